What follows belongs to an exercise in optimizing a design on an open flow for small area, a short achievable clock period and few clock cycles per item; a production flow would make more cautious choices. At most, simulation tests tie the RTL to the original design; equivalence was not proved. The runs stand in the order in which they began. Some may have run side by side, so a run need not build on the results above it, and the first need not be the original design. The series may have gaps, and a smaller design here may also do less where the tests do not look. Only the layout flow was run in runs 1, 2, 5 to 7, 15 to 19, 27, 28, 30 and 31; the RTL was not checked for function there. The clock cells of runs 17 to 20 and 31 come from the design's own scripts or RTL, not from TritonCTS. The flow treats the clock pin as an ideal source. Dropping or thinning the clock tree relies on that and would not hold on a real chip. No activity file was given, so power comes from the tool's default toggle rates.

==> flow/design.v <==
module butterfly #(
    parameter int WIDTH = 32
)(
    input  logic signed [WIDTH-1:0] A,
    input  logic signed [WIDTH-1:0] B,
    input  logic signed [WIDTH-1:0] W,
    output logic signed [WIDTH-1:0] out0,
    output logic signed [WIDTH-1:0] out1
);
    localparam int HALF = WIDTH/2;
    logic signed [HALF-1:0] A_real, A_imag, B_real, B_imag, W_real, W_imag;
    assign A_real = A[WIDTH-1:HALF];
    assign A_imag = A[HALF-1:0];
    assign B_real = B[WIDTH-1:HALF];
    assign B_imag = B[HALF-1:0];
    assign W_real = W[WIDTH-1:HALF];
    assign W_imag = W[HALF-1:0];
    logic signed [WIDTH-1:0] mult_ac, mult_bd, mult_ad, mult_bc;
    logic signed [WIDTH-1:0] temp_real, temp_imag;
    assign mult_ac  = B_real * W_real;
    assign mult_bd  = B_imag * W_imag;
    assign mult_ad  = B_real * W_imag;
    assign mult_bc  = B_imag * W_real;
    assign temp_real = mult_ac - mult_bd;
    assign temp_imag = mult_ad + mult_bc;
    logic signed [2*HALF-1:0] bw_real_full, bw_imag_full;
    logic signed [HALF-1:0]   bw_real, bw_imag;
    assign bw_real_full = (temp_real + (1 <<< 14)) >>> 15;
    assign bw_imag_full = (temp_imag + (1 <<< 14)) >>> 15;
    assign bw_real = bw_real_full[HALF-1:0];
    assign bw_imag = bw_imag_full[HALF-1:0];
    logic signed [HALF:0] sum0_r, sum0_i, sum1_r, sum1_i;
    assign sum0_r = A_real + bw_real;
    assign sum0_i = A_imag + bw_imag;
    assign sum1_r = A_real - bw_real;
    assign sum1_i = A_imag - bw_imag;
    assign out0 = {sum0_r[HALF-1:0], sum0_i[HALF-1:0]};
    assign out1 = {sum1_r[HALF-1:0], sum1_i[HALF-1:0]};
endmodule
module fft4 #(
    parameter int WIDTH = 32
)(
    input logic clk,
    input logic rst,
    input logic start,
    output logic done,
    input logic signed [WIDTH-1:0] in0,
    input logic signed [WIDTH-1:0] in1,
    input logic signed [WIDTH-1:0] in2,
    input logic signed [WIDTH-1:0] in3,
    output logic signed [WIDTH-1:0] out0,
    output logic signed [WIDTH-1:0] out1,
    output logic signed [WIDTH-1:0] out2,
    output logic signed [WIDTH-1:0] out3
);
    localparam logic signed [WIDTH-1:0] W0 = {16'sd32767,  16'sd0};           
    localparam logic signed [WIDTH-1:0] W1 = {16'sd0,     -16'sd32768};       
    localparam logic signed [WIDTH-1:0] W2 = {-16'sd32768, 16'sd0};           
    localparam logic signed [WIDTH-1:0] W3 = {16'sd0,      16'sd32767};       
    typedef enum logic [1:0] { 
        RESET = 2'b00,
        STAGE1 = 2'b01,
        STAGE2 = 2'b10,
        DONE = 2'b11
    } state;
    state current_state, next_state;
    logic signed [WIDTH-1:0] bf1_out1, bf1_out2;
    logic signed [WIDTH-1:0] bf2_out1, bf2_out2;
    logic signed [WIDTH-1:0] bf_in0, bf_in1, bf_in2, bf_in3;
    logic signed [WIDTH-1:0] tw_even, tw_odd;
    butterfly #(.WIDTH(WIDTH)) bfeven (
        .A(bf_in0),
        .B(bf_in1),
        .W(tw_even),
        .out0(bf1_out1),
        .out1(bf1_out2)
    );
    butterfly #(.WIDTH(WIDTH)) bfodd (
        .A(bf_in2),
        .B(bf_in3),
        .W(tw_odd),
        .out0(bf2_out1),
        .out1(bf2_out2)
    );
    always_comb begin : state_transition
        case (current_state)
            RESET: next_state = start ? STAGE1 : RESET;  
            STAGE1: next_state = STAGE2;
            STAGE2: next_state = DONE;
            DONE: next_state = start ? STAGE1 : DONE;  
            default next_state = RESET;  
        endcase
    end
    always_ff @(posedge clk or posedge rst) begin
        if (rst) begin
            current_state <= RESET;
        end else begin
            current_state <= next_state;
        end
    end
    always_ff @(posedge clk) begin
        case (current_state)
            RESET: begin
                done <= 0;
                out0 <= 0;
                out1 <= 0;
                out2 <= 0;
                out3 <= 0;
                if (start) begin
                    bf_in0 <= in0;
                    bf_in1 <= in2;
                    bf_in2 <= in1;
                    bf_in3 <= in3;
                    tw_even <= W0;  
                    tw_odd <= W0;   
                end
            end
            STAGE1: begin
                done <= 0;
                bf_in0 <= bf1_out1;  
                bf_in1 <= bf2_out1;  
                bf_in2 <= bf1_out2;  
                bf_in3 <= bf2_out2;  
                tw_even <= W0;  
                tw_odd <= W1;   
            end
            STAGE2: begin
                out0 <= bf1_out1;
                out2 <= bf1_out2;
                out1 <= bf2_out1;
                out3 <= bf2_out2;
                done <= 1;  
            end
            DONE: begin
                if (start) begin
                    done <= 0;
                    bf_in0 <= in0;
                    bf_in1 <= in2;
                    bf_in2 <= in1;
                    bf_in3 <= in3;
                    tw_even <= W0;
                    tw_odd <= W0;
                end
            end
        endcase
    end
endmodule
==> flow/run.sh <==
#!/bin/bash
# synth_recipe.tcl (not shown) runs the flow's synth.tcl, then flattens the netlist and writes it again
# the make line also repeats each setting of config.mk as NAME=value (left out here)
make -C /OpenROAD-flow-scripts/flow DESIGN_CONFIG=/design/flow/config.mk WORK_HOME=/design/flow/orfs CLKGATE_MAP_FILE= SYNTH_SCRIPT=/design/flow/synth_recipe.tcl finish
==> flow/config.mk <==
export PLATFORM = sky130hd
export DESIGN_NAME = fft4
export DESIGN_NICKNAME = fft4
export VERILOG_FILES = /design/flow/design.v
export SDC_FILE = /design/flow/constraint.sdc
export NUM_CORES = 4
export LEC_CHECK = 0
export CAP_MARGIN = 20
export CORE_MARGIN = 2
export CORE_UTILIZATION = 40
export SLEW_MARGIN = 20
==> flow/constraint.sdc <==
create_clock -name core_clock -period 10.0 [get_ports {clk}]
set_input_delay 2.0000 -clock core_clock [delete_from_list [all_inputs] [get_ports {clk}]]
set_output_delay 2.0000 -clock core_clock [all_outputs]
set_load 0.01 [all_outputs]
==> results of run 1 <==
==> cell families after synthesis <==
family	after synthesis	synth area share, %
multiplexers	73	1.834
XOR/XNOR	265	5.226
buffers and inverters	1353	11.49
flip-flops	257	17.35
AND/OR/NAND/NOR	646	7.231
AO/OA/AOI/OAI	482	7.026
adder cells (fa/ha/maj)	1386	49.85
==> through the flow <==
step	util, %	hold WS [ns]	setup slack, ns
5_1_grt	45.38	0.6902	0.01318
4_1_cts	45.33	0.6120	0.2299
2_1_floorplan	-	0.5250	0.7407
3_3_place_gp	44.23	0.5964	0.3741
6_report	45.39	0.6246	0.5241
3_5_place_dp	44.25	0.6046	0.2541
==> worst reg2reg max path: cells and delay by family, from the launching register on <==
kind / cells / cell delay [ns]
fa+ha+maj: 10 / 4.71
flops: 1 / 0.52
xor+xnor: 1 / 0.11
buf+inv: 6 / 0.42
compound gates: 7 / 2.47
simple gates: 6 / 0.99
==> layout make-up <==
type                       count  area, sq um  area share (%)
inverter                    1270         4768           9.519
tap                         1488         1862           3.717
multi-input combinational   2852        31680           63.23
sequential                   257         7707           15.39
clock inverter                20        188.9          0.3772
clock buffer                  46         1002           2.001
timing repair buffer         294         2879           5.747
antenna                        4        10.01         0.01998
==> sequential cells by signal, summed over array words and instances, names as in the netlist, 2 cells and up <==
name           cells
bf_in1            32
out3              32
tw_odd             2
out0              30
current_state      2
bf_in0            32
out2              32
out1              30
bf_in2            32
bf_in3            32
==> what timing repair did <==
item / CTS / global route
gates resized for setup: 0 / 11
buffers inserted: 0 / 2
setup endpoints to repair: 0 / 23
==> synthesized netlist by cell type (all sizes together) (21+ instances only) <==
master     n  area, sq um
inv     1270         4767
ha       747         9346
fa       639        12790
edfxtp   255         7657
nor2     225        844.6
xnor2    196         1717
a21oi    164        820.8
nand2     88        330.3
o21ai     87        439.2
and2      85        531.8
xor2      69        604.3
clkbuf    65        244.0
mux2      64        720.7
a21o      49        367.9
nor2b     48        300.3
nor3      45        225.2
nand3     29        150.1
or2       29        181.4
and3      28        175.2
o21bai    22        165.2
or3       21        136.4
==> layer usage <==
layer / vias up / share of wire [%] / global-route usage, %
li1: 14440 / - / -
met1: 14840 / 44 / 28.84
met2: 612 / 45 / 33.60
met3: 128 / 7.7 / 5.575
met4: 8 / 2.8 / 5.937
met5: - / 0.049 / 0
==> path summary, 6_finish.rpt <==
path,startpoint,to
worst min-delay path,current_state[1],current_state[1]
max in group asynchronous,rst,current_state[1]
min in group asynchronous,rst,current_state[0]
worst min register to register,current_state[1],current_state[1]
worst max-delay path,bf_in1[24],bf_in0[31]
worst max register to register,bf_in1[24],bf_in0[31]
==> layout by cell type, fill, tap and decap left out, drive strengths merged, types with 7 or more instances in the layout <==
cell type	n
a211oi	11
a21boi	7
a21o	49
a21oi	164
a221oi	7
a31oi	20
and2	85
and3	28
buf	35
clkbuf	46
clkdlybuf4s50	259
clkinv	13
edfxtp	255
fa	639
ha	747
inv	1273
mux2	64
mux2i	9
nand2	88
nand2b	20
nand3	29
nand4	10
nor2	225
nor2b	48
nor3	45
o2111ai	7
o211ai	14
o21a	20
o21ai	87
o21bai	22
o31ai	13
or2	29
or3	21
xnor2	196
xor2	69
==> impl_metrics.toml, run 1 <==
[floorplanning]
start_util_pct = 40.24
chipWidth_um = 337.2
core_sq_um = 110400
rows = 122
ios = 260
dieArea_sq_um = 113700
fp.dieH_um = 337.2

[drt]
num_vias = 30020
drc = 0
drt-total-wl_mm = 116.7
ant_nets = 0
drt_pre_antenna_iters = 5
drt_iter0_markers = 1484
viasPerCell = 4.818
wl_per_cell_um = 18.73

[critical_path]
arrival_ns = 9.80
rrSetupSlack_ns = 0.52
crit_family = "adder cells"
cp_slowest_cell = "fa_1"
critPathLaunchType = "register"
endpoint_kind = "register"
crit_top_cell = "fa_1"
worstSetupPathType = "register to register"
cp_num_buf_inv = 6
required_ns = 10.32
cp_num_cells = 30
max_stage_delay_ns = 0.69
cp_max_fo = 6
rr_worst_depth = 30

[clock_network]
cts_max_path_buffers = 3
cts_hold_buf = 0
clkTransAtPathRegs_ns = 0.06
cts_tree = "built"
clock_latency_ns = 0.60
cts_buffers = 37
cts-root-buf = "clkbuf_16"
htreeDepth = 2
cts_sinks = 257

[finish]
drive_gt1_share_pct = 4.516
fin_area_sq_um = 50090
areaGrowthSynthToFinish_pct = 12.78
n_fill_cell = 10450
nets = 6229
stdcell_count = 6231

[min_path]
hp-class = "register to register"
whs_path_depth = 1

[yosys]
synth-edff-count = 255
synthFlopType = "edfxtp_1"
seq_area_frac_synth_pct = 17.35
ys_ff_latch = 257
async_reset_ff_share_pct = 0.7782
syn-cell-area_sq_um = 44420
syn_avg_cell_area_sq_um = 9.954
ys_warn_count = 1
syn_nets = 5979
synthCells = 4462
synth_cell_types = 79

[timing]
tns_ns = 0
min_period_over_period_pct = 94.76
timing.fmax_mhz = 105.5
worstMarginPinSlew_ns = 1.014
finalClockSkew_ns = 0.02876
drv_slew = 0
min_period_ns = 9.476
grt_setup_unrepaired = "no"
hold_viol_final = 0
slew_headroom_pct = 32.40
setup_violations = 0

[global_route]
grt_usage_pct = 21.30
grt_max_degree = 73
grt_overflow = 0
grt_antenna_before_repair = 7
grt_pass1_wl_mm = 183.2
grt_pass1_vias = 31920

[place]
placed_area_sq_um = 48840
place.detailed.hpwl_mm = 100.2
gp_congestion = 0.9424
placedCellCount = 6159
placement.io_buffers = 259

[flow_run]
maxCapViolCount = 0

[run_status]
status = "finished clean"
Power of run 1 is not shown: default switching activity piles up to over one toggle a cycle in this logic, so the estimate is an artifact.
==> run 2: changes to the inputs <==
==> flow/design.v (replaced) <==
module butterfly #(
    parameter int WIDTH   = 32,
    parameter bit MINUS_J = 1'b0
)(
    input  logic [WIDTH-1:0] A,
    input  logic [WIDTH-1:0] B,
    output logic [WIDTH-1:0] out0,
    output logic [WIDTH-1:0] out1
);
    localparam int HALF = WIDTH/2;
    function automatic logic [HALF-1:0] mulw0(input logic [HALF-1:0] b);
        logic dn, up;
        dn = ~b[HALF-1] &  b[HALF-2] &  (|b[HALF-3:0]);
        up =  b[HALF-1] & (~b[HALF-2] | ~(|b[HALF-3:0]));
        mulw0 = b - {{(HALF-1){1'b0}}, dn} + {{(HALF-1){1'b0}}, up};
    endfunction
    logic [HALF-1:0] a_r, a_i, bw_r, bw_i;
    assign a_r = A[WIDTH-1:HALF];
    assign a_i = A[HALF-1:0];
    generate
        if (MINUS_J) begin : g_mj
            assign bw_r = B[HALF-1:0];
            assign bw_i = -B[WIDTH-1:HALF];
        end else begin : g_w0
            assign bw_r = mulw0(B[WIDTH-1:HALF]);
            assign bw_i = mulw0(B[HALF-1:0]);
        end
    endgenerate
    assign out0 = {a_r + bw_r, a_i + bw_i};
    assign out1 = {a_r - bw_r, a_i - bw_i};
endmodule
module fft4 #(
    parameter int WIDTH = 32
)(
    input logic clk,
    input logic rst,
    input logic start,
    output logic done,
    input logic signed [WIDTH-1:0] in0,
    input logic signed [WIDTH-1:0] in1,
    input logic signed [WIDTH-1:0] in2,
    input logic signed [WIDTH-1:0] in3,
    output logic signed [WIDTH-1:0] out0,
    output logic signed [WIDTH-1:0] out1,
    output logic signed [WIDTH-1:0] out2,
    output logic signed [WIDTH-1:0] out3
);
    logic [WIDTH-1:0] e0_d, e1_d, o0_d, o1_d;
    logic [WIDTH-1:0] e0, e1, o0, o1;
    butterfly #(.WIDTH(WIDTH), .MINUS_J(1'b0)) bf_e (.A(in0), .B(in2), .out0(e0_d), .out1(e1_d));
    butterfly #(.WIDTH(WIDTH), .MINUS_J(1'b0)) bf_o (.A(in1), .B(in3), .out0(o0_d), .out1(o1_d));
    always_ff @(posedge clk) begin
        if (start) begin
            e0 <= e0_d;
            e1 <= e1_d;
            o0 <= o0_d;
            o1 <= o1_d;
        end
    end
    always_ff @(posedge clk or posedge rst) begin
        if (rst) done <= 1'b0;
        else if (start) done <= 1'b1;
    end
    butterfly #(.WIDTH(WIDTH), .MINUS_J(1'b0)) bf_0 (.A(e0), .B(o0), .out0(out0), .out1(out2));
    butterfly #(.WIDTH(WIDTH), .MINUS_J(1'b1)) bf_1 (.A(e1), .B(o1), .out0(out1), .out1(out3));
endmodule
==> run 2 against run 1 <==
Net effect:
- worst setup slack gained 1.5 ns
- register-to-register slack better by 8.7 ns
- worst hold slack worse by 0.16 ns
- clock skew decreased by 0.029 ns
- synthesized cell count fell by 45%
- still clean
- critical path depth fell by 7
==> impl_metrics.toml, run 2 <==
[finish]
final_cell_mix = "386 x ha_1, 329 x inv_1, 258 x clkdlybuf4s50_1, 216 x a21oi_1, 199 x xnor2_1"
regMostFlops = "o0"
nets = 3205
layout_commonest_cell = "ha_1"
reg_top3 = "o0: 32 flops, e0: 31 flops, e1: 31 flops"
drive_gt1_share_pct = 2.949
areaGrowthSynthToFinish_pct = 18.59
largest_reg_flops = 32

[global_route]
grt_pass1_vias = 17540
grt_overflow = 0
grt_pass1_wl_mm = 90.88
grt_usage_pct = 21.38
grt_max_degree = 66
grt_antenna_before_repair = 2

[timing]
setup_ws_ns = 2.072
min_period_ns = 7.928
hold_viol_final = 0
grt_setup_unrepaired = "no"
slew_headroom_pct = 42.90
min_period_over_period_pct = 79.28
tns_ns = 0
timing.fmax_mhz = 126.1
drv_slew = 0
worstMarginPinSlew_ns = 0.8565
finalClockSkew_ns = 0
setup_violations = 0

[flow_run]
maxCapViolCount = 0

[drt]
num_vias = 17950
ant_nets = 0
wl_per_cell_um = 17.15
viasPerCell = 5.342
drt_iter0_markers = 976
drt-total-wl_mm = 57.63
drt_pre_antenna_iters = 5
drc = 0

[critical_path]
crit_path_start = "o0[3]"
r2r-start = "done"
rrSetupSlack_ns = 9.23
rr_worst_depth = 1
max_stage_delay_ns = 0.55
cp_max_fo = 13
cp_slowest_cell = "clkdlybuf4s50_1"
required_ns = 8.00
r2r-end = "done"
worstSetupEndpoint = "out0[15]"
crit_chain = "inv_1 -> ha_1 -> nand4_1 -> nor4_1 -> o21ai_0 -> ha_1 -> inv_1 -> ha_1 -> fa_1 -> a21oi_1 -> o21bai_1 -> a21oi_1 -> a211o_1 -> o221a_2 -> nor2b_1 -> xnor2_1 -> ha_1 -> inv_1 -> nor3_1 -> nand2_1 -> o31ai_1 -> xnor2_1 -> clkdlybuf4s50_1"
arrival_ns = 5.93
worstSetupPathType = "register to primary output"
endpoint_kind = "primary output"
critPathLaunchType = "register"
crit_top_cell = "ha_1"

[floorplanning]
rows = 83
fp.dieH_um = 230.6
dieArea_sq_um = 53160
core_sq_um = 50990
ios = 260
chipWidth_um = 230.6
start_util_pct = 40.27

[yosys]
yosys-top-cells-count = "386 x ha_1, 329 x inv_1, 216 x a21oi_1, 199 x xnor2_1, 176 x nor2_1"
async_reset_ff_share_pct = 0.8000
synth_cell_types = 87
synthCells = 2454
synth.most_common_cell = "ha_1"
ys_warn_count = 2
yosysTopAreaCellShare_pct = 23.52
syn_nets = 2993
seq_area_frac_synth_pct = 18.25
syn_avg_cell_area_sq_um = 8.368
syn-cell-area_sq_um = 20530
synth-edff-count = 124
ys_ff_latch = 125
synthFlopType = "edfxtp_1"
yosys.area.top_type = "ha_1"
synth.area.top_cells = "ha_1 24%, edfxtp_1 18%, xnor2_1 8.5%, inv_1 6.0%, a21oi_1 5.3%"

[min_path]
hp-class = "register to register"

[clock_network]
clkTransAtPathRegs_ns = 0.06
cts_sinks = 125
cts-root-buf = "clkbuf_16"
cts_hold_buf = 0
cts_resized = 0
postCtsSetupRepairBufs = 0
cts_max_path_buffers = 2
clock_latency_ns = 0.44
cts_tree = "built"
htreeDepth = 4
cts_buffers = 17

[place]
gp_congestion = 0.9677
pre_cts_ws_ns = 2.353
placement.io_buffers = 259
place.detailed.hpwl_mm = 48.69

[run_status]
status = "finished clean"
-- run 2: layer usage --
metal	GRT usage, %	wire, um	up-vias
li1	-	-	9032
met5	0	16	-
met2	35.52	26620	430
met1	28.62	26940	8414
met4	6.653	1555	2
met3	3.039	2505	70
-- run 2: cell type report --
class,count,area (sq um)
Tap cell,680,850.8
Clock inverter,15,225.2
Inverter,330,1239
Timing Repair Buffer,261,2605
Multi-Input combinational cell,1931,15260
Fill cell,4897,26640
Clock buffer,17,425.4
Sequential cell,125,3749
Antenna cell,1,2.502
-- run 2: cells by family (layout without fill, tap and decap cells) --
group | after synthesis | after routing | share of synthesized area, %
AO/OA/AOI/OAI | 635 | 635 | 20.45
AND/OR/NAND/NOR | 565 | 565 | 14.31
adder cells (fa/ha/maj) | 408 | 408 | 25.66
buffers and inverters | 398 | 623 | 7.452
XOR/XNOR | 317 | 317 | 13.56
flip-flops | 125 | 125 | 18.25
multiplexers | 6 | 6 | 0.3047
other | 0 | 1 | 0
-- run 2: through the flow --
step / hold WS, ns / instances / util (%) / instance area [sq um]
final: 0.4641 / 3360 / 47.76 / 24350
after global routing: 0.5041 / 3359 / 47.75 / 24350
after CTS: 0.4727 / 3359 / 47.75 / 24350
after detailed placement: 0.4599 / 3327 / 46.48 / 23700
after global placement: 0.4547 / 3327 / 46.48 / 23700
after floorplan: 0.5121 / 2454 / - / 20530
-- run 2: worst max-delay path: cells and delay by family, from the launching register on --
family / cells / cell delay, ns
adder cells (fa/ha/maj): 5 / 1.63
AO/OA/AOI/OAI: 7 / 1.37
AND/OR/NAND/NOR: 5 / 0.95
flip-flops: 1 / 0.41
XOR/XNOR: 2 / 0.26
buffers and inverters: 4 / 0.87
-- run 2: how the worst min path moves through the flow --
| stage | end | cells past startpoint | slack (ns) | start |
|---|---|---|---|---|
| finish | done | 1 | 0.46 | done |
| CTS | done | 1 | 0.47 | done |
| detailed placement | done | 1 | 0.46 | done |
| floorplan | done | 1 | 0.51 | done |
| global route | done | 1 | 0.50 | done |
| global placement | done | 1 | 0.45 | done |
Power of run 2 is not shown: the default activity estimate is doubtful for this run.
==> run 3: changes to the inputs <==
==> flow/design.v (replaced) <==
module w0_pre (
    input  logic [15:0] b,
    output logic [15:0] bm,
    output logic        up
);
    logic [14:0] z;    
    logic        dn;
    always_comb begin
        logic [13:0] t;
        t = ~b[13:0];
        for (int l = 0; l < 4; l++)
            for (int i = 0; i < 14; i++)
                if ((i >> l) & 1) t[i] = t[i] & t[((i >> l) << l) - 1];
        z = {t, 1'b1};
    end
    assign dn = ~b[15] &  b[14] & ~z[14];
    assign up =  b[15] & (~b[14] | z[14]);
    assign bm = {b[15:14], b[13:0] ^ ({14{dn}} & z[13:0])};
endmodule
module add16 (
    input  logic [15:0] a,
    input  logic [15:0] b,
    input  logic        ci,
    output logic [15:0] s
);
    localparam int STYLE = 2;
    generate
        if (STYLE == 0) begin : g_plain
            logic [16:0] t;
            assign t = {a, 1'b1} + {b, ci};
            assign s = t[16:1];
        end else if (STYLE == 1) begin : g_ripple
            logic [16:0] c;
            always_comb begin
                c[0] = ci;
                for (int i = 0; i < 16; i++)
                    c[i+1] = (a[i] & b[i]) | (a[i] & c[i]) | (b[i] & c[i]);
            end
            assign s = a ^ b ^ c[15:0];
        end else begin : g_prefix
            logic [15:0] p, g, G, P;
            always_comb begin
                p = a ^ b;
                g = a & b;
                G = g; P = p;
                G[0] = g[0] | (p[0] & ci);
                if (STYLE == 2) begin
                    for (int l = 0; l < 4; l++)
                        for (int i = 15; i >= 0; i--)
                            if ((i >> l) & 1) begin
                                G[i] = G[i] | (P[i] & G[((i >> l) << l) - 1]);
                                P[i] = P[i] & P[((i >> l) << l) - 1];
                            end
                end else if (STYLE == 3) begin
                    for (int l = 0; l < 4; l++)
                        for (int i = 15; i >= 0; i--)
                            if (i >= (1 << l)) begin
                                G[i] = G[i] | (P[i] & G[i - (1 << l)]);
                                P[i] = P[i] & P[i - (1 << l)];
                            end
                end else begin
                    for (int l = 0; l < 4; l++)
                        for (int i = 0; i < 16; i++)
                            if ((i % (2 << l)) == (2 << l) - 1) begin
                                G[i] = G[i] | (P[i] & G[i - (1 << l)]);
                                P[i] = P[i] & P[i - (1 << l)];
                            end
                    for (int l = 2; l >= 0; l--)
                        for (int i = 0; i < 16; i++)
                            if ((i % (2 << l)) == (1 << l) - 1 && i >= (2 << l)) begin
                                G[i] = G[i] | (P[i] & G[i - (1 << l)]);
                                P[i] = P[i] & P[i - (1 << l)];
                            end
                end
            end
            assign s = p ^ {G[14:0], ci};
        end
    endgenerate
endmodule
module butterfly (
    input  logic [15:0] a,
    input  logic [15:0] bm,
    input  logic        up,
    output logic [15:0] out0,
    output logic [15:0] out1
);
    add16 u_add (.a(a), .b(bm),  .ci(up),  .s(out0));
    add16 u_sub (.a(a), .b(~bm), .ci(~up), .s(out1));
endmodule
module fft4 #(
    parameter int WIDTH = 32
)(
    input logic clk,
    input logic rst,
    input logic start,
    output logic done,
    input logic signed [WIDTH-1:0] in0,
    input logic signed [WIDTH-1:0] in1,
    input logic signed [WIDTH-1:0] in2,
    input logic signed [WIDTH-1:0] in3,
    output logic signed [WIDTH-1:0] out0,
    output logic signed [WIDTH-1:0] out1,
    output logic signed [WIDTH-1:0] out2,
    output logic signed [WIDTH-1:0] out3
);
    logic [15:0] b2r, b2i, b3r, b3i;
    logic        u2r, u2i, u3r, u3i;
    w0_pre p2r (.b(in2[31:16]), .bm(b2r), .up(u2r));
    w0_pre p2i (.b(in2[15:0]),  .bm(b2i), .up(u2i));
    w0_pre p3r (.b(in3[31:16]), .bm(b3r), .up(u3r));
    w0_pre p3i (.b(in3[15:0]),  .bm(b3i), .up(u3i));
    logic [15:0] e0r_d, e0i_d, e1r_d, e1i_d, o0r_d, o0i_d, o1r_d, o1i_d;
    butterfly bf_er (.a(in0[31:16]), .bm(b2r), .up(u2r), .out0(e0r_d), .out1(e1r_d));
    butterfly bf_ei (.a(in0[15:0]),  .bm(b2i), .up(u2i), .out0(e0i_d), .out1(e1i_d));
    butterfly bf_or (.a(in1[31:16]), .bm(b3r), .up(u3r), .out0(o0r_d), .out1(o1r_d));
    butterfly bf_oi (.a(in1[15:0]),  .bm(b3i), .up(u3i), .out0(o0i_d), .out1(o1i_d));
    logic [15:0] m0r_d, m0i_d;
    logic        v0r_d, v0i_d;
    w0_pre p0r (.b(o0r_d), .bm(m0r_d), .up(v0r_d));
    w0_pre p0i (.b(o0i_d), .bm(m0i_d), .up(v0i_d));
    logic [15:0] e0r, e0i, e1r, e1i, m0r, m0i, o1r, o1i;
    logic        v0r, v0i;
    always_ff @(posedge clk) begin
        if (start) begin
            e0r <= e0r_d; e0i <= e0i_d;
            e1r <= e1r_d; e1i <= e1i_d;
            m0r <= m0r_d; m0i <= m0i_d;
            v0r <= v0r_d; v0i <= v0i_d;
            o1r <= o1r_d; o1i <= o1i_d;
        end
    end
    always_ff @(posedge clk or posedge rst) begin
        if (rst) done <= 1'b0;
        else if (start) done <= 1'b1;
    end
    butterfly bf_0r (.a(e0r), .bm(m0r), .up(v0r), .out0(out0[31:16]), .out1(out2[31:16]));
    butterfly bf_0i (.a(e0i), .bm(m0i), .up(v0i), .out0(out0[15:0]),  .out1(out2[15:0]));
    add16 a1r (.a(e1r), .b(o1i),  .ci(1'b0), .s(out1[31:16]));
    add16 a3r (.a(e1r), .b(~o1i), .ci(1'b1), .s(out3[31:16]));
    add16 a1i (.a(e1i), .b(~o1r), .ci(1'b1), .s(out1[15:0]));
    add16 a3i (.a(e1i), .b(o1r),  .ci(1'b0), .s(out3[15:0]));
endmodule
==> run 3 against run 2 <==
Net effect:
- worst setup slack improved by 0.11 ns
- first-iteration DRC count decreased by 47%
- via count decreased by 32%
- critical path depth decreased by 4
- highest routed layer is now met4
==> impl_metrics.toml, run 3 <==
[floorplanning]
fp.dieH_um = 201.4
ios = 260
chipWidth_um = 201.4
core_sq_um = 38560
start_util_pct = 40.42
rows = 72
dieArea_sq_um = 40560

[global_route]
grt_pass1_vias = 12350
grt_antenna_before_repair = 1
grt_usage_pct = 19.69
grt_pass1_wl_mm = 63.17
grt_overflow = 0
grt_max_degree = 72

[yosys]
syn-cell-area_sq_um = 15580
ys_ff_latch = 129
ys_warn_count = 3
synthCells = 1670
synthFlopType = "edfxtp_1"
yosys-top-cells-count = "257 x inv_1, 218 x ha_1, 154 x xnor2_1, 128 x edfxtp_1, 96 x nor2_1"
seq_area_frac_synth_pct = 24.82
async_reset_ff_share_pct = 0.7752
yosys.area.top_type = "edfxtp_1"
synth_cell_types = 77
syn_avg_cell_area_sq_um = 9.332
synth-edff-count = 128
synth.area.top_cells = "edfxtp_1 25%, ha_1 18%, fa_1 9.5%, xnor2_1 8.7%, inv_1 6.2%"
yosysTopAreaCellShare_pct = 24.66
syn_nets = 2093
synth.most_common_cell = "inv_1"

[finish]
final_cell_mix = "258 x clkdlybuf4s50_1, 257 x inv_1, 218 x ha_1, 154 x xnor2_1, 128 x edfxtp_1"
areaGrowthSynthToFinish_pct = 23.47
drive_gt1_share_pct = 3.443
layout_commonest_cell = "clkdlybuf4s50_1"
nets = 2327

[drt]
num_vias = 12290
wl_per_cell_um = 16.36
viasPerCell = 5.046
ant_nets = 0
drt_iter0_markers = 517
drc = 0
drt-total-wl_mm = 39.85
drt_pre_antenna_iters = 5

[place]
placement.io_buffers = 259
gp_congestion = 0.8564
place.detailed.hpwl_mm = 33.37

[timing]
finalClockSkew_ns = 0
slew_headroom_pct = 35.32
setup_violations = 0
hold_viol_final = 0
min_period_over_period_pct = 78.20
drv_slew = 0
worstMarginPinSlew_ns = 0.9701
holdWs_ns = 0.4811
timing.fmax_mhz = 127.9
tns_ns = 0
grt_setup_unrepaired = "no"
min_period_ns = 7.820

[power]
power_mw = 3.852
power_density_nw_per_um2 = 200.2
ir_drop_mv = 0.1688
p_leak_nw = 8.255

[critical_path]
rrSetupSlack_ns = 9.22
required_ns = 10.17
critPathLaunchType = "primary input"
arrival_ns = 7.99
cp_max_fo = 13
endpoint_kind = "register"
worstSetupPathType = "primary input to register"

[clock_network]
cts_resized = 0
clock_latency_ns = 0.43
cts_tree = "built"
htreeDepth = 4
postCtsSetupRepairBufs = 0
cts_hold_buf = 0
clkTransAtPathRegs_ns = 0.06
cts-root-buf = "clkbuf_16"
cts_buffers = 17
cts_sinks = 129
cts_max_path_buffers = 2

[run_status]
status = "finished clean"

[flow_run]
maxCapViolCount = 0

[min_path]
hp-class = "register to register"
## run 3: changes by cell type after synthesis, moves of 20 or more
cell	change
ha_1	-168
a21oi_1	-132
nor2_1	-80
inv_1	-72
o21ai_0	-63
fa_1	+52
xnor2_1	-45
nor2b_1	-29
xor2_1	-26
a21o_1	-24
nand2b_1	-21
nor3_1	-20
## run 3: final timing paths
check / start / end / depth (start not counted)
max in group asynchronous: rst / done / 2
max reg2reg: done / done / 1
min reg2reg: done / done / 1
max: in3[18] / m0r[11] / 19
min in group asynchronous: rst / done / 2
min: done / done / 1
## run 3: area by class of cell
class / count / area, sq um
Clock buffer: 18 / 429.2
Clock inverter: 14 / 163.9
Sequential cell: 129 / 3869
Tap cell: 518 / 648.1
Inverter: 257 / 964.7
Fill cell: 3626 / 19310
Timing Repair Buffer: 260 / 2597
Multi-Input combinational cell: 1239 / 10570
Antenna cell: 1 / 2.502
## run 3: kinds of logic (layout without fill, tap and decap cells)
| kind of cell | count (synthesis) | after routing | synth area share [%] |
|---|---|---|---|
| simple gates | 386 | 386 | 13.13 |
| compound gates | 310 | 310 | 13.50 |
| buf+inv | 302 | 549 | 7.370 |
| fa+ha+maj | 292 | 292 | 27.01 |
| xor+xnor | 245 | 245 | 13.77 |
| flops | 129 | 129 | 24.82 |
| mux | 6 | 6 | 0.3934 |
| other cells | 0 | 1 | 0 |
## run 3: worst max-delay path, cell delays in order
cell	delay (ns)
clkdlybuf4s50_1	0.46
or4_1	0.68
o41ai_1	0.49
or2_2	0.27
inv_1	0.06
ha_1	0.32
inv_1	0.07
fa_1	0.40
fa_1	0.46
a21o_1	0.19
a21oi_1	0.17
fa_1	0.48
and3_1	0.21
o311ai_0	0.16
a21oi_2	0.12
a221oi_2	0.84
and2b_1	0.28
mux2i_1	0.22
xor2_1	0.08
## run 3: metrics by stage
stage | cell area (sq um) | util (%) | std cells | setup slack, ns
after CTS | 19240 | 49.90 | 2435 | 2.249
final | 19240 | 49.91 | 2436 | 2.180
after detailed placement | 18650 | 48.36 | 2403 | 1.766
after floorplan | 15580 | - | 1670 | 3.376
after global placement | 18650 | 48.36 | 2403 | 1.913
after global routing | 19240 | 49.91 | 2436 | 1.803
## run 3: per-layer routing
layer,wire (um),track usage [%],part of all wire (%),vias to the layer above
met5,0,0,0,-
met4,646,4.753,1.6,0
met3,1600,2.770,4.0,31
met2,19290,34.38,48,249
met1,18310,25.69,46,5854
li1,-,-,-,6159
## run 3: power breakdown
group	leakage, nW	switching [mW]	internal (mW)
clock	0.288	0.249	0.391
combinational	6.71	1.17	1.22
sequential	1.26	0.0908	0.731
Testbench counts for the RTL of run 3, summed over its fixed seeds: cycles 1,600, items 1,600.
==> run 4: changes to the inputs <==
==> flow/flow/run.sh (new file) <==
#!/bin/bash
# Standard layout (standard.sh, standard synthesis), with the port
# buffers made of sky130 buf_1 cells instead of the default pick (a delay
# buffer). Every port still gets its own buffer. make's full output goes to
# standard.log; ORFS keeps each step's log under orfs/logs.
set -euo pipefail
export BUFFER_PORTS_ARGS="-buffer_cell sky130_fd_sc_hd__buf_1"
bash standard.sh > standard.log 2>&1
==> flow/standard.sh (new file) <==
#!/bin/bash
# synth_recipe.tcl (not shown) runs the flow's synth.tcl, then flattens the netlist and writes it again
# the make line also repeats each setting of config.mk as NAME=value (left out here)
make -C /OpenROAD-flow-scripts/flow DESIGN_CONFIG=/design/flow/config.mk WORK_HOME=/design/flow/orfs CLKGATE_MAP_FILE= SYNTH_SCRIPT=/design/flow/synth_recipe.tcl "${@:-finish}"
--- a/flow/config.mk
+++ b/flow/config.mk
@@ -10,2 +10,3 @@
 export CORE_UTILIZATION = 40
+export SETUP_SLACK_MARGIN = 3
 export SLEW_MARGIN = 20
removed: flow/run.sh
==> run 4 against run 3 <==
Net effect:
- still clean
- critical path depth is 1 lower
- sequential share of layout area increased by 1.7 points
- final area down 7.6%
- worst setup slack gained 1.1 ns
- largest cell class unchanged
==> impl_metrics.toml, run 4 <==
[critical_path]
cp_num_buf_inv = 3
r2r-start = "done"
rr_worst_depth = 1
crit_top_cell = "inv_1"
endpoint_kind = "register"
max_stage_delay_ns = 0.62
cp_num_cells = 18
crit_family = "compound AO/OA/AOI/OAI gates"
worstSetupPathType = "primary input to register"
crit_chain = "buf_1 -> or4_4 -> o41ai_4 -> or2_4 -> inv_1 -> ha_1 -> inv_1 -> fa_1 -> fa_2 -> a211oi_4 -> o211a_1 -> o21ai_1 -> a31oi_4 -> mux2i_2 -> a221oi_4 -> a311o_1 -> a21oi_1 -> xnor2_1"
r2r-end = "done"
worstSetupEndpoint = "m0r[9]"
arrival_ns = 6.94
crit_path_start = "in3[18]"
required_ns = 10.18
critPathLaunchType = "primary input"
rrSetupSlack_ns = 9.23
cp_slowest_cell = "or4_4"
cp_max_fo = 7

[finish]
final_cell_mix = "258 x buf_1, 257 x inv_1, 218 x ha_1, 154 x xnor2_1, 128 x edfxtp_1"
diodes = 0
layout_commonest_cell = "buf_1"
drive_gt1_share_pct = 4.309
areaGrowthSynthToFinish_pct = 14.08
nets = 2336

[power]
p_leak_nw = 7.602
power_mw = 3.370
power_density_nw_per_um2 = 189.5
ir_drop_mv = 0.1477

[timing]
min_period_ns = 6.758
setup_violations = 0
holdWs_ns = 0.4654
worstMarginPinSlew_ns = 0.9528
timing.fmax_mhz = 148.0
grt_setup_unrepaired = "no"
finalClockSkew_ns = 0
drv_slew = 0
tns_ns = 0
hold_viol_final = 0
min_period_over_period_pct = 67.58
slew_headroom_pct = 36.48

[global_route]
grt_max_degree = 74
grt_pass1_vias = 12100
grt_antenna_before_repair = 0
grt_pass1_wl_mm = 62.54
grt_overflow = 0
grt_usage_pct = 19.57

[floorplanning]
ios = 260
dieArea_sq_um = 40560
rows = 72
start_util_pct = 40.42
fp.dieH_um = 201.4
core_sq_um = 38560
chipWidth_um = 201.4

[drt]
drt_iter0_markers = 591
ant_nets = 0
num_vias = 12370
drt_pre_antenna_iters = 5
drc = 0
viasPerCell = 5.060
drt-total-wl_mm = 39.73
wl_per_cell_um = 16.26

[yosys]
async_reset_ff_share_pct = 0.7752
syn_nets = 2093
ys_warn_count = 3
yosysTopAreaCellShare_pct = 24.66
syn-cell-area_sq_um = 15580
syn_avg_cell_area_sq_um = 9.332
synth.most_common_cell = "inv_1"
yosys-top-cells-count = "257 x inv_1, 218 x ha_1, 154 x xnor2_1, 128 x edfxtp_1, 96 x nor2_1"
synthFlopType = "edfxtp_1"
seq_area_frac_synth_pct = 24.82
synth-edff-count = 128
yosys.area.top_type = "edfxtp_1"
ys_ff_latch = 129
synth_cell_types = 77
synthCells = 1670
synth.area.top_cells = "edfxtp_1 25%, ha_1 18%, fa_1 9.5%, xnor2_1 8.7%, inv_1 6.2%"

[min_path]
hp-class = "register to register"
hp-start = "done"

[place]
gp_congestion = 0.9236
placement.io_buffers = 259
place.detailed.hpwl_mm = 33.00

[clock_network]
cts_buffers = 17
clkTransAtPathRegs_ns = 0.06
cts-root-buf = "clkbuf_16"
htreeDepth = 4
clock_latency_ns = 0.43
cts_max_path_buffers = 2
cts_sinks = 129
cts_hold_buf = 0
cts_tree = "built"

[run_status]
status = "finished clean"

[flow_run]
maxCapViolCount = 0
-- run 4: cell counts after synthesis --
No cell type changed its count.
-- run 4: cell families (layout without fill, tap and decap cells) --
group           Yosys count  count (layout)  share of synthesized area [%]
mux                       6               6                         0.3934
simple gates            386             386                          13.13
fa+ha+maj               292             292                          27.01
xor+xnor                245             245                          13.77
flops                   129             129                          24.82
buf+inv                 302             557                          7.370
compound gates          310             311                          13.50
-- run 4: worst min-delay path by stage --
| stage | cells past startpoint | slack, ns | end |
|---|---|---|---|
| 2_1_floorplan | 1 | 0.51 | done |
| 3_3_place_gp | 1 | 0.46 | done |
| 3_5_place_dp | 1 | 0.46 | done |
| 4_1_cts | 1 | 0.47 | done |
| 5_1_grt | 1 | 0.51 | done |
| 6_report | 1 | 0.47 | done |
-- run 4: through the flow --
step	instance area, sq um	std cells	utilization [%]	worst slack, ns
6_report	17780	2444	46.11	3.242
3_5_place_dp	17030	2403	44.18	2.170
3_3_place_gp	17030	2403	44.18	2.299
2_1_floorplan	15580	1670	-	3.376
4_1_cts	17660	2436	45.81	3.069
5_1_grt	17780	2444	46.11	2.972
-- run 4: layout make-up --
| class | count | area, sq um |
|---|---|---|
| Timing Repair Buffer | 268 | 1044 |
| Clock buffer | 17 | 425.4 |
| Inverter | 257 | 964.7 |
| Clock inverter | 15 | 168.9 |
| Sequential cell | 129 | 3869 |
| Tap cell | 518 | 648.1 |
| Fill cell | 3777 | 20780 |
| Multi-Input combinational cell | 1240 | 10660 |
-- run 4: timing repair --
item                       4_1_cts  5_1_grt
pin swaps                        1        3
cloned                           0        1
resized for setup                3       12
buffers inserted                 1        7
setup endpoints to repair       14       25
-- run 4: metal layers --
metal  track usage, %  vias up  part of all wire [%]
li1                 -     6164                     -
met1            26.12     5878                    46
met2            33.28      290                    48
met3            2.802       35                   4.6
met4            5.095        0                   1.8
met5                0        -                     0
-- run 4: where the power goes --
group / internal, mW / total (mW) / leakage [nW] / switching, mW
combinational: 0.751 / 1.91 / 6.06 / 1.16
sequential: 0.731 / 0.824 / 1.26 / 0.0926
clock: 0.389 / 0.639 / 0.280 / 0.250
==> run 5: changes to the inputs <==
--- a/flow/design.v
+++ b/flow/design.v
@@ -1 +1,23 @@
+module zero_prefix (
+    input  logic [15:0] b,
+    output logic [14:0] z
+);
+    always_comb begin
+        logic [13:0] t;
+        t = ~b[13:0];
+        for (int l = 0; l < 4; l++)
+            for (int i = 13; i >= 0; i--)
+                if ((i >> l) & 1) t[i] = t[i] & t[((i >> l) << l) - 1];
+        z = {t, 1'b1};
+    end
+endmodule
+module w0_flags (
+    input  logic [1:0] top,    
+    input  logic       z14,
+    output logic       dn,
+    output logic       up
+);
+    assign dn = ~top[1] &  top[0] & ~z14;
+    assign up =  top[1] & (~top[0] | z14);
+endmodule
 module w0_pre (
@@ -5,14 +27,6 @@
 );
-    logic [14:0] z;    
+    logic [14:0] z;
     logic        dn;
-    always_comb begin
-        logic [13:0] t;
-        t = ~b[13:0];
-        for (int l = 0; l < 4; l++)
-            for (int i = 0; i < 14; i++)
-                if ((i >> l) & 1) t[i] = t[i] & t[((i >> l) << l) - 1];
-        z = {t, 1'b1};
-    end
-    assign dn = ~b[15] &  b[14] & ~z[14];
-    assign up =  b[15] & (~b[14] | z[14]);
+    zero_prefix u_z (.b(b), .z(z));
+    w0_flags    u_f (.top(b[15:14]), .z14(z[14]), .dn(dn), .up(up));
     assign bm = {b[15:14], b[13:0] ^ ({14{dn}} & z[13:0])};
@@ -31,10 +45,2 @@
             assign s = t[16:1];
-        end else if (STYLE == 1) begin : g_ripple
-            logic [16:0] c;
-            always_comb begin
-                c[0] = ci;
-                for (int i = 0; i < 16; i++)
-                    c[i+1] = (a[i] & b[i]) | (a[i] & c[i]) | (b[i] & c[i]);
-            end
-            assign s = a ^ b ^ c[15:0];
         end else begin : g_prefix
@@ -45,3 +51,2 @@
                 G = g; P = p;
-                G[0] = g[0] | (p[0] & ci);
                 if (STYLE == 2) begin
@@ -75,3 +80,3 @@
             end
-            assign s = p ^ {G[14:0], ci};
+            assign s = p ^ ({G[14:0], 1'b0} | ({P[14:0], 1'b1} & {16{ci}}));
         end
@@ -116,8 +121,7 @@
     butterfly bf_oi (.a(in1[15:0]),  .bm(b3i), .up(u3i), .out0(o0i_d), .out1(o1i_d));
-    logic [15:0] m0r_d, m0i_d;
-    logic        v0r_d, v0i_d;
-    w0_pre p0r (.b(o0r_d), .bm(m0r_d), .up(v0r_d));
-    w0_pre p0i (.b(o0i_d), .bm(m0i_d), .up(v0i_d));
-    logic [15:0] e0r, e0i, e1r, e1i, m0r, m0i, o1r, o1i;
-    logic        v0r, v0i;
+    logic dn0r_d, up0r_d, dn0i_d, up0i_d;
+    w0_flags f0r (.top(o0r_d[15:14]), .z14(~|o0r_d[13:0]), .dn(dn0r_d), .up(up0r_d));
+    w0_flags f0i (.top(o0i_d[15:14]), .z14(~|o0i_d[13:0]), .dn(dn0i_d), .up(up0i_d));
+    logic [15:0] e0r, e0i, e1r, e1i, o0r, o0i, o1r, o1i;
+    logic        dn0r, up0r, dn0i, up0i;
     always_ff @(posedge clk) begin
@@ -126,5 +130,6 @@
             e1r <= e1r_d; e1i <= e1i_d;
-            m0r <= m0r_d; m0i <= m0i_d;
-            v0r <= v0r_d; v0i <= v0i_d;
+            o0r <= o0r_d; o0i <= o0i_d;
             o1r <= o1r_d; o1i <= o1i_d;
+            dn0r <= dn0r_d; up0r <= up0r_d;
+            dn0i <= dn0i_d; up0i <= up0i_d;
         end
@@ -135,4 +140,10 @@
     end
-    butterfly bf_0r (.a(e0r), .bm(m0r), .up(v0r), .out0(out0[31:16]), .out1(out2[31:16]));
-    butterfly bf_0i (.a(e0i), .bm(m0i), .up(v0i), .out0(out0[15:0]),  .out1(out2[15:0]));
+    logic [14:0] z0r, z0i;
+    logic [15:0] m0r, m0i;
+    zero_prefix zp0r (.b(o0r), .z(z0r));
+    zero_prefix zp0i (.b(o0i), .z(z0i));
+    assign m0r = {o0r[15:14], o0r[13:0] ^ ({14{dn0r}} & z0r[13:0])};
+    assign m0i = {o0i[15:14], o0i[13:0] ^ ({14{dn0i}} & z0i[13:0])};
+    butterfly bf_0r (.a(e0r), .bm(m0r), .up(up0r), .out0(out0[31:16]), .out1(out2[31:16]));
+    butterfly bf_0i (.a(e0i), .bm(m0i), .up(up0i), .out0(out0[15:0]),  .out1(out2[15:0]));
     add16 a1r (.a(e1r), .b(o1i),  .ci(1'b0), .s(out1[31:16]));
==> run 5 against run 4 <==
Net effect:
- still clean on timing, DRC and antenna
- via count increased by 1.6%
- sequential power fell by 2%
- clock skew is the same
- synthesized cell count grew 2.2%
- first-iteration DRC count increased by 14%
- critical endpoint is now out2[31]
- largest cell class unchanged
==> impl_metrics.toml, run 5 <==
[run_status]
status = "finished clean"

[clock_network]
cts_tree = "built"
htreeDepth = 4
cts-root-buf = "clkbuf_16"
postCtsSetupRepairBufs = 0
cts_buffers = 17
clkTransAtPathRegs_ns = 0.06
cts_max_path_buffers = 2
clock_latency_ns = 0.43
cts_sinks = 129

[critical_path]
cp_slowest_cell = "edfxtp_1"
crit_chain = "nor4b_2 -> nor2b_1 -> nand2b_1 -> nor3_1 -> nand2b_1 -> nor3_1 -> nand2b_1 -> xnor2_1 -> ha_1 -> nor2_1 -> a311oi_1 -> nor2_1 -> o41ai_1 -> xnor2_1 -> buf_1"
endpoint_kind = "primary output"
max_stage_delay_ns = 0.50
r2r-start = "done"
cp_num_cells = 15
crit_top_cell = "nand2b_1"
required_ns = 8.00
worstSetupPathType = "register to primary output"
rr_worst_depth = 1
rrSetupSlack_ns = 9.22
critPathLaunchType = "register"
r2r-end = "done"
cp_num_buf_inv = 1
cp_max_fo = 7
crit_family = "simple AND/OR/NAND/NOR gates"
arrival_ns = 4.49

[timing]
worstMarginPinSlew_ns = 0.9811
setup_violations = 0
finalClockSkew_ns = 0
hold_viol_final = 0
tns_ns = 0
min_period_over_period_pct = 64.86
grt_setup_unrepaired = "no"
min_period_ns = 6.486
slew_headroom_pct = 32.90
drv_slew = 0
timing.fmax_mhz = 154.2

[floorplanning]
core_sq_um = 37760
start_util_pct = 40.68
rows = 71
dieArea_sq_um = 39980
ios = 260
chipWidth_um = 199.9
fp.dieH_um = 199.9

[yosys]
synth.area.top_cells = "edfxtp_1 25%, ha_1 20%, xnor2_1 8.5%, xor2_1 7.5%, inv_1 5.0%"
synth.most_common_cell = "ha_1"
yosys-top-cells-count = "250 x ha_1, 206 x inv_1, 149 x nor2_1, 149 x xnor2_1, 132 x xor2_1"
yosysTopAreaCellShare_pct = 25.03
synthCells = 1706
ys_ff_latch = 129
seq_area_frac_synth_pct = 25.19
syn_nets = 2107
yosys.area.top_type = "edfxtp_1"
synth-edff-count = 128
async_reset_ff_share_pct = 0.7752
ys_warn_count = 3
syn-cell-area_sq_um = 15360
synthFlopType = "edfxtp_1"
synth_cell_types = 68
syn_avg_cell_area_sq_um = 9.002

[finish]
n_fill_cell = 3772
drive_gt1_share_pct = 3.015
nets = 2346
seq_area_sq_um = 3869
areaGrowthSynthToFinish_pct = 13.57
multiInputGateArea_sq_um = 10530
layout_commonest_cell = "buf_1"
stdcell_count = 2469
final_cell_mix = "258 x buf_1, 250 x ha_1, 206 x inv_1, 149 x nor2_1, 149 x xnor2_1"

[power]
power_density_nw_per_um2 = 199.2
power_mw = 3.474
ir_drop_mv = 0.1408
p_leak_nw = 7.538

[global_route]
grt_usage_pct = 20.23
grt_pass1_vias = 12090
grt_use_met3_pct = 2.520
grt_use_met2_pct = 34.10
grt_most_used_layer = "met2"
grt_antenna_before_repair = 0
grt_max_degree = 71
grt_pass1_wl_mm = 62.87
grtUsageMet1_pct = 27.62
grt_overflow = 0

[drt]
drt_pre_antenna_iters = 6
ant_nets = 0
drt-total-wl_mm = 40.26
drt_iter0_markers = 676
viasPerCell = 5.092
drc = 0
wl_per_cell_um = 16.30
num_vias = 12570

[min_path]
min_to = "done"
hp-class = "register to register"
hp-start = "done"
whs_path_depth = 1

[place]
place.detailed.hpwl_mm = 33.86
gp_congestion = 0.9047
placedCellCount = 2437
placement.io_buffers = 259

[flow_run]
maxCapViolCount = 0
run 5: changes by cell type after synthesis, moves of 23 or more:
cell / delta
fa_1: -54
ha_1: +32
inv_1: -51
nor2_1: +53
nor3_1: +23
xor2_1: +41
run 5: per-layer routing:
metal  vias to the layer above  part of all wire (%)
met5                         -                     0
met4                         0                   1.7
met3                        33                   4.0
met2                       269                    47
met1                      5909                    47
li1                       6360                     -
run 5: cell type report:
class	instances	share of cell area, %
Antenna cell	1	0.01435
Clock buffer	17	2.439
Clock inverter	14	1.234
Inverter	206	4.434
Multi-Input combinational cell	1331	60.39
Sequential cell	129	22.18
Tap cell	511	3.666
Timing Repair Buffer	260	5.639
run 5: worst max-delay path by stage:
| stage | start | slack, ns | to |
|---|---|---|---|
| after global routing | o0r[0] | 3.08 | out2[31] |
| after CTS | o0r[0] | 3.32 | out2[31] |
| after floorplan | in3[20] | 4.05 | dn0r |
| final | o0r[0] | 3.51 | out2[31] |
| after global placement | in3[21] | 3.15 | dn0r |
| after detailed placement | in3[21] | 3.07 | dn0r |
run 5: where the power goes:
group	internal (mW)	total, mW	switching, mW
sequential	0.726	0.809	0.0826
clock	0.440	0.684	0.244
combinational	0.756	1.98	1.23
total	1.92	3.47	1.55
run 5: cells by family (layout without fill, tap and decap cells):
group	Yosys count	after routing	synth area share [%]
xor+xnor	281	281	16.03
buf+inv	246	497	6.298
other cells	0	1	0
flops	129	129	25.19
fa+ha+maj	270	270	22.98
simple gates	448	448	14.88
compound gates	332	332	14.63
run 5: timing repair:
item                       4_1_cts  5_1_grt
hold buffers                     0        0
setup endpoints to repair        0        2
gates resized for setup          0        2
run 5: per-stage QoR:
stage / area (sq um) / worst slack (ns) / hold slack, ns / util, %
2_1_floorplan: 15360 / 4.054 / 0.5121 / -
3_3_place_gp: 16790 / 3.155 / 0.4525 / 44.46
3_5_place_dp: 16790 / 3.070 / 0.4555 / 44.46
4_1_cts: 17430 / 3.323 / 0.4796 / 46.16
5_1_grt: 17440 / 3.080 / 0.5072 / 46.19
6_report: 17440 / 3.514 / 0.4770 / 46.19
==> run 6: changes to the inputs <==
--- a/flow/config.mk
+++ b/flow/config.mk
@@ -7,2 +7,3 @@
 export LEC_CHECK = 0
+export ABC_AREA = 1
 export CAP_MARGIN = 20
==> run 6 against run 5 <==
Net effect:
- sequential share of layout area decreased by 2.3 points
- combinational power increased by 2%
- clock-buffer cell count increased by 1
- synthesized area increased by 14%
- critical path type unchanged
==> impl_metrics.toml, run 6 <==
[run_status]
status = "finished clean"

[floorplanning]
ios = 260
start_util_pct = 40.56
rows = 76
chipWidth_um = 213.0
fp.dieH_um = 213.0
dieArea_sq_um = 45370
core_sq_um = 43080

[yosys]
syn_avg_cell_area_sq_um = 7.265
yosys-top-cells-count = "464 x nand2_1, 424 x inv_1, 250 x ha_1, 245 x nor2_1, 188 x xor2_1"
ys_ff_latch = 129
synthFlopType = "edfxtp_1"
synth-edff-count = 128
synth_cell_types = 52
yosysTopAreaCellShare_pct = 22.00
async_reset_ff_share_pct = 0.7752
ys_warn_count = 3
syn_nets = 2806
synth.most_common_cell = "nand2_1"
synth.area.top_cells = "edfxtp_1 22%, ha_1 18%, nand2_1 10%, xor2_1 9.4%, inv_1 9.1%"
synthCells = 2405
syn-cell-area_sq_um = 17470
yosys.area.top_type = "edfxtp_1"
seq_area_frac_synth_pct = 22.14

[clock_network]
htreeDepth = 4
cts_tree = "built"
cts-root-buf = "clkbuf_16"
postCtsSetupRepairBufs = 0
cts_max_path_buffers = 2
cts_buffers = 17
clock_latency_ns = 0.43
cts_resized = 0
cts_hold_buf = 0
clkTransAtPathRegs_ns = 0.06
cts_sinks = 129

[finish]
areaGrowthSynthToFinish_pct = 11.54
post-route-util_pct = 45.24
nets = 3041
layout_commonest_cell = "nand2_1"
final_cell_mix = "464 x nand2_1, 424 x inv_1, 258 x buf_1, 250 x ha_1, 245 x nor2_1"
drive_gt1_share_pct = 5.729
n_fill_cell = 4436

[power]
power_mw = 3.417
p_leak_nw = 9.808
power_density_nw_per_um2 = 175.3
ir_drop_mv = 0.1590

[critical_path]
r2r-end = "done"
rr_worst_depth = 1
cp_slowest_cell = "edfxtp_1"
crit_family = "simple AND/OR/NAND/NOR gates"
crit_chain = "nor2_1 -> nand2_1 -> nor2_2 -> nand2_2 -> nor2_4 -> nand4_2 -> or2_4 -> xor2_1 -> inv_1 -> ha_1 -> inv_1 -> nor2_1 -> nor2_1 -> nor2_1 -> nor2_1 -> inv_1 -> a31oi_1 -> nand3_1 -> xor2_1 -> buf_1"
worstSetupPathType = "register to primary output"
cp_num_buf_inv = 4
required_ns = 8.00
critPathLaunchType = "register"
max_stage_delay_ns = 0.47
endpoint_kind = "primary output"
cp_max_fo = 5
arrival_ns = 3.86
rrSetupSlack_ns = 9.22
crit_top_cell = "nor2_1"
r2r-start = "done"

[timing]
setup_violations = 0
min_period_ns = 5.863
grt_setup_unrepaired = "no"
drv_slew = 0
slew_headroom_pct = 34.73
min_period_over_period_pct = 58.63
finalClockSkew_ns = 0
tns_ns = 0
timing.fmax_mhz = 170.6
worstMarginPinSlew_ns = 0.9791
hold_viol_final = 0

[min_path]
min_to = "done"
whs_path_depth = 1
hp-class = "register to register"
hp-start = "done"

[flow_run]
maxCapViolCount = 0

[place]
place.detailed.hpwl_mm = 40.25
placement.io_buffers = 259
gp_congestion = 0.9338

[drt]
ant_nets = 0
drt-total-wl_mm = 48.30
drc = 0
drt_iter0_markers = 1064
viasPerCell = 4.885
num_vias = 15820
wl_per_cell_um = 14.91
drt_pre_antenna_iters = 5

[global_route]
grt_usage_pct = 21.12
grt_pass1_vias = 14960
grt_antenna_before_repair = 4
grt_max_degree = 74
grt_pass1_wl_mm = 75.38
grt_overflow = 0
[run 6: cell type report]
cell class                      instances  area [sq um]  area share (%)
Tap cell                              585         732.0           3.756
Antenna cell                            1         2.502         0.01284
Sequential cell                       129          3869           19.85
Timing Repair Buffer                  262         998.5           5.124
Multi-Input combinational cell       1797         11730           60.17
Inverter                              433          1625           8.340
Clock inverter                         14         105.1          0.5393
Clock buffer                           18         429.2           2.202
[run 6: cell families (layout without fill, tap and decap cells)]
logic type      count (synthesis)  in the layout  synth area share, %
flops                         129            129                22.14
fa+ha+maj                     270            270                20.19
other cells                     0              1                    0
simple gates                 1029           1029                26.22
buf+inv                       479            727                10.74
compound gates                273            273                9.331
xor+xnor                      225            225                11.36
[run 6: worst max-delay path by stage]
| stage | depth (start not counted) | slack, ns | from | to |
|---|---|---|---|---|
| after floorplan | 20 | 4.96 | in2[20] | e0r[8] |
| after global placement | 23 | 4.32 | in2[1] | e1i[13] |
| after detailed placement | 19 | 4.28 | in2[17] | e0r[8] |
| after CTS | 20 | 4.08 | o0r[0] | out0[30] |
| after global routing | 20 | 3.74 | o0r[0] | out0[29] |
| final | 20 | 4.14 | o0r[0] | out0[30] |
[run 6: power by group]
part / switching, mW / internal [mW]
clock network: 0.268 / 0.319
logic: 1.32 / 0.701
registers: 0.0825 / 0.722
total: 1.67 / 1.74
[run 6: through the flow]
stage	worst slack (ns)	cell area (sq um)	instances	hold WS (ns)
floorplan	4.963	17470	2405	0.5121
global placement	4.320	18950	3206	0.4587
detailed placement	4.279	18950	3206	0.4705
CTS	4.080	19480	3238	0.4855
global route	3.745	19490	3239	0.5086
finish	4.137	19490	3239	0.4835
[run 6: per-layer routing]
metal  GRT usage [%]  part of all wire (%)  wire length, um  vias to the layer above
met5               0                 0.087               42                        -
met4           6.197                   2.3             1122                        6
met3           2.397                   3.7             1805                       64
met2           37.22                    49            23660                      347
met1           27.08                    45            21670                     7293
li1                -                     -                -                     8114
==> run 7: changes to the inputs <==
--- a/flow/config.mk
+++ b/flow/config.mk
@@ -7,3 +7,2 @@
 export LEC_CHECK = 0
-export ABC_AREA = 1
 export CAP_MARGIN = 20
@@ -11,3 +10,3 @@
 export CORE_UTILIZATION = 40
-export SETUP_SLACK_MARGIN = 3
+export SETUP_SLACK_MARGIN = 4
 export SLEW_MARGIN = 20
==> run 7 against run 6 <==
Net effect:
- still clean on timing, DRC and antenna
- register-to-register slack about the same
- clock-buffer cell count decreased by 1
- sequential share of layout area increased by 1.1 points
- via count decreased by 19%
- fmax decreased by 2.9%
- flip-flop and latch count unchanged
- critical endpoint is now out2[31]
==> impl_metrics.toml, run 7 <==
[critical_path]
critPathLaunchType = "register"
required_ns = 8.00
arrival_ns = 4.04
worstSetupPathType = "register to primary output"
endpoint_kind = "primary output"
rr_worst_depth = 1
cp_max_fo = 4

[finish]
final_cell_mix = "250 x buf_1, 238 x ha_1, 206 x inv_1, 147 x xnor2_1, 145 x nor2_1"
diodes = 0
nets = 2386
areaGrowthSynthToFinish_pct = 20.11
drive_gt1_share_pct = 9.514
seq_area_sq_um = 3869
multiInputGateArea_sq_um = 11230
n_fill_cell = 3695
layout_commonest_cell = "buf_1"

[yosys]
ys_ff_latch = 129
ys_warn_count = 3
synth-edff-count = 128
syn_avg_cell_area_sq_um = 9.002
syn_nets = 2107
async_reset_ff_share_pct = 0.7752
synth_cell_types = 68
synthCells = 1706
yosys.area.top_type = "edfxtp_1"
seq_area_frac_synth_pct = 25.19
yosysTopAreaCellShare_pct = 25.03
syn-cell-area_sq_um = 15360
synth.most_common_cell = "ha_1"
synthFlopType = "edfxtp_1"
yosys-top-cells-count = "250 x ha_1, 206 x inv_1, 149 x nor2_1, 149 x xnor2_1, 132 x xor2_1"
synth.area.top_cells = "edfxtp_1 25%, ha_1 20%, xnor2_1 8.5%, xor2_1 7.5%, inv_1 5.0%"

[place]
placement.io_buffers = 259
gp_congestion = 0.9047
place.detailed.hpwl_mm = 33.86

[timing]
worstMarginPinSlew_ns = 0.9402
slew_headroom_pct = 37.32
holdWs_ns = 0.4772
finalClockSkew_ns = 0
tns_ns = 0
grt_setup_unrepaired = "yes"
timing.fmax_mhz = 165.7
min_period_over_period_pct = 60.36
min_period_ns = 6.036
hold_viol_final = 0
drv_slew = 0
setup_violations = 0

[drt]
drt_iter0_markers = 720
wl_per_cell_um = 16.52
ant_nets = 0
drc = 0
num_vias = 12840
viasPerCell = 5.119
drt_pre_antenna_iters = 5
drt-total-wl_mm = 41.42

[power]
power_switching_mw = 1.622
power_density_nw_per_um2 = 196.7
seq_power_share_pct = 22.5
intPower_mw = 2.006
p_clk_share_pct = 18.9
switching_share_pct = 44.70
ir_drop_mv = 0.1436
combPwrFrac_pct = 58.6
p_leak_nw = 7.898

[floorplanning]
rows = 71
dieArea_sq_um = 39980
ios = 260
core_sq_um = 37760
fp.dieH_um = 199.9
chipWidth_um = 199.9
start_util_pct = 40.68

[clock_network]
cts_buffers = 17
cts_max_path_buffers = 2
cts_tree = "built"
clock_latency_ns = 0.43
cts_hold_buf = 0
cts-root-buf = "clkbuf_16"
clkTransAtPathRegs_ns = 0.06
htreeDepth = 4
cts_sinks = 129

[global_route]
grt_antenna_before_repair = 1
grt_usage_pct = 20.41
grt_pass1_wl_mm = 63.49
grt_max_degree = 71
grt_pass1_vias = 12240
grt_overflow = 0

[min_path]
hp-class = "register to register"
whs_path_depth = 1

[run_status]
status = "finished clean"

[flow_run]
maxCapViolCount = 0
==> run 7: changes by cell type after synthesis, moves of 21 or more <==
cell | previous run | this run
nand2_1 | 464 | 60
a21oi_1 | 140 | 106
xor2_1 | 188 | 132
nand2_2 | 27 | 0
or3_1 | 0 | 21
nor3_1 | 19 | 67
xnor2_1 | 35 | 149
nor2_1 | 245 | 149
inv_1 | 424 | 206
nand3_1 | 169 | 17
nand2b_1 | 0 | 31
==> run 7: repair_timing <==
| action | in CTS | in global routing |
|---|---|---|
| setup buffers | 12 | 28 |
| pin swaps | 10 | 39 |
| resized for setup | 43 | 91 |
| setup endpoints to repair | 37 | 42 |
==> run 7: layer usage <==
| metal | vias to the layer above | track usage, % | part of all wire, % |
|---|---|---|---|
| li1 | 6425 | - | - |
| met3 | 46 | 2.537 | 4.1 |
| met5 | - | 0 | 0.029 |
| met4 | 2 | 4.966 | 2.0 |
| met1 | 6061 | 27.69 | 46 |
| met2 | 305 | 34.56 | 48 |
==> run 7: path summary, 6_finish.rpt <==
kind	from	end	slack (ns)
setup / recovery	o0r[0]	out2[31]	3.96
hold / removal	done	done	0.48
setup reg to reg	done	done	9.22
min in group asynchronous	rst	done	1.37
max in group asynchronous	rst	done	8.54
hold reg to reg	done	done	0.48
==> run 7: power by group through the flow <==
stage                     sequential (mW)  combinational (mW)  clock (mW)
after floorplan                     0.784                1.36           0
after global routing                0.831                2.36       0.717
after detailed placement            0.820                1.97           0
after CTS                           0.815                2.03       0.700
after global placement              0.819                1.96           0
final                               0.818                2.13       0.685
==> run 7: worst max-delay path: stages, from the launching register on <==
cell and delay, ns:
edfxtp_1 0.46, nor4b_4 0.32, nor2b_4 0.22, buf_4 0.13
xor2_2 0.17, inv_1 0.07, ha_2 0.18, or3_4 0.39
o22ai_4 0.23, o211ai_1 0.11, buf_4 0.16, a311oi_4 0.26
nor2_2 0.08, o41ai_2 0.38, xnor2_1 0.24, buf_2 0.20
==> run 7: through the flow <==
stage	worst slack, ns	instances	instance area, sq um	total power [mW]	util (%)
after global routing	3.773	2508	18450	3.907	48.86
after floorplan	4.054	1706	15360	2.141	-
after CTS	3.944	2480	17730	3.549	46.97
after global placement	3.155	2437	16790	2.777	44.46
final	3.964	2508	18450	3.628	48.86
after detailed placement	3.070	2437	16790	2.793	44.46
==> run 7: cell type report <==
cell class / instances / share of cell area (%)
Clock buffer: 17 / 2.306
Sequential cell: 129 / 20.97
Clock inverter: 14 / 1.167
Inverter: 206 / 4.192
Multi-Input combinational cell: 1331 / 60.86
Tap cell: 511 / 3.466
Timing Repair Buffer: 300 / 7.034
==> run 7: cell families (layout without fill, tap and decap cells) <==
kind of cell / Yosys count / after routing / share of synthesized area (%)
compound gates: 332 / 332 / 14.63
xor+xnor: 281 / 281 / 16.03
fa+ha+maj: 270 / 270 / 22.98
buf+inv: 246 / 537 / 6.298
flops: 129 / 129 / 25.19
simple gates: 448 / 448 / 14.88
==> run 8: changes to the inputs <==
==> flow/design.v (replaced) <==
module w0_flags (
    input  logic [1:0] top,    
    input  logic       nz,
    output logic       dn,
    output logic       up
);
    assign dn = ~top[1] &  top[0] & nz;
    assign up =  top[1] & (~top[0] | ~nz);
endmodule
module w0_dec (
    input  logic [15:0] b,
    input  logic        dn,
    output logic [15:0] bm
);
    logic [13:0] z;    
    always_comb begin
        logic [13:0] t;
        t = {~b[12:0], 1'b1};
        for (int l = 0; l < 4; l++)
            for (int i = 13; i >= 0; i--)
                if ((i >> l) & 1) t[i] = t[i] & t[((i >> l) << l) - 1];
        z = t;
    end
    assign bm = {b[15:14], b[13:0] ^ ({14{dn}} & z)};
endmodule
module w0_pre (
    input  logic [15:0] b,
    output logic [15:0] bm,
    output logic        up
);
    logic dn;
    w0_flags u_f (.top(b[15:14]), .nz(|b[13:0]), .dn(dn), .up(up));
    w0_dec   u_d (.b(b), .dn(dn), .bm(bm));
endmodule
module add16 #(
    parameter bit SUB = 1'b0,
    parameter int CI  = 2
)(
    input  logic [15:0] a,
    input  logic [15:0] b,
    input  logic        ci,
    output logic [15:0] s
);
    logic [15:0] bb, p, g, G, P;
    logic        c;
    assign bb = SUB ? ~b : b;
    assign c  = (CI == 2) ? ci : (CI == 3) ? ~ci : CI[0];
    always_comb begin
        p = a ^ bb;
        g = a & bb;
        G = g; P = p;
        for (int l = 0; l < 4; l++)
            for (int i = 0; i < 16; i++)
                if ((i % (2 << l)) == (2 << l) - 1) begin
                    G[i] = G[i] | (P[i] & G[i - (1 << l)]);
                    P[i] = P[i] & P[i - (1 << l)];
                end
        for (int l = 2; l >= 0; l--)
            for (int i = 0; i < 16; i++)
                if ((i % (2 << l)) == (1 << l) - 1 && i >= (2 << l)) begin
                    G[i] = G[i] | (P[i] & G[i - (1 << l)]);
                    P[i] = P[i] & P[i - (1 << l)];
                end
    end
    assign s = p ^ ({G[14:0], 1'b0} | ({P[14:0], 1'b1} & {16{c}}));
endmodule
module butterfly (
    input  logic [15:0] a,
    input  logic [15:0] bm,
    input  logic        up,
    output logic [15:0] out0,
    output logic [15:0] out1
);
    add16 #(.SUB(1'b0), .CI(2)) u_add (.a(a), .b(bm), .ci(up),  .s(out0));
    add16 #(.SUB(1'b1), .CI(3)) u_sub (.a(a), .b(bm), .ci(up), .s(out1));
endmodule
module fft4 #(
    parameter int WIDTH = 32
)(
    input logic clk,
    input logic rst,
    input logic start,
    output logic done,
    input logic signed [WIDTH-1:0] in0,
    input logic signed [WIDTH-1:0] in1,
    input logic signed [WIDTH-1:0] in2,
    input logic signed [WIDTH-1:0] in3,
    output logic signed [WIDTH-1:0] out0,
    output logic signed [WIDTH-1:0] out1,
    output logic signed [WIDTH-1:0] out2,
    output logic signed [WIDTH-1:0] out3
);
    logic [15:0] b2r, b2i, b3r, b3i;
    logic        u2r, u2i, u3r, u3i;
    w0_pre p2r (.b(in2[31:16]), .bm(b2r), .up(u2r));
    w0_pre p2i (.b(in2[15:0]),  .bm(b2i), .up(u2i));
    w0_pre p3r (.b(in3[31:16]), .bm(b3r), .up(u3r));
    w0_pre p3i (.b(in3[15:0]),  .bm(b3i), .up(u3i));
    logic [15:0] e0r_d, e0i_d, e1r_d, e1i_d, o0r_d, o0i_d, o1r_d, o1i_d;
    butterfly bf_er (.a(in0[31:16]), .bm(b2r), .up(u2r), .out0(e0r_d), .out1(e1r_d));
    butterfly bf_ei (.a(in0[15:0]),  .bm(b2i), .up(u2i), .out0(e0i_d), .out1(e1i_d));
    butterfly bf_or (.a(in1[31:16]), .bm(b3r), .up(u3r), .out0(o0r_d), .out1(o1r_d));
    butterfly bf_oi (.a(in1[15:0]),  .bm(b3i), .up(u3i), .out0(o0i_d), .out1(o1i_d));
    logic dn0r_d, up0r_d, dn0i_d, up0i_d;
    w0_flags f0r (.top(o0r_d[15:14]), .nz(|o0r_d[13:0]), .dn(dn0r_d), .up(up0r_d));
    w0_flags f0i (.top(o0i_d[15:14]), .nz(|o0i_d[13:0]), .dn(dn0i_d), .up(up0i_d));
    logic [15:0] e0r, e0i, o0r, o0i;
    logic [15:1] e1r_h, e1i_h, o1r_h, o1i_h;
    logic        dn0r, up0r, dn0i, up0i;
    always_ff @(posedge clk) begin
        if (start) begin
            e0r <= e0r_d; e0i <= e0i_d;
            e1r_h <= e1r_d[15:1]; e1i_h <= e1i_d[15:1];
            o0r <= o0r_d; o0i <= o0i_d;
            o1r_h <= o1r_d[15:1]; o1i_h <= o1i_d[15:1];
            dn0r <= dn0r_d; up0r <= up0r_d;
            dn0i <= dn0i_d; up0i <= up0i_d;
        end
    end
    logic [15:0] e1r, e1i, o1r, o1i;
    assign e1r = {e1r_h, e0r[0]};
    assign e1i = {e1i_h, e0i[0]};
    assign o1r = {o1r_h, o0r[0]};
    assign o1i = {o1i_h, o0i[0]};
    always_ff @(posedge clk or posedge rst) begin
        if (rst) done <= 1'b0;
        else if (start) done <= 1'b1;
    end
    logic [15:0] m0r, m0i;
    w0_dec d0r (.b(o0r), .dn(dn0r), .bm(m0r));
    w0_dec d0i (.b(o0i), .dn(dn0i), .bm(m0i));
    butterfly bf_0r (.a(e0r), .bm(m0r), .up(up0r), .out0(out0[31:16]), .out1(out2[31:16]));
    butterfly bf_0i (.a(e0i), .bm(m0i), .up(up0i), .out0(out0[15:0]),  .out1(out2[15:0]));
    add16 #(.SUB(1'b0), .CI(0)) a1r (.a(e1r), .b(o1i), .ci(1'b0), .s(out1[31:16]));
    add16 #(.SUB(1'b1), .CI(1)) a3r (.a(e1r), .b(o1i), .ci(1'b0), .s(out3[31:16]));
    add16 #(.SUB(1'b1), .CI(1)) a1i (.a(e1i), .b(o1r), .ci(1'b0), .s(out1[15:0]));
    add16 #(.SUB(1'b0), .CI(0)) a3i (.a(e1i), .b(o1r), .ci(1'b0), .s(out3[15:0]));
endmodule
--- a/flow/config.mk
+++ b/flow/config.mk
@@ -7,2 +7,3 @@
 export LEC_CHECK = 0
+export ABC_AREA = 1
 export CAP_MARGIN = 20
@@ -10,3 +11,5 @@
 export CORE_UTILIZATION = 40
-export SETUP_SLACK_MARGIN = 4
+export SETUP_SLACK_MARGIN = 5
 export SLEW_MARGIN = 20
+export SYNTH_HIERARCHICAL = 1
+export SYNTH_MINIMUM_KEEP_SIZE = 0
==> run 8 against run 7 <==
Net effect:
- still clean on timing, DRC and antenna
- clock-buffer cell count stayed put
- non-clock buffer count is 4 higher
- clock power is 3.5% lower
- die area is 12% higher
- sequential power is 1% higher
- largest power group unchanged
==> impl_metrics.toml, run 8 <==
[run_status]
status = "finished clean"

[critical_path]
rrSetupSlack_ns = 9.22
worstSetupEndpoint = "out2[30]"
cp_max_fo = 5
crit_path_start = "o0r[0]"
endpoint_kind = "primary output"
worstSetupPathType = "register to primary output"
r2r-end = "done"
rr_worst_depth = 1
r2r-start = "done"
required_ns = 8.00
critPathLaunchType = "register"
arrival_ns = 3.07

[min_path]
hp-class = "register to register"

[finish]
areaGrowthSynthToFinish_pct = 21.26
final_cell_mix = "555 x nand2_1, 380 x inv_1, 207 x ha_1, 205 x buf_1, 195 x nor2_1"
drive_gt1_share_pct = 19.30
n_fill_cell = 4305
layout_commonest_cell = "nand2_1"
post-route-util_pct = 48.85
nets = 3089

[clock_network]
cts-root-buf = "clkbuf_16"
cts_sinks = 129
clkTransAtPathRegs_ns = 0.06
clock_latency_ns = 0.44
cts_tree = "built"
cts_hold_buf = 0
htreeDepth = 4
cts_max_path_buffers = 2
cts_buffers = 17

[drt]
drt_pre_antenna_iters = 5
drc = 0
wl_per_cell_um = 14.46
num_vias = 15580
drt-total-wl_mm = 46.96
ant_nets = 0
drt_iter0_markers = 688
viasPerCell = 4.797

[timing]
slew_headroom_pct = 33.31
drv_slew = 0
worstMarginPinSlew_ns = 1.000
grt_setup_unrepaired = "yes"
hold_viol_final = 0
tns_ns = 0
min_period_over_period_pct = 50.72
setup_violations = 0
min_period_ns = 5.072
finalClockSkew_ns = 0
timing.fmax_mhz = 197.2

[yosys]
syn-cell-area_sq_um = 17240
syn_avg_cell_area_sq_um = 7.252
ys_warn_count = 12
synthCells = 2377
syn_nets = 2780

[place]
place.detailed.hpwl_mm = 39.33
placement.io_buffers = 259
gp_congestion = 0.9165

[power]
ir_drop_mv = 0.1196
seq_power_share_pct = 21.1
switching_share_pct = 45.87
combPwrFrac_pct = 62.1
p_clk_share_pct = 16.9
power_switching_mw = 1.800
power_density_nw_per_um2 = 187.7
p_leak_nw = 10.41
intPower_mw = 2.123

[global_route]
grt_max_degree = 76
grt_usage_pct = 20.87
grt_pass1_vias = 15220
grt_antenna_before_repair = 3
grt_pass1_wl_mm = 73.84
grt_overflow = 0

[floorplanning]
fp.dieH_um = 211.6
dieArea_sq_um = 44770
ios = 260
chipWidth_um = 211.6
start_util_pct = 40.29
core_sq_um = 42790
rows = 76

[flow_run]
maxCapViolCount = 0
==> run 8: how the worst min path moves through the flow <==
| stage | from | to | slack [ns] | cells after the start |
|---|---|---|---|---|
| after detailed placement | done | done | 0.46 | 1 |
| after CTS | done | done | 0.48 | 1 |
| after global routing | done | done | 0.52 | 1 |
| after global placement | done | done | 0.45 | 1 |
| after floorplan | done | done | 0.51 | 1 |
| final | done | done | 0.47 | 1 |
==> run 8: per-layer routing <==
layer | GRT usage (%) | up-vias | share of wire (%)
met4 | 5.221 | 4 | 1.8
li1 | - | 8106 | -
met2 | 36.85 | 288 | 49
met5 | 0 | - | 0.055
met1 | 25.98 | 7129 | 45
met3 | 4.139 | 49 | 4.7
==> run 8: area by class of cell <==
class                   instances  area (sq um)  area share [%]
multi-input cells            1817         12730           60.90
well taps                     546         683.2           3.268
clock buffers                  17         425.4           2.035
inverters                     417          1568           7.500
clock inverters                15         190.2          0.9098
diodes                          2         5.005         0.02394
repair buffers                304          1434           6.859
flip-flops and latches        129          3869           18.51
==> run 8: worst max-delay path: stages, from the launching register on <==
cell and delay [ns]:
edfxtp_1 0.50, inv_2 0.13, nand2_4 0.06, nor2_4 0.20, xor2_2 0.27, inv_2 0.08
ha_4 0.29, nand2_2 0.08, inv_2 0.05, nand2_1 0.06, nand2_2 0.11, nand2_2 0.08
nand2_2 0.07, nand2_2 0.06, nand2_4 0.09, nand2_4 0.06, nand2_4 0.07, xor2_2 0.19
buf_2 0.18
==> run 8: through the flow <==
step | area [sq um] | instances | hold WS (ns) | setup WS, ns | total power [mW]
final | 20900 | 3247 | 0.4729 | 4.928 | 3.923
after global placement | 18800 | 3169 | 0.4528 | 4.501 | 2.922
after detailed placement | 18800 | 3169 | 0.4615 | 4.532 | 2.958
after CTS | 19910 | 3216 | 0.4767 | 4.955 | 3.734
after global routing | 20900 | 3245 | 0.5177 | 4.767 | 4.264
after floorplan | 17240 | 2377 | 0.5121 | 5.313 | 2.301
==> run 8: power groups by stage <==
stage	sequential, mW	clock (mW)	combinational [mW]
final	0.827	0.661	2.43
after global placement	0.833	0	2.09
after detailed placement	0.832	0	2.13
after global routing	0.838	0.699	2.73
after floorplan	0.787	0	1.51
after CTS	0.824	0.676	2.23
==> run 8: what timing repair did <==
item / CTS / global route
setup buffers: 15 / 29
gates resized for setup: 78 / 206
pin swaps: 21 / 71
endpoints found under the setup margin: 39 / 60
Testbench counts for the RTL of run 8, summed over its fixed seeds: cycles 1,600, items 1,600.
==> run 9: changes to the inputs <==
--- a/flow/config.mk
+++ b/flow/config.mk
@@ -11,3 +11,3 @@
 export CORE_UTILIZATION = 40
-export SETUP_SLACK_MARGIN = 5
+export SETUP_SLACK_MARGIN = 3
 export SLEW_MARGIN = 20
==> run 9 against run 8 <==
Net effect:
- synthesized cell count stayed put
- fmax fell by 5.2%
- clock skew unchanged
- critical path type unchanged
- largest power group unchanged
- highest routed layer unchanged
==> impl_metrics.toml, run 9 <==
[run_status]
status = "finished clean"

[drt]
viasPerCell = 4.768
ant_nets = 0
wl_per_cell_um = 14.09
drt_pre_antenna_iters = 7
drt_iter0_markers = 823
drc = 0
wl_met2_mm = 21.70
highest_layer = "met5"
wl_met1_mm = 20.46
met3_length_mm = 2.272
num_vias = 15270
drt-total-wl_mm = 45.14

[timing]
slew_headroom_pct = 31.69
drv_slew = 0
worstMarginPinSlew_ns = 1.025
setup_violations = 0
grt_setup_unrepaired = "no"
tns_ns = 0
min_period_over_period_pct = 53.53
finalClockSkew_ns = 0
min_period_ns = 5.353
timing.fmax_mhz = 186.8
setup_ws_ns = 4.647
hold_viol_final = 0

[critical_path]
critPathLaunchType = "register"
cp_slowest_cell = "edfxtp_1"
max_stage_delay_ns = 0.54
crit_top_cell = "nand2_1"
crit_chain = "nor2_1 -> nand2_1 -> nor2_1 -> nand2_1 -> nand2_1 -> nand2_1 -> ha_1 -> nand2_1 -> nor2_1 -> nand3_1 -> nand2_1 -> nor2_1 -> nand2_2 -> nand2_2 -> nand2_2 -> xor2_1 -> buf_1"
endpoint_kind = "primary output"
rrSetupSlack_ns = 9.22
cp_max_fo = 5
arrival_ns = 3.35
required_ns = 8.00
worstSetupPathType = "register to primary output"

[finish]
final_cell_mix = "602 x nand2_1, 389 x inv_1, 258 x buf_1, 244 x ha_1, 218 x nor2_1"
n_fill_cell = 4452
layout_commonest_cell = "nand2_1"
areaGrowthSynthToFinish_pct = 12.66
fin_area_sq_um = 19420
nets = 3045
drive_gt1_share_pct = 9.642

[place]
gp_congestion = 0.9165
placed_area_sq_um = 18800
placement.io_buffers = 259
pre_cts_ws_ns = 4.532
place.detailed.hpwl_mm = 39.33

[floorplanning]
ios = 260
chipWidth_um = 211.6
start_util_pct = 40.29
dieArea_sq_um = 44770
fp.dieH_um = 211.6
rows = 76
core_sq_um = 42790

[yosys]
syn_nets = 2780
ys_warn_count = 12
syn_avg_cell_area_sq_um = 7.252
syn-cell-area_sq_um = 17240
synthCells = 2377

[clock_network]
cts_resized = 0
cts_tree = "built"
cts_max_path_buffers = 2
cts-root-buf = "clkbuf_16"
clkTransAtPathRegs_ns = 0.06
postCtsSetupRepairBufs = 0
cts_sinks = 129
htreeDepth = 4
clock_latency_ns = 0.44
cts_buffers = 17
cts_hold_buf = 0

[global_route]
grt_usage_pct = 20.57
grt_overflow = 0
grt_antenna_before_repair = 3
grt_pass1_wl_mm = 72.77
grt_pass1_vias = 14990
grt_max_degree = 76

[power]
power_switching_mw = 1.670
intPower_mw = 1.925
p_leak_nw = 9.880
p_clk_share_pct = 18.4
ir_drop_mv = 0.1194
switching_share_pct = 46.45
combPwrFrac_pct = 58.8
seq_power_share_pct = 22.8
power_density_nw_per_um2 = 185.1

[flow_run]
maxCapViolCount = 0

[min_path]
hp-class = "register to register"
==> run 9: path summary, 6_finish.rpt <==
kind / cells after the start / endpoint / startpoint
hold / removal: 1 / done / done
hold reg to reg: 1 / done / done
setup / recovery: 17 / out0[30] / o0r[0]
setup reg to reg: 1 / done / done
max in group asynchronous: 2 / done / rst
min in group asynchronous: 2 / done / rst
==> run 9: layout make-up <==
type | count | area (sq um) | area share [%]
multi-input combinational | 1817 | 11700 | 60.24
tap | 546 | 683.2 | 3.518
clock buffer | 17 | 425.4 | 2.190
inverter | 417 | 1565 | 8.060
timing repair buffer | 260 | 983.4 | 5.064
sequential | 129 | 3869 | 19.92
clock inverter | 15 | 190.2 | 0.9793
antenna | 2 | 5.005 | 0.02577
==> run 9: power by group through the flow <==
stage	combinational, mW	clock, mW	sequential (mW)
after global placement	2.09	0	0.833
after CTS	2.14	0.676	0.824
after floorplan	1.51	0	0.787
after detailed placement	2.13	0	0.832
final	2.11	0.661	0.821
after global routing	2.40	0.698	0.834
==> run 9: per-layer routing <==
| metal | vias to the layer above | global-route usage [%] |
|---|---|---|
| met4 | 4 | 4.760 |
| met1 | 6913 | 25.82 |
| li1 | 8027 | - |
| met5 | - | 0 |
| met3 | 39 | 4.035 |
| met2 | 289 | 36.30 |
==> run 9: per-stage QoR <==
step / total power, mW / util (%) / hold WS (ns) / instances
after CTS: 3.642 / 45.37 / 0.4767 / 3201
final: 3.594 / 45.39 / 0.4733 / 3203
after detailed placement: 2.958 / 43.94 / 0.4615 / 3169
after global routing: 3.933 / 45.37 / 0.5167 / 3201
after floorplan: 2.301 / - / 0.5121 / 2377
after global placement: 2.922 / 43.94 / 0.4528 / 3169
==> run 9: worst max-delay path, delay by kind of cell (launching register included) <==
kind                       cells  cell delay (ns)
DFF                            1             0.54
adders and majority gates      1             0.38
xor gates and xnor gates       1             0.26
buffers and inverters          1             0.22
and+or+nand+nor               14             1.51
==> run 10: changes to the inputs <==
--- a/flow/config.mk
+++ b/flow/config.mk
@@ -11,2 +11,4 @@
 export CORE_UTILIZATION = 40
+export CTS_CLUSTER_DIAMETER = 300
+export CTS_CLUSTER_SIZE = 40
 export SETUP_SLACK_MARGIN = 3
==> run 10 against run 9 <==
Net effect:
- still clean on timing, DRC and antenna
- clock power about the same
- fmax unchanged
- synthesized cell count unchanged
- synthesized area unchanged
- sequential power about the same
- critical endpoint unchanged
- highest routed layer unchanged
==> impl_metrics.toml, run 10 <==
[yosys]
syn-cell-area_sq_um = 17240
ys_warn_count = 12
syn_nets = 2780
syn_avg_cell_area_sq_um = 7.252
synthCells = 2377

[power]
ir_drop_mv = 0.1194
intPower_mw = 1.925
p_clk_share_pct = 18.4
p_leak_nw = 9.880
seq_power_share_pct = 22.8
combPwrFrac_pct = 58.8
power_switching_mw = 1.670
switching_share_pct = 46.45
power_density_nw_per_um2 = 185.1

[critical_path]
rrSetupSlack_ns = 9.22
arrival_ns = 3.35
critPathLaunchType = "register"
r2r-start = "done"
required_ns = 8.00
cp_max_fo = 5
endpoint_kind = "primary output"
worstSetupPathType = "register to primary output"
crit_path_start = "o0r[0]"

[finish]
multiInputGateArea_sq_um = 11700
layout_commonest_cell = "nand2_1"
areaGrowthSynthToFinish_pct = 12.66
drive_gt1_share_pct = 9.642
seq_area_sq_um = 3869
n_fill_cell = 4452
nets = 3045
final_cell_mix = "602 x nand2_1, 389 x inv_1, 258 x buf_1, 244 x ha_1, 218 x nor2_1"

[clock_network]
htreeDepth = 4
cts_buffers = 17
cts_max_path_buffers = 2
cts_hold_buf = 0
cts_sinks = 129
clkTransAtPathRegs_ns = 0.06
clock_latency_ns = 0.44
cts_resized = 0
postCtsSetupRepairBufs = 0
cts-root-buf = "clkbuf_16"
cts_tree = "built"

[floorplanning]
rows = 76
core_sq_um = 42790
start_util_pct = 40.29
fp.dieH_um = 211.6
ios = 260
dieArea_sq_um = 44770
chipWidth_um = 211.6

[min_path]
hp-start = "done"
hp-class = "register to register"

[run_status]
status = "finished clean"

[timing]
setup_violations = 0
timing.fmax_mhz = 186.8
holdWs_ns = 0.4733
slew_headroom_pct = 31.69
tns_ns = 0
grt_setup_unrepaired = "no"
worstMarginPinSlew_ns = 1.025
hold_viol_final = 0
min_period_ns = 5.353
min_period_over_period_pct = 53.53
drv_slew = 0
finalClockSkew_ns = 0

[drt]
drt_pre_antenna_iters = 7
drt-total-wl_mm = 45.14
ant_nets = 0
num_vias = 15270
drt_iter0_markers = 823
wl_per_cell_um = 14.09
drc = 0
viasPerCell = 4.768

[global_route]
grt_antenna_before_repair = 3
grt_usage_pct = 20.57
grt_pass1_vias = 14990
grt_pass1_wl_mm = 72.77
grt_overflow = 0
grt_max_degree = 76

[place]
gp_congestion = 0.9165
placement.io_buffers = 259
place.detailed.hpwl_mm = 39.33

[flow_run]
maxCapViolCount = 0
## run 10: cell counts in the layout (fill, tap and decap cells not counted)
Identical to the previous run, type by type.
## run 10: power groups by stage
stage          registers [mW]  logic, mW  clock network, mW
2_1_floorplan           0.787       1.51                  0
3_3_place_gp            0.833       2.09                  0
3_5_place_dp            0.832       2.13                  0
4_1_cts                 0.824       2.14              0.676
5_1_grt                 0.834       2.40              0.698
6_report                0.821       2.11              0.661
## run 10: per-stage QoR
step / setup slack [ns] / power, mW / cell area (sq um) / utilization (%) / cells
global route: 4.390 / 3.933 / 19420 / 45.37 / 3201
finish: 4.647 / 3.594 / 19420 / 45.39 / 3203
global placement: 4.501 / 2.922 / 18800 / 43.94 / 3169
detailed placement: 4.532 / 2.958 / 18800 / 43.94 / 3169
CTS: 4.631 / 3.642 / 19420 / 45.37 / 3201
floorplan: 5.313 / 2.301 / 17240 / - / 2377
## run 10: metal layers
layer  global-route usage (%)  wire length, um
met1                    25.82            20460
met2                    36.30            21700
met3                    4.035             2272
met4                    4.760              673
met5                        0               26
## run 10: worst paths after layout
| kind | to | cells after the start |
|---|---|---|
| max reg2reg | done | 1 |
| max in group asynchronous | done | 2 |
| min reg2reg | done | 1 |
| min | done | 1 |
| max | out0[30] | 17 |
| min in group asynchronous | done | 2 |
## run 10: cell type report
| type | instances | area share, % |
|---|---|---|
| Antenna cell | 2 | 0.02577 |
| Clock buffer | 17 | 2.190 |
| Clock inverter | 15 | 0.9793 |
| Inverter | 417 | 8.060 |
| Multi-Input combinational cell | 1817 | 60.24 |
| Sequential cell | 129 | 19.92 |
| Tap cell | 546 | 3.518 |
| Timing Repair Buffer | 260 | 5.064 |
## run 10: critical path, cell delays in order, from the launching register on
cell	delay, ns
edfxtp_1	0.54
nor2_1	0.28
nand2_1	0.10
nor2_1	0.17
nand2_1	0.11
nand2_1	0.08
nand2_1	0.11
ha_1	0.38
nand2_1	0.08
nor2_1	0.14
nand3_1	0.09
nand2_1	0.07
nor2_1	0.04
nand2_2	0.10
nand2_2	0.06
nand2_2	0.08
xor2_1	0.26
buf_1	0.22
==> run 11: changes to the inputs <==
--- a/flow/config.mk
+++ b/flow/config.mk
@@ -10,5 +10,3 @@
 export CORE_MARGIN = 2
-export CORE_UTILIZATION = 40
-export CTS_CLUSTER_DIAMETER = 300
-export CTS_CLUSTER_SIZE = 40
+export CORE_UTILIZATION = 60
 export SETUP_SLACK_MARGIN = 3
==> run 11 against run 10 <==
Net effect:
- still clean
- worst hold slack improved by 0.0030 ns
- sequential share of layout area rose by 0.16 points
- fmax rose by 2.6%
- worst setup slack improved by 0.14 ns
- final area fell by 0.81%
- clock power rose by 6.8%
- routed wire length fell by 6.0%
- register-to-register slack barely moved
- sequential power fell by 1%
- global-route usage rose by 7.9 points
- largest cell class unchanged
- largest power group unchanged
==> impl_metrics.toml, run 11 <==
[flow_run]
maxCapViolCount = 0

[drt]
wl_per_cell_um = 13.95
drt-total-wl_mm = 42.44
viasPerCell = 5.089
drt_pre_antenna_iters = 6
ant_nets = 0
drc = 0
drt_iter0_markers = 874
num_vias = 15480

[floorplanning]
start_util_pct = 60.55
ios = 260
chipWidth_um = 173.5
rows = 62
core_sq_um = 28470
dieArea_sq_um = 30100
fp.dieH_um = 173.5

[timing]
min_period_ns = 5.217
grt_setup_unrepaired = "no"
finalClockSkew_ns = 0
hold_viol_final = 0
drv_slew = 0
timing.fmax_mhz = 191.7
worstMarginPinSlew_ns = 1.002
setup_violations = 0
min_period_over_period_pct = 52.17
tns_ns = 0
slew_headroom_pct = 33.21
setup_ws_ns = 4.783

[clock_network]
cts_tree = "built"
cts-root-buf = "clkbuf_16"
postCtsSetupRepairBufs = 0
cts_max_path_buffers = 2
cts_buffers = 17
cts_hold_buf = 0
clock_latency_ns = 0.43
htreeDepth = 4
cts_resized = 0
clkTransAtPathRegs_ns = 0.07
cts_sinks = 129

[place]
placedCellCount = 3007
place.detailed.hpwl_mm = 36.09
placement.io_buffers = 259
pre_cts_ws_ns = 4.561
gp_congestion = 0.9440

[finish]
nets = 3045
stdcell_count = 3042
layout_commonest_cell = "nand2_1"
drive_gt1_share_pct = 9.755
areaGrowthSynthToFinish_pct = 11.74
final_cell_mix = "602 x nand2_1, 389 x inv_1, 258 x buf_1, 244 x ha_1, 218 x nor2_1"

[critical_path]
rr_worst_depth = 1
required_ns = 8.00
critPathLaunchType = "register"
worstSetupPathType = "register to primary output"
arrival_ns = 3.22
endpoint_kind = "primary output"
cp_max_fo = 5
rrSetupSlack_ns = 9.22

[power]
power_density_nw_per_um2 = 188.2
power_mw = 3.625
ir_drop_mv = 0.1361
p_leak_nw = 9.906

[yosys]
syn-cell-area_sq_um = 17240
synthCells = 2377
ys_warn_count = 12
syn_avg_cell_area_sq_um = 7.252
syn_nets = 2780

[run_status]
status = "finished clean"

[global_route]
grt_most_used_layer = "met2"
grt_usage_pct = 28.46
grtUsageMet1_pct = 35.32
grt_pass1_vias = 14830
grt_antenna_before_repair = 5
grt_pass1_wl_mm = 69.39
grt_overflow = 0
grt_use_met2_pct = 49.67
grt_max_degree = 77
grt_use_met3_pct = 5.811

[min_path]
hp-class = "register to register"
whs_path_depth = 1
run 11: metrics by stage:
stage                     cell area [sq um]  hold slack [ns]  util, %
after detailed placement              18600           0.4665    65.32
after floorplan                       17240           0.5121        -
final                                 19260           0.4763    67.66
after global placement                18600           0.4527    65.32
after CTS                             19260           0.4818    67.64
after global routing                  19260           0.4899    67.65
run 11: routing by layer:
layer  part of all wire, %  up-vias
li1                      -     8037
met1                    43     6963
met2                    47      403
met3                   6.8       73
met4                   2.8        4
met5                 0.047        -
run 11: path summary, 6_finish.rpt:
path / from / to
worst max register to register: done / done
max in group asynchronous: rst / done
worst min register to register: done / done
worst max-delay path: o0r[0] / out2[31]
min in group asynchronous: rst / done
worst min-delay path: done / done
run 11: final cells by class:
| cell class | instances | area (sq um) |
|---|---|---|
| multi-input combinational | 1817 | 11700 |
| fill | 2535 | 9206 |
| sequential | 129 | 3869 |
| inverter | 417 | 1565 |
| timing repair buffer | 260 | 983.4 |
| tap | 384 | 480.5 |
| clock buffer | 17 | 425.4 |
| clock inverter | 15 | 232.7 |
| antenna | 3 | 7.507 |
run 11: critical path, stage by stage, from the launching register on:
cell and delay (ns):
edfxtp_1 0.48, nor2_1 0.25, nand2_1 0.09, nor2_1 0.16
nand2_1 0.10, nand2_1 0.18, inv_1 0.07, ha_1 0.34
nand2_1 0.10, nand2_1 0.07, nand2_1 0.04, a21oi_1 0.20
nor2_1 0.09, nand2_2 0.12, nand2_2 0.06, nand2_2 0.07
nand2_2 0.05, nand2_1 0.05, nand2_1 0.05, nand2_1 0.07
buf_1 0.15
run 11: where the power goes:
| group | total, mW | internal, mW | switching [mW] |
|---|---|---|---|
| clock network | 0.706 | 0.446 | 0.261 |
| logic | 2.11 | 0.785 | 1.32 |
| registers | 0.812 | 0.724 | 0.0878 |
==> run 12: changes to the inputs <==
--- a/flow/config.mk
+++ b/flow/config.mk
@@ -11,3 +11,3 @@
 export CORE_UTILIZATION = 60
-export SETUP_SLACK_MARGIN = 3
+export SETUP_SLACK_MARGIN = 4
 export SLEW_MARGIN = 20
==> run 12 against run 11 <==
Net effect:
- first-iteration DRC count did not move
- still clean
- fmax did not move
- synthesized cell count did not move
- sequential power barely moved
- via count did not move
- non-clock buffer count did not move
- largest cell class unchanged
- flip-flop and latch count did not move
==> impl_metrics.toml, run 12 <==
[run_status]
status = "finished clean"

[finish]
drive_gt1_share_pct = 9.755
post-route-util_pct = 67.66
areaGrowthSynthToFinish_pct = 11.74
nets = 3045
final_cell_mix = "602 x nand2_1, 389 x inv_1, 258 x buf_1, 244 x ha_1, 218 x nor2_1"
stdcell_count = 3042
layout_commonest_cell = "nand2_1"

[timing]
timing.fmax_mhz = 191.7
worstMarginPinSlew_ns = 1.002
slew_headroom_pct = 33.21
hold_viol_final = 0
setup_violations = 0
tns_ns = 0
holdWs_ns = 0.4763
min_period_ns = 5.217
grt_setup_unrepaired = "no"
finalClockSkew_ns = 0
drv_slew = 0
min_period_over_period_pct = 52.17

[power]
switching_share_pct = 46.09
p_leak_nw = 9.906
intPower_mw = 1.955
power_switching_mw = 1.671
ir_drop_mv = 0.1361
seq_power_share_pct = 22.4
combPwrFrac_pct = 58.1
power_mw = 3.625
power_density_nw_per_um2 = 188.2
p_clk_share_pct = 19.5

[clock_network]
cts-root-buf = "clkbuf_16"
cts_sinks = 129
htreeDepth = 4
cts_max_path_buffers = 2
clkTransAtPathRegs_ns = 0.07
cts_buffers = 17
cts_tree = "built"
postCtsSetupRepairBufs = 0
clock_latency_ns = 0.43
cts_hold_buf = 0
cts_resized = 0

[drt]
drt_pre_antenna_iters = 6
drc = 0
drt_iter0_markers = 874
ant_nets = 0
wl_per_cell_um = 13.95
drt-total-wl_mm = 42.44
num_vias = 15480
viasPerCell = 5.089

[critical_path]
crit_top_cell = "nand2_1"
cp_max_fo = 5
worstSetupPathType = "register to primary output"
critPathLaunchType = "register"
max_stage_delay_ns = 0.48
required_ns = 8.00
cp_slowest_cell = "edfxtp_1"
crit_chain = "nor2_1 -> nand2_1 -> nor2_1 -> nand2_1 -> nand2_1 -> inv_1 -> ha_1 -> nand2_1 -> nand2_1 -> nand2_1 -> a21oi_1 -> nor2_1 -> nand2_2 -> nand2_2 -> nand2_2 -> nand2_2 -> nand2_1 -> nand2_1 -> nand2_1 -> buf_1"
endpoint_kind = "primary output"
arrival_ns = 3.22

[yosys]
syn_avg_cell_area_sq_um = 7.252
ys_warn_count = 12
synthCells = 2377
syn-cell-area_sq_um = 17240
syn_nets = 2780

[floorplanning]
rows = 62
core_sq_um = 28470
ios = 260
fp.dieH_um = 173.5
chipWidth_um = 173.5
start_util_pct = 60.55
dieArea_sq_um = 30100

[global_route]
grt_overflow = 0
grt_pass1_vias = 14830
grt_max_degree = 77
grt_usage_pct = 28.46
grt_pass1_wl_mm = 69.39
grt_antenna_before_repair = 5

[place]
placedCellCount = 3007
place.detailed.hpwl_mm = 36.09
placement.io_buffers = 259
gp_congestion = 0.9440

[min_path]
hp-class = "register to register"

[flow_run]
maxCapViolCount = 0
[run 12: layout make-up]
type,instances,area (sq um)
Timing Repair Buffer,260,983.4
Fill cell,2535,9206
Tap cell,384,480.5
Antenna cell,3,7.507
Clock inverter,15,232.7
Sequential cell,129,3869
Multi-Input combinational cell,1817,11700
Clock buffer,17,425.4
Inverter,417,1565
[run 12: power by group through the flow]
stage                     Clock, mW  Combinational [mW]  Sequential (mW)
after floorplan                   0                1.51            0.787
after global placement            0                2.04            0.819
after detailed placement          0                2.09            0.821
after CTS                     0.713                2.11            0.812
after global routing          0.739                2.36            0.823
final                         0.706                2.11            0.812
[run 12: worst paths after layout]
path / start / slack [ns] / cells past startpoint / end
worst max-delay path: o0r[0] / 4.78 / 20 / out2[31]
worst min-delay path: done / 0.48 / 1 / done
worst max register to register: done / 9.22 / 1 / done
worst min register to register: done / 0.48 / 1 / done
max in group asynchronous: rst / 8.54 / 2 / done
min in group asynchronous: rst / 1.37 / 2 / done
[run 12: layer usage]
layer	part of all wire, %	track usage (%)	routed length, um	vias to the layer above
met5	0.047	0	20	-
met4	2.8	8.934	1183	4
met3	6.8	5.811	2900	73
met2	47	49.67	20140	403
met1	43	35.32	18200	6963
li1	-	-	-	8037
[run 12: worst max-delay path: cells and delay by family, from the launching register on]
kind	cells	cell delay (ns)
buf+inv	2	0.22
compound gates	1	0.20
flops	1	0.48
simple gates	16	1.55
fa+ha+maj	1	0.34
[run 12: stage by stage]
stage	worst slack (ns)	instance area (sq um)
4_1_cts	4.805	19260
2_1_floorplan	5.313	17240
3_3_place_gp	4.676	18600
3_5_place_dp	4.561	18600
6_report	4.783	19260
5_1_grt	4.471	19260
==> run 13: changes to the inputs <==
--- a/flow/config.mk
+++ b/flow/config.mk
@@ -11,3 +11,5 @@
 export CORE_UTILIZATION = 60
-export SETUP_SLACK_MARGIN = 4
+export GPL_ROUTABILITY_DRIVEN = 0
+export GPL_TIMING_DRIVEN = 1
+export SETUP_SLACK_MARGIN = 3
 export SLEW_MARGIN = 20
==> run 13 against run 12 <==
Net effect:
- synthesized area did not move
- worst setup slack worse by 0.053 ns
- largest cell class unchanged
- clock skew is the same
- cell count is essentially flat
- sequential power down 0.5%
==> impl_metrics.toml, run 13 <==
[run_status]
status = "finished clean"

[clock_network]
cts_max_path_buffers = 2
clock_latency_ns = 0.43
postCtsSetupRepairBufs = 0
cts_hold_buf = 0
cts_tree = "built"
htreeDepth = 4
cts_resized = 0
cts-root-buf = "clkbuf_16"
clkTransAtPathRegs_ns = 0.06
cts_buffers = 17
cts_sinks = 129

[critical_path]
worstSetupPathType = "register to primary output"
crit_path_start = "o0r[0]"
r2r-end = "done"
worstSetupEndpoint = "out2[30]"
arrival_ns = 3.27
rr_worst_depth = 1
rrSetupSlack_ns = 9.21
r2r-start = "done"
endpoint_kind = "primary output"
required_ns = 8.00
critPathLaunchType = "register"
cp_max_fo = 5

[global_route]
grt_pass1_wl_mm = 66.83
grt_antenna_before_repair = 2
grt_max_degree = 75
grt_usage_pct = 27.34
grt_pass1_vias = 14750
grt_overflow = 0

[drt]
num_vias = 15360
ant_nets = 0
viasPerCell = 5.054
drc = 0
drt-total-wl_mm = 40.51
drt_iter0_markers = 884
drt_pre_antenna_iters = 5
wl_per_cell_um = 13.32

[timing]
min_period_ns = 5.270
grt_setup_unrepaired = "no"
setup_violations = 0
worstMarginPinSlew_ns = 0.9513
drv_slew = 0
timing.fmax_mhz = 189.7
finalClockSkew_ns = 0
hold_viol_final = 0
min_period_over_period_pct = 52.70
holdWs_ns = 0.4849
tns_ns = 0
slew_headroom_pct = 36.58

[place]
placedCellCount = 3007
placement.io_buffers = 259
place.detailed.hpwl_mm = 34.97

[yosys]
syn_nets = 2780
ys_warn_count = 12
synthCells = 2377
syn-cell-area_sq_um = 17240
syn_avg_cell_area_sq_um = 7.252

[finish]
areaGrowthSynthToFinish_pct = 11.05
drive_gt1_share_pct = 9.605
nets = 3045
stdcell_count = 3040
final_cell_mix = "602 x nand2_1, 389 x inv_1, 258 x buf_1, 244 x ha_1, 218 x nor2_1"
layout_commonest_cell = "nand2_1"

[min_path]
whs_path_depth = 1
hp-start = "done"
hp-class = "register to register"

[floorplanning]
core_sq_um = 28470
rows = 62
ios = 260
dieArea_sq_um = 30100
fp.dieH_um = 173.5
chipWidth_um = 173.5
start_util_pct = 60.55

[flow_run]
maxCapViolCount = 0

[power]
p_leak_nw = 9.851
power_mw = 3.490
ir_drop_mv = 0.1354
power_density_nw_per_um2 = 182.3
==> run 13: cell count changes in the layout (fill, tap and decap cells not counted) <==
cell and change:
clkinvlp_4 +1, clkbuf_1 +1, inv_6 +1, clkinv_1 +3
clkinv_4 -4, bufinv_16 -4, clkinv_2 +2, diode_2 -2
==> run 13: worst min path at each step <==
| stage | endpoint |
|---|---|
| global route | done |
| floorplan | done |
| detailed placement | done |
| finish | done |
| CTS | done |
| global placement | done |
==> run 13: final cells by class <==
cell class                 instances  area [sq um]
tap                              384         480.5
fill                            2651          9325
multi-input combinational       1817         11700
clock inverter                    14         115.1
sequential                       129          3869
timing repair buffer             260         983.4
inverter                         417          1565
clock buffer                      18         429.2
antenna                            1         2.502
==> run 13: stage by stage <==
| stage | setup WS [ns] | instance area (sq um) | util (%) |
|---|---|---|---|
| floorplan | 5.313 | 17240 | - |
| global placement | 4.714 | 18600 | 65.32 |
| detailed placement | 4.680 | 18600 | 65.32 |
| CTS | 4.738 | 19140 | 67.24 |
| global route | 4.510 | 19140 | 67.24 |
| finish | 4.730 | 19140 | 67.25 |
==> run 13: metal layers <==
layer  wire length, um  up-vias  global-route usage (%)
met5                17        -                       0
met4              1032        2                   8.898
met3              2571       65                   5.263
met2             19220      368                   47.68
met1             17670     6903                   34.02
li1                  -     8025                       -
==> run 13: power by group <==
part / switching (mW) / total, mW / internal [mW]
clock network: 0.246 / 0.586 / 0.340
logic: 1.31 / 2.10 / 0.783
registers: 0.0840 / 0.808 / 0.724
total: 1.64 / 3.49 / 1.85
==> run 13: worst max-delay path, stage by stage, from the launching register on <==
cell      delay [ns]
edfxtp_1        0.47
nor2_1          0.23
nand2_1         0.08
nor2_1          0.20
nand2_1         0.10
nand2_1         0.16
inv_1           0.06
ha_1            0.34
nand2_1         0.07
nor2_1          0.16
nand3_1         0.10
nand2_1         0.07
nor2_1          0.04
nand2_2         0.11
nand2_2         0.06
nand2_2         0.10
xor2_1          0.30
buf_1           0.19
==> run 14: changes to the inputs <==
--- a/flow/config.mk
+++ b/flow/config.mk
@@ -10,5 +10,3 @@
 export CORE_MARGIN = 2
-export CORE_UTILIZATION = 60
-export GPL_ROUTABILITY_DRIVEN = 0
-export GPL_TIMING_DRIVEN = 1
+export CORE_UTILIZATION = 75
 export SETUP_SLACK_MARGIN = 3
==> run 14 against run 13 <==
Net effect:
- worst hold slack worse by 0.0057 ns
- final area is 0.59% lower
- die area is 20% lower
- clock-buffer cell count is 1 higher
- fmax is 3.3% lower
- via count is 9.0% higher
- cell count is 3.3% lower
- register-to-register slack hardly changed
- critical endpoint is now out2[31]
==> impl_metrics.toml, run 14 <==
[floorplanning]
ios = 260
dieArea_sq_um = 24210
start_util_pct = 76.37
chipWidth_um = 155.6
rows = 55
core_sq_um = 22570
fp.dieH_um = 155.6

[finish]
final_cell_mix = "602 x nand2_1, 389 x inv_1, 258 x buf_1, 244 x ha_1, 218 x nor2_1"
multiInputGateArea_sq_um = 11700
post-route-util_pct = 84.31
nets = 3045
areaGrowthSynthToFinish_pct = 10.39
stdcell_count = 2941
n_fill_cell = 1311
seq_area_sq_um = 3869
drive_gt1_share_pct = 9.570
layout_commonest_cell = "nand2_1"

[clock_network]
cts_buffers = 17
cts_sinks = 129
clkTransAtPathRegs_ns = 0.06
cts_hold_buf = 0
htreeDepth = 4
clock_latency_ns = 0.43
cts_max_path_buffers = 2
cts_resized = 0
postCtsSetupRepairBufs = 0
cts-root-buf = "clkbuf_16"
cts_tree = "built"

[drt]
drt_iter0_markers = 1393
wl_per_cell_um = 16.27
drt-total-wl_mm = 47.84
viasPerCell = 5.693
drt_pre_antenna_iters = 6
num_vias = 16740
ant_nets = 0
drc = 0

[yosys]
synthCells = 2377
syn_avg_cell_area_sq_um = 7.252
syn-cell-area_sq_um = 17240
syn_nets = 2780
ys_warn_count = 12

[timing]
finalClockSkew_ns = 0
tns_ns = 0
grt_setup_unrepaired = "no"
drv_slew = 0
timing.fmax_mhz = 183.5
worstMarginPinSlew_ns = 0.9700
min_period_ns = 5.451
hold_viol_final = 0
setup_violations = 0
min_period_over_period_pct = 54.51
slew_headroom_pct = 35.33

[critical_path]
r2r-start = "done"
r2r-end = "done"
cp_max_fo = 5
endpoint_kind = "primary output"
worstSetupPathType = "register to primary output"
rr_worst_depth = 1
critPathLaunchType = "register"
rrSetupSlack_ns = 9.21
required_ns = 8.00
arrival_ns = 3.45

[global_route]
grt_max_degree = 71
grt_usage_pct = 38.85
grt_overflow = 0
grt_antenna_before_repair = 3
grt_pass1_vias = 16250
grt_pass1_wl_mm = 74.78

[place]
placement.io_buffers = 259
placedCellCount = 2908
gp_congestion = 0.9314
place.detailed.hpwl_mm = 38.10

[min_path]
hp-start = "done"
hp-class = "register to register"
whs_path_depth = 1
min_to = "done"

[power]
p_leak_nw = 9.851
power_density_nw_per_um2 = 190.7
power_mw = 3.629
ir_drop_mv = 0.1672

[flow_run]
maxCapViolCount = 0

[run_status]
status = "finished clean"
## run 14: area by class of cell
cell class / instances / share of cell area, %
Timing Repair Buffer: 260 / 5.168
Multi-Input combinational cell: 1817 / 61.48
Inverter: 417 / 8.225
Sequential cell: 129 / 20.33
Clock buffer: 19 / 2.275
Clock inverter: 12 / 0.6246
Tap cell: 285 / 1.874
Antenna cell: 2 / 0.02630
## run 14: per-stage QoR
step	hold WS (ns)	area [sq um]	setup slack, ns
finish	0.4792	19030	4.549
global route	0.4908	19030	4.403
CTS	0.4841	19030	4.664
detailed placement	0.4703	18470	4.518
global placement	0.4503	18470	4.686
floorplan	0.5121	17240	5.313
## run 14: power breakdown
part | internal (mW) | leakage, nW | switching, mW
clock | 0.361 | 0.263 | 0.248
combinational | 0.793 | 8.33 | 1.41
sequential | 0.725 | 1.26 | 0.0928
## run 14: worst max path at each step
stage,start,endpoint,slack (ns),cells after the start
finish,o0r[0],out2[31],4.55,20
global route,o0r[0],out2[31],4.40,20
CTS,o0r[0],out2[31],4.66,20
detailed placement,in3[3],dn0i,4.52,29
global placement,in3[19],dn0r,4.69,30
floorplan,in3[1],dn0i,5.31,27
## run 14: critical path: stages (launching register included)
cell	delay, ns
edfxtp_1	0.48
nor2_1	0.25
nand2_1	0.09
nor2_1	0.24
nand2_1	0.12
nand2_1	0.18
inv_1	0.06
ha_1	0.34
nand2_1	0.10
nand2_1	0.07
nand2_1	0.05
a21oi_1	0.16
nor2_1	0.08
nand2_2	0.14
nand2_2	0.07
nand2_2	0.08
nand2_2	0.05
nand2_1	0.06
nand2_1	0.06
nand2_1	0.09
buf_1	0.25
## run 14: layer usage
metal | track usage, % | routed length (um) | vias to the layer above
li1 | - | - | 8044
met1 | 44.59 | 18200 | 7670
met2 | 68.84 | 23320 | 825
met3 | 7.667 | 3923 | 201
met4 | 19.92 | 2381 | 4
met5 | 0 | 24 | -
==> run 15: changes to the inputs <==
--- a/flow/design.v
+++ b/flow/design.v
@@ -1,18 +1,9 @@
-module w0_flags (
-    input  logic [1:0] top,    
-    input  logic       nz,
-    output logic       dn,
-    output logic       up
+module w0_pre (
+    input  logic [15:0] b,
+    output logic [15:0] bm,
+    output logic        up
 );
-    assign dn = ~top[1] &  top[0] & nz;
-    assign up =  top[1] & (~top[0] | ~nz);
-endmodule
-module w0_dec (
-    input  logic [15:0] b,
-    input  logic        dn,
-    output logic [15:0] bm
-);
-    logic [13:0] z;    
+    logic [13:0] z, s;    
     always_comb begin
-        logic [13:0] t;
+        logic [13:0] t, u;
         t = {~b[12:0], 1'b1};
@@ -22,13 +13,10 @@
         z = t;
+        u = b[13:0];
+        for (int l = 0; l < 4; l++)
+            for (int j = 13; j >= 0; j--)
+                if ((j >> l) & 1) u[13 - j] = u[13 - j] | u[13 - (((j >> l) << l) - 1)];
+        s = u;
     end
-    assign bm = {b[15:14], b[13:0] ^ ({14{dn}} & z)};
-endmodule
-module w0_pre (
-    input  logic [15:0] b,
-    output logic [15:0] bm,
-    output logic        up
-);
-    logic dn;
-    w0_flags u_f (.top(b[15:14]), .nz(|b[13:0]), .dn(dn), .up(up));
-    w0_dec   u_d (.b(b), .dn(dn), .bm(bm));
+    assign up = b[15] & (~b[14] | ~s[0]);
+    assign bm = {b[15:14], b[13:0] ^ ({14{~b[15] & b[14]}} & z & s)};
 endmodule
@@ -103,8 +91,9 @@
     butterfly bf_oi (.a(in1[15:0]),  .bm(b3i), .up(u3i), .out0(o0i_d), .out1(o1i_d));
-    logic dn0r_d, up0r_d, dn0i_d, up0i_d;
-    w0_flags f0r (.top(o0r_d[15:14]), .nz(|o0r_d[13:0]), .dn(dn0r_d), .up(up0r_d));
-    w0_flags f0i (.top(o0i_d[15:14]), .nz(|o0i_d[13:0]), .dn(dn0i_d), .up(up0i_d));
-    logic [15:0] e0r, e0i, o0r, o0i;
-    logic [15:1] e1r_h, e1i_h, o1r_h, o1i_h;
-    logic        dn0r, up0r, dn0i, up0i;
+    logic [15:0] m0r_d, m0i_d;
+    logic        up0r_d, up0i_d;
+    w0_pre p0r (.b(o0r_d), .bm(m0r_d), .up(up0r_d));
+    w0_pre p0i (.b(o0i_d), .bm(m0i_d), .up(up0i_d));
+    logic [15:0] e0r, e0i, m0r, m0i, o1r, o1i;
+    logic [15:1] e1r_h, e1i_h;
+    logic        up0r, up0i;
     always_ff @(posedge clk) begin
@@ -113,13 +102,10 @@
             e1r_h <= e1r_d[15:1]; e1i_h <= e1i_d[15:1];
-            o0r <= o0r_d; o0i <= o0i_d;
-            o1r_h <= o1r_d[15:1]; o1i_h <= o1i_d[15:1];
-            dn0r <= dn0r_d; up0r <= up0r_d;
-            dn0i <= dn0i_d; up0i <= up0i_d;
+            m0r <= m0r_d; m0i <= m0i_d;
+            up0r <= up0r_d; up0i <= up0i_d;
+            o1r <= o1r_d; o1i <= o1i_d;
         end
     end
-    logic [15:0] e1r, e1i, o1r, o1i;
+    logic [15:0] e1r, e1i;
     assign e1r = {e1r_h, e0r[0]};
     assign e1i = {e1i_h, e0i[0]};
-    assign o1r = {o1r_h, o0r[0]};
-    assign o1i = {o1i_h, o0i[0]};
     always_ff @(posedge clk or posedge rst) begin
@@ -128,5 +114,2 @@
     end
-    logic [15:0] m0r, m0i;
-    w0_dec d0r (.b(o0r), .dn(dn0r), .bm(m0r));
-    w0_dec d0i (.b(o0i), .dn(dn0i), .bm(m0i));
     butterfly bf_0r (.a(e0r), .bm(m0r), .up(up0r), .out0(out0[31:16]), .out1(out2[31:16]));
--- a/flow/config.mk
+++ b/flow/config.mk
@@ -10,3 +10,5 @@
 export CORE_MARGIN = 2
-export CORE_UTILIZATION = 75
+export CORE_UTILIZATION = 60
+export GPL_ROUTABILITY_DRIVEN = 0
+export GPL_TIMING_DRIVEN = 1
 export SETUP_SLACK_MARGIN = 3
==> run 15 against run 14 <==
Net effect:
- largest power group unchanged
- register-to-register slack better by 0.21 ns
- clock skew stayed put
- fmax is 8.1% higher
- clock power is 5.1% higher
- sequential power is 0.7% lower
- synthesized area is 2.0% higher
- first-iteration DRC count is 42% lower
- combinational power is 7% lower
- flip-flop and latch count stayed put
- cell count is 5.3% higher
- die area is 27% higher
==> impl_metrics.toml, run 15 <==
[drt]
ant_nets = 0
drc = 0
viasPerCell = 5.058
drt_iter0_markers = 803
drt_pre_antenna_iters = 5
wl_per_cell_um = 13.50
num_vias = 15660
drt-total-wl_mm = 41.82

[clock_network]
cts_buffers = 17
htreeDepth = 4
cts_resized = 0
cts-root-buf = "clkbuf_16"
cts_sinks = 129
clock_latency_ns = 0.43
cts_hold_buf = 0
postCtsSetupRepairBufs = 0
cts_max_path_buffers = 2
clkTransAtPathRegs_ns = 0.06
cts_tree = "built"

[critical_path]
cp_max_fo = 7
cp_num_buf_inv = 1
max_stage_delay_ns = 0.58
critPathLaunchType = "register"
endpoint_kind = "primary output"
arrival_ns = 3.04
crit_family = "adder cells"
crit_chain = "ha_1 -> fa_1 -> nand3_1 -> nand3_2 -> nand2_1 -> nand2_2 -> nand2_2 -> nand2_2 -> nand2_1 -> nand2_1 -> fa_1 -> xnor2_1 -> buf_1"
worstSetupPathType = "register to primary output"
cp_slowest_cell = "edfxtp_1"
required_ns = 8.00

[floorplanning]
chipWidth_um = 175.2
start_util_pct = 61.07
ios = 260
dieArea_sq_um = 30680
rows = 62
core_sq_um = 28780
fp.dieH_um = 175.2

[yosys]
synthCells = 2441
syn_nets = 2838
syn_avg_cell_area_sq_um = 7.201
syn-cell-area_sq_um = 17580
ys_warn_count = 12

[finish]
fin_area_sq_um = 19460
n_fill_cell = 2548
layout_commonest_cell = "nand2_1"
post-route-util_pct = 67.62
drive_gt1_share_pct = 10.07
seq_area_sq_um = 3869
areaGrowthSynthToFinish_pct = 10.73
final_cell_mix = "607 x nand2_1, 453 x inv_1, 258 x buf_1, 238 x ha_1, 178 x nor2_1"
stdcell_count = 3097
multiInputGateArea_sq_um = 11720
nets = 3097

[timing]
slew_headroom_pct = 30.49
min_period_ns = 5.041
worstMarginPinSlew_ns = 1.043
setup_ws_ns = 4.959
tns_ns = 0
setup_violations = 0
holdWs_ns = 0.4684
timing.fmax_mhz = 198.4
min_period_over_period_pct = 50.41
drv_slew = 0
grt_setup_unrepaired = "no"
hold_viol_final = 0
finalClockSkew_ns = 0

[global_route]
grt_use_met2_pct = 50.71
grt_max_degree = 70
grt_most_used_layer = "met2"
grt_antenna_before_repair = 1
grt_overflow = 0
grt_pass1_vias = 15180
grtUsageMet1_pct = 32.86
grt_use_met3_pct = 4.983
grt_usage_pct = 27.73
grt_pass1_wl_mm = 68.93

[place]
placement.io_buffers = 259
pre_cts_ws_ns = 4.739
placed_area_sq_um = 18870
place.detailed.hpwl_mm = 35.98
placedCellCount = 3065

[min_path]
hp-class = "register to register"

[power]
p_leak_nw = 10.08
power_mw = 3.501
ir_drop_mv = 0.1238
power_density_nw_per_um2 = 179.9

[flow_run]
maxCapViolCount = 0

[run_status]
status = "finished clean"
## run 15: final cells by class
cell class | instances | share of cell area [%]
Multi-Input combinational cell | 1807 | 60.19
Sequential cell | 129 | 19.88
Inverter | 485 | 9.354
Timing Repair Buffer | 260 | 5.053
Tap cell | 384 | 2.469
Clock buffer | 18 | 2.205
Clock inverter | 13 | 0.8357
Antenna cell | 1 | 0.01286
## run 15: final timing paths
| kind | from | to | slack, ns | cells past startpoint |
|---|---|---|---|---|
| setup / recovery | e0i[0] | out3[15] | 4.96 | 13 |
| hold / removal | done | done | 0.47 | 2 |
| setup reg to reg | done | done | 9.42 | 2 |
| hold reg to reg | done | done | 0.47 | 2 |
| max in group asynchronous | rst | done | 8.54 | 2 |
| min in group asynchronous | rst | done | 1.37 | 2 |
## run 15: per-layer routing
layer	vias to the layer above	part of all wire, %	wire length (um)
met2	353	49	20640
met5	-	0.038	16
met3	57	5.9	2455
met4	2	2.3	945
met1	7048	42	17760
li1	8204	-	-
## run 15: worst reg2reg max path, cell delays in order (launching register included)
cell and delay [ns]:
dfrtp_1 0.38, inv_1 0.06, nand2_1 0.04
## run 15: power breakdown
group / switching [mW] / total, mW / internal [mW] / leakage, nW
clock network: 0.249 / 0.640 / 0.391 / 0.284
registers: 0.0868 / 0.811 / 0.725 / 1.26
logic: 1.29 / 2.05 / 0.760 / 8.53
total: 1.63 / 3.50 / 1.88 / 10.1
==> run 16: changes to the inputs <==
--- a/flow/config.mk
+++ b/flow/config.mk
@@ -13,3 +13,3 @@
 export GPL_TIMING_DRIVEN = 1
-export SETUP_SLACK_MARGIN = 3
+export SETUP_SLACK_MARGIN = 5
 export SLEW_MARGIN = 20
==> run 16 against run 15 <==
Net effect:
- still clean
- global-route usage rose by 0.056 points
- synthesized cell count did not move
- worst setup slack better by 0.21 ns
- clock power hardly changed
- critical path type unchanged
==> impl_metrics.toml, run 16 <==
[clock_network]
cts_max_path_buffers = 2
cts_sinks = 129
htreeDepth = 4
cts_buffers = 17
cts_hold_buf = 0
clock_latency_ns = 0.43
cts-root-buf = "clkbuf_16"
cts_tree = "built"
clkTransAtPathRegs_ns = 0.06

[drt]
drt_iter0_markers = 933
wl_per_cell_um = 13.61
viasPerCell = 5.093
num_vias = 15850
ant_nets = 0
drc = 0
drt_pre_antenna_iters = 5
drt-total-wl_mm = 42.36

[critical_path]
worstSetupPathType = "register to primary output"
cp_max_fo = 3
crit_path_start = "e0i[0]"
rrSetupSlack_ns = 9.42
required_ns = 8.00
rr_worst_depth = 2
crit_chain = "ha_1 -> fa_1 -> nand3_1 -> nand3_2 -> nand2_1 -> nand2_2 -> nand2_2 -> nand2_2 -> nand2_1 -> nand2_1 -> fa_1 -> xnor2_1 -> buf_1"
cp_slowest_cell = "edfxtp_1"
cp_num_cells = 13
arrival_ns = 2.83
r2r-start = "done"
cp_num_buf_inv = 1
crit_family = "adder cells"
endpoint_kind = "primary output"
worstSetupEndpoint = "out3[15]"
max_stage_delay_ns = 0.43
critPathLaunchType = "register"
r2r-end = "done"

[finish]
areaGrowthSynthToFinish_pct = 11.72
layout_commonest_cell = "nand2_1"
stdcell_count = 3112
post-route-util_pct = 68.23
final_cell_mix = "606 x nand2_1, 453 x inv_1, 255 x buf_1, 237 x ha_1, 176 x nor2_1"
nets = 3112
n_fill_cell = 2537
drive_gt1_share_pct = 11.04

[power]
power_density_nw_per_um2 = 178.9
p_leak_nw = 10.16
p_clk_share_pct = 18.2
ir_drop_mv = 0.1240
power_switching_mw = 1.632
switching_share_pct = 46.44
combPwrFrac_pct = 58.8
seq_power_share_pct = 23.0
intPower_mw = 1.882

[timing]
timing.fmax_mhz = 207.1
holdWs_ns = 0.4683
drv_slew = 0
min_period_over_period_pct = 48.30
finalClockSkew_ns = 0
slew_headroom_pct = 31.14
worstMarginPinSlew_ns = 1.033
setup_ws_ns = 5.170
hold_viol_final = 0
setup_violations = 0
tns_ns = 0
min_period_ns = 4.830
grt_setup_unrepaired = "yes"

[yosys]
synthCells = 2441
syn_nets = 2838
syn-cell-area_sq_um = 17580
ys_warn_count = 12
syn_avg_cell_area_sq_um = 7.201

[floorplanning]
ios = 260
core_sq_um = 28780
rows = 62
fp.dieH_um = 175.2
chipWidth_um = 175.2
start_util_pct = 61.07
dieArea_sq_um = 30680

[global_route]
grt_pass1_wl_mm = 69.06
grt_max_degree = 70
grt_overflow = 0
grt_antenna_before_repair = 1
grt_usage_pct = 27.79
grt_pass1_vias = 15200

[place]
place.detailed.hpwl_mm = 35.98
placedCellCount = 3065
placement.io_buffers = 259
pre_cts_ws_ns = 4.739

[run_status]
status = "finished clean"

[flow_run]
maxCapViolCount = 0

[min_path]
hp-class = "register to register"
[run 16: cell count changes in the layout (fill, tap and decap cells not counted), sizes merged]
cell / previous run / this run
nor2: 236 / 239
buf: 259 / 268
clkbuf: 19 / 22
[run 16: per-stage QoR]
| stage | power, mW | cell area, sq um |
|---|---|---|
| floorplan | 2.268 | 17580 |
| global placement | 2.834 | 18870 |
| detailed placement | 2.872 | 18870 |
| CTS | 3.531 | 19480 |
| global route | 3.817 | 19630 |
| finish | 3.513 | 19640 |
[run 16: metal layers]
metal  up-vias  GRT usage [%]  part of all wire [%]
li1       8245              -                     -
met1      7162          32.90                    42
met2       367          50.84                    49
met3        72          5.004                   6.0
met4         2          8.542                   2.8
met5         -              0                 0.038
[run 16: area by class of cell]
type	count	area [sq um]	share of cell area [%]
clock buffers	18	429.2	2.186
well taps	384	480.5	2.447
multi-input cells	1810	11790	60.02
flip-flops and latches	129	3869	19.70
inverters	485	1821	9.271
repair buffers	272	1087	5.537
clock inverters	13	162.7	0.8283
diodes	1	2.502	0.01274
[run 16: timing repair]
item,4_1_cts,5_1_grt
gates resized for setup,1,14
endpoints found under the setup margin,3,29
cloned,0,3
buffers inserted,3,9
pin swaps,0,6
[run 16: worst min-delay path by stage]
| stage | depth (start not counted) | from | slack, ns | to |
|---|---|---|---|---|
| 3_5_place_dp | 2 | done | 0.45 | done |
| 6_report | 2 | done | 0.47 | done |
| 3_3_place_gp | 2 | done | 0.43 | done |
| 4_1_cts | 2 | done | 0.47 | done |
| 5_1_grt | 2 | done | 0.48 | done |
| 2_1_floorplan | 2 | done | 0.49 | done |
[run 16: tightest hold or removal path: stages, from the launching register on]
cell	delay, ns
dfrtp_1	0.35
inv_1	0.04
nand2_1	0.04
[run 16: power groups by stage]
stage,Combinational [mW],Clock [mW],Sequential (mW)
floorplan,1.49,0,0.782
global placement,2.01,0,0.821
detailed placement,2.05,0,0.821
CTS,2.07,0.648,0.810
global route,2.32,0.672,0.820
finish,2.07,0.639,0.809
==> run 17: changes to the inputs <==
==> flow/flow/run.sh (replaced) <==
#!/bin/bash
# Standard layout (standard.sh, standard synthesis), with two changes:
#  - the port buffers are sky130 buf_1 cells instead of the default pick (a
#    delay buffer); every port still gets its own buffer;
#  - the clock tree is a balanced two-stage tree built by cts_pre.tcl
#    (4 clkbuf_8 driven by the clock port, 8 clkbuf_16 leaves) instead of
#    TritonCTS's 17-buffer H-tree.
# make's full output goes to standard.log; ORFS keeps each step's log under
# orfs/logs.
set -euo pipefail
export BUFFER_PORTS_ARGS="-buffer_cell sky130_fd_sc_hd__buf_1"
export PRE_CTS_TCL="$PWD/flow/cts_pre.tcl"
bash standard.sh > standard.log 2>&1
==> flow/flow/cts_pre.tcl (new file) <==
# Clock tree built here instead of by TritonCTS (hooked in as PRE_CTS_TCL).
# The clock port drives 4 level-1 clock buffers; each drives 2 leaf clock
# buffers; each leaf drives the clock pins of one group of flip-flops.
# Groups come from recursive halving of the flip-flop positions, alternating
# x and y, so every flip-flop sits behind the same two buffer stages.
# The tree only balances the clock: no register is given a clock earlier or
# later than the others on purpose.
proc my_split {items idx} {
  set s [lsort -integer -index $idx $items]
  set n [llength $s]
  return [list [lrange $s 0 [expr {$n / 2 - 1}]] [lrange $s [expr {$n / 2}] end]]
}
proc my_groups {items n idx} {
  if {$n <= 1} { return [list $items] }
  set halves [my_split $items $idx]
  set nidx [expr {3 - $idx}]
  return [concat [my_groups [lindex $halves 0] [expr {$n / 2}] $nidx] \
                 [my_groups [lindex $halves 1] [expr {$n / 2}] $nidx]]
}
proc my_centroid {items} {
  set sx 0; set sy 0
  foreach s $items { incr sx [lindex $s 1]; incr sy [lindex $s 2] }
  set n [llength $items]
  return [list [expr {$sx / $n}] [expr {$sy / $n}]]
}
proc my_build_clock_tree {nl1 nl2 l1cell l2cell} {
  set block [ord::get_db_block]
  set clknet [$block findNet clk]
  set sinks {}
  foreach it [$clknet getITerms] {
    set inst [$it getInst]
    set loc [$inst getLocation]
    lappend sinks [list $it [lindex $loc 0] [lindex $loc 1]]
  }
  puts "bench clock tree: [llength $sinks] clock sinks"
  set m1 [[ord::get_db] findMaster $l1cell]
  set m2 [[ord::get_db] findMaster $l2cell]
  set k 0
  set j 0
  foreach grp [my_groups $sinks $nl1 1] {
    set n1 [odb::dbNet_create $block "clknet_l1_$k"]
    $n1 setSigType CLOCK
    set b1 [odb::dbInst_create $block $m1 "clkbuf_l1_$k"]
    [$b1 findITerm A] connect $clknet
    [$b1 findITerm X] connect $n1
    set c [my_centroid $grp]
    $b1 setLocation [lindex $c 0] [lindex $c 1]
    $b1 setPlacementStatus PLACED
    foreach leaf [my_groups $grp $nl2 2] {
      set n2 [odb::dbNet_create $block "clknet_l2_$j"]
      $n2 setSigType CLOCK
      set b2 [odb::dbInst_create $block $m2 "clkbuf_l2_$j"]
      [$b2 findITerm A] connect $n1
      [$b2 findITerm X] connect $n2
      foreach s $leaf {
        set it [lindex $s 0]
        $it disconnect
        $it connect $n2
      }
      set c [my_centroid $leaf]
      $b2 setLocation [lindex $c 0] [lindex $c 1]
      $b2 setPlacementStatus PLACED
      puts "bench clock tree: clkbuf_l2_$j drives [llength $leaf] sinks"
      incr j
    }
    incr k
  }
}

my_build_clock_tree 4 2 sky130_fd_sc_hd__clkbuf_8 sky130_fd_sc_hd__clkbuf_16
set_propagated_clock [all_clocks]
rename clock_tree_synthesis my_tritoncts_unused
proc clock_tree_synthesis {args} {
  puts "clock_tree_synthesis skipped: the clock tree was built by cts_pre.tcl"
}
--- a/flow/config.mk
+++ b/flow/config.mk
@@ -13,3 +13,3 @@
 export GPL_TIMING_DRIVEN = 1
-export SETUP_SLACK_MARGIN = 5
+export SETUP_SLACK_MARGIN = 3
 export SLEW_MARGIN = 20
==> run 17 against run 16 <==
Net effect:
- power down 8.6%
- flip-flop and latch count unchanged
- synthesized cell count stayed put
- largest cell class unchanged
- clock skew unchanged
- critical path depth rose by 12
- clock power shrank 45%
- worst setup slack worse by 0.16 ns
- critical path type is now primary input to register
- die area stayed put
- cell count is 1.1% lower
- still clean
- routed wire length shrank 2.4%
==> impl_metrics.toml, run 17 <==
[run_status]
status = "finished clean"

[critical_path]
worstSetupEndpoint = "m0i[10]"
rrSetupSlack_ns = 9.42
cp_max_fo = 12
required_ns = 10.04
r2r-end = "done"
endpoint_kind = "register"
worstSetupPathType = "primary input to register"
r2r-start = "done"
crit_path_start = "in3[14]"
arrival_ns = 5.03
critPathLaunchType = "primary input"
rr_worst_depth = 2

[global_route]
grt_overflow = 0
grt_use_met3_pct = 3.525
grt_pass1_vias = 15010
grt_pass1_wl_mm = 67.74
grt_usage_pct = 26.70
grtUsageMet1_pct = 32.51
grt_most_used_layer = "met2"
grt_max_degree = 70
grt_antenna_before_repair = 2
grt_use_met2_pct = 48.87

[clock_network]
clock_latency_ns = 0.28
cts_hold_buf = 0
cts_resized = 0
clkTransAtPathRegs_ns = 0.07
postCtsSetupRepairBufs = 0

[finish]
final_cell_mix = "607 x nand2_1, 453 x inv_1, 258 x buf_1, 238 x ha_1, 178 x nor2_1"
seq_area_sq_um = 3869
multiInputGateArea_sq_um = 11720
layout_commonest_cell = "nand2_1"
fin_area_sq_um = 19130
n_fill_cell = 2614
nets = 3092
drive_gt1_share_pct = 9.506
stdcell_count = 3078
areaGrowthSynthToFinish_pct = 8.812

[place]
placement.io_buffers = 259
place.detailed.hpwl_mm = 35.98
placed_area_sq_um = 18870
placedCellCount = 3065

[yosys]
syn_nets = 2838
synthCells = 2441
syn-cell-area_sq_um = 17580
syn_avg_cell_area_sq_um = 7.201
ys_warn_count = 12

[timing]
min_period_over_period_pct = 49.93
drv_slew = 0
hold_viol_final = 0
grt_setup_unrepaired = "no"
worstMarginPinSlew_ns = 1.034
timing.fmax_mhz = 200.3
slew_headroom_pct = 31.07
min_period_ns = 4.993
setup_violations = 0
finalClockSkew_ns = 0
holdWs_ns = 0.4700
tns_ns = 0

[flow_run]
maxCapViolCount = 0

[power]
ir_drop_mv = 0.1296
power_density_nw_per_um2 = 167.9
p_leak_nw = 9.920
power_mw = 3.211

[floorplanning]
ios = 260
dieArea_sq_um = 30680
core_sq_um = 28780
start_util_pct = 61.07
fp.dieH_um = 175.2
rows = 62
chipWidth_um = 175.2

[min_path]
hp-class = "register to register"

[drt]
viasPerCell = 5.060
drt_iter0_markers = 800
ant_nets = 0
wl_per_cell_um = 13.43
drt_pre_antenna_iters = 5
drc = 0
drt-total-wl_mm = 41.34
num_vias = 15580
[run 17: changes by cell type in the layout (fill, tap and decap cells not counted), sizes merged]
cell,delta
clkinvlp,-2
inv,-2
clkbuf,-9
nor2,-3
bufinv,-3
clkinv,-6
buf,-9
[run 17: worst min path at each step]
stage | endpoint | slack [ns] | start | cells after the start
2_1_floorplan | done | 0.49 | done | 2
3_3_place_gp | done | 0.43 | done | 2
3_5_place_dp | done | 0.45 | done | 2
4_1_cts | done | 0.47 | done | 2
5_1_grt | done | 0.48 | done | 2
6_report | done | 0.47 | done | 2
[run 17: power breakdown]
| part | internal (mW) | total, mW | switching, mW |
|---|---|---|---|
| combinational | 0.760 | 2.05 | 1.29 |
| sequential | 0.724 | 0.810 | 0.0870 |
| clock | 0.179 | 0.354 | 0.175 |
[run 17: worst max-delay path: stages]
cell	delay, ns
buf_1	0.21
inv_2	0.07
nor2_4	0.12
nand3_4	0.09
nor2_4	0.23
nand2_1	0.11
nand2_1	0.06
nand2_1	0.07
ha_1	0.36
nand2_1	0.07
nor2_1	0.16
nand3_1	0.09
nand2_1	0.06
nor2_1	0.04
nand2_2	0.10
nand2_2	0.06
nand2_2	0.08
xor2_1	0.29
inv_2	0.08
nor2_4	0.11
nand3_4	0.09
nor2_4	0.22
nand2_1	0.12
nand2_1	0.07
nand2_1	0.05
[run 17: area by class of cell]
| cell class | count | area share [%] |
|---|---|---|
| antenna | 1 | 0.01308 |
| buffer | 12 | 1.335 |
| inverter | 485 | 9.519 |
| multi-input combinational | 1807 | 61.25 |
| sequential | 129 | 20.23 |
| tap | 384 | 2.512 |
| timing repair buffer | 260 | 5.142 |
[run 17: per-layer routing]
metal / wire (um) / part of all wire [%]
met1: 17640 / 43
met2: 19810 / 48
met3: 2381 / 5.8
met4: 1466 / 3.5
met5: 41 / 0.099
[run 17: metrics by stage]
step / utilization (%) / setup WS [ns]
CTS: 66.45 / 5.043
floorplan: - / 5.317
global placement: 65.56 / 4.872
global route: 66.45 / 4.598
detailed placement: 65.56 / 4.739
finish: 66.46 / 5.007
==> run 18: changes to the inputs <==
--- a/flow/config.mk
+++ b/flow/config.mk
@@ -13,3 +13,3 @@
 export GPL_TIMING_DRIVEN = 1
-export SETUP_SLACK_MARGIN = 3
+export SETUP_SLACK_MARGIN = 5
 export SLEW_MARGIN = 20
==> run 18 against run 17 <==
Net effect:
- sequential share of layout area fell by 0.39 points
- worst hold slack barely moved
- worst setup slack improved by 0.16 ns
- global-route usage stayed put
- routed wire length is 2.0% higher
- clock power barely moved
- die area is the same
- critical endpoint unchanged
- highest routed layer unchanged
==> impl_metrics.toml, run 18 <==
[clock_network]
clock_latency_ns = 0.28
clkTransAtPathRegs_ns = 0.07

[drt]
viasPerCell = 5.094
drt_pre_antenna_iters = 5
drt_iter0_markers = 856
wl_per_cell_um = 13.61
drt-total-wl_mm = 42.16
ant_nets = 0
drc = 0
num_vias = 15780

[critical_path]
worstSetupPathType = "primary input to register"
rr_worst_depth = 2
cp_max_fo = 5
required_ns = 10.04
rrSetupSlack_ns = 9.42
r2r-end = "done"
endpoint_kind = "register"
arrival_ns = 4.87
r2r-start = "done"
critPathLaunchType = "primary input"

[global_route]
grt_pass1_vias = 15010
grt_pass1_wl_mm = 67.74
grt_max_degree = 70
grt_overflow = 0
grt_antenna_before_repair = 2
grt_usage_pct = 26.70

[min_path]
hp-start = "done"
whs_path_depth = 2
min_to = "done"
hp-class = "register to register"

[yosys]
syn-cell-area_sq_um = 17580
ys_warn_count = 12
synthCells = 2441
syn_avg_cell_area_sq_um = 7.201
syn_nets = 2838

[timing]
timing.fmax_mhz = 207.0
tns_ns = 0
grt_setup_unrepaired = "yes"
setup_violations = 0
drv_slew = 0
min_period_ns = 4.831
min_period_over_period_pct = 48.31
hold_viol_final = 0
worstMarginPinSlew_ns = 1.036
finalClockSkew_ns = 0
slew_headroom_pct = 30.92

[power]
power_density_nw_per_um2 = 166.0
p_leak_nw = 10.05
ir_drop_mv = 0.1306

[floorplanning]
fp.dieH_um = 175.2
dieArea_sq_um = 30680
ios = 260
core_sq_um = 28780
chipWidth_um = 175.2
rows = 62
start_util_pct = 61.07

[finish]
layout_commonest_cell = "nand2_1"
diodes = 0
nets = 3113
areaGrowthSynthToFinish_pct = 10.98
drive_gt1_share_pct = 11.50
final_cell_mix = "602 x nand2_1, 451 x inv_1, 255 x buf_1, 234 x ha_1, 168 x nor2_1"
fin_area_sq_um = 19510

[flow_run]
maxCapViolCount = 0

[place]
placement.io_buffers = 259
place.detailed.hpwl_mm = 35.98
placed_area_sq_um = 18870

[run_status]
status = "finished clean"
-- run 18: cell count changes in the layout (fill, tap and decap cells not counted), moves of 5 or more --
cell / previous run / this run
buf_4: 1 / 17
nand2_1: 607 / 602
nor2_1: 178 / 168
nor2_2: 44 / 50
nor2_4: 14 / 21
-- run 18: timing repair --
action | CTS | global route
endpoints found under the setup margin | 0 | 33
setup buffers | 0 | 18
gates resized for setup | 0 | 46
hold buffers | 0 | 0
-- run 18: report_power, final --
group	total (mW)	leakage (nW)	internal [mW]	switching, mW
combinational	2.08	8.67	0.773	1.30
sequential	0.808	1.26	0.724	0.0848
clock	0.353	0.127	0.179	0.174
total	3.24	10.1	1.68	1.56
-- run 18: layout make-up --
type                       instances  area [sq um]
buffer                            12         255.2
fill                            2576          9274
inverter                         485          1821
multi-input combinational       1810         11950
sequential                       129          3869
tap                              384         480.5
timing repair buffer             278          1132
-- run 18: how the worst max path moves through the flow --
stage | end | start | cells after the start
after detailed placement | m0i[10] | in3[14] | 25
after global placement | m0i[10] | in3[14] | 25
after global routing | m0i[10] | in3[8] | 25
after floorplan | m0i[13] | in3[5] | 25
final | m0i[10] | in3[4] | 24
after CTS | m0i[10] | in3[14] | 25
-- run 18: per-layer routing --
metal,global-route usage (%),up-vias,routed length [um]
met5,0,-,41
met4,7.951,6,1482
met3,3.525,82,2394
met2,48.87,386,20300
met1,32.51,7082,17940
li1,-,8225,-
-- run 18: critical path, stage by stage --
cell and delay (ns):
buf_1 0.11, nor2_1 0.21, nand2_1 0.13, nor2_4 0.14
clkbuf_2 0.18, nand2_1 0.06, nand2_1 0.06, nand2_1 0.11
ha_4 0.31, nand2_1 0.05, nor2_1 0.14, nand3_1 0.09
nand2_1 0.06, nor2_1 0.04, nand2_2 0.10, a21oi_1 0.09
xnor2_1 0.33, inv_1 0.10, nand2_1 0.11, nor2_1 0.07
nor2_1 0.15, nand2_1 0.09, nand2_1 0.07, nand2_1 0.05
-- run 18: per-stage QoR --
step                instances  setup slack [ns]  hold slack, ns  power (mW)  util (%)
finish                   3098             5.169          0.4698       3.239     67.78
detailed placement       3065             4.739          0.4527       2.872     65.56
floorplan                2441             5.317          0.4928       2.268         -
global route             3098             4.882          0.4816       3.535     67.78
CTS                      3077             5.043          0.4705       3.236     66.45
global placement         3065             4.872          0.4347       2.834     65.56
==> run 19: changes to the inputs <==
--- a/flow/flow/run.sh
+++ b/flow/flow/run.sh
@@ -12,2 +12,3 @@
 export PRE_CTS_TCL="$PWD/flow/cts_pre.tcl"
+export SETUP_SLACK_MARGIN=6
 bash standard.sh > standard.log 2>&1
--- a/flow/config.mk
+++ b/flow/config.mk
@@ -13,3 +13,2 @@
 export GPL_TIMING_DRIVEN = 1
-export SETUP_SLACK_MARGIN = 5
 export SLEW_MARGIN = 20
==> run 19 against run 18 <==
Net effect:
- still clean on timing, DRC and antenna
- utilization grew 23 points
- global-route usage grew 5.2 points
- synthesized area is the same
- routed wire length grew 67%
- final area grew 34%
- flip-flop and latch count is the same
- fmax shrank 1.8%
- worst setup slack lost 0.090 ns
- critical endpoint unchanged
- largest power group unchanged
==> impl_metrics.toml, run 19 <==
[critical_path]
endpoint_kind = "register"
critPathLaunchType = "primary input"
r2r-start = "done"
required_ns = 10.04
rrSetupSlack_ns = 9.43
cp_max_fo = 7
worstSetupPathType = "primary input to register"
arrival_ns = 4.96
r2r-end = "done"
rr_worst_depth = 2

[timing]
hold_viol_final = 0
timing.fmax_mhz = 203.2
slew_headroom_pct = 51.68
grt_setup_unrepaired = "yes"
min_period_ns = 4.921
setup_violations = 0
tns_ns = 0
worstMarginPinSlew_ns = 0.7248
drv_slew = 0
holdWs_ns = 0.4616
finalClockSkew_ns = 0
min_period_over_period_pct = 49.21

[min_path]
whs_path_depth = 2
hp-class = "register to register"
min_to = "done"
hp-start = "done"

[floorplanning]
fp.dieH_um = 175.2
chipWidth_um = 175.2
rows = 62
dieArea_sq_um = 30680
ios = 260
core_sq_um = 28780
start_util_pct = 61.07

[power]
switching_share_pct = 48.35
power_density_nw_per_um2 = 168.9
intPower_mw = 2.280
seq_power_share_pct = 19.0
ir_drop_mv = 0.1435
power_switching_mw = 2.135
p_leak_nw = 12.62
p_clk_share_pct = 8.5
combPwrFrac_pct = 72.4

[place]
place.detailed.hpwl_mm = 38.03
placement.io_buffers = 259

[yosys]
ys_warn_count = 12
synthCells = 2441
syn_nets = 2838
syn_avg_cell_area_sq_um = 7.201
syn-cell-area_sq_um = 17580

[drt]
drt-total-wl_mm = 70.31
wl_per_cell_um = 21.20
drt_pre_antenna_iters = 8
drc = 0
viasPerCell = 5.968
drt_iter0_markers = 1799
ant_nets = 0
num_vias = 19790

[finish]
nets = 3330
drive_gt1_share_pct = 45.99
layout_commonest_cell = "nand2_1"
n_fill_cell = 1150
post-route-util_pct = 90.84
areaGrowthSynthToFinish_pct = 48.75
final_cell_mix = "406 x nand2_1, 394 x inv_1, 229 x nand2_2, 153 x ha_1, 147 x buf_4"

[global_route]
grt_antenna_before_repair = 3
grt_pass1_vias = 16550
grt_max_degree = 52
grt_usage_pct = 31.90
grt_pass1_wl_mm = 80.03
grt_overflow = 0

[flow_run]
maxCapViolCount = 0

[run_status]
status = "finished clean"

[clock_network]
clock_latency_ns = 0.29
clkTransAtPathRegs_ns = 0.08
cts_hold_buf = 0
run 19: worst max-delay path: stages:
cell and delay (ns):
clkbuf_2 0.11, inv_1 0.13, nand3_2 0.15, nor2_4 0.21
nand2_2 0.11, nand2_2 0.10, nand2_4 0.07, ha_4 0.29
nand2_2 0.07, nand2_2 0.08, nand2_2 0.07, nand2_4 0.10
nor2_4 0.05, nor2_2 0.12, nor2_1 0.09, xnor2_1 0.38
nor2_1 0.16, buf_4 0.18, nand2_1 0.09, nor2_4 0.08
buf_6 0.14, nand3_1 0.10, nand2_1 0.06
run 19: per-layer routing:
| metal | routed length [um] | vias up | track usage, % |
|---|---|---|---|
| met4 | 5513 | 4 | 8.021 |
| li1 | - | 8649 | - |
| met2 | 33080 | 1434 | 55.10 |
| met1 | 24680 | 9229 | 42.95 |
| met3 | 7006 | 473 | 3.003 |
| met5 | 29 | - | 0 |
run 19: worst max path at each step:
stage                       start  endpoint  slack (ns)  cells after the start
after floorplan            in3[7]   m0i[13]        5.43                     26
after global placement    in3[30]   m0r[10]        4.82                     25
after detailed placement  in3[14]   m0i[10]        4.72                     25
after CTS                  in3[8]   m0i[10]        5.37                     26
after global routing       in3[8]   m0i[10]        4.91                     23
final                     in3[11]   m0i[10]        5.08                     23
run 19: power by group through the flow:
stage / Sequential [mW] / Combinational (mW) / Clock (mW)
2_1_floorplan: 0.782 / 1.51 / 0
3_3_place_gp: 0.836 / 2.02 / 0
3_5_place_dp: 0.836 / 2.07 / 0
4_1_cts: 0.827 / 2.54 / 0.362
5_1_grt: 0.845 / 3.39 / 0.393
6_report: 0.841 / 3.20 / 0.377
run 19: through the flow:
stage	setup slack [ns]	power [mW]	std cells	area, sq um
2_1_floorplan	5.430	2.292	2441	17820
3_3_place_gp	4.820	2.859	3067	19130
3_5_place_dp	4.720	2.902	3067	19130
4_1_cts	5.370	3.728	3208	22470
5_1_grt	4.905	4.623	3316	26150
6_report	5.079	4.415	3316	26150
run 19: cell type report:
class | instances | area (sq um) | share of cell area, %
antenna | 1 | 2.502 | 0.009571
buffer | 12 | 255.2 | 0.9763
inverter | 485 | 1866 | 7.135
multi-input combinational | 1810 | 16030 | 61.33
sequential | 129 | 3869 | 14.80
tap | 384 | 480.5 | 1.838
timing repair buffer | 495 | 3638 | 13.92
run 19: what timing repair did:
action	4_1_cts	5_1_grt
pin swaps	231	352
resized for setup	519	755
setup endpoints to repair	193	214
setup buffers	126	107
cloned	3	0
==> run 20: changes to the inputs <==
--- a/flow/design.v
+++ b/flow/design.v
@@ -22,5 +22,4 @@
 endmodule
-module add16 #(
-    parameter bit SUB = 1'b0,
-    parameter int CI  = 2
+module add16_pg #(
+    parameter bit SUB = 1'b0
 )(
@@ -28,2 +27,15 @@
     input  logic [15:0] b,
+    output logic [15:0] p,
+    output logic [15:0] g
+);
+    logic [15:0] bb;
+    assign bb = SUB ? ~b : b;
+    assign p = a ^ bb;
+    assign g = a & bb;
+endmodule
+module add16_sum #(
+    parameter int CI = 2
+)(
+    input  logic [15:0] p,
+    input  logic [15:0] g,
     input  logic        ci,
@@ -31,9 +43,6 @@
 );
-    logic [15:0] bb, p, g, G, P;
+    logic [15:0] G, P;
     logic        c;
-    assign bb = SUB ? ~b : b;
-    assign c  = (CI == 2) ? ci : (CI == 3) ? ~ci : CI[0];
+    assign c = (CI == 2) ? ci : (CI == 3) ? ~ci : CI[0];
     always_comb begin
-        p = a ^ bb;
-        g = a & bb;
         G = g; P = p;
@@ -53,2 +62,15 @@
     assign s = p ^ ({G[14:0], 1'b0} | ({P[14:0], 1'b1} & {16{c}}));
+endmodule
+module add16 #(
+    parameter bit SUB = 1'b0,
+    parameter int CI  = 2
+)(
+    input  logic [15:0] a,
+    input  logic [15:0] b,
+    input  logic        ci,
+    output logic [15:0] s
+);
+    logic [15:0] p, g;
+    add16_pg  #(.SUB(SUB)) u_pg  (.a(a), .b(b), .p(p), .g(g));
+    add16_sum #(.CI(CI))   u_sum (.p(p), .g(g), .ci(ci), .s(s));
 endmodule
--- a/flow/flow/run.sh
+++ b/flow/flow/run.sh
@@ -12,3 +12,2 @@
 export PRE_CTS_TCL="$PWD/flow/cts_pre.tcl"
-export SETUP_SLACK_MARGIN=6
 bash standard.sh > standard.log 2>&1
--- a/flow/config.mk
+++ b/flow/config.mk
@@ -13,2 +13,3 @@
 export GPL_TIMING_DRIVEN = 1
+export SETUP_SLACK_MARGIN = 5
 export SLEW_MARGIN = 20
==> run 20 against run 19 <==
Net effect:
- still clean on timing, DRC and antenna
- utilization shrank 23 points
- sequential power shrank 5.1%
- via count shrank 20%
- worst hold slack lost 0.0047 ns
- fmax grew 0.87%
- synthesized area grew 0.38%
- critical path depth grew 3
- cell count shrank 6.5%
- synthesized cell count is essentially flat
- die area grew 0.38%
- power shrank 24%
- largest cell class unchanged
==> impl_metrics.toml, run 20 <==
[run_status]
status = "finished clean"

[floorplanning]
ios = 260
rows = 62
dieArea_sq_um = 30800
fp.dieH_um = 175.5
core_sq_um = 28860
start_util_pct = 61.14
chipWidth_um = 175.5

[finish]
drive_gt1_share_pct = 12.89
nets = 3133
layout_commonest_cell = "nand2_1"
post-route-util_pct = 68.17
stdcell_count = 3101
areaGrowthSynthToFinish_pct = 11.49
final_cell_mix = "592 x nand2_1, 439 x inv_1, 277 x ha_1, 254 x buf_1, 193 x nor2_1"

[critical_path]
critPathLaunchType = "primary input"
cp_slowest_cell = "ha_1"
endpoint_kind = "register"
max_stage_delay_ns = 0.35
crit_top_cell = "nand2_1"
worstSetupPathType = "primary input to register"
cp_max_fo = 4
required_ns = 10.06
arrival_ns = 4.93

[place]
pre_cts_ws_ns = 4.608
place.detailed.hpwl_mm = 36.41
placedCellCount = 3064
placement.io_buffers = 259

[timing]
hold_viol_final = 0
tns_ns = 0
drv_slew = 0
finalClockSkew_ns = 0
grt_setup_unrepaired = "yes"
timing.fmax_mhz = 205.0
slew_headroom_pct = 35.51
worstMarginPinSlew_ns = 0.9674
setup_ws_ns = 5.122
setup_violations = 0
min_period_over_period_pct = 48.78
min_period_ns = 4.878

[drt]
wl_per_cell_um = 13.94
highest_layer = "met5"
drc = 0
met3_length_mm = 2.594
ant_nets = 0
drt-total-wl_mm = 43.23
drt_pre_antenna_iters = 10
wl_met2_mm = 19.83
wl_met1_mm = 19.81
num_vias = 15910
viasPerCell = 5.131
drt_iter0_markers = 954

[global_route]
grt_max_degree = 74
grt_pass1_wl_mm = 67.61
grt_antenna_before_repair = 2
grt_overflow = 0
grt_pass1_vias = 14530
grt_usage_pct = 26.76

[flow_run]
maxCapViolCount = 0

[power]
switching_share_pct = 48.53
power_switching_mw = 1.618
p_clk_share_pct = 10.8
seq_power_share_pct = 23.9
p_leak_nw = 10.13
ir_drop_mv = 0.1409
power_density_nw_per_um2 = 169.5
combPwrFrac_pct = 65.2
intPower_mw = 1.716

[yosys]
synthCells = 2439
ys_warn_count = 12
syn_avg_cell_area_sq_um = 7.234
syn_nets = 2854
syn-cell-area_sq_um = 17640

[clock_network]
clock_latency_ns = 0.29
clkTransAtPathRegs_ns = 0.08

[min_path]
hp-class = "register to register"
[run 20: power groups by stage]
| stage | sequential (mW) | combinational, mW | clock (mW) |
|---|---|---|---|
| 3_5_place_dp | 0.810 | 2.14 | 0 |
| 6_report | 0.798 | 2.18 | 0.361 |
| 3_3_place_gp | 0.809 | 2.08 | 0 |
| 4_1_cts | 0.799 | 2.15 | 0.363 |
| 2_1_floorplan | 0.773 | 1.55 | 0 |
| 5_1_grt | 0.807 | 2.43 | 0.381 |
[run 20: layout make-up]
class | count | area, sq um
timing repair buffer | 281 | 1149
tap | 384 | 480.5
multi-input combinational | 1823 | 12150
inverter | 471 | 1768
buffer | 12 | 255.2
antenna | 1 | 2.502
sequential | 129 | 3869
fill | 2648 | 9186
[run 20: path summary, 6_finish.rpt]
kind	to	start	cells past startpoint	slack, ns
min in group asynchronous	done	rst	2	1.50
max	m0i[12]	in3[13]	26	5.12
max in group asynchronous	done	rst	2	8.41
min	done	done	2	0.46
min reg2reg	done	done	2	0.46
max reg2reg	done	done	2	9.43
[run 20: through the flow]
stage               hold slack [ns]  area, sq um  total power, mW
floorplan                    0.4928        17640            2.322
global placement             0.4360        18940            2.894
detailed placement           0.4414        18940            2.946
CTS                          0.4603        19210            3.314
global route                 0.4814        19670            3.618
finish                       0.4568        19670            3.335
[run 20: critical path, delay by kind of cell]
| family | cells | cell delay, ns |
|---|---|---|
| adder cells (fa/ha/maj) | 1 | 0.35 |
| AND/OR/NAND/NOR | 21 | 2.09 |
| AO/OA/AOI/OAI | 2 | 0.29 |
| buffers and inverters | 2 | 0.20 |
[run 20: timing repair]
item / in CTS / in global routing
buffers inserted: 0 / 20
endpoints found under the hold margin: 0 / 0
pin swaps: 0 / 25
endpoints found under the setup margin: 10 / 30
gates resized for setup: 2 / 59
gates cloned: 0 / 4
hold buffers: 0 / 0
[run 20: routing by layer]
metal,global-route usage [%],vias up
li1,-,8243
met1,36.85,7161
met2,45.90,437
met3,2.641,67
met4,5.234,2
met5,0,-
Testbench counts for the RTL of run 20, summed over its fixed seeds: cycles 1,600, items 1,600.
==> run 21: changes to the inputs <==
==> flow/flow/run.sh (replaced) <==
#!/bin/bash
# Standard layout (standard.sh, standard synthesis), with the port
# buffers made of sky130 buf_1 cells instead of the default pick (a delay
# buffer). Every port still gets its own buffer. make's full output goes to
# standard.log; ORFS keeps each step's log under orfs/logs.
set -euo pipefail
export BUFFER_PORTS_ARGS="-buffer_cell sky130_fd_sc_hd__buf_1"
bash standard.sh > standard.log 2>&1
removed: flow/flow/cts_pre.tcl
==> run 21 against run 20 <==
Net effect:
- clock skew unchanged
- global-route usage up 0.97 points
- power up 8.8%
- first-iteration DRC count down 9.4%
- cell count up 0.23%
- flip-flop and latch count unchanged
- synthesized area unchanged
- sequential share of layout area about the same
- largest power group unchanged
- highest routed layer unchanged
==> impl_metrics.toml, run 21 <==
[critical_path]
endpoint_kind = "primary output"
required_ns = 8.00
cp_slowest_cell = "edfxtp_1"
crit_chain = "ha_1 -> ha_1 -> inv_1 -> nand2_4 -> nand2_2 -> nand2_2 -> nand2_2 -> nand2_4 -> nand2_2 -> nand2_2 -> nand2_1 -> nand2_1 -> ha_1 -> nor2_1 -> xnor2_1 -> buf_1"
cp_num_buf_inv = 2
rr_worst_depth = 2
critPathLaunchType = "register"
max_stage_delay_ns = 0.52
cp_max_fo = 4
arrival_ns = 2.73
cp_num_cells = 16
worstSetupPathType = "register to primary output"
crit_top_cell = "nand2_2"
crit_family = "simple AND/OR/NAND/NOR gates"

[timing]
slew_headroom_pct = 35.97
setup_violations = 0
hold_viol_final = 0
worstMarginPinSlew_ns = 0.9605
tns_ns = 0
min_period_over_period_pct = 47.27
timing.fmax_mhz = 211.6
grt_setup_unrepaired = "yes"
drv_slew = 0
min_period_ns = 4.727
finalClockSkew_ns = 0

[global_route]
grt_antenna_before_repair = 2
grt_usage_pct = 27.72
grt_pass1_vias = 14630
grt_pass1_wl_mm = 68.61
grt_overflow = 0
grt_max_degree = 74

[finish]
final_cell_mix = "603 x nand2_1, 439 x inv_1, 284 x ha_1, 256 x buf_1, 198 x nor2_1"
stdcell_count = 3108
drive_gt1_share_pct = 11.86
layout_commonest_cell = "nand2_1"
n_fill_cell = 2658
areaGrowthSynthToFinish_pct = 11.64
nets = 3125

[floorplanning]
core_sq_um = 28860
ios = 260
fp.dieH_um = 175.5
dieArea_sq_um = 30800
rows = 62
start_util_pct = 61.14
chipWidth_um = 175.5

[drt]
viasPerCell = 5.090
wl_per_cell_um = 13.86
num_vias = 15820
drc = 0
drt_iter0_markers = 864
drt_pre_antenna_iters = 6
drt-total-wl_mm = 43.07
ant_nets = 0

[run_status]
status = "finished clean"

[power]
ir_drop_mv = 0.1430
power_density_nw_per_um2 = 184.2
p_leak_nw = 10.19

[place]
placedCellCount = 3064
place.detailed.hpwl_mm = 36.41
placement.io_buffers = 259

[clock_network]
cts_hold_buf = 0
cts_max_path_buffers = 2
cts-root-buf = "clkbuf_16"
cts_sinks = 129
htreeDepth = 4
clkTransAtPathRegs_ns = 0.06
clock_latency_ns = 0.43
cts_tree = "built"
cts_buffers = 17

[yosys]
syn_avg_cell_area_sq_um = 7.234
syn-cell-area_sq_um = 17640
synthCells = 2439
syn_nets = 2854
ys_warn_count = 12

[min_path]
hp-class = "register to register"
whs_path_depth = 2

[flow_run]
maxCapViolCount = 0
-- run 21: worst paths after layout --
| path | startpoint | endpoint | slack (ns) |
|---|---|---|---|
| max | e0i[0] | out3[15] | 5.27 |
| min | done | done | 0.45 |
| max reg2reg | done | done | 9.43 |
| min reg2reg | done | done | 0.45 |
| max in group asynchronous | rst | done | 8.55 |
| min in group asynchronous | rst | done | 1.37 |
-- run 21: metal layers --
metal  vias up  wire [um]  track usage, %
met4         2       1011           7.507
li1       8240          -               -
met5         -         13               0
met2       444      19720           46.59
met3        60       2515           4.004
met1      7075      19810           37.36
-- run 21: area by class of cell --
type                            count  area (sq um)  area share [%]
Tap cell                          384         480.5           2.439
Clock inverter                     14         191.4          0.9719
Timing Repair Buffer              269          1054           5.348
Clock buffer                       18         429.2           2.179
Antenna cell                        1         2.502         0.01270
Sequential cell                   129          3869           19.64
Inverter                          471          1768           8.975
Multi-Input combinational cell   1822         11900           60.43
-- run 21: report_power, final --
| group | switching [mW] | internal [mW] |
|---|---|---|
| Clock | 0.257 | 0.417 |
| Combinational | 1.36 | 0.799 |
| Sequential | 0.0733 | 0.726 |
| Total | 1.69 | 1.94 |
-- run 21: tightest hold or removal path, cell delays in order (launching register included) --
cell and delay (ns):
dfrtp_1 0.34, inv_1 0.04, nand2_1 0.05
-- run 21: metrics by stage --
step	total power [mW]	setup WS (ns)	hold WS, ns	area, sq um	utilization (%)
4_1_cts	3.637	5.069	0.4572	19560	67.79
5_1_grt	3.916	4.919	0.4783	19700	68.26
6_report	3.628	5.273	0.4530	19700	68.26
3_5_place_dp	2.946	4.608	0.4414	18940	65.64
3_3_place_gp	2.894	4.742	0.4360	18940	65.64
2_1_floorplan	2.322	5.321	0.4928	17640	-
-- run 21: timing repair --
action,4_1_cts,5_1_grt
gates resized for setup,0,14
buffers inserted,0,8
setup endpoints to repair,0,29
==> run 22: changes to the inputs <==
--- a/flow/design.v
+++ b/flow/design.v
@@ -22,5 +22,3 @@
 endmodule
-module add16_pg #(
-    parameter bit SUB = 1'b0
-)(
+module bf_pg (
     input  logic [15:0] a,
@@ -30,8 +28,14 @@
 );
-    logic [15:0] bb;
-    assign bb = SUB ? ~b : b;
-    assign p = a ^ bb;
-    assign g = a & bb;
+    assign p = a ^ b;
+    assign g = a & b;
+endmodule
+module bf_gs (
+    input  logic [15:0] a,
+    input  logic [15:0] b,
+    output logic [15:0] gs
+);
+    assign gs = a & ~b;
 endmodule
 module add16_sum #(
+    parameter bit PN = 1'b0,
     parameter int CI = 2
@@ -43,7 +47,8 @@
 );
-    logic [15:0] G, P;
+    logic [15:0] pp, G, P;
     logic        c;
-    assign c = (CI == 2) ? ci : (CI == 3) ? ~ci : CI[0];
+    assign pp = PN ? ~p : p;
+    assign c  = (CI == 2) ? ci : (CI == 3) ? ~ci : CI[0];
     always_comb begin
-        G = g; P = p;
+        G = g; P = pp;
         for (int l = 0; l < 4; l++)
@@ -61,7 +66,6 @@
     end
-    assign s = p ^ ({G[14:0], 1'b0} | ({P[14:0], 1'b1} & {16{c}}));
+    assign s = pp ^ ({G[14:0], 1'b0} | ({P[14:0], 1'b1} & {16{c}}));
 endmodule
-module add16 #(
-    parameter bit SUB = 1'b0,
-    parameter int CI  = 2
+module butterfly #(
+    parameter bit FIXED = 1'b0
 )(
@@ -70,12 +74,2 @@
     input  logic        ci,
-    output logic [15:0] s
-);
-    logic [15:0] p, g;
-    add16_pg  #(.SUB(SUB)) u_pg  (.a(a), .b(b), .p(p), .g(g));
-    add16_sum #(.CI(CI))   u_sum (.p(p), .g(g), .ci(ci), .s(s));
-endmodule
-module butterfly (
-    input  logic [15:0] a,
-    input  logic [15:0] bm,
-    input  logic        up,
     output logic [15:0] out0,
@@ -83,4 +77,7 @@
 );
-    add16 #(.SUB(1'b0), .CI(2)) u_add (.a(a), .b(bm), .ci(up),  .s(out0));
-    add16 #(.SUB(1'b1), .CI(3)) u_sub (.a(a), .b(bm), .ci(up), .s(out1));
+    logic [15:0] p, g, gs;
+    bf_pg u_pg (.a(a), .b(b), .p(p), .g(g));
+    bf_gs u_gs (.a(a), .b(b), .gs(gs));
+    add16_sum #(.PN(1'b0), .CI(FIXED ? 0 : 2)) u_add (.p(p), .g(g),  .ci(ci), .s(out0));
+    add16_sum #(.PN(1'b1), .CI(FIXED ? 1 : 3)) u_sub (.p(p), .g(gs), .ci(ci), .s(out1));
 endmodule
@@ -109,6 +106,6 @@
     logic [15:0] e0r_d, e0i_d, e1r_d, e1i_d, o0r_d, o0i_d, o1r_d, o1i_d;
-    butterfly bf_er (.a(in0[31:16]), .bm(b2r), .up(u2r), .out0(e0r_d), .out1(e1r_d));
-    butterfly bf_ei (.a(in0[15:0]),  .bm(b2i), .up(u2i), .out0(e0i_d), .out1(e1i_d));
-    butterfly bf_or (.a(in1[31:16]), .bm(b3r), .up(u3r), .out0(o0r_d), .out1(o1r_d));
-    butterfly bf_oi (.a(in1[15:0]),  .bm(b3i), .up(u3i), .out0(o0i_d), .out1(o1i_d));
+    butterfly bf_er (.a(in0[31:16]), .b(b2r), .ci(u2r), .out0(e0r_d), .out1(e1r_d));
+    butterfly bf_ei (.a(in0[15:0]),  .b(b2i), .ci(u2i), .out0(e0i_d), .out1(e1i_d));
+    butterfly bf_or (.a(in1[31:16]), .b(b3r), .ci(u3r), .out0(o0r_d), .out1(o1r_d));
+    butterfly bf_oi (.a(in1[15:0]),  .b(b3i), .ci(u3i), .out0(o0i_d), .out1(o1i_d));
     logic [15:0] m0r_d, m0i_d;
@@ -136,8 +133,6 @@
     end
-    butterfly bf_0r (.a(e0r), .bm(m0r), .up(up0r), .out0(out0[31:16]), .out1(out2[31:16]));
-    butterfly bf_0i (.a(e0i), .bm(m0i), .up(up0i), .out0(out0[15:0]),  .out1(out2[15:0]));
-    add16 #(.SUB(1'b0), .CI(0)) a1r (.a(e1r), .b(o1i), .ci(1'b0), .s(out1[31:16]));
-    add16 #(.SUB(1'b1), .CI(1)) a3r (.a(e1r), .b(o1i), .ci(1'b0), .s(out3[31:16]));
-    add16 #(.SUB(1'b1), .CI(1)) a1i (.a(e1i), .b(o1r), .ci(1'b0), .s(out1[15:0]));
-    add16 #(.SUB(1'b0), .CI(0)) a3i (.a(e1i), .b(o1r), .ci(1'b0), .s(out3[15:0]));
+    butterfly bf_0r (.a(e0r), .b(m0r), .ci(up0r), .out0(out0[31:16]), .out1(out2[31:16]));
+    butterfly bf_0i (.a(e0i), .b(m0i), .ci(up0i), .out0(out0[15:0]),  .out1(out2[15:0]));
+    butterfly #(.FIXED(1'b1)) bf_1r (.a(e1r), .b(o1i), .ci(1'b0), .out0(out1[31:16]), .out1(out3[31:16]));
+    butterfly #(.FIXED(1'b1)) bf_1i (.a(e1i), .b(o1r), .ci(1'b0), .out0(out3[15:0]),  .out1(out1[15:0]));
 endmodule
==> run 22 against run 21 <==
Net effect:
- synthesized cell count increased by 2.5%
- utilization increased by 0.90 points
- power decreased by 2.5%
- sequential share of layout area increased by 0.39 points
- critical endpoint is now m0i[10]
- largest cell class unchanged
- largest power group unchanged
==> impl_metrics.toml, run 22 <==
[run_status]
status = "finished clean"

[drt]
viasPerCell = 4.946
wl_met2_mm = 20.43
met3_length_mm = 2.492
drt_pre_antenna_iters = 5
ant_nets = 0
wl_per_cell_um = 13.09
drc = 0
highest_layer = "met5"
drt-total-wl_mm = 41.46
drt_iter0_markers = 756
wl_met1_mm = 17.61
num_vias = 15660

[global_route]
grt_overflow = 0
grt_antenna_before_repair = 3
grt_pass1_vias = 14630
grt_pass1_wl_mm = 66.91
grt_max_degree = 70
grt_usage_pct = 27.28

[critical_path]
crit_top_cell = "nand2_1"
r2r-end = "done"
rr_worst_depth = 2
worstSetupPathType = "primary input to register"
crit_path_start = "in3[1]"
arrival_ns = 4.95
r2r-start = "done"
worstSetupEndpoint = "m0i[10]"
cp_max_fo = 6
max_stage_delay_ns = 0.35
endpoint_kind = "register"
cp_slowest_cell = "ha_1"
critPathLaunchType = "primary input"
required_ns = 10.18
rrSetupSlack_ns = 9.42

[finish]
seq_area_sq_um = 3869
multiInputGateArea_sq_um = 11190
nets = 3061
areaGrowthSynthToFinish_pct = 12.77
drive_gt1_share_pct = 17.94
layout_commonest_cell = "nand2_1"
n_fill_cell = 2457
final_cell_mix = "576 x nand2_1, 511 x inv_1, 255 x buf_1, 184 x nor2_1, 176 x nor2_2"

[timing]
grt_setup_unrepaired = "no"
finalClockSkew_ns = 0
setup_violations = 0
drv_slew = 0
worstMarginPinSlew_ns = 0.9130
min_period_ns = 4.777
slew_headroom_pct = 39.13
timing.fmax_mhz = 209.3
tns_ns = 0
min_period_over_period_pct = 47.77
hold_viol_final = 0

[floorplanning]
rows = 61
dieArea_sq_um = 29920
fp.dieH_um = 173.0
core_sq_um = 27930
ios = 260
start_util_pct = 61.33
chipWidth_um = 173.0

[clock_network]
cts_max_path_buffers = 2
htreeDepth = 4
cts_buffers = 17
clock_latency_ns = 0.43
cts_hold_buf = 0
clkTransAtPathRegs_ns = 0.07
cts_tree = "built"
cts-root-buf = "clkbuf_16"
cts_sinks = 129

[flow_run]
maxCapViolCount = 0

[power]
p_leak_nw = 9.863
ir_drop_mv = 0.1255
power_density_nw_per_um2 = 183.2
power_mw = 3.539

[place]
place.detailed.hpwl_mm = 34.34
placement.io_buffers = 259

[yosys]
syn-cell-area_sq_um = 17130
syn_nets = 2788
ys_warn_count = 12
syn_avg_cell_area_sq_um = 6.850
synthCells = 2501

[min_path]
hp-class = "register to register"
## run 22: layer usage
layer  GRT usage [%]  vias to the layer above
met3           3.936                       64
met5               0                        -
li1                -                     8210
met2           49.33                      421
met4           7.662                        2
met1           33.71                     6967
## run 22: per-stage QoR
step,setup slack (ns),utilization (%),instance area (sq um),hold slack [ns],std cells
2_1_floorplan,5.210,-,17130,0.4928,2501
5_1_grt,4.968,69.14,19310,0.5099,3165
6_report,5.223,69.16,19320,0.4635,3167
3_5_place_dp,4.593,65.87,18400,0.4454,3117
4_1_cts,5.038,67.96,18980,0.4617,3149
3_3_place_gp,4.732,65.87,18400,0.4393,3117
## run 22: worst max-delay path: cells and delay by family
family	cells	cell delay, ns
simple gates	20	1.92
fa+ha+maj	1	0.35
buf+inv	3	0.35
compound gates	2	0.32
## run 22: final cells by class
cell class,count,share of cell area (%)
Antenna cell,2,0.02591
Clock buffer,17,2.202
Clock inverter,15,0.7772
Inverter,565,10.98
Multi-Input combinational cell,1787,57.90
Sequential cell,129,20.03
Tap cell,378,2.448
Timing Repair Buffer,274,5.641
## run 22: how the worst min path moves through the flow
stage	start	to	cells past startpoint
finish	done	done	2
global route	done	done	2
global placement	done	done	2
floorplan	done	done	2
detailed placement	done	done	2
CTS	done	done	2
## run 22: where the power goes
| group | internal (mW) | total (mW) | switching (mW) |
|---|---|---|---|
| logic | 0.755 | 2.12 | 1.37 |
| registers | 0.727 | 0.800 | 0.0730 |
| clock network | 0.350 | 0.617 | 0.267 |
## run 22: repair_timing
action	4_1_cts	5_1_grt
setup endpoints to repair	1	30
setup buffers	0	14
hold endpoints to repair	0	0
pin swaps	0	13
cloned	0	2
gates resized for setup	1	41
Testbench counts for the RTL of run 22, summed over its fixed seeds: cycles 1,600, items 1,600.
==> run 23: changes to the inputs <==
==> flow/flow/run.sh (replaced) <==
#!/bin/bash
set -euo pipefail
export BUFFER_PORTS_ARGS="-buffer_cell sky130_fd_sc_hd__buf_1"
export SETUP_SLACK_MARGIN=5.3
bash standard.sh > standard.log 2>&1
--- a/flow/config.mk
+++ b/flow/config.mk
@@ -13,3 +13,2 @@
 export GPL_TIMING_DRIVEN = 1
-export SETUP_SLACK_MARGIN = 5
 export SLEW_MARGIN = 20
==> run 23 against run 22 <==
Net effect:
- largest cell class unchanged
- cell count rose by 1.2%
- synthesized cell count stayed put
- worst setup slack better by 0.11 ns
- flip-flop and latch count unchanged
- utilization increased by 4.4 points
- still clean on timing, DRC and antenna
- sequential power up 0.5%
- synthesized area unchanged
- final area up 6.3%
- critical path type unchanged
- first-iteration DRC count grew 30%
- routed wire length up 8.5%
- register-to-register slack hardly changed
==> impl_metrics.toml, run 23 <==
[power]
seq_power_share_pct = 21.1
ir_drop_mv = 0.1569
power_switching_mw = 1.756
switching_share_pct = 46.07
power_mw = 3.811
power_density_nw_per_um2 = 185.5
p_leak_nw = 10.27
intPower_mw = 2.055
combPwrFrac_pct = 58.8
p_clk_share_pct = 20.1

[clock_network]
cts_tree = "built"
cts_buffers = 17
cts_max_path_buffers = 2
cts-root-buf = "clkbuf_16"
htreeDepth = 4
cts_sinks = 129
cts_hold_buf = 0
clock_latency_ns = 0.42
clkTransAtPathRegs_ns = 0.06

[timing]
slew_headroom_pct = 29.03
drv_slew = 0
timing.fmax_mhz = 214.3
hold_viol_final = 0
grt_setup_unrepaired = "yes"
min_period_over_period_pct = 46.66
tns_ns = 0
finalClockSkew_ns = 0
min_period_ns = 4.666
setup_violations = 0
worstMarginPinSlew_ns = 1.065

[floorplanning]
rows = 61
fp.dieH_um = 173.0
dieArea_sq_um = 29920
start_util_pct = 61.33
ios = 260
core_sq_um = 27930
chipWidth_um = 173.0

[critical_path]
critPathLaunchType = "primary input"
arrival_ns = 4.82
rr_worst_depth = 2
endpoint_kind = "register"
required_ns = 10.15
worstSetupPathType = "primary input to register"
cp_max_fo = 5

[drt]
viasPerCell = 5.019
ant_nets = 0
wl_per_cell_um = 14.03
drt_iter0_markers = 980
drt-total-wl_mm = 44.98
num_vias = 16090
drt_pre_antenna_iters = 7
drc = 0

[finish]
nets = 3098
final_cell_mix = "531 x nand2_1, 501 x inv_1, 240 x buf_1, 187 x nor2_2, 160 x nor2_1"
stdcell_count = 3206
n_fill_cell = 2258
layout_commonest_cell = "nand2_1"
fin_area_sq_um = 20540
drive_gt1_share_pct = 24.15
areaGrowthSynthToFinish_pct = 19.89

[place]
place.detailed.hpwl_mm = 35.33
placement.io_buffers = 259
placed_area_sq_um = 18530
placedCellCount = 3117

[yosys]
syn_avg_cell_area_sq_um = 6.850
synthCells = 2501
syn-cell-area_sq_um = 17130
syn_nets = 2788
ys_warn_count = 12

[global_route]
grt_pass1_wl_mm = 68.31
grt_antenna_before_repair = 5
grt_pass1_vias = 14550
grt_max_degree = 82
grt_usage_pct = 27.95
grt_overflow = 0

[flow_run]
maxCapViolCount = 0

[min_path]
whs_path_depth = 2
hp-class = "register to register"

[run_status]
status = "finished clean"
run 23: final timing paths:
| path | startpoint | to | slack (ns) |
|---|---|---|---|
| max | in3[8] | m0i[3] | 5.33 |
| min | done | done | 0.46 |
| max reg2reg | done | done | 9.42 |
| min reg2reg | done | done | 0.46 |
| max in group asynchronous | rst | done | 8.54 |
| min in group asynchronous | rst | done | 1.37 |
run 23: layout make-up:
| cell class | instances | area (sq um) | share of cell area, % |
|---|---|---|---|
| Inverter | 565 | 2121 | 10.33 |
| Sequential cell | 129 | 3869 | 18.84 |
| Tap cell | 378 | 473.0 | 2.303 |
| Clock buffer | 18 | 429.2 | 2.089 |
| Multi-Input combinational cell | 1789 | 11920 | 58.04 |
| Clock inverter | 14 | 284.0 | 1.383 |
| Antenna cell | 4 | 10.01 | 0.04873 |
| Timing Repair Buffer | 309 | 1433 | 6.975 |
run 23: power groups by stage:
stage / logic, mW / clock network [mW] / registers, mW
2_1_floorplan: 1.54 / 0 / 0.779
3_3_place_gp: 2.08 / 0 / 0.808
3_5_place_dp: 2.11 / 0 / 0.810
4_1_cts: 2.13 / 0.772 / 0.800
5_1_grt: 2.47 / 0.793 / 0.814
6_report: 2.24 / 0.767 / 0.804
run 23: repair_timing:
action	4_1_cts	5_1_grt
buffers inserted	3	46
setup endpoints to repair	25	44
endpoints found under the hold margin	0	0
pin swaps	4	104
cloned	3	1
gates resized for setup	6	224
run 23: per-stage QoR:
stage / setup WS, ns / utilization (%) / hold slack [ns]
6_report: 5.334 / 73.53 / 0.4650
5_1_grt: 5.130 / 73.53 / 0.4983
4_1_cts: 5.308 / 69.07 / 0.4695
3_5_place_dp: 4.649 / 66.32 / 0.4541
3_3_place_gp: 4.770 / 66.32 / 0.4379
2_1_floorplan: 5.312 / - / 0.4928
run 23: metal layers:
| layer | GRT usage (%) | wire length, um | vias to the layer above |
|---|---|---|---|
| met5 | 0 | 0 | - |
| li1 | - | - | 8272 |
| met3 | 4.222 | 2820 | 56 |
| met2 | 46.43 | 21090 | 447 |
| met4 | 7.274 | 768 | 0 |
| met1 | 38.07 | 20300 | 7316 |
run 23: critical path: stages:
cell and delay, ns:
buf_8 0.10, nor2_4 0.12, nand3b_1 0.19, nor2_4 0.18, nand2_2 0.09, nand2_2 0.08, o21ai_4 0.08, ha_4 0.26
a21oi_1 0.21, nand2_2 0.11, nand2_2 0.08, nand2_1 0.05, nand2_1 0.07, nand2_2 0.07, buf_4 0.13, a21oi_1 0.17
xnor2_1 0.17, nor2_1 0.16, nand3_2 0.11, nor2_4 0.15, nand2_1 0.08, nand2_1 0.06, o21ai_1 0.09
==> run 24: changes to the inputs <==
--- a/flow/design.v
+++ b/flow/design.v
@@ -5,18 +5,13 @@
 );
-    logic [13:0] z, s;    
+    logic [14:0] z;    
     always_comb begin
-        logic [13:0] t, u;
-        t = {~b[12:0], 1'b1};
+        logic [14:0] t;
+        t = {~b[13:0], 1'b1};
         for (int l = 0; l < 4; l++)
-            for (int i = 13; i >= 0; i--)
+            for (int i = 14; i >= 0; i--)
                 if ((i >> l) & 1) t[i] = t[i] & t[((i >> l) << l) - 1];
         z = t;
-        u = b[13:0];
-        for (int l = 0; l < 4; l++)
-            for (int j = 13; j >= 0; j--)
-                if ((j >> l) & 1) u[13 - j] = u[13 - j] | u[13 - (((j >> l) << l) - 1)];
-        s = u;
     end
-    assign up = b[15] & (~b[14] | ~s[0]);
-    assign bm = {b[15:14], b[13:0] ^ ({14{~b[15] & b[14]}} & z & s)};
+    assign up = (b[15] & ~b[14]) | (b[14] & z[14]);
+    assign bm = {b[15], b[14:0] ^ ({15{~b[15] & b[14]}} & z)};
 endmodule
==> flow/flow/run.sh (replaced) <==
#!/bin/bash
# Standard layout (standard.sh, standard synthesis), with the port
# buffers made of sky130 buf_1 cells instead of the default pick (a delay
# buffer). Every port still gets its own buffer. make's full output goes to
# standard.log; ORFS keeps each step's log under orfs/logs.
set -euo pipefail
export BUFFER_PORTS_ARGS="-buffer_cell sky130_fd_sc_hd__buf_1"
bash standard.sh > standard.log 2>&1
--- a/flow/config.mk
+++ b/flow/config.mk
@@ -13,2 +13,3 @@
 export GPL_TIMING_DRIVEN = 1
+export SETUP_SLACK_MARGIN = 5
 export SLEW_MARGIN = 20
==> run 24 against run 23 <==
Net effect:
- final area shrank 8.2%
- largest power group unchanged
- utilization is 5.3 points lower
- clock-buffer cell count fell by 1
- critical path type unchanged
- power shrank 5.7%
- worst setup slack got worse by 0.096 ns
- worst hold slack worse by 0.014 ns
- synthesized cell count decreased by 6.5%
- still clean on timing, DRC and antenna
- flip-flop and latch count stayed put
- non-clock buffer count fell by 37
- combinational power down 4%
- critical endpoint is now m0i[4]
==> impl_metrics.toml, run 24 <==
[clock_network]
cts-root-buf = "clkbuf_16"
clkTransAtPathRegs_ns = 0.07
cts_buffers = 17
cts_sinks = 129
cts_max_path_buffers = 2
htreeDepth = 4
clock_latency_ns = 0.42
cts_hold_buf = 0
cts_tree = "built"

[global_route]
grt_max_degree = 62
grt_pass1_wl_mm = 61.76
grt_usage_pct = 26.48
grt_pass1_vias = 13500
grt_antenna_before_repair = 2
grt_overflow = 0

[power]
power_mw = 3.592
switching_share_pct = 47.19
combPwrFrac_pct = 59.9
power_density_nw_per_um2 = 190.5
p_clk_share_pct = 17.7
power_switching_mw = 1.695
ir_drop_mv = 0.1481
p_leak_nw = 9.871
intPower_mw = 1.897
seq_power_share_pct = 22.4

[finish]
drive_gt1_share_pct = 19.27
multiInputGateArea_sq_um = 10970
areaGrowthSynthToFinish_pct = 12.36
final_cell_mix = "522 x nand2_1, 451 x inv_1, 258 x buf_1, 165 x nor2_2, 160 x ha_1"
nets = 2907
n_fill_cell = 2521
seq_area_sq_um = 3869
layout_commonest_cell = "nand2_1"

[timing]
tns_ns = 0
worstMarginPinSlew_ns = 0.8441
min_period_over_period_pct = 47.62
setup_violations = 0
slew_headroom_pct = 43.73
finalClockSkew_ns = 0
timing.fmax_mhz = 210.0
grt_setup_unrepaired = "yes"
min_period_ns = 4.762
hold_viol_final = 0
drv_slew = 0

[drt]
wl_per_cell_um = 12.99
drt_pre_antenna_iters = 5
ant_nets = 0
drc = 0
num_vias = 14710
viasPerCell = 4.896
drt-total-wl_mm = 39.02
drt_iter0_markers = 693

[critical_path]
critPathLaunchType = "primary input"
cp_max_fo = 9
endpoint_kind = "register"
required_ns = 10.17
worstSetupPathType = "primary input to register"
crit_chain = "buf_1 -> nor2_4 -> nand2_2 -> nor2_8 -> nand3_2 -> nand2_1 -> nand2_1 -> ha_1 -> nand2_1 -> nor2_1 -> nand3_1 -> nand2_1 -> nor2_1 -> nand2_2 -> nand2_2 -> nand2_2 -> xor2_4 -> inv_2 -> nor2_4 -> buf_4 -> nand3b_4 -> o21ai_1 -> nand2_1"
cp_slowest_cell = "ha_1"
crit_family = "simple AND/OR/NAND/NOR gates"
max_stage_delay_ns = 0.39
arrival_ns = 4.93
crit_path_start = "in3[1]"
r2r-start = "done"
cp_num_buf_inv = 3
crit_top_cell = "nand2_1"

[floorplanning]
chipWidth_um = 171.2
dieArea_sq_um = 29320
ios = 260
fp.dieH_um = 171.2
rows = 61
start_util_pct = 60.73
core_sq_um = 27630

[yosys]
syn-cell-area_sq_um = 16780
syn_avg_cell_area_sq_um = 7.173
synthCells = 2339
ys_warn_count = 12
syn_nets = 2632

[run_status]
status = "finished clean"

[place]
placement.io_buffers = 259
place.detailed.hpwl_mm = 33.04

[min_path]
hp-start = "done"
hp-class = "register to register"

[flow_run]
maxCapViolCount = 0
## run 24: stage by stage
step	hold slack [ns]	instances	setup WS [ns]	utilization (%)	instance area, sq um
final	0.4514	3005	5.238	68.24	18850
after global routing	0.4891	3004	4.940	68.23	18850
after CTS	0.4569	2997	5.036	67.83	18740
after detailed placement	0.4416	2962	3.853	65.51	18100
after global placement	0.4352	2962	4.025	65.51	18100
after floorplan	0.4928	2339	5.360	-	16780
## run 24: worst paths after layout
| kind | end | slack [ns] | cells after the start |
|---|---|---|---|
| worst min register to register | done | 0.45 | 2 |
| worst max register to register | done | 9.43 | 2 |
| worst max-delay path | m0i[4] | 5.24 | 23 |
| max in group asynchronous | done | 8.55 | 2 |
| min in group asynchronous | done | 1.37 | 2 |
| worst min-delay path | done | 0.45 | 2 |
## run 24: cell type report
| cell class | count | area share (%) |
|---|---|---|
| Tap cell | 378 | 2.509 |
| Sequential cell | 129 | 20.52 |
| Clock inverter | 14 | 0.8827 |
| Antenna cell | 1 | 0.01327 |
| Inverter | 499 | 9.935 |
| Clock buffer | 17 | 2.256 |
| Timing Repair Buffer | 272 | 5.694 |
| Multi-Input combinational cell | 1695 | 58.19 |
## run 24: worst min-delay path, cell delays in order (launching register included)
cell and delay [ns]:
dfrtp_1 0.34, inv_1 0.04, nand2_1 0.04
## run 24: timing repair
| action | CTS | global route |
|---|---|---|
| resized for setup | 4 | 10 |
| hold endpoints to repair | 0 | 0 |
| setup endpoints to repair | 31 | 33 |
| buffers inserted | 4 | 7 |
| pin swaps | 2 | 3 |
## run 24: power by group through the flow
stage               registers (mW)  clock network [mW]  logic (mW)
global route                 0.816               0.666        2.41
global placement             0.815                   0        2.09
CTS                          0.805               0.647        2.15
detailed placement           0.815                   0        2.13
finish                       0.804               0.636        2.15
floorplan                    0.784                   0        1.57
## run 24: metal layers
| metal | up-vias | wire, um | track usage (%) |
|---|---|---|---|
| met5 | - | 16 | 0 |
| met4 | 2 | 852 | 7.738 |
| met3 | 48 | 1777 | 3.382 |
| met2 | 297 | 18840 | 46.91 |
| met1 | 6640 | 17530 | 33.72 |
| li1 | 7725 | - | - |
Testbench counts for the RTL of run 24, summed over its fixed seeds: cycles 1,600, items 1,600.
==> run 25: changes to the inputs <==
--- a/flow/config.mk
+++ b/flow/config.mk
@@ -10,3 +10,3 @@
 export CORE_MARGIN = 2
-export CORE_UTILIZATION = 60
+export CORE_UTILIZATION = 50
 export GPL_ROUTABILITY_DRIVEN = 0
==> run 25 against run 24 <==
Net effect:
- still clean on timing, DRC and antenna
- worst setup slack better by 0.031 ns
- via count down 0.48%
- sequential share of layout area fell by 0.060 points
- worst hold slack gained 0.0026 ns
- first-iteration DRC count decreased by 0.87%
- register-to-register slack hardly changed
- final area increased by 0.29%
- synthesized cell count unchanged
- flip-flop and latch count is the same
- critical endpoint is now m0r[10]
- largest cell class unchanged
==> impl_metrics.toml, run 25 <==
[timing]
min_period_ns = 4.732
finalClockSkew_ns = 0
tns_ns = 0
setup_violations = 0
timing.fmax_mhz = 211.3
drv_slew = 0
min_period_over_period_pct = 47.32
grt_setup_unrepaired = "no"
slew_headroom_pct = 33.69
worstMarginPinSlew_ns = 0.9946
holdWs_ns = 0.4539
setup_ws_ns = 5.268
hold_viol_final = 0

[global_route]
grt_antenna_before_repair = 0
grt_pass1_wl_mm = 65.98
grt_overflow = 0
grt_use_met2_pct = 40.36
grt_use_met3_pct = 3.696
grt_max_degree = 79
grt_usage_pct = 23.32
grtUsageMet1_pct = 31.10
grt_pass1_vias = 13800
grt_most_used_layer = "met2"

[critical_path]
r2r-end = "done"
endpoint_kind = "register"
required_ns = 10.17
rr_worst_depth = 2
crit_chain = "buf_1 -> inv_2 -> nor2_4 -> buf_4 -> nand3b_4 -> xnor2_1 -> ha_1 -> nand2_1 -> nor2_2 -> nor2_1 -> o21bai_1 -> a21oi_1 -> xnor2_1 -> nor2_1 -> nand2_1 -> inv_1 -> nand3_2 -> nand2_1"
arrival_ns = 4.90
critPathLaunchType = "primary input"
cp_num_buf_inv = 4
crit_top_cell = "nand2_1"
max_stage_delay_ns = 0.44
cp_max_fo = 6
cp_slowest_cell = "xnor2_1"
cp_num_cells = 18
r2r-start = "done"
worstSetupPathType = "primary input to register"
crit_family = "simple AND/OR/NAND/NOR gates"
rrSetupSlack_ns = 9.43

[finish]
drive_gt1_share_pct = 19.41
nets = 2908
areaGrowthSynthToFinish_pct = 12.69
final_cell_mix = "523 x nand2_1, 451 x inv_1, 258 x buf_1, 167 x nor2_2"
layout_commonest_cell = "nand2_1"
diodes = 0

[min_path]
hp-start = "done"
hp-class = "register to register"
whs_path_depth = 2
min_to = "done"

[drt]
drc = 0
viasPerCell = 4.760
wl_per_cell_um = 13.20
drt_pre_antenna_iters = 5
drt_iter0_markers = 687
drt-total-wl_mm = 40.60
ant_nets = 0
num_vias = 14640

[yosys]
syn-cell-area_sq_um = 16780
syn_nets = 2632
synthCells = 2339
syn_avg_cell_area_sq_um = 7.173
ys_warn_count = 12

[run_status]
status = "finished clean"

[floorplanning]
chipWidth_um = 187.2
core_sq_um = 33280
fp.dieH_um = 187.2
dieArea_sq_um = 35040
rows = 67
start_util_pct = 50.42
ios = 260

[clock_network]
htreeDepth = 4
cts_sinks = 129
cts_tree = "built"
cts_max_path_buffers = 2
clock_latency_ns = 0.43
cts_buffers = 17
clkTransAtPathRegs_ns = 0.07
cts-root-buf = "clkbuf_16"

[place]
place.detailed.hpwl_mm = 34.28
placement.io_buffers = 259
pre_cts_ws_ns = 3.842

[power]
power_density_nw_per_um2 = 190.7
ir_drop_mv = 0.1646
p_leak_nw = 9.862
power_mw = 3.605

[flow_run]
maxCapViolCount = 0
-- run 25: layout make-up --
| cell class | count | area, sq um |
|---|---|---|
| fill | 3164 | 14370 |
| multi-input combinational | 1695 | 10950 |
| sequential | 129 | 3869 |
| inverter | 499 | 1873 |
| timing repair buffer | 273 | 1081 |
| tap | 448 | 560.5 |
| clock buffer | 17 | 425.4 |
| clock inverter | 15 | 148.9 |
-- run 25: layer usage --
metal	vias to the layer above	share of wire [%]	wire length, um
li1	7749	-	-
met1	6581	46	18670
met2	292	48	19380
met3	20	5.6	2256
met4	0	0.72	292
met5	-	0	0
-- run 25: timing repair --
item	4_1_cts	5_1_grt
pin swaps	3	3
buffers inserted	9	4
endpoints found under the setup margin	32	29
gates resized for setup	4	10
hold buffers	0	0
hold endpoints to repair	0	0
-- run 25: stage by stage --
step,cells,instance area [sq um],util [%]
floorplan,2339,16780,-
global placement,3031,18180,54.63
detailed placement,3031,18180,54.63
CTS,3072,18840,56.61
global route,3076,18910,56.81
finish,3076,18910,56.81
-- run 25: tightest hold or removal path: stages, from the launching register on --
cell,delay (ns)
dfrtp_1,0.34
inv_1,0.04
nand2_1,0.04
-- run 25: worst max path at each step --
| stage | start | end | slack [ns] |
|---|---|---|---|
| CTS | in3[30] | m0r[4] | 5.08 |
| floorplan | in3[14] | m0i[4] | 5.36 |
| detailed placement | in3[14] | m0i[5] | 3.84 |
| global route | in3[1] | m0i[4] | 5.01 |
| global placement | in3[14] | m0i[5] | 3.93 |
| finish | in3[30] | m0r[10] | 5.27 |
-- run 25: power breakdown --
group	total, mW	switching [mW]	internal, mW
sequential	0.806	0.0752	0.731
clock	0.622	0.273	0.349
combinational	2.18	1.40	0.773
total	3.61	1.75	1.85
==> run 26: changes to the inputs <==
--- a/flow/design.v
+++ b/flow/design.v
@@ -26,9 +26,2 @@
 endmodule
-module bf_gs (
-    input  logic [15:0] a,
-    input  logic [15:0] b,
-    output logic [15:0] gs
-);
-    assign gs = a & ~b;
-endmodule
 module add16_sum #(
@@ -37,2 +30,3 @@
 )(
+    input  logic [15:0] a,
     input  logic [15:0] p,
@@ -42,8 +36,9 @@
 );
-    logic [15:0] pp, G, P;
+    logic [15:0] pp, gg, G, P;
     logic        c;
     assign pp = PN ? ~p : p;
+    assign gg = PN ? a & ~g : g;
     assign c  = (CI == 2) ? ci : (CI == 3) ? ~ci : CI[0];
     always_comb begin
-        G = g; P = pp;
+        G = gg; P = pp;
         for (int l = 0; l < 4; l++)
@@ -72,7 +67,6 @@
 );
-    logic [15:0] p, g, gs;
+    logic [15:0] p, g;
     bf_pg u_pg (.a(a), .b(b), .p(p), .g(g));
-    bf_gs u_gs (.a(a), .b(b), .gs(gs));
-    add16_sum #(.PN(1'b0), .CI(FIXED ? 0 : 2)) u_add (.p(p), .g(g),  .ci(ci), .s(out0));
-    add16_sum #(.PN(1'b1), .CI(FIXED ? 1 : 3)) u_sub (.p(p), .g(gs), .ci(ci), .s(out1));
+    add16_sum #(.PN(1'b0), .CI(FIXED ? 0 : 2)) u_add (.a(a), .p(p), .g(g), .ci(ci), .s(out0));
+    add16_sum #(.PN(1'b1), .CI(FIXED ? 1 : 3)) u_sub (.a(a), .p(p), .g(g), .ci(ci), .s(out1));
 endmodule
--- a/flow/config.mk
+++ b/flow/config.mk
@@ -10,3 +10,3 @@
 export CORE_MARGIN = 2
-export CORE_UTILIZATION = 50
+export CORE_UTILIZATION = 60
 export GPL_ROUTABILITY_DRIVEN = 0
==> run 26 against run 25 <==
Net effect:
- routed wire length decreased by 5.0%
- critical path depth increased by 6
- fmax increased by 1.8%
- worst setup slack improved by 0.083 ns
- register-to-register slack about the same
- global-route usage increased by 4.3 points
- clock-buffer cell count unchanged
- still clean
- utilization increased by 11 points
- clock power increased by 0.8%
- sequential power decreased by 2%
- critical path type unchanged
- first-iteration DRC count increased by 0.73%
- largest cell class unchanged
==> impl_metrics.toml, run 26 <==
[finish]
final_cell_mix = "645 x nand2_1, 421 x inv_1, 258 x buf_1, 186 x nor2_1, 161 x ha_1"
drive_gt1_share_pct = 11.71
n_fill_cell = 2415
layout_commonest_cell = "nand2_1"
areaGrowthSynthToFinish_pct = 12.44
fin_area_sq_um = 18130
nets = 2860
post-route-util_pct = 68.04

[timing]
timing.fmax_mhz = 215.1
min_period_over_period_pct = 46.48
slew_headroom_pct = 53.88
drv_slew = 0
hold_viol_final = 0
finalClockSkew_ns = 0
holdWs_ns = 0.4499
worstMarginPinSlew_ns = 0.6911
grt_setup_unrepaired = "yes"
min_period_ns = 4.648
tns_ns = 0
setup_violations = 0

[clock_network]
cts_max_path_buffers = 2
cts_tree = "built"
clkTransAtPathRegs_ns = 0.07
clock_latency_ns = 0.43
cts-root-buf = "clkbuf_16"
htreeDepth = 4
cts_sinks = 129
cts_hold_buf = 0
cts_buffers = 17

[run_status]
status = "finished clean"

[place]
placement.io_buffers = 259
placed_area_sq_um = 17420
place.detailed.hpwl_mm = 32.33

[critical_path]
critPathLaunchType = "primary input"
max_stage_delay_ns = 0.42
cp_slowest_cell = "ha_1"
required_ns = 10.18
crit_chain = "buf_1 -> nor2_2 -> nand2_2 -> nor2_8 -> nand3_2 -> nand2_1 -> nand2_1 -> ha_1 -> nand2_1 -> nor2_1 -> nand3_1 -> nand2_1 -> nor2_1 -> nand2_2 -> nand2_2 -> nand2_2 -> xor2_2 -> inv_2 -> nor2_4 -> nand2_1 -> nor2_1 -> nand2_1 -> nand2_1 -> o21ai_1"
worstSetupPathType = "primary input to register"
rr_worst_depth = 2
r2r-end = "done"
rrSetupSlack_ns = 9.44
cp_max_fo = 9
endpoint_kind = "register"
crit_top_cell = "nand2_1"
arrival_ns = 4.83
r2r-start = "done"

[power]
power_density_nw_per_um2 = 195.4
ir_drop_mv = 0.1476
p_leak_nw = 9.600

[floorplanning]
chipWidth_um = 168.0
ios = 260
core_sq_um = 26650
rows = 60
dieArea_sq_um = 28210
fp.dieH_um = 168.0
start_util_pct = 60.52

[drt]
wl_per_cell_um = 13.19
num_vias = 14650
ant_nets = 0
drc = 0
drt-total-wl_mm = 38.55
drt_pre_antenna_iters = 5
viasPerCell = 5.012
drt_iter0_markers = 692

[min_path]
hp-start = "done"
whs_path_depth = 2
min_to = "done"
hp-class = "register to register"

[global_route]
grt_antenna_before_repair = 1
grt_pass1_wl_mm = 62.98
grt_max_degree = 62
grt_usage_pct = 27.61
grt_pass1_vias = 13690
grt_overflow = 0

[yosys]
syn_nets = 2584
synthCells = 2291
ys_warn_count = 12
syn-cell-area_sq_um = 16130
syn_avg_cell_area_sq_um = 7.040

[flow_run]
maxCapViolCount = 0
## run 26: area by class of cell
| cell class | count | area (sq um) | area share, % |
|---|---|---|---|
| clock buffers | 17 | 425.4 | 2.346 |
| well taps | 341 | 426.7 | 2.353 |
| repair buffers | 273 | 1101 | 6.072 |
| diodes | 1 | 2.502 | 0.01380 |
| inverters | 451 | 1693 | 9.336 |
| flip-flops and latches | 129 | 3869 | 21.33 |
| multi-input cells | 1695 | 10460 | 57.69 |
| clock inverters | 15 | 155.1 | 0.8556 |
## run 26: through the flow
stage,total power [mW],setup slack (ns),cells
after floorplan,2.300,5.412,2291
after global placement,2.857,4.120,2876
after detailed placement,2.899,3.935,2877
after CTS,3.548,5.072,2913
after global routing,3.833,4.977,2921
final,3.543,5.352,2922
## run 26: worst max-delay path by stage
stage                     startpoint  endpoint  depth (start not counted)
after floorplan              in3[14]    m0i[4]                         21
final                        in3[19]    m0r[5]                         24
after CTS                    in3[19]    m0r[5]                         24
after detailed placement     in3[30]    m0r[5]                         25
after global placement       in3[30]    m0r[5]                         25
after global routing         in3[19]    m0r[7]                         24
## run 26: report_power, final
group,leakage (nW),internal (mW),switching [mW],total (mW)
clock,0.272,0.369,0.259,0.627
sequential,1.26,0.728,0.0592,0.787
combinational,8.07,0.769,1.36,2.13
total,9.60,1.87,1.68,3.54
## run 26: metal layers
| layer | part of all wire [%] | GRT usage, % | up-vias |
|---|---|---|---|
| met5 | 0 | 0 | - |
| met3 | 5.1 | 4.937 | 58 |
| met1 | 45 | 34.57 | 6546 |
| met2 | 48 | 48.35 | 322 |
| li1 | - | - | 7720 |
| met4 | 2.3 | 8.733 | 0 |
## run 26: worst max-delay path: cells and delay by family
kind / cells / cell delay, ns
adders and majority gates: 1 / 0.42
xor gates and xnor gates: 1 / 0.19
and+or+nand+nor: 19 / 1.93
buffers and inverters: 2 / 0.20
AOI/OAI and AO/OA: 1 / 0.05
## run 26: repair_timing
item | in CTS | in global routing
pin swaps | 2 | 2
gates resized for setup | 4 | 4
endpoints found under the setup margin | 31 | 31
buffers inserted | 4 | 8
Testbench counts for the RTL of run 26, summed over its fixed seeds: cycles 1,600, items 1,600.
==> run 27: changes to the inputs <==
--- a/flow/design.v
+++ b/flow/design.v
@@ -39,3 +39,3 @@
     assign pp = PN ? ~p : p;
-    assign gg = PN ? a & ~g : g;
+    assign gg = PN ? a & p : g;
     assign c  = (CI == 2) ? ci : (CI == 3) ? ~ci : CI[0];
--- a/flow/config.mk
+++ b/flow/config.mk
@@ -10,3 +10,4 @@
 export CORE_MARGIN = 2
-export CORE_UTILIZATION = 60
+export CORE_UTILIZATION = 50
+export CTS_BUF_LIST = sky130_fd_sc_hd__clkbuf_4 sky130_fd_sc_hd__clkbuf_8
 export GPL_ROUTABILITY_DRIVEN = 0
==> run 27 against run 26 <==
Net effect:
- utilization shrank 11 points
- worst hold slack gained 0.0077 ns
- non-clock buffer count grew 1
- clock power shrank 23%
- sequential power grew 2%
- register-to-register slack is essentially flat
==> impl_metrics.toml, run 27 <==
[clock_network]
cts_max_path_buffers = 2
htreeDepth = 4
cts_tree = "built"
cts-root-buf = "clkbuf_8"
clock_latency_ns = 0.45
clkTransAtPathRegs_ns = 0.09
cts_sinks = 129
cts_buffers = 17

[power]
ir_drop_mv = 0.1673
power_density_nw_per_um2 = 205.7
p_leak_nw = 9.110

[finish]
areaGrowthSynthToFinish_pct = 12.03
final_cell_mix = "639 x nand2_1, 281 x inv_1, 258 x buf_1, 170 x nor2_1, 153 x ha_1"
layout_commonest_cell = "nand2_1"
nets = 2759
drive_gt1_share_pct = 15.86
stdcell_count = 2889
fin_area_sq_um = 17930

[critical_path]
critPathLaunchType = "register"
arrival_ns = 2.78
endpoint_kind = "primary output"
max_stage_delay_ns = 0.57
cp_slowest_cell = "edfxtp_1"
crit_family = "adder cells"
required_ns = 8.00
crit_chain = "ha_1 -> ha_1 -> inv_1 -> nand2_4 -> nand2_2 -> nand2_2 -> nand2_2 -> nand2_4 -> nand3_1 -> nand2_1 -> ha_1 -> nor2_1 -> xor2_1 -> buf_1"
cp_num_buf_inv = 2
worstSetupPathType = "register to primary output"
cp_max_fo = 6

[global_route]
grt_pass1_vias = 13330
grt_pass1_wl_mm = 63.74
grt_use_met3_pct = 4.706
grt_use_met2_pct = 38.52
grt_most_used_layer = "met2"
grtUsageMet1_pct = 32.25
grt_antenna_before_repair = 4
grt_max_degree = 78
grt_usage_pct = 23.68
grt_overflow = 0

[yosys]
synthCells = 2195
syn_nets = 2482
syn_avg_cell_area_sq_um = 7.292
syn-cell-area_sq_um = 16010
ys_warn_count = 12

[drt]
num_vias = 14320
drt-total-wl_mm = 39.04
viasPerCell = 4.957
wl_per_cell_um = 13.51
drt_iter0_markers = 647
ant_nets = 0
drc = 0
drt_pre_antenna_iters = 5

[floorplanning]
ios = 260
dieArea_sq_um = 33460
fp.dieH_um = 182.9
start_util_pct = 50.72
core_sq_um = 31560
rows = 65
chipWidth_um = 182.9

[timing]
finalClockSkew_ns = 0
tns_ns = 0
hold_viol_final = 0
timing.fmax_mhz = 209.2
min_period_ns = 4.780
holdWs_ns = 0.4576
min_period_over_period_pct = 47.80
grt_setup_unrepaired = "yes"
drv_slew = 0
worstMarginPinSlew_ns = 1.012
setup_violations = 0
slew_headroom_pct = 32.52

[place]
placement.io_buffers = 259
placedCellCount = 2841
placed_area_sq_um = 17350
place.detailed.hpwl_mm = 32.88

[run_status]
status = "finished clean"

[min_path]
hp-class = "register to register"

[flow_run]
maxCapViolCount = 0
[run 27: metrics by stage]
| step | setup WS [ns] | utilization (%) | power [mW] |
|---|---|---|---|
| after floorplan | 5.397 | - | 2.531 |
| after global placement | 4.061 | 54.98 | 3.174 |
| after detailed placement | 3.914 | 54.98 | 3.206 |
| after CTS | 5.125 | 56.52 | 3.714 |
| after global routing | 4.973 | 56.82 | 4.031 |
| final | 5.220 | 56.82 | 3.689 |
[run 27: timing repair]
| item | CTS | global route |
|---|---|---|
| resized for setup | 4 | 6 |
| buffers inserted | 6 | 8 |
| hold buffers | 0 | 0 |
| endpoints found under the setup margin | 31 | 33 |
| pin swaps | 2 | 2 |
[run 27: routing by layer]
layer	share of wire, %	vias up
li1	-	7557
met1	48	6418
met2	45	302
met3	5.9	40
met4	1.8	4
met5	0.074	-
[run 27: final cells by class]
type | instances | area (sq um)
repair buffers | 274 | 1089
clock buffers | 18 | 241.5
well taps | 402 | 503.0
flip-flops and latches | 129 | 3869
fillers | 3131 | 13620
inverters | 311 | 1182
clock inverters | 14 | 180.2
multi-input cells | 1739 | 10860
diodes | 2 | 5.005
[run 27: power by group]
group,internal (mW),switching (mW)
sequential,0.735,0.0679
combinational,0.861,1.54
clock,0.253,0.229
total,1.85,1.84
[run 27: worst paths after layout]
check | startpoint | endpoint | slack (ns) | cells after the start
hold reg to reg | done | done | 0.46 | 2
max in group asynchronous | rst | done | 8.58 | 2
min in group asynchronous | rst | done | 1.33 | 2
setup reg to reg | done | done | 9.43 | 2
setup / recovery | e0i[0] | out3[11] | 5.22 | 14
hold / removal | done | done | 0.46 | 2
[run 27: tightest hold or removal path, cell delays in order (launching register included)]
cell	delay, ns
dfrtp_1	0.35
inv_1	0.04
nand2_1	0.04
==> run 28: changes to the inputs <==
--- a/flow/config.mk
+++ b/flow/config.mk
@@ -10,3 +10,3 @@
 export CORE_MARGIN = 2
-export CORE_UTILIZATION = 50
+export CORE_UTILIZATION = 60
 export CTS_BUF_LIST = sky130_fd_sc_hd__clkbuf_4 sky130_fd_sc_hd__clkbuf_8
==> run 28 against run 27 <==
Net effect:
- clock power shrank 3%
- combinational power is essentially flat
- highest routed layer unchanged
- utilization grew 11 points
- via count grew 1.1%
- power shrank 0.52%
- flip-flop and latch count is the same
- largest cell class unchanged
==> impl_metrics.toml, run 28 <==
[drt]
drt_iter0_markers = 743
ant_nets = 0
wl_per_cell_um = 13.73
drc = 0
viasPerCell = 5.133
num_vias = 14470
drt_pre_antenna_iters = 16
drt-total-wl_mm = 38.71

[place]
place.detailed.hpwl_mm = 32.20
placement.io_buffers = 259
pre_cts_ws_ns = 3.937

[global_route]
grt_pass1_vias = 13570
grt_max_degree = 77
grt_usage_pct = 27.89
grt_pass1_wl_mm = 63.53
grt_antenna_before_repair = 3
grt_overflow = 0

[clock_network]
clock_latency_ns = 0.45
htreeDepth = 4
cts_tree = "built"
cts_max_path_buffers = 2
cts-root-buf = "clkbuf_8"
clkTransAtPathRegs_ns = 0.08
cts_buffers = 17
cts_hold_buf = 0
cts_sinks = 129

[timing]
tns_ns = 0
min_period_over_period_pct = 47.31
setup_ws_ns = 5.269
drv_slew = 0
holdWs_ns = 0.4535
hold_viol_final = 0
finalClockSkew_ns = 0
grt_setup_unrepaired = "no"
min_period_ns = 4.731
timing.fmax_mhz = 211.4
worstMarginPinSlew_ns = 1.027
slew_headroom_pct = 31.53
setup_violations = 0

[critical_path]
required_ns = 10.19
crit_chain = "buf_1 -> inv_2 -> nor2_4 -> buf_4 -> ha_1 -> xor2_1 -> ha_1 -> nand3_1 -> nor2_2 -> nand3_1 -> nand2_1 -> nor2_1 -> nand2_2 -> nand2_2 -> nand2_2 -> xor2_1 -> inv_2 -> nor2_4 -> buf_4 -> nand3b_4 -> o21ai_1 -> nand2_1"
rrSetupSlack_ns = 9.43
cp_num_buf_inv = 5
cp_slowest_cell = "ha_1"
cp_num_cells = 22
crit_path_start = "in3[30]"
crit_family = "simple AND/OR/NAND/NOR gates"
endpoint_kind = "register"
r2r-end = "done"
max_stage_delay_ns = 0.42
worstSetupEndpoint = "m0r[4]"
cp_max_fo = 6
r2r-start = "done"
crit_top_cell = "nand2_2"
worstSetupPathType = "primary input to register"
rr_worst_depth = 2
critPathLaunchType = "primary input"
arrival_ns = 4.92

[power]
ir_drop_mv = 0.1531
power_density_nw_per_um2 = 206.1
power_mw = 3.670
p_leak_nw = 9.101

[run_status]
status = "finished clean"

[min_path]
hp-class = "register to register"
whs_path_depth = 2

[yosys]
synthCells = 2195
syn_avg_cell_area_sq_um = 7.292
syn-cell-area_sq_um = 16010
ys_warn_count = 12
syn_nets = 2482

[finish]
nets = 2757
seq_area_sq_um = 3869
areaGrowthSynthToFinish_pct = 11.24
n_fill_cell = 2357
drive_gt1_share_pct = 15.75
final_cell_mix = "639 x nand2_1, 281 x inv_1, 257 x buf_1, 170 x nor2_1, 153 x ha_1"
layout_commonest_cell = "nand2_1"
multiInputGateArea_sq_um = 10850

[floorplanning]
dieArea_sq_um = 28000
start_util_pct = 61.25
core_sq_um = 26130
fp.dieH_um = 167.3
chipWidth_um = 167.3
ios = 260
rows = 59

[flow_run]
maxCapViolCount = 0
## run 28: routing by layer
metal	routed length, um	up-vias	track usage [%]	share of wire [%]
met2	18170	389	47.75	47
met1	16870	6477	35.38	44
li1	-	7553	-	-
met4	826	2	8.733	2.1
met5	13	-	0	0.034
met3	2831	53	5.861	7.3
## run 28: area by class of cell
class | instances | share of cell area (%)
Clock inverter | 9 | 0.5833
Sequential cell | 129 | 21.73
Tap cell | 335 | 2.354
Timing Repair Buffer | 272 | 6.037
Clock buffer | 23 | 1.708
Inverter | 311 | 6.641
Antenna cell | 2 | 0.02811
Multi-Input combinational cell | 1739 | 60.92
## run 28: tightest hold or removal path, cell delays in order, from the launching register on
cell and delay [ns]:
dfrtp_1 0.34, inv_1 0.04, nand2_1 0.04
## run 28: what timing repair did
action / in CTS / in global routing
setup buffers: 4 / 8
pin swaps: 2 / 2
setup endpoints to repair: 31 / 33
resized for setup: 4 / 6
## run 28: worst min-delay path by stage
stage	from	endpoint	slack, ns
after floorplan	done	done	0.49
after global placement	done	done	0.44
after detailed placement	done	done	0.44
after CTS	done	done	0.46
after global routing	done	done	0.50
final	done	done	0.45
## run 28: through the flow
stage / area, sq um / utilization (%) / cells
finish: 17800 / 68.13 / 2820
global placement: 17270 / 66.07 / 2774
global route: 17800 / 68.13 / 2820
floorplan: 16010 / - / 2195
CTS: 17720 / 67.82 / 2810
detailed placement: 17270 / 66.07 / 2774
## run 28: power breakdown
| part | total (mW) | internal, mW | switching, mW |
|---|---|---|---|
| sequential | 0.796 | 0.735 | 0.0609 |
| combinational | 2.41 | 0.857 | 1.55 |
| clock | 0.468 | 0.253 | 0.215 |
| total | 3.67 | 1.84 | 1.83 |
==> run 29: changes to the inputs <==
--- a/flow/design.v
+++ b/flow/design.v
@@ -39,3 +39,3 @@
     assign pp = PN ? ~p : p;
-    assign gg = PN ? a & p : g;
+    assign gg = PN ? a & ~g : g;
     assign c  = (CI == 2) ? ci : (CI == 3) ? ~ci : CI[0];
==> run 29 against run 28 <==
Net effect:
- still clean on timing, DRC and antenna
- combinational power is 12% lower
- routed wire length down 0.73%
- clock skew is the same
- worst hold slack better by 0.0024 ns
- power down 7.9%
- via count rose by 1.2%
- register-to-register slack about the same
==> impl_metrics.toml, run 29 <==
[flow_run]
maxCapViolCount = 0

[place]
placement.io_buffers = 259
placed_area_sq_um = 17420
place.detailed.hpwl_mm = 32.33
placedCellCount = 2877

[run_status]
status = "finished clean"

[finish]
layout_commonest_cell = "nand2_1"
areaGrowthSynthToFinish_pct = 11.25
drive_gt1_share_pct = 11.67
post-route-util_pct = 67.32
fin_area_sq_um = 17940
nets = 2860
final_cell_mix = "645 x nand2_1, 421 x inv_1, 258 x buf_1, 186 x nor2_1, 162 x ha_1"
stdcell_count = 2923

[critical_path]
critPathLaunchType = "register"
r2r-start = "done"
required_ns = 8.00
endpoint_kind = "primary output"
rr_worst_depth = 2
arrival_ns = 2.69
rrSetupSlack_ns = 9.43
r2r-end = "done"
cp_max_fo = 3
worstSetupPathType = "register to primary output"

[floorplanning]
core_sq_um = 26650
fp.dieH_um = 168.0
chipWidth_um = 168.0
dieArea_sq_um = 28210
ios = 260
rows = 60
start_util_pct = 60.52

[power]
power_density_nw_per_um2 = 188.4
power_mw = 3.380
p_leak_nw = 9.514
ir_drop_mv = 0.1417

[timing]
tns_ns = 0
slew_headroom_pct = 53.48
finalClockSkew_ns = 0
setup_violations = 0
drv_slew = 0
min_period_over_period_pct = 46.91
hold_viol_final = 0
grt_setup_unrepaired = "no"
min_period_ns = 4.691
worstMarginPinSlew_ns = 0.6971
timing.fmax_mhz = 213.2

[yosys]
syn_avg_cell_area_sq_um = 7.040
ys_warn_count = 12
synthCells = 2291
syn-cell-area_sq_um = 16130
syn_nets = 2584

[global_route]
grt_pass1_wl_mm = 62.65
grt_overflow = 0
grt_max_degree = 62
grt_usage_pct = 27.50
grt_antenna_before_repair = 3
grt_pass1_vias = 13670

[clock_network]
cts_sinks = 129
cts_hold_buf = 0
cts_buffers = 17
clock_latency_ns = 0.48
cts_tree = "built"
htreeDepth = 4
cts_max_path_buffers = 2
cts-root-buf = "clkbuf_8"
clkTransAtPathRegs_ns = 0.10

[min_path]
whs_path_depth = 2
hp-class = "register to register"
hp-start = "done"
min_to = "done"

[drt]
drt-total-wl_mm = 38.42
wl_per_cell_um = 13.14
drc = 0
drt_pre_antenna_iters = 5
drt_iter0_markers = 673
ant_nets = 0
num_vias = 14650
viasPerCell = 5.011
[run 29: through the flow]
| step | hold slack [ns] | setup slack (ns) |
|---|---|---|
| floorplan | 0.4928 | 5.412 |
| global placement | 0.4349 | 4.120 |
| detailed placement | 0.4395 | 3.935 |
| CTS | 0.4627 | 5.127 |
| global route | 0.4851 | 5.031 |
| finish | 0.4559 | 5.309 |
[run 29: critical path, stage by stage (launching register included)]
cell and delay [ns]:
edfxtp_1 0.42, ha_1 0.36, ha_1 0.22, inv_1 0.09
nand2_4 0.06, nand2_2 0.06, nand2_2 0.06, nand2_2 0.08
nand2_4 0.06, nand2_2 0.06, nand2_2 0.05, nand2_1 0.06
nand2_1 0.05, ha_1 0.17, nor2_1 0.13, xnor2_1 0.13
buf_1 0.16
[run 29: per-layer routing]
layer	vias up	routed length [um]	GRT usage, %
met5	-	7	0
met1	6511	17030	34.70
met3	69	2340	4.772
li1	7716	-	-
met4	2	1074	9.414
met2	349	17970	47.61
[run 29: power by group]
group / total [mW] / switching, mW / internal [mW]
Clock: 0.466 / 0.243 / 0.223
Combinational: 2.13 / 1.36 / 0.769
Sequential: 0.786 / 0.0587 / 0.727
Total: 3.38 / 1.66 / 1.72
[run 29: area by class of cell]
class,count,area [sq um]
flip-flops and latches,129,3869
fillers,2439,8708
well taps,341,426.7
inverters,451,1693
clock inverters,15,155.1
repair buffers,273,1101
diodes,2,5.005
multi-input cells,1695,10460
clock buffers,17,234.0
[run 29: worst max-delay path by stage]
stage,slack [ns],end,startpoint
CTS,5.13,m0r[5],in3[19]
global placement,4.12,m0r[5],in3[30]
global route,5.03,m0r[7],in3[19]
floorplan,5.41,m0i[4],in3[14]
finish,5.31,out3[15],e1i_h[1]
detailed placement,3.94,m0r[5],in3[30]
[run 29: timing repair]
item                                   in CTS  in global routing
pin swaps                                   2                  2
gates resized for setup                     4                  3
setup buffers                               4                  8
setup endpoints to repair                  30                 27
endpoints found under the hold margin       0                  0
gates cloned                                0                  0
Testbench counts for the RTL of run 29, summed over its fixed seeds: cycles 1,600, items 1,600.
==> run 30: changes to the inputs <==
--- a/flow/design.v
+++ b/flow/design.v
@@ -16,2 +16,26 @@
     assign bm = {b[15], b[14:0] ^ ({15{~b[15] & b[14]}} & z)};
+endmodule
+module w0_sum (
+    input  logic [15:0] s,
+    input  logic [15:14] p,
+    input  logic [15:14] g,
+    input  logic        c14,
+    output logic [15:0] bm,
+    output logic        up
+);
+    logic [14:0] z;    
+    logic        dn0, dn1, dnp;
+    always_comb begin
+        logic [14:0] t;
+        t = {~s[13:0], 1'b1};
+        for (int l = 0; l < 4; l++)
+            for (int i = 14; i >= 0; i--)
+                if ((i >> l) & 1) t[i] = t[i] & t[((i >> l) << l) - 1];
+        z = t;
+    end
+    assign dn0 =  p[14] & ~(p[15] ^ g[14]);
+    assign dn1 = ~p[14] & ~(p[15] ^ (g[14] | p[14]));
+    assign dnp = c14 ? dn1 : dn0;
+    assign up = (s[15] & ~s[14]) | (s[14] & z[14]);
+    assign bm = {s[15], s[14:0] ^ ({15{dnp}} & z)};
 endmodule
@@ -34,3 +58,4 @@
     input  logic        ci,
-    output logic [15:0] s
+    output logic [15:0] s,
+    output logic        c14      
 );
@@ -39,3 +64,3 @@
     assign pp = PN ? ~p : p;
-    assign gg = PN ? a & ~g : g;
+    assign gg = PN ? a & p : g;
     assign c  = (CI == 2) ? ci : (CI == 3) ? ~ci : CI[0];
@@ -57,2 +82,3 @@
     assign s = pp ^ ({G[14:0], 1'b0} | ({P[14:0], 1'b1} & {16{c}}));
+    assign c14 = G[13] | (P[13] & c);
 endmodule
@@ -65,8 +91,13 @@
     output logic [15:0] out0,
-    output logic [15:0] out1
+    output logic [15:0] out1,
+    output logic [15:14] p_hi,     
+    output logic [15:14] g_hi,
+    output logic        c14        
 );
     logic [15:0] p, g;
+    assign p_hi = p[15:14];
+    assign g_hi = g[15:14];
     bf_pg u_pg (.a(a), .b(b), .p(p), .g(g));
-    add16_sum #(.PN(1'b0), .CI(FIXED ? 0 : 2)) u_add (.a(a), .p(p), .g(g), .ci(ci), .s(out0));
-    add16_sum #(.PN(1'b1), .CI(FIXED ? 1 : 3)) u_sub (.a(a), .p(p), .g(g), .ci(ci), .s(out1));
+    add16_sum #(.PN(1'b0), .CI(FIXED ? 0 : 2)) u_add (.a(a), .p(p), .g(g), .ci(ci), .s(out0), .c14(c14));
+    add16_sum #(.PN(1'b1), .CI(FIXED ? 1 : 3)) u_sub (.a(a), .p(p), .g(g), .ci(ci), .s(out1), .c14());
 endmodule
@@ -95,10 +126,16 @@
     logic [15:0] e0r_d, e0i_d, e1r_d, e1i_d, o0r_d, o0i_d, o1r_d, o1i_d;
-    butterfly bf_er (.a(in0[31:16]), .b(b2r), .ci(u2r), .out0(e0r_d), .out1(e1r_d));
-    butterfly bf_ei (.a(in0[15:0]),  .b(b2i), .ci(u2i), .out0(e0i_d), .out1(e1i_d));
-    butterfly bf_or (.a(in1[31:16]), .b(b3r), .ci(u3r), .out0(o0r_d), .out1(o1r_d));
-    butterfly bf_oi (.a(in1[15:0]),  .b(b3i), .ci(u3i), .out0(o0i_d), .out1(o1i_d));
+    butterfly bf_er (.a(in0[31:16]), .b(b2r), .ci(u2r), .out0(e0r_d), .out1(e1r_d),
+                     .p_hi(), .g_hi(), .c14());
+    butterfly bf_ei (.a(in0[15:0]),  .b(b2i), .ci(u2i), .out0(e0i_d), .out1(e1i_d),
+                     .p_hi(), .g_hi(), .c14());
+    logic [15:14] po0r, go0r, po0i, go0i;
+    logic         c14o0r, c14o0i;
+    butterfly bf_or (.a(in1[31:16]), .b(b3r), .ci(u3r), .out0(o0r_d), .out1(o1r_d),
+                     .p_hi(po0r), .g_hi(go0r), .c14(c14o0r));
+    butterfly bf_oi (.a(in1[15:0]),  .b(b3i), .ci(u3i), .out0(o0i_d), .out1(o1i_d),
+                     .p_hi(po0i), .g_hi(go0i), .c14(c14o0i));
     logic [15:0] m0r_d, m0i_d;
     logic        up0r_d, up0i_d;
-    w0_pre p0r (.b(o0r_d), .bm(m0r_d), .up(up0r_d));
-    w0_pre p0i (.b(o0i_d), .bm(m0i_d), .up(up0i_d));
+    w0_sum p0r (.s(o0r_d), .p(po0r), .g(go0r), .c14(c14o0r), .bm(m0r_d), .up(up0r_d));
+    w0_sum p0i (.s(o0i_d), .p(po0i), .g(go0i), .c14(c14o0i), .bm(m0i_d), .up(up0i_d));
     logic [15:0] e0r, e0i, m0r, m0i, o1r, o1i;
@@ -122,6 +159,10 @@
     end
-    butterfly bf_0r (.a(e0r), .b(m0r), .ci(up0r), .out0(out0[31:16]), .out1(out2[31:16]));
-    butterfly bf_0i (.a(e0i), .b(m0i), .ci(up0i), .out0(out0[15:0]),  .out1(out2[15:0]));
-    butterfly #(.FIXED(1'b1)) bf_1r (.a(e1r), .b(o1i), .ci(1'b0), .out0(out1[31:16]), .out1(out3[31:16]));
-    butterfly #(.FIXED(1'b1)) bf_1i (.a(e1i), .b(o1r), .ci(1'b0), .out0(out3[15:0]),  .out1(out1[15:0]));
+    butterfly bf_0r (.a(e0r), .b(m0r), .ci(up0r), .out0(out0[31:16]), .out1(out2[31:16]),
+                     .p_hi(), .g_hi(), .c14());
+    butterfly bf_0i (.a(e0i), .b(m0i), .ci(up0i), .out0(out0[15:0]),  .out1(out2[15:0]),
+                     .p_hi(), .g_hi(), .c14());
+    butterfly #(.FIXED(1'b1)) bf_1r (.a(e1r), .b(o1i), .ci(1'b0), .out0(out1[31:16]), .out1(out3[31:16]),
+                     .p_hi(), .g_hi(), .c14());
+    butterfly #(.FIXED(1'b1)) bf_1i (.a(e1i), .b(o1r), .ci(1'b0), .out0(out3[15:0]),  .out1(out1[15:0]),
+                     .p_hi(), .g_hi(), .c14());
 endmodule
==> run 30 against run 29 <==
Net effect:
- highest routed layer is now met4
- non-clock buffer count fell by 3
- sequential share of layout area up 0.083 points
- synthesized area up 0.23%
==> impl_metrics.toml, run 30 <==
[timing]
finalClockSkew_ns = 0
drv_slew = 0
grt_setup_unrepaired = "no"
tns_ns = 0
slew_headroom_pct = 36.16
min_period_ns = 4.753
timing.fmax_mhz = 210.4
setup_violations = 0
min_period_over_period_pct = 47.53
holdWs_ns = 0.4606
hold_viol_final = 0
worstMarginPinSlew_ns = 0.9576

[global_route]
grt_max_degree = 74
grt_usage_pct = 27.04
grt_pass1_vias = 13480
grt_pass1_wl_mm = 62.42
grt_overflow = 0
grt_antenna_before_repair = 0

[place]
place.detailed.hpwl_mm = 31.99
placedCellCount = 2812
placed_area_sq_um = 17400
placement.io_buffers = 259

[finish]
fin_area_sq_um = 17870
multiInputGateArea_sq_um = 10940
seq_area_sq_um = 3869
n_fill_cell = 2461
final_cell_mix = "649 x nand2_1, 289 x inv_1, 258 x buf_1, 174 x nor2_1, 156 x ha_1"
layout_commonest_cell = "nand2_1"
nets = 2787
stdcell_count = 2855
areaGrowthSynthToFinish_pct = 10.57
drive_gt1_share_pct = 15.24

[floorplanning]
dieArea_sq_um = 28270
rows = 60
ios = 260
fp.dieH_um = 168.1
chipWidth_um = 168.1
core_sq_um = 26730
start_util_pct = 60.49

[critical_path]
max_stage_delay_ns = 0.46
worstSetupPathType = "register to primary output"
endpoint_kind = "primary output"
cp_slowest_cell = "edfxtp_1"
critPathLaunchType = "register"
rr_worst_depth = 2
crit_top_cell = "nand2_2"
r2r-start = "done"
r2r-end = "done"
cp_max_fo = 5
crit_family = "adder cells"
cp_num_buf_inv = 2
required_ns = 8.00
rrSetupSlack_ns = 9.43
arrival_ns = 2.75
crit_chain = "ha_1 -> ha_1 -> inv_1 -> nand2_4 -> nand2_2 -> nand2_2 -> nand2_2 -> nand2_4 -> nand2_2 -> nand2_2 -> nand2_1 -> nand2_1 -> ha_1 -> nor2_1 -> xnor2_1 -> buf_1"

[run_status]
status = "finished clean"

[yosys]
syn_nets = 2516
synthCells = 2229
ys_warn_count = 13
syn-cell-area_sq_um = 16170
syn_avg_cell_area_sq_um = 7.252

[drt]
wl_met2_mm = 18.01
viasPerCell = 5.112
wl_per_cell_um = 13.49
wl_met1_mm = 17.48
drt_iter0_markers = 743
drt-total-wl_mm = 38.52
highest_layer = "met4"
num_vias = 14600
ant_nets = 0
drc = 0
drt_pre_antenna_iters = 5
met3_length_mm = 2.020

[power]
p_leak_nw = 9.072
power_density_nw_per_um2 = 202.5
ir_drop_mv = 0.1642
power_mw = 3.619

[min_path]
hp-class = "register to register"
hp-start = "done"
whs_path_depth = 2
min_to = "done"

[clock_network]
htreeDepth = 4
cts_tree = "built"
cts-root-buf = "clkbuf_8"
cts_buffers = 17
cts_max_path_buffers = 2
cts_hold_buf = 0
clkTransAtPathRegs_ns = 0.09
clock_latency_ns = 0.45
cts_sinks = 129

[flow_run]
maxCapViolCount = 0
run 30: how the worst max path moves through the flow:
| stage | slack, ns | depth (start not counted) | endpoint | startpoint |
|---|---|---|---|---|
| after floorplan | 5.48 | 18 | m0i[14] | in3[14] |
| final | 5.25 | 16 | out3[15] | e1i_h[1] |
| after detailed placement | 4.54 | 24 | m0i[14] | in3[14] |
| after global placement | 4.68 | 24 | m0r[14] | in3[30] |
| after CTS | 5.02 | 24 | m0i[14] | in3[14] |
| after global routing | 4.99 | 24 | m0i[14] | in3[14] |
run 30: per-layer routing:
| metal | GRT usage (%) | vias up |
|---|---|---|
| met5 | 0 | - |
| met4 | 7.946 | 0 |
| met3 | 4.114 | 62 |
| met2 | 47.34 | 338 |
| met1 | 34.64 | 6548 |
| li1 | - | 7648 |
run 30: final cells by class:
cell class              instances  area share [%]
well taps                     341           2.387
diodes                          1         0.01400
repair buffers                270           5.922
clock buffers                  18           1.351
multi-input cells            1765           61.23
clock inverters                14          0.7910
flip-flops and latches        129           21.65
inverters                     317           6.657
run 30: worst reg2reg max path, delay by kind of cell (launching register included):
kind | cells | cell delay, ns
flops | 1 | 0.38
buf+inv | 1 | 0.05
simple gates | 1 | 0.04
run 30: timing repair:
item	4_1_cts	5_1_grt
buffers inserted	0	10
endpoints found under the setup margin	0	32
resized for setup	0	2
run 30: per-stage QoR:
step / setup WS (ns) / util [%]
2_1_floorplan: 5.478 / -
3_3_place_gp: 4.678 / 65.12
3_5_place_dp: 4.540 / 65.12
4_1_cts: 5.017 / 66.55
5_1_grt: 4.992 / 66.87
6_report: 5.247 / 66.88
run 30: power by group:
group	leakage [nW]	internal, mW	switching, mW
Clock	0.181	0.222	0.225
Sequential	1.26	0.734	0.0638
Combinational	7.63	0.847	1.53
Total	9.07	1.80	1.82
==> run 31: changes to the inputs <==
==> flow/flow/run.sh (replaced) <==
#!/bin/bash
# Standard layout (standard.sh, standard synthesis), with two changes:
#  - the port buffers are sky130 buf_1 cells instead of the default pick (a
#    delay buffer); every port still gets its own buffer;
#  - the clock tree is a balanced two-stage tree built by cts_pre.tcl
#    (4 clkbuf_8 driven by the clock port, 8 clkbuf_16 leaves) instead of
#    TritonCTS's 17-buffer H-tree.
# make's full output goes to standard.log; ORFS keeps each step's log under
# orfs/logs.
set -euo pipefail
export BUFFER_PORTS_ARGS="-buffer_cell sky130_fd_sc_hd__buf_1"
export PRE_CTS_TCL="$PWD/flow/cts_pre.tcl"
bash standard.sh > standard.log 2>&1
==> flow/flow/cts_pre.tcl: back to that of run 17 <==
--- a/flow/config.mk
+++ b/flow/config.mk
@@ -11,3 +11,2 @@
 export CORE_UTILIZATION = 60
-export CTS_BUF_LIST = sky130_fd_sc_hd__clkbuf_4 sky130_fd_sc_hd__clkbuf_8
 export GPL_ROUTABILITY_DRIVEN = 0
==> run 31 against run 30 <==
Net effect:
- combinational power is essentially flat
- cell count shrank 0.77%
- first-iteration DRC count shrank 1.5%
- final area shrank 0.54%
- die area is the same
- fmax shrank 0.57%
- critical path depth grew 8
- critical path type is now primary input to register
- largest power group unchanged
==> impl_metrics.toml, run 31 <==
[run_status]
status = "finished clean"

[global_route]
grt_pass1_wl_mm = 62.13
grt_max_degree = 74
grt_pass1_vias = 13410
grt_usage_pct = 26.37
grt_antenna_before_repair = 0
grt_overflow = 0

[finish]
post-route-util_pct = 66.52
areaGrowthSynthToFinish_pct = 9.969
stdcell_count = 2833
nets = 2780
layout_commonest_cell = "nand2_1"
drive_gt1_share_pct = 15.13
final_cell_mix = "649 x nand2_1, 289 x inv_1, 258 x buf_1, 170 x nor2_1, 152 x ha_1"
fin_area_sq_um = 17780

[yosys]
synthCells = 2229
ys_warn_count = 13
syn_avg_cell_area_sq_um = 7.252
syn-cell-area_sq_um = 16170
syn_nets = 2516

[drt]
wl_per_cell_um = 13.51
drc = 0
num_vias = 14450
drt-total-wl_mm = 38.27
drt_pre_antenna_iters = 5
drt_iter0_markers = 732
ant_nets = 0
viasPerCell = 5.101

[min_path]
min_to = "done"
hp-start = "done"
hp-class = "register to register"
whs_path_depth = 2

[critical_path]
required_ns = 10.03
r2r-start = "done"
r2r-end = "done"
endpoint_kind = "register"
worstSetupPathType = "primary input to register"
arrival_ns = 4.81
cp_max_fo = 7
rrSetupSlack_ns = 9.43
critPathLaunchType = "primary input"
rr_worst_depth = 2

[power]
power_density_nw_per_um2 = 198.4
ir_drop_mv = 0.1645
p_leak_nw = 9.017
power_mw = 3.527

[timing]
setup_ws_ns = 5.220
min_period_over_period_pct = 47.80
finalClockSkew_ns = 0
drv_slew = 0
timing.fmax_mhz = 209.2
grt_setup_unrepaired = "yes"
slew_headroom_pct = 36.56
tns_ns = 0
holdWs_ns = 0.4585
hold_viol_final = 0
worstMarginPinSlew_ns = 0.9516
setup_violations = 0
min_period_ns = 4.780

[place]
placement.io_buffers = 259
placedCellCount = 2812
place.detailed.hpwl_mm = 31.99
pre_cts_ws_ns = 4.540
placed_area_sq_um = 17400

[floorplanning]
rows = 60
ios = 260
dieArea_sq_um = 28270
chipWidth_um = 168.1
fp.dieH_um = 168.1
start_util_pct = 60.49
core_sq_um = 26730

[clock_network]
cts_hold_buf = 0
clock_latency_ns = 0.29
clkTransAtPathRegs_ns = 0.08

[flow_run]
maxCapViolCount = 0
==> run 31: critical path, stage by stage <==
cell	delay [ns]
buf_1	0.14
inv_2	0.08
nor2_4	0.17
nand2_1	0.14
nor2_1	0.12
nand2_1	0.07
nand2_1	0.06
nand2_1	0.06
ha_1	0.40
nand2_2	0.14
inv_1	0.06
a21oi_2	0.17
nand3_2	0.12
nand2_1	0.08
nand2_1	0.07
nand2_1	0.06
nand2_1	0.06
xor2_1	0.19
nor2_2	0.17
nand2_1	0.06
nor2_1	0.17
nand3_1	0.10
nand2_1	0.07
nand2_1	0.05
==> run 31: routing by layer <==
metal  vias to the layer above  global-route usage, %  share of wire (%)
met4                         0                  4.985                2.1
met5                         -                      0                  0
li1                       7619                      -                  -
met2                       314                  47.50                 47
met3                        45                  2.327                4.5
met1                      6474                  34.83                 46
==> run 31: report_power, final <==
| group | switching [mW] | internal, mW | leakage [nW] |
|---|---|---|---|
| combinational | 1.53 | 0.849 | 7.63 |
| clock | 0.172 | 0.179 | 0.127 |
| sequential | 0.0638 | 0.734 | 1.26 |
| total | 1.77 | 1.76 | 9.02 |
==> run 31: worst max-delay path by stage <==
stage,to,from,slack [ns],depth (start not counted)
2_1_floorplan,m0i[14],in3[14],5.48,18
3_3_place_gp,m0r[14],in3[30],4.68,24
3_5_place_dp,m0i[14],in3[14],4.54,24
4_1_cts,m0r[14],in3[30],5.07,24
5_1_grt,m0r[8],in3[19],4.97,23
6_report,m0r[14],in3[30],5.22,24
==> run 31: timing repair <==
action                                  CTS  global route
pin swaps                                 0             3
endpoints found under the setup margin   18            32
setup buffers                             0             8
resized for setup                         2            13
==> run 31: layout make-up <==
cell class	instances	area (sq um)
Inverter	317	1190
Sequential cell	129	3869
Buffer	12	255.2
Antenna cell	1	2.502
Multi-Input combinational cell	1765	10990
Timing Repair Buffer	268	1044
Tap cell	341	426.7
Fill cell	2465	8949
==> run 32: changes to the inputs <==
==> flow/design.v: back to that of run 26 <==
==> flow/flow/run.sh (replaced) <==
#!/bin/bash
set -euo pipefail
export BUFFER_PORTS_ARGS="-buffer_cell sky130_fd_sc_hd__buf_1"
export SETUP_SLACK_MARGIN=5.8
bash standard.sh > standard.log 2>&1
--- a/flow/config.mk
+++ b/flow/config.mk
@@ -11,5 +11,5 @@
 export CORE_UTILIZATION = 60
+export CTS_BUF_LIST = sky130_fd_sc_hd__clkbuf_4 sky130_fd_sc_hd__clkbuf_8
 export GPL_ROUTABILITY_DRIVEN = 0
 export GPL_TIMING_DRIVEN = 1
-export SETUP_SLACK_MARGIN = 5
 export SLEW_MARGIN = 20
@@ -17 +17,2 @@
 export SYNTH_MINIMUM_KEEP_SIZE = 0
+export TNS_END_PERCENT = 0
removed: flow/flow/cts_pre.tcl
==> run 32 against run 31 <==
Net effect:
- still clean
- power rose by 1.4%
- cell count increased by 4.6%
- first-iteration DRC count down 1.5%
- critical path depth is 12 lower
- routed wire length grew 6.7%
- fmax is 6.7% higher
- sequential power increased by 1%
- combinational power decreased by 3%
- critical endpoint is now out1[23]
==> impl_metrics.toml, run 32 <==
[power]
switching_share_pct = 48.56
combPwrFrac_pct = 64.9
intPower_mw = 1.840
power_density_nw_per_um2 = 185.8
ir_drop_mv = 0.1802
seq_power_share_pct = 22.6
power_mw = 3.578
power_switching_mw = 1.738
p_leak_nw = 9.855
p_clk_share_pct = 12.5

[yosys]
syn_avg_cell_area_sq_um = 7.040
synthCells = 2291
syn-cell-area_sq_um = 16130
ys_warn_count = 12
syn_nets = 2584

[timing]
worstMarginPinSlew_ns = 0.9834
drv_slew = 0
slew_headroom_pct = 34.44
min_period_over_period_pct = 44.80
timing.fmax_mhz = 223.2
tns_ns = 0
min_period_ns = 4.480
finalClockSkew_ns = 0
hold_viol_final = 0
setup_violations = 0
grt_setup_unrepaired = "yes"

[drt]
ant_nets = 0
highest_layer = "met5"
drt_pre_antenna_iters = 6
wl_per_cell_um = 13.78
wl_met2_mm = 19.57
met3_length_mm = 2.556
drt_iter0_markers = 721
num_vias = 15070
drc = 0
drt-total-wl_mm = 40.84
wl_met1_mm = 17.61
viasPerCell = 5.083

[clock_network]
cts_tree = "built"
cts_buffers = 17
clkTransAtPathRegs_ns = 0.09
cts_sinks = 129
cts-root-buf = "clkbuf_8"
clock_latency_ns = 0.46
htreeDepth = 4
cts_max_path_buffers = 2

[place]
place.detailed.hpwl_mm = 32.76
placedCellCount = 2876
placement.io_buffers = 259

[critical_path]
cp_num_cells = 12
max_stage_delay_ns = 0.44
critPathLaunchType = "register"
required_ns = 8.00
crit_family = "adder cells"
arrival_ns = 2.48
crit_top_cell = "nand2_4"
worstSetupPathType = "register to primary output"
cp_num_buf_inv = 3
rr_worst_depth = 2
crit_chain = "ha_4 -> ha_4 -> inv_2 -> nand2_4 -> nand2_4 -> nand2_4 -> buf_4 -> a31o_1 -> ha_1 -> nor2_1 -> xnor2_1 -> buf_1"
cp_max_fo = 3
cp_slowest_cell = "edfxtp_1"
endpoint_kind = "primary output"

[run_status]
status = "finished clean"

[finish]
post-route-util_pct = 72.27
nets = 2902
areaGrowthSynthToFinish_pct = 19.42
final_cell_mix = "618 x nand2_1, 419 x inv_1, 242 x buf_1, 168 x nor2_1, 141 x xor2_1"
stdcell_count = 2964
drive_gt1_share_pct = 18.92
n_fill_cell = 2268
layout_commonest_cell = "nand2_1"

[global_route]
grt_overflow = 0
grt_pass1_wl_mm = 64.85
grt_usage_pct = 28.39
grt_max_degree = 75
grt_pass1_vias = 14230
grt_antenna_before_repair = 2

[floorplanning]
core_sq_um = 26650
dieArea_sq_um = 28210
fp.dieH_um = 168.0
start_util_pct = 60.52
chipWidth_um = 168.0
ios = 260
rows = 60

[min_path]
hp-class = "register to register"
whs_path_depth = 2

[flow_run]
maxCapViolCount = 0
-- run 32: cell count changes in the layout (fill, tap and decap cells not counted), sizes merged, moves of 18 or more --
cell	before	now
nand3b	18	36
inv	313	455
nand3	162	118
o21ai	78	44
nor2	256	234
xor2	128	146
buf	267	306
nand2	773	739
o22ai	0	28
-- run 32: final cells by class --
type                    instances  area (sq um)  share of cell area [%]
clock buffers                  17         234.0                   1.215
flip-flops and latches        129          3869                   20.09
well taps                     341         426.7                   2.215
inverters                     451          1698                   8.816
diodes                          1         2.502                 0.01299
repair buffers                315          1446                   7.510
clock inverters                15         147.6                  0.7666
multi-input cells            1695         11440                   59.38
-- run 32: routing by layer --
| layer | vias to the layer above | global-route usage [%] |
|---|---|---|
| met4 | 2 | 9.225 |
| met5 | - | 0 |
| met2 | 390 | 49.82 |
| met1 | 6807 | 35.46 |
| met3 | 63 | 4.960 |
| li1 | 7804 | - |
-- run 32: through the flow --
stage / hold WS, ns / worst slack, ns / instance area, sq um
2_1_floorplan: 0.4928 / 5.464 / 16220
5_1_grt: 0.4957 / 5.375 / 19260
3_5_place_dp: 0.4457 / 3.892 / 17490
4_1_cts: 0.4676 / 5.515 / 18470
3_3_place_gp: 0.4350 / 4.077 / 17490
6_report: 0.4657 / 5.520 / 19260
-- run 32: power by group through the flow --
stage                     Combinational (mW)  Clock [mW]  Sequential [mW]
after global placement                  2.06           0            0.800
after CTS                               2.21       0.459            0.800
after floorplan                         1.54           0            0.768
after global routing                    2.58       0.478            0.816
after detailed placement                2.10           0            0.800
final                                   2.32       0.448            0.808
-- run 32: worst paths after layout --
kind,start,to,slack [ns]
min in group asynchronous,rst,done,1.34
max in group asynchronous,rst,done,8.58
min,done,done,0.47
min reg2reg,done,done,0.47
max reg2reg,done,done,9.42
max,e1r_h[1],out1[23],5.52
-- run 32: what timing repair did --
action	4_1_cts	5_1_grt
hold buffers	0	0
endpoints found under the setup margin	179	185
endpoints found under the hold margin	0	0
resized for setup	71	125
setup buffers	30	25
pin swaps	28	53
-- run 32: worst min-delay path: cells and delay by family (launching register included) --
kind | cells | cell delay, ns
simple gates | 1 | 0.04
flops | 1 | 0.36
buf+inv | 1 | 0.04
Testbench counts for the RTL of run 32, summed over its fixed seeds: cycles 1,600, items 1,600.
==> run 33: changes to the inputs <==
==> flow/flow/run.sh (replaced) <==
#!/bin/bash
set -euo pipefail
export BUFFER_PORTS_ARGS="-buffer_cell sky130_fd_sc_hd__buf_1"
export SETUP_SLACK_MARGIN=5.5
bash standard.sh > standard.log 2>&1
==> run 33 against run 32 <==
Net effect:
- sequential power down 0.6%
- final area is 1.5% lower
- first-iteration DRC count down 5.7%
- fmax fell by 1.4%
- power shrank 1.2%
==> impl_metrics.toml, run 33 <==
[run_status]
status = "finished clean"

[floorplanning]
rows = 60
chipWidth_um = 168.0
ios = 260
dieArea_sq_um = 28210
fp.dieH_um = 168.0
core_sq_um = 26650
start_util_pct = 60.52

[clock_network]
clkTransAtPathRegs_ns = 0.09
htreeDepth = 4
cts_buffers = 17
cts_sinks = 129
cts_tree = "built"
cts-root-buf = "clkbuf_8"
cts_max_path_buffers = 2
clock_latency_ns = 0.45

[place]
placed_area_sq_um = 17490
place.detailed.hpwl_mm = 32.76
placement.io_buffers = 259
placedCellCount = 2876

[yosys]
ys_warn_count = 12
syn-cell-area_sq_um = 16130
syn_nets = 2584
syn_avg_cell_area_sq_um = 7.040
synthCells = 2291

[timing]
setup_violations = 0
hold_viol_final = 0
min_period_over_period_pct = 45.46
finalClockSkew_ns = 0
worstMarginPinSlew_ns = 0.9854
timing.fmax_mhz = 220.0
slew_headroom_pct = 34.31
grt_setup_unrepaired = "yes"
tns_ns = 0
min_period_ns = 4.546
drv_slew = 0

[finish]
n_fill_cell = 2322
areaGrowthSynthToFinish_pct = 17.68
seq_area_sq_um = 3869
fin_area_sq_um = 18980
stdcell_count = 2950
multiInputGateArea_sq_um = 11280
final_cell_mix = "624 x nand2_1, 419 x inv_1, 246 x buf_1, 171 x nor2_1, 141 x xor2_1"
nets = 2887
layout_commonest_cell = "nand2_1"
drive_gt1_share_pct = 17.41

[global_route]
grt_max_degree = 75
grt_pass1_vias = 14120
grt_pass1_wl_mm = 64.38
grt_usage_pct = 28.22
grt_overflow = 0
grt_antenna_before_repair = 3

[drt]
drt-total-wl_mm = 40.48
viasPerCell = 5.076
ant_nets = 0
num_vias = 14970
drt_iter0_markers = 680
drc = 0
drt_pre_antenna_iters = 5
wl_per_cell_um = 13.72

[min_path]
hp-class = "register to register"

[power]
ir_drop_mv = 0.1825
power_mw = 3.536
power_density_nw_per_um2 = 186.3
p_leak_nw = 9.757

[critical_path]
required_ns = 10.19
worstSetupPathType = "primary input to register"
endpoint_kind = "register"
critPathLaunchType = "primary input"
cp_max_fo = 8
arrival_ns = 4.74

[flow_run]
maxCapViolCount = 0
==> run 33: final timing paths <==
path	start	endpoint	slack, ns	depth (start not counted)
setup / recovery	in3[17]	m0r[1]	5.45	24
hold / removal	done	done	0.47	2
setup reg to reg	done	done	9.42	2
hold reg to reg	done	done	0.47	2
max in group asynchronous	rst	done	8.57	2
min in group asynchronous	rst	done	1.34	2
==> run 33: power breakdown <==
group / internal [mW] / total [mW] / switching [mW]
sequential: 0.728 / 0.803 / 0.0741
combinational: 0.879 / 2.29 / 1.41
clock: 0.204 / 0.447 / 0.243
total: 1.81 / 3.54 / 1.72
==> run 33: stage by stage <==
stage          setup WS (ns)  hold WS [ns]  util, %
3_3_place_gp           4.077        0.4350    65.61
5_1_grt                5.324        0.4957    71.22
3_5_place_dp           3.892        0.4457    65.61
6_report               5.454        0.4664    71.22
2_1_floorplan          5.464        0.4928        -
4_1_cts                5.480        0.4676    68.58
==> run 33: critical path, cell delays in order <==
cell and delay (ns):
clkbuf_2 0.17, nor2_4 0.18, nand2_2 0.11, nor2_8 0.18, nand3_2 0.08, nand2_1 0.07
nand2_1 0.08, ha_4 0.30, nand2_1 0.11, nor2_2 0.17, nand3_1 0.09, nand2_1 0.08
nor2_2 0.04, nand2_2 0.10, nand2_2 0.07, nand2_4 0.09, nand2_2 0.06, nand2_1 0.06
nand2_1 0.06, nand2_2 0.10, nor2_4 0.05, buf_6 0.14, ha_1 0.18, xor2_1 0.14
==> run 33: what timing repair did <==
item                       4_1_cts  5_1_grt
hold buffers                     0        0
pin swaps                       18       40
gates resized for setup         43      118
buffers inserted                25       15
setup endpoints to repair       71      110
==> run 33: metal layers <==
layer	part of all wire, %	GRT usage [%]	vias to the layer above
li1	-	-	7763
met1	43	35.17	6748
met2	48	49.19	398
met3	6.5	4.960	63
met4	2.8	9.981	2
met5	0.032	0	-
==> run 33: final cells by class <==
class | instances | share of cell area, %
clock inverters | 15 | 0.7779
diodes | 2 | 0.02637
inverters | 451 | 8.933
clock buffers | 17 | 1.233
multi-input cells | 1695 | 59.44
repair buffers | 300 | 6.962
flip-flops and latches | 129 | 20.38
well taps | 341 | 2.248
==> run 34: changes to the inputs <==
==> flow/flow/run.sh (replaced) <==
#!/bin/bash
# Standard layout (standard.sh, standard synthesis), with the port
# buffers made of sky130 buf_1 cells instead of the default pick (a delay
# buffer). Every port still gets its own buffer. make's full output goes to
# standard.log; ORFS keeps each step's log under orfs/logs.
set -euo pipefail
export BUFFER_PORTS_ARGS="-buffer_cell sky130_fd_sc_hd__buf_1"
bash standard.sh > standard.log 2>&1
--- a/flow/config.mk
+++ b/flow/config.mk
@@ -14,2 +14,4 @@
 export GPL_TIMING_DRIVEN = 1
+export PLACE_DENSITY = 0.75
+export SETUP_SLACK_MARGIN = 5
 export SLEW_MARGIN = 20
@@ -17,2 +19 @@
 export SYNTH_MINIMUM_KEEP_SIZE = 0
-export TNS_END_PERCENT = 0
==> run 34 against run 33 <==
Net effect:
- clock power up 19%
- routed wire length down 3.3%
- first-iteration DRC count up 20%
- utilization down 3.6 points
- sequential share of layout area up 1.1 points
==> impl_metrics.toml, run 34 <==
[global_route]
grt_pass1_vias = 13860
grt_usage_pct = 27.66
grt_antenna_before_repair = 0
grt_pass1_wl_mm = 63.71
grt_max_degree = 52
grt_overflow = 0

[timing]
worstMarginPinSlew_ns = 0.6958
min_period_ns = 4.779
finalClockSkew_ns = 0
slew_headroom_pct = 53.56
setup_violations = 0
setup_ws_ns = 5.221
timing.fmax_mhz = 209.2
grt_setup_unrepaired = "yes"
tns_ns = 0
drv_slew = 0
hold_viol_final = 0
min_period_over_period_pct = 47.79

[drt]
highest_layer = "met4"
drt_iter0_markers = 814
met3_length_mm = 2.569
wl_met2_mm = 18.86
viasPerCell = 5.098
ant_nets = 0
wl_met1_mm = 17.17
drt-total-wl_mm = 39.14
drc = 0
num_vias = 14910
drt_pre_antenna_iters = 6
wl_per_cell_um = 13.38

[finish]
final_cell_mix = "645 x nand2_1, 421 x inv_1, 258 x buf_1, 186 x nor2_1, 159 x ha_1"
drive_gt1_share_pct = 11.92
areaGrowthSynthToFinish_pct = 11.69
layout_commonest_cell = "nand2_1"
fin_area_sq_um = 18010
nets = 2863
diodes = 0
stdcell_count = 2924

[critical_path]
worstSetupPathType = "primary input to register"
required_ns = 10.22
arrival_ns = 5.00
crit_top_cell = "nand2_1"
endpoint_kind = "register"
cp_max_fo = 8
rrSetupSlack_ns = 9.43
crit_family = "simple AND/OR/NAND/NOR gates"
max_stage_delay_ns = 0.37
critPathLaunchType = "primary input"
rr_worst_depth = 2
crit_chain = "buf_1 -> inv_2 -> nor2_4 -> buf_4 -> nand3_2 -> nand2_1 -> nand2_1 -> ha_1 -> nand2_1 -> nand2_1 -> nand2_1 -> a21boi_0 -> nor2_1 -> nand2_2 -> nand2_2 -> nand2_2 -> xor2_1 -> inv_2 -> nor2_4 -> nand2_1 -> nor2_1 -> nand2_1 -> nand2_1 -> nand2_1"
cp_num_buf_inv = 4
cp_slowest_cell = "ha_1"
r2r-end = "done"
r2r-start = "done"

[yosys]
ys_warn_count = 12
synthCells = 2291
syn_avg_cell_area_sq_um = 7.040
syn_nets = 2584
syn-cell-area_sq_um = 16130

[floorplanning]
rows = 60
ios = 260
fp.dieH_um = 168.0
core_sq_um = 26650
dieArea_sq_um = 28210
chipWidth_um = 168.0
start_util_pct = 60.52

[clock_network]
htreeDepth = 4
cts_max_path_buffers = 2
cts_buffers = 17
cts_hold_buf = 0
cts-root-buf = "clkbuf_8"
clkTransAtPathRegs_ns = 0.08
cts_tree = "built"
cts_sinks = 129
clock_latency_ns = 0.45

[power]
p_leak_nw = 9.561
power_density_nw_per_um2 = 191.6
ir_drop_mv = 0.1713
power_mw = 3.451

[place]
place.detailed.hpwl_mm = 32.57
placement.io_buffers = 259
placedCellCount = 2877
pre_cts_ws_ns = 3.870
placed_area_sq_um = 17400

[min_path]
hp-class = "register to register"
hp-start = "done"
whs_path_depth = 2
min_to = "done"

[run_status]
status = "finished clean"

[flow_run]
maxCapViolCount = 0
[run 34: changes by cell type in the layout (fill, tap and decap cells not counted), moves of 7 or more]
cell     delta
buf_4      -18
buf_1      +12
nor2_2      -7
nor2_1     +15
ha_1       +50
nand2_4     -8
ha_4       -39
nor2_4      -8
nand2_1    +21
a21oi_1     +7
nand2_2    -13
a21oi_2     -7
ha_2       -11
[run 34: cell type report]
class	count	area, sq um
multi-input cells	1695	10460
fillers	2348	8637
clock buffers	17	234.0
flip-flops and latches	129	3869
inverters	451	1693
well taps	341	426.7
clock inverters	15	229.0
repair buffers	276	1104
[run 34: report_power, final]
group          switching [mW]  internal, mW
clock network           0.230         0.300
logic                    1.36         0.770
registers              0.0607         0.727
total                    1.65          1.80
[run 34: timing repair]
item	in CTS	in global routing
pin swaps	2	2
buffers inserted	6	9
setup endpoints to repair	31	13
gates resized for setup	4	4
[run 34: routing by layer]
layer	GRT usage (%)	vias to the layer above
li1	-	7716
met1	34.89	6780
met2	48.99	368
met3	5.712	43
met4	5.709	0
met5	0	-
[run 34: worst max-delay path by stage]
stage                     startpoint  depth (start not counted)      to  slack, ns
after detailed placement     in3[14]                         23  m0i[6]       3.87
after global routing         in3[19]                         24  m0r[5]       4.98
after CTS                    in3[14]                         24  m0i[7]       5.09
after global placement       in3[14]                         25  m0i[5]       4.01
final                        in3[14]                         24  m0i[7]       5.22
after floorplan              in3[14]                         21  m0i[4]       5.41
[run 34: metrics by stage]
step                      util (%)  hold slack [ns]
after global placement       65.30           0.4367
after global routing         67.59           0.4813
after CTS                    67.28           0.4613
after detailed placement     65.30           0.4419
final                        67.59           0.4599
after floorplan                  -           0.4928
[run 34: worst reg2reg max path, delay by kind of cell, from the launching register on]
kind / cells / cell delay (ns)
and+or+nand+nor: 1 / 0.04
buffers and inverters: 1 / 0.05
DFF: 1 / 0.38
==> run 35: changes to the inputs <==
--- a/flow/config.mk
+++ b/flow/config.mk
@@ -14,3 +14,3 @@
 export GPL_TIMING_DRIVEN = 1
-export PLACE_DENSITY = 0.75
+export PLACE_DENSITY = 0.5
 export SETUP_SLACK_MARGIN = 5
==> run 35 against run 34 <==
Net effect:
- critical endpoint is now out3[15]
- critical path depth shrank 8
- via count fell by 1.7%
- sequential power about the same
- still clean
- worst setup slack gained 0.088 ns
- highest routed layer is now met5
==> impl_metrics.toml, run 35 <==
[finish]
nets = 2860
areaGrowthSynthToFinish_pct = 11.25
layout_commonest_cell = "nand2_1"
final_cell_mix = "645 x nand2_1, 421 x inv_1, 258 x buf_1, 186 x nor2_1, 162 x ha_1"
drive_gt1_share_pct = 11.67
stdcell_count = 2923

[floorplanning]
rows = 60
chipWidth_um = 168.0
core_sq_um = 26650
ios = 260
start_util_pct = 60.52
fp.dieH_um = 168.0
dieArea_sq_um = 28210

[timing]
slew_headroom_pct = 53.48
drv_slew = 0
hold_viol_final = 0
min_period_over_period_pct = 46.91
worstMarginPinSlew_ns = 0.6971
min_period_ns = 4.691
setup_violations = 0
tns_ns = 0
finalClockSkew_ns = 0
grt_setup_unrepaired = "no"
timing.fmax_mhz = 213.2

[global_route]
grt_pass1_vias = 13670
grt_overflow = 0
grt_pass1_wl_mm = 62.65
grt_max_degree = 62
grt_usage_pct = 27.50
grt_antenna_before_repair = 3

[min_path]
hp-class = "register to register"

[clock_network]
cts_max_path_buffers = 2
cts-root-buf = "clkbuf_8"
htreeDepth = 4
cts_sinks = 129
cts_tree = "built"
clkTransAtPathRegs_ns = 0.10
clock_latency_ns = 0.48
cts_buffers = 17
cts_hold_buf = 0

[drt]
drt-total-wl_mm = 38.42
viasPerCell = 5.011
drc = 0
wl_per_cell_um = 13.14
ant_nets = 0
drt_iter0_markers = 673
num_vias = 14650
drt_pre_antenna_iters = 5

[power]
power_mw = 3.380
ir_drop_mv = 0.1417
power_density_nw_per_um2 = 188.4
p_leak_nw = 9.514

[yosys]
syn_nets = 2584
syn_avg_cell_area_sq_um = 7.040
syn-cell-area_sq_um = 16130
synthCells = 2291
ys_warn_count = 12

[critical_path]
cp_max_fo = 3
worstSetupPathType = "register to primary output"
critPathLaunchType = "register"
required_ns = 8.00
endpoint_kind = "primary output"
arrival_ns = 2.69

[place]
placement.io_buffers = 259
placedCellCount = 2877
place.detailed.hpwl_mm = 32.33

[flow_run]
maxCapViolCount = 0

[run_status]
status = "finished clean"
==> run 35: cell count changes in the layout (fill, tap and decap cells not counted), sizes merged <==
cell	delta
clkinv	-1
clkinvlp	+3
bufinv	-3
inv	+1
diode	+2
buf	-3
==> run 35: layer usage <==
layer  up-vias  global-route usage (%)  part of all wire [%]
met1      6511                   34.70                    44
li1       7716                       -                     -
met3        69                   4.772                   6.1
met5         -                       0                 0.018
met4         2                   9.414                   2.8
met2       349                   47.61                    47
==> run 35: final timing paths <==
check | start | endpoint | slack (ns) | cells past startpoint
hold reg to reg | done | done | 0.46 | 2
hold / removal | done | done | 0.46 | 2
min in group asynchronous | rst | done | 1.30 | 2
setup reg to reg | done | done | 9.43 | 2
setup / recovery | e1i_h[1] | out3[15] | 5.31 | 16
max in group asynchronous | rst | done | 8.61 | 2
==> run 35: power breakdown <==
| part | switching (mW) | total, mW | leakage, nW | internal (mW) |
|---|---|---|---|---|
| Combinational | 1.36 | 2.13 | 8.07 | 0.769 |
| Clock | 0.243 | 0.466 | 0.185 | 0.223 |
| Sequential | 0.0587 | 0.786 | 1.26 | 0.727 |
| Total | 1.66 | 3.38 | 9.51 | 1.72 |
==> run 35: critical path: stages (launching register included) <==
cell and delay (ns):
edfxtp_1 0.42, ha_1 0.36, ha_1 0.22, inv_1 0.09, nand2_4 0.06, nand2_2 0.06, nand2_2 0.06, nand2_2 0.08
nand2_4 0.06, nand2_2 0.06, nand2_2 0.05, nand2_1 0.06, nand2_1 0.05, ha_1 0.17, nor2_1 0.13, xnor2_1 0.13
buf_1 0.16
==> run 35: what timing repair did <==
item                       in CTS  in global routing
buffers inserted                4                  8
setup endpoints to repair      30                 27
resized for setup               4                  3
pin swaps                       2                  2
==> run 35: metrics by stage <==
stage	hold slack, ns	worst slack (ns)	util [%]	cell area [sq um]
6_report	0.4559	5.309	67.32	17940
5_1_grt	0.4851	5.031	67.31	17940
4_1_cts	0.4627	5.127	67.02	17860
3_5_place_dp	0.4395	3.935	65.38	17420
3_3_place_gp	0.4349	4.120	65.27	17400
2_1_floorplan	0.4928	5.412	-	16130
==> run 35: final cells by class <==
type                       count  area (sq um)
clock buffer                  17         234.0
inverter                     451          1693
tap                          341         426.7
multi-input combinational   1695         10460
antenna                        2         5.005
sequential                   129          3869
fill                        2439          8708
timing repair buffer         273          1101
clock inverter                15         155.1
==> run 36: changes to the inputs <==
==> flow/flow/run.sh (replaced) <==
#!/bin/bash
set -euo pipefail
export BUFFER_PORTS_ARGS="-buffer_cell sky130_fd_sc_hd__buf_1"
export SETUP_SLACK_MARGIN=5.6
export SETUP_MOVE_SEQUENCE="sizeup,swap"
bash standard.sh > standard.log 2>&1
--- a/flow/config.mk
+++ b/flow/config.mk
@@ -14,4 +14,2 @@
 export GPL_TIMING_DRIVEN = 1
-export PLACE_DENSITY = 0.5
-export SETUP_SLACK_MARGIN = 5
 export SLEW_MARGIN = 20
@@ -19 +17,2 @@
 export SYNTH_MINIMUM_KEEP_SIZE = 0
+export TNS_END_PERCENT = 0
==> run 36 against run 35 <==
Net effect:
- worst hold slack better by 0.0095 ns
- global-route usage up 0.20 points
- flip-flop and latch count unchanged
- still clean
- utilization up 0.31 points
- die area unchanged
- highest routed layer unchanged
- critical path depth up 8
- sequential power about the same
==> impl_metrics.toml, run 36 <==
[floorplanning]
rows = 60
ios = 260
start_util_pct = 60.52
fp.dieH_um = 168.0
chipWidth_um = 168.0
dieArea_sq_um = 28210
core_sq_um = 26650

[min_path]
min_to = "done"
whs_path_depth = 2
hp-start = "done"
hp-class = "register to register"

[place]
placement.io_buffers = 259
place.detailed.hpwl_mm = 32.76
placed_area_sq_um = 17490
pre_cts_ws_ns = 3.892

[global_route]
grt_use_met2_pct = 48.45
grt_usage_pct = 27.70
grt_antenna_before_repair = 2
grt_max_degree = 75
grtUsageMet1_pct = 34.79
grt_overflow = 0
grt_use_met3_pct = 5.101
grt_pass1_wl_mm = 63.22
grt_most_used_layer = "met2"
grt_pass1_vias = 13880

[yosys]
syn_nets = 2584
syn_avg_cell_area_sq_um = 7.040
synthCells = 2291
syn-cell-area_sq_um = 16130
ys_warn_count = 12

[drt]
wl_per_cell_um = 13.34
drc = 0
drt_iter0_markers = 684
viasPerCell = 5.042
num_vias = 14670
ant_nets = 0
drt-total-wl_mm = 38.82
drt_pre_antenna_iters = 6

[power]
power_density_nw_per_um2 = 186.0
p_leak_nw = 9.489
ir_drop_mv = 0.1752
power_mw = 3.352

[clock_network]
clock_latency_ns = 0.46
cts_tree = "built"
cts-root-buf = "clkbuf_8"
postCtsSetupRepairBufs = 0
cts_max_path_buffers = 2
cts_buffers = 17
cts_sinks = 129
cts_hold_buf = 0
htreeDepth = 4
clkTransAtPathRegs_ns = 0.09

[critical_path]
crit_family = "simple AND/OR/NAND/NOR gates"
cp_max_fo = 11
rr_worst_depth = 2
max_stage_delay_ns = 0.39
cp_slowest_cell = "ha_1"
required_ns = 10.21
cp_num_buf_inv = 2
rrSetupSlack_ns = 9.42
arrival_ns = 5.13
critPathLaunchType = "primary input"
endpoint_kind = "register"
worstSetupPathType = "primary input to register"
crit_chain = "buf_1 -> nor2_4 -> nand2_2 -> nor2_8 -> nand3_2 -> nand2_1 -> nand2_1 -> ha_1 -> nand2_1 -> nor2_1 -> nand3_1 -> nand2_1 -> nor2_1 -> nand2_2 -> nand2_2 -> nand2_4 -> xor2_4 -> inv_2 -> nor2_4 -> nand2_4 -> nor2_1 -> nand2_1 -> nand2_1 -> o21ai_1"
r2r-start = "done"
r2r-end = "done"
crit_top_cell = "nand2_1"

[finish]
nets = 2847
areaGrowthSynthToFinish_pct = 11.77
fin_area_sq_um = 18030
post-route-util_pct = 67.64
layout_commonest_cell = "nand2_1"
final_cell_mix = "636 x nand2_1, 421 x inv_1, 255 x buf_1, 185 x nor2_1, 154 x ha_1"
drive_gt1_share_pct = 12.27

[timing]
min_period_over_period_pct = 49.18
tns_ns = 0
slew_headroom_pct = 34.63
setup_ws_ns = 5.082
drv_slew = 0
finalClockSkew_ns = 0
min_period_ns = 4.918
hold_viol_final = 0
setup_violations = 0
timing.fmax_mhz = 203.3
grt_setup_unrepaired = "yes"
worstMarginPinSlew_ns = 0.9805

[flow_run]
maxCapViolCount = 0

[run_status]
status = "finished clean"
==> run 36: changes by cell type in the layout (fill, tap and decap cells not counted), sizes merged <==
cell and delta:
diode -1, clkinvlp -2, inv +3, buf -13, bufinv -1
==> run 36: worst reg2reg max path, cell delays in order (launching register included) <==
cell     delay, ns
dfrtp_1       0.39
inv_1         0.05
nand2_1       0.04
==> run 36: worst max path at each step <==
stage                 start      to  slack, ns  cells after the start
global placement    in3[14]  m0i[5]       4.08                     23
CTS                 in3[14]  m0i[5]       5.12                     27
floorplan           in3[14]  m0i[4]       5.46                     21
detailed placement  in3[14]  m0i[5]       3.89                     23
finish              in3[17]  m0r[5]       5.08                     24
global route        in3[15]  m0i[7]       4.83                     24
==> run 36: per-layer routing <==
layer  wire (um)  share of wire, %
met5          13             0.033
met4         890               2.3
met3        2388               6.2
met2       18320                47
met1       17210                44
==> run 36: report_power, final <==
part / total, mW / internal (mW) / switching (mW) / leakage, nW
clock: 0.448 / 0.204 / 0.244 / 0.192
combinational: 2.12 / 0.767 / 1.35 / 8.04
sequential: 0.788 / 0.727 / 0.0609 / 1.26
==> run 36: layout make-up <==
| type | count | area, sq um |
|---|---|---|
| Tap cell | 341 | 426.7 |
| Fill cell | 2460 | 8625 |
| Timing Repair Buffer | 260 | 1007 |
| Sequential cell | 129 | 3869 |
| Clock inverter | 15 | 147.6 |
| Inverter | 451 | 1695 |
| Multi-Input combinational cell | 1695 | 10640 |
| Antenna cell | 1 | 2.502 |
| Clock buffer | 17 | 234.0 |
==> run 36: what timing repair did <==
item,in CTS,in global routing
hold endpoints to repair,0,0
pin swaps,21,20
endpoints found under the setup margin,106,159
resized for setup,21,16
==> run 36: stage by stage <==
step | std cells | hold slack (ns)
after detailed placement | 2876 | 0.4457
after global placement | 2876 | 0.4350
final | 2909 | 0.4654
after global routing | 2909 | 0.4958
after CTS | 2908 | 0.4676
after floorplan | 2291 | 0.4928
==> run 37: changes to the inputs <==
==> flow/flow/run.sh (replaced) <==
#!/bin/bash
# Standard layout (standard.sh, standard synthesis), with the port
# buffers made of sky130 buf_1 cells instead of the default pick (a delay
# buffer). Every port still gets its own buffer. make's full output goes to
# standard.log; ORFS keeps each step's log under orfs/logs.
set -euo pipefail
export BUFFER_PORTS_ARGS="-buffer_cell sky130_fd_sc_hd__buf_1"
bash standard.sh > standard.log 2>&1
--- a/flow/config.mk
+++ b/flow/config.mk
@@ -10,3 +10,3 @@
 export CORE_MARGIN = 2
-export CORE_UTILIZATION = 60
+export CORE_UTILIZATION = 65
 export CTS_BUF_LIST = sky130_fd_sc_hd__clkbuf_4 sky130_fd_sc_hd__clkbuf_8
@@ -14,2 +14,3 @@
 export GPL_TIMING_DRIVEN = 1
+export SETUP_SLACK_MARGIN = 5
 export SLEW_MARGIN = 20
@@ -17,2 +18 @@
 export SYNTH_MINIMUM_KEEP_SIZE = 0
-export TNS_END_PERCENT = 0
==> run 37 against run 36 <==
Net effect:
- still clean
- global-route usage grew 2.2 points
- sequential power is essentially flat
- cell count is essentially flat
- sequential share of layout area is 0.061 points higher
- routed wire length increased by 0.71%
- combinational power about the same
- final area shrank 0.28%
- non-clock buffer count rose by 18
- via count rose by 3.0%
- worst setup slack gained 0.16 ns
==> impl_metrics.toml, run 37 <==
[place]
placed_area_sq_um = 17370
place.detailed.hpwl_mm = 32.38
placement.io_buffers = 259
pre_cts_ws_ns = 3.892
placedCellCount = 2859

[flow_run]
maxCapViolCount = 0

[floorplanning]
chipWidth_um = 161.5
ios = 260
rows = 57
core_sq_um = 24320
fp.dieH_um = 161.5
start_util_pct = 66.32
dieArea_sq_um = 26090

[critical_path]
r2r-start = "done"
cp_max_fo = 9
r2r-end = "done"
critPathLaunchType = "primary input"
rr_worst_depth = 2
arrival_ns = 4.96
endpoint_kind = "register"
crit_path_start = "in3[14]"
rrSetupSlack_ns = 9.41
required_ns = 10.20
worstSetupPathType = "primary input to register"

[yosys]
syn_avg_cell_area_sq_um = 7.040
ys_warn_count = 12
syn_nets = 2584
synthCells = 2291
syn-cell-area_sq_um = 16130

[min_path]
min_to = "done"
hp-start = "done"
whs_path_depth = 2
hp-class = "register to register"

[timing]
setup_ws_ns = 5.241
min_period_ns = 4.759
min_period_over_period_pct = 47.59
slew_headroom_pct = 39.18
finalClockSkew_ns = 0
holdWs_ns = 0.4747
worstMarginPinSlew_ns = 0.9122
hold_viol_final = 0
timing.fmax_mhz = 210.1
setup_violations = 0
tns_ns = 0
drv_slew = 0
grt_setup_unrepaired = "yes"

[finish]
post-route-util_pct = 73.91
areaGrowthSynthToFinish_pct = 11.45
stdcell_count = 2908
layout_commonest_cell = "nand2_1"
diodes = 0
nets = 2865
fin_area_sq_um = 17970
final_cell_mix = "644 x nand2_1, 421 x inv_1, 258 x buf_1, 186 x nor2_1, 160 x ha_1"
drive_gt1_share_pct = 11.96

[clock_network]
clock_latency_ns = 0.47
clkTransAtPathRegs_ns = 0.09
cts-root-buf = "clkbuf_8"
cts_hold_buf = 0
htreeDepth = 4
cts_max_path_buffers = 2
cts_sinks = 129
cts_buffers = 17
cts_tree = "built"

[drt]
num_vias = 15100
drc = 0
drt_iter0_markers = 977
ant_nets = 0
wl_per_cell_um = 13.44
viasPerCell = 5.193
drt-total-wl_mm = 39.09
drt_pre_antenna_iters = 5

[power]
power_density_nw_per_um2 = 190.6
power_mw = 3.425
ir_drop_mv = 0.1784
p_leak_nw = 9.554

[global_route]
grt_usage_pct = 29.87
grt_pass1_vias = 14180
grt_overflow = 0
grt_pass1_wl_mm = 63.16
grt_antenna_before_repair = 0
grt_max_degree = 71

[run_status]
status = "finished clean"
-- run 37: routing by layer --
metal / vias up / wire [um] / GRT usage [%]
met3: 89 / 2605 / 4.802
met2: 516 / 18770 / 52.47
li1: 7732 / - / -
met5: - / 0 / 0
met4: 0 / 1300 / 11.32
met1: 6765 / 16420 / 36.83
-- run 37: worst max-delay path by stage --
stage,endpoint,depth (start not counted)
finish,up0i,18
global route,m0r[5],24
CTS,m0i[4],24
detailed placement,m0i[5],25
global placement,m0i[7],25
floorplan,m0i[4],21
-- run 37: layout make-up --
| cell class | count | area (sq um) |
|---|---|---|
| multi-input combinational | 1695 | 10470 |
| fill | 2046 | 6345 |
| sequential | 129 | 3869 |
| inverter | 451 | 1693 |
| timing repair buffer | 278 | 1119 |
| tap | 324 | 405.4 |
| clock buffer | 17 | 234.0 |
| clock inverter | 14 | 188.9 |
-- run 37: critical path, cell delays in order --
cell	delay [ns]
buf_1	0.13
inv_2	0.07
nor2_4	0.22
buf_4	0.18
ha_1	0.16
xor2_1	0.07
ha_1	0.41
nand3_1	0.15
nor2_2	0.18
nor2_1	0.09
o21bai_1	0.23
a21oi_1	0.12
xnor2_1	0.42
nor2_1	0.15
nand2_1	0.16
nor2_1	0.08
nand3_1	0.06
nand2_1	0.08
-- run 37: timing repair --
action | CTS | global route
endpoints found under the setup margin | 30 | 31
resized for setup | 4 | 5
buffers inserted | 4 | 14
hold endpoints to repair | 0 | 0
pin swaps | 2 | 2
-- run 37: power by group --
group / total, mW / internal (mW) / leakage (nW) / switching (mW)
Clock: 0.497 / 0.270 / 0.210 / 0.227
Sequential: 0.786 / 0.727 / 1.26 / 0.0583
Combinational: 2.14 / 0.771 / 8.08 / 1.37
==> run 38: changes to the inputs <==
--- a/flow/config.mk
+++ b/flow/config.mk
@@ -10,3 +10,3 @@
 export CORE_MARGIN = 2
-export CORE_UTILIZATION = 65
+export CORE_UTILIZATION = 55
 export CTS_BUF_LIST = sky130_fd_sc_hd__clkbuf_4 sky130_fd_sc_hd__clkbuf_8
==> run 38 against run 37 <==
Net effect:
- synthesized cell count is the same
- non-clock buffer count shrank 4
- clock skew is the same
- combinational power is essentially flat
- critical path type unchanged
- worst hold slack lost 0.0071 ns
- largest cell class unchanged
- still clean
- largest power group unchanged
- register-to-register slack is essentially flat
==> impl_metrics.toml, run 38 <==
[min_path]
hp-class = "register to register"

[global_route]
grt_pass1_wl_mm = 62.88
grt_overflow = 0
grt_use_met3_pct = 3.634
grt_antenna_before_repair = 4
grt_max_degree = 80
grt_most_used_layer = "met2"
grt_use_met2_pct = 44.41
grt_pass1_vias = 13580
grtUsageMet1_pct = 33.57
grt_usage_pct = 25.49

[yosys]
syn-cell-area_sq_um = 16130
synthCells = 2291
ys_warn_count = 12
syn_nets = 2584
syn_avg_cell_area_sq_um = 7.040

[drt]
drt_pre_antenna_iters = 4
ant_nets = 0
num_vias = 14570
drt_iter0_markers = 660
drc = 0
viasPerCell = 4.910
wl_per_cell_um = 13.17
drt-total-wl_mm = 39.07

[critical_path]
arrival_ns = 4.95
critPathLaunchType = "primary input"
cp_max_fo = 9
endpoint_kind = "register"
worstSetupPathType = "primary input to register"
crit_chain = "buf_1 -> nor2_2 -> nand2_2 -> nor2_8 -> nand3_2 -> nand2_1 -> nand2_1 -> ha_1 -> nand2_1 -> nor2_1 -> nand3_1 -> nand2_1 -> nor2_1 -> nand2_2 -> nand2_2 -> nand2_2 -> xor2_2 -> inv_2 -> nor2_4 -> nand2_1 -> nor2_1 -> nand2_1 -> nand2_1 -> o21ai_1"
required_ns = 10.21
cp_slowest_cell = "ha_1"
max_stage_delay_ns = 0.39
crit_top_cell = "nand2_1"

[floorplanning]
dieArea_sq_um = 30710
ios = 260
rows = 62
core_sq_um = 28780
start_util_pct = 56.04
fp.dieH_um = 175.2
chipWidth_um = 175.2

[finish]
layout_commonest_cell = "nand2_1"
nets = 2861
areaGrowthSynthToFinish_pct = 12.02
fin_area_sq_um = 18070
drive_gt1_share_pct = 11.78
final_cell_mix = "645 x nand2_1, 421 x inv_1, 258 x buf_1, 186 x nor2_1, 160 x ha_1"
stdcell_count = 2967

[clock_network]
cts_buffers = 17
cts-root-buf = "clkbuf_8"
cts_tree = "built"
cts_max_path_buffers = 2
cts_sinks = 129
htreeDepth = 4
clkTransAtPathRegs_ns = 0.08
clock_latency_ns = 0.45

[timing]
drv_slew = 0
holdWs_ns = 0.4676
grt_setup_unrepaired = "yes"
min_period_ns = 4.740
worstMarginPinSlew_ns = 1.034
setup_violations = 0
slew_headroom_pct = 31.06
hold_viol_final = 0
finalClockSkew_ns = 0
timing.fmax_mhz = 211.0
min_period_over_period_pct = 47.40
tns_ns = 0

[place]
placement.io_buffers = 259
placedCellCount = 2919
placed_area_sq_um = 17450
place.detailed.hpwl_mm = 33.02

[run_status]
status = "finished clean"

[flow_run]
maxCapViolCount = 0

[power]
power_density_nw_per_um2 = 190.1
ir_drop_mv = 0.1876
p_leak_nw = 9.552
run 38: changes by cell type in the layout (fill, tap and decap cells not counted), sizes merged:
cell / previous run / this run
buf: 277 / 273
clkinvlp: 2 / 1
diode: 0 / 3
clkinv: 10 / 9
bufinv: 4 / 5
clkbuf: 18 / 19
run 38: final timing paths:
kind	start	endpoint	slack, ns	cells after the start
min in group asynchronous	rst	done	1.34	2
worst min-delay path	done	done	0.47	2
worst max register to register	done	done	9.42	2
worst max-delay path	in3[19]	m0r[5]	5.26	24
worst min register to register	done	done	0.47	2
max in group asynchronous	rst	done	8.57	2
run 38: repair_timing:
item | in CTS | in global routing
pin swaps | 2 | 2
hold buffers | 0 | 0
hold endpoints to repair | 0 | 0
cloned | 0 | 0
endpoints found under the setup margin | 30 | 16
resized for setup | 4 | 5
buffers inserted | 4 | 10
run 38: routing by layer:
metal | up-vias | wire length [um]
li1 | 7715 | -
met1 | 6501 | 18240
met2 | 321 | 18470
met3 | 28 | 1907
met4 | 2 | 439
met5 | - | 12
run 38: per-stage QoR:
| step | power [mW] | worst slack, ns | utilization (%) |
|---|---|---|---|
| 6_report | 3.434 | 5.260 | 62.77 |
| 5_1_grt | 3.731 | 4.956 | 62.76 |
| 4_1_cts | 3.440 | 5.077 | 62.42 |
| 3_5_place_dp | 2.897 | 3.917 | 60.63 |
| 3_3_place_gp | 2.869 | 4.060 | 60.63 |
| 2_1_floorplan | 2.300 | 5.412 | - |
run 38: worst max-delay path, delay by kind of cell:
kind	cells	cell delay [ns]
and+or+nand+nor	19	2.07
adders and majority gates	1	0.39
buffers and inverters	2	0.22
xor gates and xnor gates	1	0.21
AOI/OAI and AO/OA	1	0.06
run 38: final cells by class:
| class | instances | area, sq um |
|---|---|---|
| antenna | 3 | 7.507 |
| clock buffer | 18 | 241.5 |
| clock inverter | 13 | 210.2 |
| fill | 2731 | 10710 |
| inverter | 451 | 1693 |
| multi-input combinational | 1695 | 10460 |
| sequential | 129 | 3869 |
| tap | 384 | 480.5 |
| timing repair buffer | 274 | 1101 |
run 38: where the power goes:
| part | switching (mW) | internal [mW] |
|---|---|---|
| clock network | 0.225 | 0.299 |
| registers | 0.0618 | 0.728 |
| logic | 1.35 | 0.772 |
==> run 39: changes to the inputs <==
--- a/flow/config.mk
+++ b/flow/config.mk
@@ -10,5 +10,5 @@
 export CORE_MARGIN = 2
-export CORE_UTILIZATION = 55
+export CORE_UTILIZATION = 60
 export CTS_BUF_LIST = sky130_fd_sc_hd__clkbuf_4 sky130_fd_sc_hd__clkbuf_8
-export GPL_ROUTABILITY_DRIVEN = 0
+export GPL_ROUTABILITY_DRIVEN = 1
 export GPL_TIMING_DRIVEN = 1
==> run 39 against run 38 <==
Net effect:
- still clean on timing, DRC and antenna
- global-route usage increased by 1.7 points
- first-iteration DRC count increased by 28%
- clock-buffer cell count increased by 2
- non-clock buffer count fell by 4
- fmax is 1.9% lower
- final area decreased by 0.94%
- worst setup slack got worse by 0.092 ns
- flip-flop and latch count stayed put
- die area down 8.1%
- combinational power about the same
- clock power shrank 11%
- sequential share of layout area is 0.20 points higher
- largest cell class unchanged
==> impl_metrics.toml, run 39 <==
[power]
p_clk_share_pct = 13.8
ir_drop_mv = 0.1629
power_switching_mw = 1.627
combPwrFrac_pct = 62.8
switching_share_pct = 48.28
intPower_mw = 1.743
p_leak_nw = 9.508
seq_power_share_pct = 23.3
power_density_nw_per_um2 = 188.3

[finish]
final_cell_mix = "645 x nand2_1, 421 x inv_1, 258 x buf_1, 186 x nor2_1, 162 x ha_1"
nets = 2857
stdcell_count = 2918
drive_gt1_share_pct = 11.49
n_fill_cell = 2420
diodes = 0
areaGrowthSynthToFinish_pct = 10.96
layout_commonest_cell = "nand2_1"

[yosys]
synthCells = 2291
ys_warn_count = 12
syn-cell-area_sq_um = 16130
syn_avg_cell_area_sq_um = 7.040
syn_nets = 2584

[timing]
min_period_over_period_pct = 48.32
setup_violations = 0
hold_viol_final = 0
worstMarginPinSlew_ns = 1.068
drv_slew = 0
tns_ns = 0
min_period_ns = 4.832
timing.fmax_mhz = 206.9
finalClockSkew_ns = 0
grt_setup_unrepaired = "yes"
slew_headroom_pct = 28.83

[run_status]
status = "finished clean"

[critical_path]
cp_max_fo = 10
critPathLaunchType = "primary input"
crit_top_cell = "nand2_1"
worstSetupPathType = "primary input to register"
worstSetupEndpoint = "m0r[4]"
crit_chain = "buf_1 -> nor2_2 -> nand2_2 -> nor2_8 -> nand3_2 -> nand2_1 -> nand2_1 -> ha_1 -> nand2_1 -> nand2_1 -> nand2_1 -> a21boi_0 -> nor2_1 -> nand2_2 -> nand2_2 -> nand2_2 -> xor2_1 -> inv_2 -> nor2_4 -> buf_4 -> nand3b_4 -> o21ai_1 -> nand2_1"
rrSetupSlack_ns = 9.43
max_stage_delay_ns = 0.36
endpoint_kind = "register"
arrival_ns = 5.04
required_ns = 10.21
r2r-start = "done"
cp_slowest_cell = "ha_1"
rr_worst_depth = 2
r2r-end = "done"
crit_path_start = "in3[19]"

[drt]
num_vias = 14590
drt-total-wl_mm = 38.34
wl_per_cell_um = 13.14
drc = 0
drt_pre_antenna_iters = 5
drt_iter0_markers = 846
ant_nets = 0
viasPerCell = 5.000

[clock_network]
cts_buffers = 17
cts_tree = "built"
cts_max_path_buffers = 2
htreeDepth = 4
cts_sinks = 129
clock_latency_ns = 0.46
cts-root-buf = "clkbuf_8"
clkTransAtPathRegs_ns = 0.08

[global_route]
grt_overflow = 0
grt_pass1_wl_mm = 61.55
grt_antenna_before_repair = 1
grt_max_degree = 80
grt_usage_pct = 27.15
grt_pass1_vias = 13410

[floorplanning]
dieArea_sq_um = 28210
rows = 60
fp.dieH_um = 168.0
ios = 260
core_sq_um = 26650
start_util_pct = 60.52
chipWidth_um = 168.0

[place]
place.detailed.hpwl_mm = 32.43
gp_congestion = 0.9410
placement.io_buffers = 259
placedCellCount = 2877

[flow_run]
maxCapViolCount = 0

[min_path]
hp-class = "register to register"
==> run 39: cell type report <==
type | instances | area, sq um | share of cell area (%)
clock buffer | 20 | 256.5 | 1.433
clock inverter | 12 | 141.4 | 0.7900
inverter | 451 | 1693 | 9.460
multi-input combinational | 1695 | 10450 | 58.40
sequential | 129 | 3869 | 21.62
tap | 341 | 426.7 | 2.384
timing repair buffer | 270 | 1059 | 5.915
==> run 39: metrics by stage <==
stage               power (mW)  hold slack (ns)  area (sq um)  utilization, %  setup WS, ns
global route             3.657           0.4835         17900           67.15         4.956
detailed placement       2.899           0.4416         17400           65.30         3.920
floorplan                2.300           0.4928         16130               -         5.412
CTS                      3.382           0.4611         17860           67.01         5.038
global placement         2.863           0.4350         17400           65.30         4.078
finish                   3.370           0.4618         17900           67.15         5.168
==> run 39: repair_timing <==
item	in CTS	in global routing
buffers inserted	5	4
pin swaps	2	2
hold buffers	0	0
resized for setup	4	1
setup endpoints to repair	32	22
==> run 39: routing by layer <==
layer | vias to the layer above | GRT usage (%) | wire [um]
li1 | 7707 | - | -
met1 | 6452 | 34.46 | 16940
met2 | 370 | 46.87 | 17930
met3 | 60 | 5.148 | 2486
met4 | 0 | 8.393 | 993
met5 | - | 0 | 0
==> run 39: power by group through the flow <==
stage	Combinational (mW)	Clock, mW	Sequential, mW
finish	2.12	0.466	0.786
global route	2.36	0.498	0.796
CTS	2.12	0.476	0.788
detailed placement	2.10	0	0.798
global placement	2.06	0	0.799
floorplan	1.53	0	0.768
==> run 39: worst min-delay path by stage <==
| stage | startpoint | to | slack [ns] | cells after the start |
|---|---|---|---|---|
| after floorplan | done | done | 0.49 | 2 |
| after global placement | done | done | 0.44 | 2 |
| after detailed placement | done | done | 0.44 | 2 |
| after CTS | done | done | 0.46 | 2 |
| after global routing | done | done | 0.48 | 2 |
| final | done | done | 0.46 | 2 |
==> run 39: critical path, delay by kind of cell <==
family,cells,cell delay (ns)
adder cells (fa/ha/maj),1,0.36
AO/OA/AOI/OAI,2,0.42
AND/OR/NAND/NOR,16,1.52
buffers and inverters,3,0.45
XOR/XNOR,1,0.28

-- what the ideal ports hide --
Ports are ideal in the flow. The routed layouts listed here were re-timed in OpenROAD.
Step 1 assumes that a clkbuf_16 drives the clock port and a buf_2 every other input.
Step 2 moves the port delays by t, midway between the first and last clock arrival at a register: inputs arrive t later, outputs are due t later. That takes back most of the time a late clock gives input paths.
Slacks: ideal ports / drivers / drivers and shift; pairs: ideal ports / drivers.
run | t, ns | slack for setup (ns) | latest minus earliest clock arrival (ns) | worst register clock-pin slew, ns | cell pins on the clock port's net
run 1 | 0.649 | 0.524 / 0.524 / 0.524 | 0.029 / 0.029 | 0.07 / 0.07 | 1
run 2 | 0.495 | 2.072 / 2.017 / 2.342 | 0.010 / 0.010 | 0.06 / 0.06 | 1
run 3 | 0.471 | 2.180 / 2.198 / 1.727 | 0.012 / 0.012 | 0.06 / 0.06 | 1
run 4 | 0.481 | 3.242 / 3.266 / 2.785 | 0.012 / 0.012 | 0.06 / 0.06 | 1
run 5 | 0.474 | 3.514 / 3.461 / 3.175 | 0.015 / 0.015 | 0.07 / 0.07 | 1
run 6 | 0.477 | 4.137 / 4.084 / 4.212 | 0.011 / 0.011 | 0.07 / 0.07 | 1
run 7 | 0.475 | 3.964 / 3.911 / 3.752 | 0.012 / 0.012 | 0.07 / 0.07 | 1
run 8 | 0.490 | 4.928 / 4.876 / 4.833 | 0.009 / 0.009 | 0.06 / 0.06 | 1
run 9 | 0.490 | 4.647 / 4.596 / 4.471 | 0.009 / 0.009 | 0.06 / 0.06 | 1
run 10 | 0.490 | 4.647 / 4.596 / 4.471 | 0.009 / 0.009 | 0.06 / 0.06 | 1
run 11 | 0.476 | 4.783 / 4.731 / 4.479 | 0.015 / 0.015 | 0.07 / 0.07 | 1
run 12 | 0.476 | 4.783 / 4.731 / 4.479 | 0.015 / 0.015 | 0.07 / 0.07 | 1
run 13 | 0.478 | 4.730 / 4.677 / 4.635 | 0.015 / 0.015 | 0.06 / 0.06 | 1
run 14 | 0.478 | 4.549 / 4.501 / 4.451 | 0.010 / 0.010 | 0.06 / 0.06 | 1
run 15 | 0.474 | 4.959 / 4.909 / 4.682 | 0.011 / 0.011 | 0.06 / 0.06 | 1
run 16 | 0.477 | 5.170 / 5.121 / 4.785 | 0.009 / 0.009 | 0.06 / 0.06 | 1
run 17 | 0.378 | 5.007 / 5.019 / 4.694 | 0.031 / 0.031 | 0.09 / 0.09 | 4
run 18 | 0.378 | 5.169 / 5.083 / 4.863 | 0.032 / 0.031 | 0.09 / 0.09 | 4
run 19 | 0.395 | 5.079 / 5.145 / 4.750 | 0.040 / 0.040 | 0.09 / 0.09 | 4
run 20 | 0.371 | 5.122 / 5.147 / 4.776 | 0.014 / 0.014 | 0.08 / 0.08 | 4
run 21 | 0.472 | 5.273 / 5.223 / 4.799 | 0.018 / 0.018 | 0.07 / 0.07 | 1
run 22 | 0.476 | 5.223 / 5.226 / 4.754 | 0.017 / 0.017 | 0.07 / 0.07 | 1
run 23 | 0.471 | 5.334 / 5.344 / 4.873 | 0.017 / 0.017 | 0.07 / 0.07 | 1
run 24 | 0.468 | 5.238 / 5.254 / 4.798 | 0.015 / 0.015 | 0.07 / 0.07 | 1
run 25 | 0.477 | 5.268 / 5.273 / 4.796 | 0.016 / 0.016 | 0.07 / 0.07 | 1
run 26 | 0.476 | 5.352 / 5.314 / 4.890 | 0.016 / 0.016 | 0.07 / 0.07 | 1
run 27 | 0.494 | 5.220 / 5.173 / 4.766 | 0.020 / 0.020 | 0.09 / 0.09 | 1
run 28 | 0.481 | 5.269 / 5.234 / 4.806 | 0.019 / 0.018 | 0.08 / 0.08 | 1
run 29 | 0.516 | 5.309 / 5.262 / 4.896 | 0.021 / 0.021 | 0.10 / 0.10 | 1
run 30 | 0.488 | 5.247 / 5.202 / 4.782 | 0.024 / 0.023 | 0.09 / 0.09 | 1
run 31 | 0.370 | 5.220 / 5.286 / 4.916 | 0.024 / 0.025 | 0.08 / 0.08 | 4
run 32 | 0.500 | 5.520 / 5.474 / 5.048 | 0.017 / 0.016 | 0.09 / 0.09 | 1
run 33 | 0.491 | 5.454 / 5.457 / 4.988 | 0.017 / 0.017 | 0.09 / 0.09 | 1
run 34 | 0.496 | 5.221 / 5.237 / 4.744 | 0.016 / 0.016 | 0.09 / 0.09 | 1
run 35 | 0.516 | 5.309 / 5.262 / 4.896 | 0.021 / 0.021 | 0.10 / 0.10 | 1
run 36 | 0.498 | 5.082 / 5.091 / 4.593 | 0.022 / 0.022 | 0.10 / 0.10 | 1
run 37 | 0.502 | 5.241 / 5.260 / 4.757 | 0.019 / 0.019 | 0.09 / 0.09 | 1
run 38 | 0.494 | 5.260 / 5.258 / 4.772 | 0.022 / 0.022 | 0.09 / 0.09 | 1
run 39 | 0.499 | 5.168 / 5.194 / 4.694 | 0.014 / 0.013 | 0.08 / 0.08 | 1
After both steps every run listed still meets setup and hold. For run 36, which loses most, drivers alone change the setup slack by +0.009 ns; drivers and shift together by -0.489 ns.
